This design comes from an exercise in tuning for small area on the open sky130 flow, not from production work. Where RTL was checked, it was by simulation tests only, not by an equivalence proof against the original. Runs are listed by start time; runs that overlapped did not see each other's results, and the first one shown may already differ from the original design. Not every run is shown, and edits may drop behaviour that the tests do not exercise. The RTL of runs 3 to 5, 7 to 9, 16 and 17 was laid out without a check of its function. The flow treats the clock pin as an ideal source, which a real chip does not have. Power is estimated from default activity; no workload was simulated.

==> design/flow/design.v <==
module popcount #(
	parameter W_IN = 8,
	parameter W_OUT = $clog2(W_IN + 1)  
) (
	input  wire [W_IN-1:0]  din,
	output wire [W_OUT-1:0] dout
);
reg [W_OUT-1:0] accum;
integer i;
always @ (*) begin
	accum = {W_OUT{1'b0}};
	for (i = 0; i < W_IN; i = i + 1)
		accum = accum + din[i];
end
assign dout = accum;
endmodule
module tmds_encode (
	input  wire       clk,    
	input  wire       rst_n,
	input  wire [1:0] c,
	input  wire [7:0] d,
	input  wire       den,
	output reg  [9:0] q
);
reg [8:0] q_m;
wire [3:0] d_count;
popcount #(
	.W_IN (8)
) popcount_d (
	.din  (d),
	.dout (d_count)
);
always @ (posedge clk or negedge rst_n) begin
	if (!rst_n) begin
		q_m <= 9'h0;
	end else if (d_count > 4'd4 || (d_count == 4'd4 && !d[0])) begin
		q_m <= {1'b0, ~^d[7:0],  ^d[6:0], ~^d[5:0],  ^d[4:0], ~^d[3:0],  ^d[2:0], ~^d[1:0], d[0]};
	end else begin
		q_m <= {1'b1,  ^d[7:0],  ^d[6:0],  ^d[5:0],  ^d[4:0],  ^d[3:0],  ^d[2:0],  ^d[1:0], d[0]};
	end
end
localparam W_IMBALANCE = 5;
reg [W_IMBALANCE-1:0] imbalance;
wire [3:0] q_m_count;
popcount #(
	.W_IN (8)
) popcount_q_m (
	.din  (q_m[7:0]),
	.dout (q_m_count)
);
reg [1:0] den_delayed;
always @ (posedge clk or negedge rst_n) begin
	if (!rst_n) begin
		den_delayed <= 2'h0;
	end else begin
		den_delayed <= {den_delayed[0], den};
	end
end
reg [9:0] q_m_inv;
always @ (posedge clk or negedge rst_n) begin
	if (!rst_n) begin
		imbalance <= {W_IMBALANCE{1'b0}};
		q_m_inv <= 10'h0;
	end else begin
		if (~|imbalance || q_m_count == 4'd4) begin
			q_m_inv <= {!q_m[8], q_m[8], q_m[8] ? q_m[7:0] : ~q_m[7:0]};
			if (!q_m[8])
				imbalance <= imbalance + 5'd4 - q_m_count;
			else
				imbalance <= imbalance + q_m_count - 5'd4;
		end else if ($signed(imbalance) > 5'sh0 && q_m_count > 4'd4
		          || $signed(imbalance) < 5'sh0 && q_m_count < 4'd4) begin
			q_m_inv <= {1'b1, q_m[8], ~q_m[7:0]};
			imbalance <= imbalance + {4'h0, q_m[8]} - q_m_count + 5'd4;
		end else begin
			q_m_inv <= {1'b0, q_m[8],  q_m[7:0]};
			imbalance <= imbalance - {4'h0, !q_m[8]} + q_m_count - 5'd4;
		end 
		if (!den_delayed[0])
			imbalance <= 5'd0;
	end
end
reg [1:0] c_delayed [0:1];
always @ (posedge clk or negedge rst_n) begin
	if (!rst_n) begin
		q <= 10'd0;
		c_delayed[0] <= 2'b00;
		c_delayed[1] <= 2'b00;
	end else begin
		{c_delayed[1], c_delayed[0]} <= {c_delayed[0], c};
		if (den_delayed[1]) begin
			q <= q_m_inv;
		end else begin
			case (c_delayed[1])
				2'b00: q <= 10'b1101010100;
				2'b01: q <= 10'b0010101011;
				2'b10: q <= 10'b0101010100;
				2'b11: q <= 10'b1010101011;
			endcase
		end
	end
end
endmodule
module smoldvi_tmds_encode (
	input  wire       clk,
	input  wire       rst_n,
	input  wire [1:0] c,
	input  wire [7:0] d,
	input  wire       den,
	output reg  [9:0] q
);
reg [2:0] popcount;
wire low_balance = !popcount[2];
always @ (*) begin: count_d_pop
	integer i;
	popcount = 3'd0;
	for (i = 1; i < 8; i = i + 1)
		popcount = popcount + {2'h0, d[i]};
end
reg [7:0] d_reduced;
reg symbol_is_second;
always @ (*) begin: reduce_d
	integer i;
	d_reduced = 8'h0;
	for (i = 1; i < 8; i = i + 1)
		d_reduced[i] = d_reduced[i - 1] ^ d[i];
end
wire [9:0] pixel_q = {
	!low_balance,
	low_balance,
	d_reduced ^ (8'h55 & {8{!low_balance}}) ^ {8{symbol_is_second}}
};
always @ (posedge clk or negedge rst_n) begin
	if (!rst_n) begin
		symbol_is_second <= 1'b0;
		q <= 10'd0;
	end else begin
		if (den) begin
			symbol_is_second <= !symbol_is_second;
			q <= pixel_q;
		end else begin
			symbol_is_second <= 1'b0;
			case (c)
				2'b00: q <= 10'b1101010100;
				2'b01: q <= 10'b0010101011;
				2'b10: q <= 10'b0101010100;
				2'b11: q <= 10'b1010101011;
			endcase
		end
	end
end
endmodule
module dvi_timing #(
	parameter H_SYNC_POLARITY   = 1'b0,  
	parameter H_FRONT_PORCH     = 16,
	parameter H_SYNC_WIDTH      = 96,
	parameter H_BACK_PORCH      = 48,
	parameter H_ACTIVE_PIXELS   = 640,
	parameter V_SYNC_POLARITY   = 1'b0,  
	parameter V_FRONT_PORCH     = 10,
	parameter V_SYNC_WIDTH      = 2,
	parameter V_BACK_PORCH      = 33,
	parameter V_ACTIVE_LINES    = 480
) (
	input wire clk,
	input wire rst_n,
	input wire en,
	output reg vsync,
	output reg hsync,
	output reg den
);
parameter W_H_CTR = $clog2(H_ACTIVE_PIXELS);
parameter W_V_CTR = $clog2(V_ACTIVE_LINES);
localparam W_STATE = 2;
localparam S_FRONT_PORCH = 2'h0;
localparam S_SYNC        = 2'h1;
localparam S_BACK_PORCH  = 2'h2;
localparam S_ACTIVE      = 2'h3;
reg [W_H_CTR-1:0] h_ctr;
reg [W_STATE-1:0] h_state;
reg in_active_vertical_period;
reg v_advance;
always @ (posedge clk or negedge rst_n) begin
	if (!rst_n) begin
		h_state <= S_FRONT_PORCH;
		h_ctr <= {W_H_CTR{1'b0}};
		hsync <= !H_SYNC_POLARITY;
		den <= 1'b0;
		v_advance <= 1'b0;
	end else if (!en) begin
		hsync <= !H_SYNC_POLARITY;
		den <= 1'b0;
		h_ctr <= {W_H_CTR{1'b0}};
		h_state <= S_FRONT_PORCH;
		v_advance <= 1'b0;
	end else begin
		h_ctr <= h_ctr - 1'b1;
		v_advance <= h_state == S_ACTIVE && h_ctr == 1;
		case (h_state)
		S_FRONT_PORCH: if (h_ctr == 0) begin
			h_ctr <= H_SYNC_WIDTH - 1;
			h_state <= S_SYNC;
			hsync <= H_SYNC_POLARITY;
		end
		S_SYNC: if (h_ctr == 0) begin
			h_ctr <= H_BACK_PORCH - 1;
			h_state <= S_BACK_PORCH;
			hsync <= !H_SYNC_POLARITY;
		end
		S_BACK_PORCH: if (h_ctr == 0) begin
			h_ctr <= H_ACTIVE_PIXELS - 1;
			h_state <= S_ACTIVE;
			den <= in_active_vertical_period;
		end
		S_ACTIVE: if (h_ctr == 0) begin
			h_ctr <= H_FRONT_PORCH - 1;
			h_state <= S_FRONT_PORCH;
			den <= 1'b0;
		end
		endcase
	end
end
reg [W_V_CTR-1:0] v_ctr;
reg [W_STATE-1:0] v_state;
always @ (posedge clk or negedge rst_n) begin
	if (!rst_n) begin
		v_state <= S_FRONT_PORCH;
		v_ctr <= {W_V_CTR{1'b0}};
		vsync <= !V_SYNC_POLARITY;
		in_active_vertical_period <= 1'b0;
	end else if (!en) begin
		vsync <= !V_SYNC_POLARITY;
		in_active_vertical_period <= 1'b0;
		v_ctr <= {W_V_CTR{1'b0}};
		v_state <= S_FRONT_PORCH;
	end else if (v_advance) begin
		v_ctr <= v_ctr - 1'b1;
		case (v_state)
		S_FRONT_PORCH: if (v_ctr == 0) begin
			v_ctr <= V_SYNC_WIDTH - 1;
			v_state <= S_SYNC;
			vsync <= V_SYNC_POLARITY;
		end
		S_SYNC: if (v_ctr == 0) begin
			v_ctr <= V_BACK_PORCH - 1;
			v_state <= S_BACK_PORCH;
			vsync <= !V_SYNC_POLARITY;
		end
		S_BACK_PORCH: if (v_ctr == 0) begin
			v_ctr <= V_ACTIVE_LINES - 1;
			v_state <= S_ACTIVE;
			in_active_vertical_period <= 1'b1;
		end
		S_ACTIVE: if (v_ctr == 0) begin
			v_ctr <= V_FRONT_PORCH - 1;
			v_state <= S_FRONT_PORCH;
			in_active_vertical_period <= 1'b0;
		end
		endcase
	end
end
endmodule
module dvi_tx_parallel #(
	parameter H_SYNC_POLARITY   = 1'b0,  
	parameter H_FRONT_PORCH     = 16,
	parameter H_SYNC_WIDTH      = 96,
	parameter H_BACK_PORCH      = 48,
	parameter H_ACTIVE_PIXELS   = 640,
	parameter V_SYNC_POLARITY   = 1'b0,  
	parameter V_FRONT_PORCH     = 10,
	parameter V_SYNC_WIDTH      = 2,
	parameter V_BACK_PORCH      = 33,
	parameter V_ACTIVE_LINES    = 480,
	parameter SMOL_TMDS_ENCODE  = 0
) (
	input wire clk,
	input wire rst_n,
	input wire en,  
	input  wire [7:0] r,
	input  wire [7:0] g,
	input  wire [7:0] b,
	output wire       rgb_rdy,
	output wire [9:0]  tmds2,
	output wire [9:0]  tmds1,
	output wire [9:0]  tmds0
);
wire hsync;
wire vsync;
wire den;
dvi_timing #(
	.H_SYNC_POLARITY (H_SYNC_POLARITY),
	.H_FRONT_PORCH   (H_FRONT_PORCH),
	.H_SYNC_WIDTH    (H_SYNC_WIDTH),
	.H_BACK_PORCH    (H_BACK_PORCH),
	.H_ACTIVE_PIXELS (H_ACTIVE_PIXELS),
	.V_SYNC_POLARITY (V_SYNC_POLARITY),
	.V_FRONT_PORCH   (V_FRONT_PORCH),
	.V_SYNC_WIDTH    (V_SYNC_WIDTH),
	.V_BACK_PORCH    (V_BACK_PORCH),
	.V_ACTIVE_LINES  (V_ACTIVE_LINES)
) inst_dvi_timing (
	.clk   (clk),
	.rst_n (rst_n),
	.en    (en),
	.vsync (vsync),
	.hsync (hsync),
	.den   (den)
);
generate
if (SMOL_TMDS_ENCODE) begin: smol_encode
	smoldvi_tmds_encode tmds2_encoder (
		.clk   (clk),
		.rst_n (rst_n),
		.c     (2'b00),
		.d     (r),
		.den   (den),
		.q     (tmds2)
	);
	smoldvi_tmds_encode tmds1_encoder (
		.clk   (clk),
		.rst_n (rst_n),
		.c     (2'b00),
		.d     (g),
		.den   (den),
		.q     (tmds1)
	);
	smoldvi_tmds_encode tmds0_encoder (
		.clk   (clk),
		.rst_n (rst_n),
		.c     ({vsync, hsync}),
		.d     (b),
		.den   (den),
		.q     (tmds0)
	);
end else begin: full_encode
	tmds_encode tmds2_encoder (
		.clk   (clk),
		.rst_n (rst_n),
		.c     (2'b00),
		.d     (r),
		.den   (den),
		.q     (tmds2)
	);
	tmds_encode tmds1_encoder (
		.clk   (clk),
		.rst_n (rst_n),
		.c     (2'b00),
		.d     (g),
		.den   (den),
		.q     (tmds1)
	);
	tmds_encode tmds0_encoder (
		.clk   (clk),
		.rst_n (rst_n),
		.c     ({vsync, hsync}),
		.d     (b),
		.den   (den),
		.q     (tmds0)
	);
end
endgenerate
assign rgb_rdy = den;
endmodule
==> design/flow/run.sh <==
#!/bin/bash
# synth_recipe.tcl (not shown) runs the flow's synth.tcl, then flattens the netlist and writes it again
# the make line also repeats each setting of config.mk as NAME=value (left out here)
make -C /OpenROAD-flow-scripts/flow DESIGN_CONFIG=/design/flow/config.mk WORK_HOME=/design/flow/orfs CLKGATE_MAP_FILE= SYNTH_SCRIPT=/design/flow/synth_recipe.tcl finish
==> design/flow/config.mk <==
export PLATFORM = sky130hd
export DESIGN_NAME = dvi_tx_parallel
export DESIGN_NICKNAME = dvi_tx_parallel
export VERILOG_FILES = /design/flow/design.v
export SDC_FILE = /design/flow/constraint.sdc
export NUM_CORES = 4
export LEC_CHECK = 0
export CAP_MARGIN = 20
export CORE_MARGIN = 2
export CORE_UTILIZATION = 40
export SLEW_MARGIN = 20
==> design/flow/constraint.sdc <==
create_clock -name core_clock -period 6.0 [get_ports {clk}]
set_input_delay 1.2000 -clock core_clock [delete_from_list [all_inputs] [get_ports {clk}]]
set_output_delay 1.2000 -clock core_clock [all_outputs]
set_load 0.01 [all_outputs]
==> flow_metrics.env, run 1 <==
export IMPL_setup_tns_ns=0
export IMPL_critical_path_startpoint_type="flip-flop"
export IMPL_final_max_slew_viol_count=0
export IMPL_postRouteAntennaNets=0
export IMPL_first_iter_violations=269
export IMPL_global_route_usage_met3=0.0318
export IMPL_syn_mean_instance_area_um2=10.5
export IMPL_synthTopCellsByArea="dfrtp_1 (36%), ha_1 (15%), fa_1 (7.8%), inv_1 (5.5%), xnor2_1 (5.5%)"
export IMPL_grt_max_degree=85
export IMPL_netlist_area_um2=9280
export IMPL_timing_worst_setup_path_type="flip-flop to flip-flop"
export IMPL_cts_sink_count=136
export IMPL_port_buffers=57
export IMPL_cts_buffers_inserted=17
export IMPL_timing_worst_slew_pin_value_ns=0.872
export IMPL_dp_hpwl_um=12800
export IMPL_setup_viol=0
export IMPL_via_count_of_the_first_global_routing_pass=6009
export IMPL_drc=0
export IMPL_max_cap_viol_count=0
export IMPL_cts_repair_resized=0
export IMPL_synthesis_nets=1058
export IMPL_worst_path_max_fanout=6
export IMPL_r2r_worst_path_cells=17
export IMPL_layout_area_seq_um2=3410
export IMPL_grt_setup_unrepaired="no"
export IMPL_clock_fmax_mhz=202
export IMPL_core_area_um2=22700
export IMPL_die_w_um=156
export IMPL_fraction_of_layout_instances_using_a_drive_strength_above_1=0.0776
export IMPL_drt_vias_per_instance=4.90
export IMPL_top_ports=58
export IMPL_postSynthCellCount=882
export IMPL_finalWorstPathRequiredPeriod_ns=4.94
export IMPL_top_library_cells_by_usage_in_the_layout_fill_and_taps_aside="inv_1 (136), dfrtp_1 (134), ha_1 (113)"
export IMPL_chipHeight_um=156
export IMPL_cts_tree="yes"
export IMPL_groute_layer_met1_usage=0.209
export IMPL_antenna_violations_before_repair=0
export IMPL_whs_path_depth=0
export IMPL_synth_top_cell_area_share=0.361
export IMPL_synth_largest_area_cell="dfrtp_1"
export IMPL_drtPass1Iterations=5
export IMPL_yosys_warnings=4
export IMPL_nature_of_the_critical_path_endpoint="flip-flop"
export IMPL_yosys_cell_types_count=64
export IMPL_grtUsageMet2=0.238
export IMPL_globalRoute_busiestLayer="met2"
export IMPL_postCtsSetupRepairBufs=0
export IMPL_synth_enable_flop_cells=0
export IMPL_gp_congestion=0.811
export IMPL_async_sr_flop_fraction=1.00
export IMPL_timing_max_slew_rel_slack=0.419
export IMPL_critical_path_arrival_ns=5.25
export IMPL_final_common_cell="inv_1"
export IMPL_grt_overflow_total=0
export IMPL_area_delta_synth_final_pct=15.7
export IMPL_floorplan_die_area_um2=24400
export IMPL_postSynth_topFlopCell="dfrtp_1"
export IMPL_clock_latency_ns=0.42
export IMPL_root_buffer="clkbuf_16"
export IMPL_grt_first_pass_wirelength_um=29200
export IMPL_clock_tree_buffer_depth=2
export IMPL_num_fill_cells=2100
export IMPL_detailroute_via_count=6068
export IMPL_synth_seq_cells=136
export IMPL_wl_per_cell_um=13.8
export IMPL_final_setup_skew_ns=0.0140
export IMPL_core_rowCount=55
export IMPL_grtUsageTotal=0.150
export IMPL_fin_nets=1117
export IMPL_htree_levels=4
export IMPL_count_of_inserted_antenna_diode_cells=0
export IMPL_result_of_the_run="complete, no violations"
export IMPL_critical_path_required_time_ns=6.31
export IMPL_timing_final_hold_violations=0
export IMPL_multiInputGateArea_um2=5280
export IMPL_clk_pin_slew_worst_paths_ns=0.06
export IMPL_wirelength_um=17000
export IMPL_hold_path_class="flip-flop to flip-flop"
export IMPL_layout_worst_path_cycle_share=0.824
export IMPL_seq_area_frac_synth=0.367
export IMPL_floorplan_initialDensity=0.409
export IMPL_holdBufCountCts=0
kinds of logic after synthesis:
group / synth area share
muxes: 0.0213
adders and majority gates: 0.230
xor gates and xnor gates: 0.107
and+or+nand+nor: 0.0951
AOI/OAI and AO/OA: 0.115
DFF: 0.367
buffers and inverters: 0.0647
final cells by class:
type | count | area share
flip-flops and latches | 136 | 0.317
multi-input cells | 589 | 0.491
well taps | 285 | 0.0332
clock inverters | 14 | 0.0143
clock buffers | 18 | 0.0409
inverters | 136 | 0.0475
repair buffers | 61 | 0.0560
worst paths after layout:
path | from | to | slack (ns)
setup reg to reg | full_encode.tmds1_encoder.q_m[1] | full_encode.tmds1_encoder.imbalance[4] | 1.06
setup / recovery | full_encode.tmds1_encoder.q_m[1] | full_encode.tmds1_encoder.imbalance[4] | 1.06
hold reg to reg | full_encode.tmds0_encoder.c_delayed[0][0] | full_encode.tmds0_encoder.c_delayed[1][0] | 0.36
max in group asynchronous | rst_n | full_encode.tmds0_encoder.imbalance[4] | 4.02
hold / removal | full_encode.tmds0_encoder.c_delayed[0][0] | full_encode.tmds0_encoder.c_delayed[1][0] | 0.36
min in group asynchronous | rst_n | full_encode.tmds2_encoder.q[2] | 0.82
flip-flops by register name, summed over array words and instances, names as in the netlist, 2 cells and up:
register,count
full_encode.tmds0_encoder.c_delayed,4
full_encode.tmds0_encoder.den_delayed,2
full_encode.tmds0_encoder.imbalance,5
full_encode.tmds0_encoder.q,10
full_encode.tmds0_encoder.q_m,9
full_encode.tmds0_encoder.q_m_inv,10
full_encode.tmds1_encoder.imbalance,5
full_encode.tmds1_encoder.q,10
full_encode.tmds1_encoder.q_m,9
full_encode.tmds1_encoder.q_m_inv,10
full_encode.tmds2_encoder.imbalance,5
full_encode.tmds2_encoder.q,10
full_encode.tmds2_encoder.q_m,9
full_encode.tmds2_encoder.q_m_inv,10
inst_dvi_timing.h_ctr,10
inst_dvi_timing.h_state,2
inst_dvi_timing.v_ctr,9
inst_dvi_timing.v_state,2
worst max-delay path, stage by stage, from the launching register on:
cell,delay [ns]
dfrtp_1,0.36
inv_1,0.13
fa_1,0.45
fa_1,0.45
fa_1,0.51
inv_1,0.05
ha_1,0.19
fa_1,0.51
xor2_2,0.39
ha_1,0.34
inv_1,0.12
ha_1,0.28
a21o_1,0.18
a21oi_1,0.20
xor2_1,0.16
mux2i_1,0.11
xnor2_1,0.14
a32o_1,0.26
routing by layer:
metal  routed length, um  vias up
li1                    -     3058
met1                8480     2900
met2                7860      100
met3                 553       10
met4                 157        0
met5                   0        -
cells in the mapped netlist, drive strengths merged, types with 4 or more instances:
| library cell | count |
|---|---|
| a211oi | 5 |
| a21o | 23 |
| a21oi | 51 |
| a31oi | 8 |
| and2 | 13 |
| and3 | 5 |
| buf | 7 |
| clkbuf | 14 |
| dfrtp | 134 |
| fa | 36 |
| ha | 113 |
| inv | 136 |
| mux2 | 6 |
| mux2i | 13 |
| nand2 | 35 |
| nand2b | 23 |
| nand3 | 15 |
| nand4 | 6 |
| nor2 | 28 |
| nor2b | 5 |
| nor3 | 11 |
| nor4 | 8 |
| o211a | 4 |
| o211ai | 5 |
| o21ai | 25 |
| o22ai | 4 |
| o32ai | 5 |
| or4 | 5 |
| xnor2 | 69 |
| xor2 | 32 |
metrics by stage:
step | hold slack, ns | util | cell area [um2] | worst slack (ns) | std cells
after floorplan | 0.331 | - | 9280 | 1.41 | 882
after detailed placement | 0.338 | 0.447 | 10200 | 0.793 | 1207
after global placement | 0.342 | 0.447 | 10200 | 0.802 | 1207
after CTS | 0.359 | 0.473 | 10700 | 1.04 | 1239
after global routing | 0.370 | 0.473 | 10700 | 0.759 | 1239
final | 0.358 | 0.473 | 10700 | 1.06 | 1239
Power of run 1 is left out: the tool's default activity adds up to more than one toggle a clock period on the data nets, which glitch-free logic cannot reach.
==> run 2, diff against run 1 <==
==> design/flow/design.v (replaced) <==
module popcount #(
	parameter W_IN = 8,
	parameter W_OUT = $clog2(W_IN + 1)
) (
	input  wire [W_IN-1:0]  din,
	output wire [W_OUT-1:0] dout
);
reg [W_OUT-1:0] accum;
integer i;
always @ (*) begin
	accum = {W_OUT{1'b0}};
	for (i = 0; i < W_IN; i = i + 1)
		accum = accum + din[i];
end
assign dout = accum;
endmodule
module tmds_encode (
	input  wire [7:0] d,
	input  wire [3:0] imb,
	output wire [9:0] q,
	output wire [3:0] imb_next
);
wire [3:0] n_d;
popcount #(.W_IN(8)) pc_d (.din(d), .dout(n_d));
wire x = n_d > 4'd4 || (n_d == 4'd4 && !d[0]);
wire [7:0] pre = {^d[7:0], ^d[6:0], ^d[5:0], ^d[4:0], ^d[3:0], ^d[2:0], ^d[1:0], d[0]};
wire [7:0] q_m = pre ^ {4{x, 1'b0}};
wire [3:0] n_q;
popcount #(.W_IN(8)) pc_q (.din(q_m), .dout(n_q));
wire imb_zero = imb == 4'd0;
wire n_four = n_q == 4'd4;
wire inv = imb_zero || n_four ? x : (imb[3] == (n_q < 4'd4));
assign q = {inv, !x, q_m ^ {8{inv}}};
wire [3:0] d_q = n_q - 4'd4;
assign imb_next = inv ? imb + {3'b000, !x} - d_q : imb + d_q - {3'b000, x};
endmodule
module dvi_timing (
	input  wire clk,
	input  wire rst_n,
	input  wire en,
	output wire vsync,
	output wire hsync,
	output wire den
);
localparam S_FRONT_PORCH = 2'h0;
localparam S_SYNC        = 2'h1;
localparam S_BACK_PORCH  = 2'h2;
localparam S_ACTIVE      = 2'h3;
reg [9:0] h_ctr;
reg [1:0] h_state;
reg [8:0] v_ctr;
reg [1:0] v_state;
wire h_end = h_ctr == 10'd0;
wire v_advance = h_state == S_ACTIVE && h_end;
always @ (posedge clk or negedge rst_n) begin
	if (!rst_n) begin
		h_state <= S_FRONT_PORCH;
		h_ctr <= 10'd0;
	end else if (!en) begin
		h_ctr <= 10'd0;
		h_state <= S_FRONT_PORCH;
	end else begin
		h_ctr <= h_ctr - 1'b1;
		if (h_end) begin
			h_state <= h_state + 1'b1;
			case (h_state)
			S_FRONT_PORCH: h_ctr <= 10'd95;
			S_SYNC:        h_ctr <= 10'd47;
			S_BACK_PORCH:  h_ctr <= 10'd639;
			S_ACTIVE:      h_ctr <= 10'd15;
			endcase
		end
	end
end
always @ (posedge clk or negedge rst_n) begin
	if (!rst_n) begin
		v_state <= S_FRONT_PORCH;
		v_ctr <= 9'd0;
	end else if (!en) begin
		v_ctr <= 9'd0;
		v_state <= S_FRONT_PORCH;
	end else if (v_advance) begin
		v_ctr <= v_ctr - 1'b1;
		if (v_ctr == 9'd0) begin
			v_state <= v_state + 1'b1;
			case (v_state)
			S_FRONT_PORCH: v_ctr <= 9'd1;
			S_SYNC:        v_ctr <= 9'd32;
			S_BACK_PORCH:  v_ctr <= 9'd479;
			S_ACTIVE:      v_ctr <= 9'd9;
			endcase
		end
	end
end
assign hsync = h_state != S_SYNC;
assign vsync = v_state != S_SYNC;
assign den = h_state == S_ACTIVE && v_state == S_ACTIVE;
endmodule
module dvi_tx_parallel (
	input  wire       clk,
	input  wire       rst_n,
	input  wire       en,
	input  wire [7:0] r,
	input  wire [7:0] g,
	input  wire [7:0] b,
	output wire       rgb_rdy,
	output wire [9:0] tmds2,
	output wire [9:0] tmds1,
	output wire [9:0] tmds0
);
wire hsync, vsync, den;
dvi_timing inst_dvi_timing (
	.clk   (clk),
	.rst_n (rst_n),
	.en    (en),
	.vsync (vsync),
	.hsync (hsync),
	.den   (den)
);
assign rgb_rdy = den;
reg started;
reg den1, den2, den3;
reg [1:0] c1, c2, c3;
always @ (posedge clk or negedge rst_n) begin
	if (!rst_n) begin
		started <= 1'b0;
		{den3, den2, den1} <= 3'b000;
		{c3, c2, c1} <= 6'd0;
	end else begin
		started <= 1'b1;
		{den3, den2, den1} <= {den2, den1, den};
		{c3, c2, c1} <= {c2, c1, vsync, hsync};
	end
end
reg [23:0] p1, p2, p3;
always @ (posedge clk) begin
	p1 <= {r, g, b};
	p2 <= p1;
	p3 <= p2;
end
reg  [3:0] imb2, imb1, imb0;
wire [3:0] imb2_nxt, imb1_nxt, imb0_nxt;
wire [9:0] e2, e1, e0;
tmds_encode enc2 (.d(p3[23:16]), .imb(imb2), .q(e2), .imb_next(imb2_nxt));
tmds_encode enc1 (.d(p3[15:8]),  .imb(imb1), .q(e1), .imb_next(imb1_nxt));
tmds_encode enc0 (.d(p3[7:0]),   .imb(imb0), .q(e0), .imb_next(imb0_nxt));
always @ (posedge clk or negedge rst_n) begin
	if (!rst_n) begin
		imb2 <= 4'd0;
		imb1 <= 4'd0;
		imb0 <= 4'd0;
	end else if (den3) begin
		imb2 <= imb2_nxt;
		imb1 <= imb1_nxt;
		imb0 <= imb0_nxt;
	end else begin
		imb2 <= 4'd0;
		imb1 <= 4'd0;
		imb0 <= 4'd0;
	end
end
wire [9:0] ctl0 = {c3[1] ~^ c3[0], !c3[0], {3{c3[0], !c3[0]}}, c3[0], c3[0]};
wire [9:0] ctl00 = 10'b1101010100;
assign tmds2 = den3 ? e2 : ctl00 & {10{started}};
assign tmds1 = den3 ? e1 : ctl00 & {10{started}};
assign tmds0 = den3 ? e0 : ctl0  & {10{started}};
endmodule
==> run 2 against run 1 <==
The layout now fails its checks (negative setup slack). Register-to-register slack worse by 2.0 ns. Routed wire length down 18%. Count of clock-buffer cells in the layout rose by 1. Maximum frequency is 41% lower. Critical endpoint is now tmds2[1].
==> flow_metrics.env, run 2 <==
export IMPL_result_of_the_run="failed layout checks"
export IMPL_violations="negative setup slack"
export IMPL_clk_pin_slew_worst_paths_ns=0.06
export IMPL_setup_viol=39
export IMPL_fin_nets=963
export IMPL_postPlaceCellArea_um2=8510
export IMPL_synthTopCellsByArea="dfxtp_1 (22%), dfrtp_1 (17%), ha_1 (14%), fa_1 (9.0%), xnor2_1 (6.6%)"
export IMPL_worst_path_max_fanout=3
export IMPL_grt_max_degree=46
export IMPL_grt_overflow_total=0
export IMPL_top_library_cells_by_usage_in_the_layout_fill_and_taps_aside="buf_4 (121), inv_1 (80), dfxtp_1 (66)"
export IMPL_postRouteAntennaNets=0
export IMPL_synth_largest_area_cell="dfxtp_1"
export IMPL_r2r_worst_path_cells=41
export IMPL_chipHeight_um=133
export IMPL_fraction_of_layout_instances_using_a_drive_strength_above_1=0.390
export IMPL_dp_hpwl_um=10100
export IMPL_final_setup_skew_ns=0.00719
export IMPL_timing_worst_setup_path_type="flip-flop to primary output"
export IMPL_antenna_violations_before_repair=0
export IMPL_htree_levels=4
export IMPL_grt_first_pass_wirelength_um=24400
export IMPL_whs_path_depth=0
export IMPL_final_common_cell="buf_4"
export IMPL_postSynth_topFlopCell="dfxtp_1"
export IMPL_synth_top_cell_area_share=0.216
export IMPL_timing_max_slew_rel_slack=0.333
export IMPL_via_count_of_the_first_global_routing_pass=5182
export IMPL_clock_latency_ns=0.41
export IMPL_synth_seq_cells=117
export IMPL_cp_common_cell="buf_4"
export IMPL_synthesis_nets=759
export IMPL_wirelength_um=14000
export IMPL_postSynthCellCount=626
export IMPL_grtUsageTotal=0.172
export IMPL_drt_vias_per_instance=4.49
export IMPL_synth_top_cells_by_count="inv_1 (96), ha_1 (76), dfxtp_1 (72)"
export IMPL_clock_tree_buffer_depth=2
export IMPL_holdBufCountCts=0
export IMPL_netlist_area_um2=6670
export IMPL_detailroute_via_count=4773
export IMPL_critical_path_startpoint_type="flip-flop"
export IMPL_yosys_warnings=3
export IMPL_async_sr_flop_fraction=0.385
export IMPL_whs_ns=0.320
export IMPL_synth_most_common_cell="inv_1"
export IMPL_finalWorstPathRequiredPeriod_ns=8.38
export IMPL_clock_fmax_mhz=119
export IMPL_floorplan_initialDensity=0.405
export IMPL_root_buffer="clkbuf_16"
export IMPL_max_cap_viol_count=0
export IMPL_floorplan_die_area_um2=17700
export IMPL_core_area_um2=16500
export IMPL_cts_buffers_inserted=17
export IMPL_syn_mean_instance_area_um2=10.7
export IMPL_seq_area_frac_synth=0.385
export IMPL_final_setup_worst_slack_ns=-2.38
export IMPL_worst_path_largest_cell_delay_ns=0.48
export IMPL_cts_tree="yes"
export IMPL_critical_path_arrival_ns=7.18
export IMPL_timing_final_hold_violations=0
export IMPL_count_of_inserted_antenna_diode_cells=0
export IMPL_finalCoreUtilization=0.591
export IMPL_timing_critical_path_slowest_stage_cell="fa_1"
export IMPL_cts_sink_count=117
export IMPL_top_ports=58
export IMPL_layout_worst_path_cycle_share=1.40
export IMPL_first_iter_violations=145
export IMPL_drtPass1Iterations=4
export IMPL_area_delta_synth_final_pct=45.9
export IMPL_synth_enable_flop_cells=0
export IMPL_core_rowCount=47
export IMPL_grt_setup_unrepaired="yes"
export IMPL_port_buffers=57
export IMPL_final_cell_area_um2=9740
export IMPL_largestRegisters="p1 (24), p2 (24), p3 (24)"
export IMPL_nature_of_the_critical_path_endpoint="primary output"
export IMPL_final_max_slew_viol_count=0
export IMPL_die_w_um=133
export IMPL_hold_path_class="flip-flop to flip-flop"
export IMPL_timing_worst_slew_pin_value_ns=0.997
export IMPL_drc=0
export IMPL_yosys_cell_types_count=46
export IMPL_critical_path_required_time_ns=4.80
export IMPL_wl_per_cell_um=13.1
export IMPL_gp_congestion=0.806
-- run 2: cell count changes in the layout (fill, tap and decap cells not counted), sizes merged, moves of 27 or more --
cell           previous run  this run
inv                     146        98
ha                      113        76
dfxtp                     0        72
clkdlybuf4s50            56        29
dfrtp                   134        45
buf                       5       165
-- run 2: stage by stage --
| step | setup TNS, ns | setup WS [ns] | instances |
|---|---|---|---|
| after global placement | -66.81 | -2.27 | 984 |
| after global routing | -79.56 | -2.66 | 1063 |
| after floorplan | -51.16 | -1.76 | 626 |
| after detailed placement | -73.07 | -2.44 | 984 |
| after CTS | -71.38 | -2.41 | 1059 |
| final | -69.46 | -2.38 | 1063 |
-- run 2: final timing paths --
check,slack [ns],endpoint,start
hold / removal,0.32,p3[2],p2[2]
hold reg to reg,0.32,p3[2],p2[2]
min in group asynchronous,0.79,inst_dvi_timing.h_state[1],rst_n
max in group asynchronous,4.78,imb0[2],rst_n
setup / recovery,-2.38,tmds2[1],p3[16]
setup reg to reg,-0.99,imb2[2],p3[16]
-- run 2: area by class of cell --
class | count | area [um2]
fill | 1362 | 6730
multi-input combinational | 404 | 4400
sequential | 117 | 2570
timing repair buffer | 194 | 1530
clock buffer | 19 | 443
inverter | 96 | 380
tap | 220 | 275
clock inverter | 13 | 133
-- run 2: logic make-up after synthesis --
| family | after synthesis | synth area share |
|---|---|---|
| xor gates and xnor gates | 96 | 0.149 |
| muxes | 12 | 0.0180 |
| DFF | 117 | 0.385 |
| adders and majority gates | 106 | 0.232 |
| and+or+nand+nor | 107 | 0.0793 |
| other | 1 | 0.000562 |
| AOI/OAI and AO/OA | 82 | 0.0757 |
| buffers and inverters | 105 | 0.0598 |
-- run 2: what timing repair did --
item / in CTS / in global routing
buffers inserted: 66 / 13
pin swaps: 62 / 37
resized for setup: 149 / 34
setup endpoints to repair: 39 / 39
-- run 2: critical path: cells and delay by family (launching register included) --
kind | cells | cell delay, ns
xor gates and xnor gates | 3 | 0.46
adders and majority gates | 6 | 2.16
buffers and inverters | 32 | 3.60
DFF | 1 | 0.34
and+or+nand+nor | 3 | 0.23
-- run 2: routing by layer --
layer	vias to the layer above	wire length (um)	GRT usage
met5	-	0	0
met4	0	232	0.0650
met3	19	322	0.0426
met2	46	7350	0.305
met1	2288	6070	0.202
li1	2420	-	-
Power of run 2 is left out for the same reason.
==> run 3, diff against run 2 <==
--- a/design/flow/design.v
+++ b/design/flow/design.v
@@ -15,23 +15,29 @@
 assign dout = accum;
 endmodule
-module tmds_encode (
+module tmds_minimise (
 	input  wire [7:0] d,
+	output wire [8:0] q_m
+);
+wire [2:0] n_d;
+popcount #(.W_IN(7)) pc_d (.din(d[7:1]), .dout(n_d));
+wire x = n_d[2];
+wire [7:0] pre = {^d[7:0], ^d[6:0], ^d[5:0], ^d[4:0], ^d[3:0], ^d[2:0], ^d[1:0], d[0]};
+assign q_m = {!x, pre ^ {4{x, 1'b0}}};
+endmodule
+module tmds_balance (
+	input  wire [8:0] q_m,
 	input  wire [3:0] imb,
 	output wire [9:0] q,
 	output wire [3:0] imb_next
 );
-wire [3:0] n_d;
-popcount #(.W_IN(8)) pc_d (.din(d), .dout(n_d));
-wire x = n_d > 4'd4 || (n_d == 4'd4 && !d[0]);
-wire [7:0] pre = {^d[7:0], ^d[6:0], ^d[5:0], ^d[4:0], ^d[3:0], ^d[2:0], ^d[1:0], d[0]};
-wire [7:0] q_m = pre ^ {4{x, 1'b0}};
 wire [3:0] n_q;
-popcount #(.W_IN(8)) pc_q (.din(q_m), .dout(n_q));
+popcount #(.W_IN(8)) pc_q (.din(q_m[7:0]), .dout(n_q));
+wire x = !q_m[8];
 wire imb_zero = imb == 4'd0;
 wire n_four = n_q == 4'd4;
 wire inv = imb_zero || n_four ? x : (imb[3] == (n_q < 4'd4));
-assign q = {inv, !x, q_m ^ {8{inv}}};
+assign q = {inv, q_m[8], q_m[7:0] ^ {8{inv}}};
 wire [3:0] d_q = n_q - 4'd4;
-assign imb_next = inv ? imb + {3'b000, !x} - d_q : imb + d_q - {3'b000, x};
+assign imb_next = inv ? imb + {3'b000, q_m[8]} - d_q : imb + d_q - {3'b000, x};
 endmodule
 module dvi_timing (
@@ -121,42 +127,42 @@
 reg started;
 reg den1, den2, den3;
-reg [1:0] c1, c2, c3;
+reg [1:0] c1, c2;
 always @ (posedge clk or negedge rst_n) begin
 	if (!rst_n) begin
 		started <= 1'b0;
 		{den3, den2, den1} <= 3'b000;
-		{c3, c2, c1} <= 6'd0;
+		{c2, c1} <= 4'd0;
 	end else begin
 		started <= 1'b1;
 		{den3, den2, den1} <= {den2, den1, den};
-		{c3, c2, c1} <= {c2, c1, vsync, hsync};
+		{c2, c1} <= {c1, vsync, hsync};
 	end
 end
-reg [23:0] p1, p2, p3;
+reg [1:0] c3;
+always @ (posedge clk)
+	c3 <= c2;
+reg  [23:0] p1, p2;
+reg  [8:0]  m2, m1, m0;
+wire [8:0]  m2_nxt, m1_nxt, m0_nxt;
+tmds_minimise min2 (.d(p2[23:16]), .q_m(m2_nxt));
+tmds_minimise min1 (.d(p2[15:8]),  .q_m(m1_nxt));
+tmds_minimise min0 (.d(p2[7:0]),   .q_m(m0_nxt));
 always @ (posedge clk) begin
 	p1 <= {r, g, b};
 	p2 <= p1;
-	p3 <= p2;
+	m2 <= m2_nxt;
+	m1 <= m1_nxt;
+	m0 <= m0_nxt;
 end
 reg  [3:0] imb2, imb1, imb0;
 wire [3:0] imb2_nxt, imb1_nxt, imb0_nxt;
 wire [9:0] e2, e1, e0;
-tmds_encode enc2 (.d(p3[23:16]), .imb(imb2), .q(e2), .imb_next(imb2_nxt));
-tmds_encode enc1 (.d(p3[15:8]),  .imb(imb1), .q(e1), .imb_next(imb1_nxt));
-tmds_encode enc0 (.d(p3[7:0]),   .imb(imb0), .q(e0), .imb_next(imb0_nxt));
-always @ (posedge clk or negedge rst_n) begin
-	if (!rst_n) begin
-		imb2 <= 4'd0;
-		imb1 <= 4'd0;
-		imb0 <= 4'd0;
-	end else if (den3) begin
-		imb2 <= imb2_nxt;
-		imb1 <= imb1_nxt;
-		imb0 <= imb0_nxt;
-	end else begin
-		imb2 <= 4'd0;
-		imb1 <= 4'd0;
-		imb0 <= 4'd0;
-	end
+tmds_balance bal2 (.q_m(m2), .imb(imb2), .q(e2), .imb_next(imb2_nxt));
+tmds_balance bal1 (.q_m(m1), .imb(imb1), .q(e1), .imb_next(imb1_nxt));
+tmds_balance bal0 (.q_m(m0), .imb(imb0), .q(e0), .imb_next(imb0_nxt));
+always @ (posedge clk) begin
+	imb2 <= den3 ? imb2_nxt : 4'd0;
+	imb1 <= den3 ? imb1_nxt : 4'd0;
+	imb0 <= den3 ? imb0_nxt : 4'd0;
 end
 wire [9:0] ctl0 = {c3[1] ~^ c3[0], !c3[0], {3{c3[0], !c3[0]}}, c3[0], c3[0]};
--- a/design/flow/config.mk
+++ b/design/flow/config.mk
@@ -6,4 +6,5 @@
 export NUM_CORES = 4
 export LEC_CHECK = 0
+export ABC_AREA = 1
 export CAP_MARGIN = 20
 export CORE_MARGIN = 2
==> run 3 against run 2 <==
The run now finishes clean. Final cell count grew 14%. Clock skew shrank 0.00089 ns. Critical path depth shrank 28. Flip-flop and latch count grew 3. Die area grew 3.8%. Maximum frequency grew 41%. Worst setup slack gained 2.4 ns.
==> flow_metrics.env, run 3 <==
export IMPL_drc=0
export IMPL_result_of_the_run="complete, no violations"
export IMPL_postSynth_topFlopCell="dfxtp_1"
export IMPL_synth_largest_area_cell="dfxtp_1"
export IMPL_synth_top_cells_by_count="nand2_1 (267), inv_1 (154), dfxtp_1 (89)"
export IMPL_drtPass1Iterations=4
export IMPL_clock_tree_buffer_depth=2
export IMPL_final_common_cell="nand2_1"
export IMPL_synth_top_cell_area_share=0.257
export IMPL_grt_first_pass_wirelength_um=22000
export IMPL_fin_nets=1083
export IMPL_count_of_inserted_antenna_diode_cells=0
export IMPL_drt_vias_per_instance=4.44
export IMPL_netlist_area_um2=6940
export IMPL_nature_of_the_critical_path_endpoint="primary output"
export IMPL_top_library_cells_by_usage_in_the_layout_fill_and_taps_aside="nand2_1 (261), inv_1 (154), dfxtp_1 (89)"
export IMPL_htree_levels=4
export IMPL_postSynthCellCount=889
export IMPL_worst_path_max_fanout=9
export IMPL_async_sr_flop_fraction=0.258
export IMPL_die_w_um=136
export IMPL_yosys_warnings=4
export IMPL_multiInputGateArea_um2=3810
export IMPL_timing_final_hold_violations=0
export IMPL_detailroute_via_count=5359
export IMPL_fraction_of_layout_instances_using_a_drive_strength_above_1=0.0946
export IMPL_clk_pin_slew_worst_paths_ns=0.06
export IMPL_synthTopCellsByArea="dfxtp_1 (26%), nand2_1 (14%), dfrtp_1 (11%), ha_1 (11%), inv_1 (8.3%)"
export IMPL_wl_per_cell_um=11.1
export IMPL_seq_area_frac_synth=0.369
export IMPL_postRouteAntennaNets=0
export IMPL_largestRegisters="p1 (24), p2 (24), inst_dvi_timing.h_ctr (10)"
export IMPL_grtUsageTotal=0.151
export IMPL_syn_mean_instance_area_um2=7.80
export IMPL_top_ports=58
export IMPL_core_rowCount=48
export IMPL_floorplan_die_area_um2=18400
export IMPL_floorplan_initialDensity=0.405
export IMPL_wirelength_um=13400
export IMPL_synthesis_nets=1002
export IMPL_synth_seq_cells=120
export IMPL_first_iter_violations=190
export IMPL_beginning_of_the_critical_path="m2[0]"
export IMPL_cts_buffers_inserted=17
export IMPL_core_area_um2=17100
export IMPL_timing_max_slew_rel_slack=0.280
export IMPL_synth_enable_flop_cells=0
export IMPL_final_setup_skew_ns=0.00630
export IMPL_finalCoreUtilization=0.498
export IMPL_root_buffer="clkbuf_16"
export IMPL_hold_path_class="flip-flop to flip-flop"
export IMPL_area_delta_synth_final_pct=23.0
export IMPL_finalWorstPathRequiredPeriod_ns=5.94
export IMPL_setup_viol=0
export IMPL_via_count_of_the_first_global_routing_pass=4885
export IMPL_num_fill_cells=1663
export IMPL_cts_tree="yes"
export IMPL_critical_path_startpoint_type="flip-flop"
export IMPL_dp_hpwl_um=9990
export IMPL_min_delay_start="p1[13]"
export IMPL_clock_fmax_mhz=168
export IMPL_grt_max_degree=34
export IMPL_synth_most_common_cell="nand2_1"
export IMPL_crit_reg2reg_launch="m1[0]"
export IMPL_gp_congestion=0.802
export IMPL_layout_worst_path_cycle_share=0.990
export IMPL_antenna_violations_before_repair=0
export IMPL_cts_sink_count=120
export IMPL_layout_area_seq_um2=2560
export IMPL_max_cap_viol_count=0
export IMPL_timing_worst_setup_path_type="flip-flop to primary output"
export IMPL_grt_overflow_total=0
export IMPL_setup_tns_ns=0
export IMPL_final_max_slew_viol_count=0
export IMPL_yosys_cell_types_count=30
export IMPL_chipHeight_um=136
export IMPL_clock_latency_ns=0.41
export IMPL_grt_setup_unrepaired="yes"
export IMPL_timing_worst_slew_pin_value_ns=1.08
export IMPL_critical_path_arrival_ns=4.74
export IMPL_critical_path_required_time_ns=4.80
export IMPL_port_buffers=57
[run 3: cell types whose count changed in the layout (fill, tap and decap cells not counted), moves of 12 or more]
cell,before,now
dfrtp_1,45,31
buf_4,121,12
buf_6,16,0
xnor2_1,33,9
dfxtp_1,66,89
ha_4,16,0
xnor2_2,20,5
dlymetal6s2s_1,0,21
nand3_1,3,66
ha_1,50,62
buf_2,27,0
nand2_1,18,261
o21ai_1,4,17
inv_1,80,154
[run 3: final cells by class]
class | count | area share
Multi-Input combinational cell | 600 | 0.446
Inverter | 162 | 0.0713
Clock buffer | 22 | 0.0581
Tap cell | 225 | 0.0330
Sequential cell | 120 | 0.300
Timing Repair Buffer | 69 | 0.0836
Clock inverter | 10 | 0.00807
[run 3: final timing paths]
kind	endpoint	slack (ns)	cells past startpoint
max	tmds2[1]	0.06	16
min	p2[13]	0.32	0
max reg2reg	imb1[3]	1.97	18
min reg2reg	p2[13]	0.32	0
max in group asynchronous	inst_dvi_timing.h_ctr[7]	4.52	2
min in group asynchronous	inst_dvi_timing.v_ctr[3]	1.18	2
[run 3: what timing repair did]
action | CTS | global route
hold buffers | 0 | 0
setup buffers | 0 | 10
resized for setup | 3 | 36
gates cloned | 0 | 3
endpoints found under the setup margin | 4 | 27
pin swaps | 0 | 4
[run 3: routing by layer]
| layer | global-route usage | vias to the layer above | part of all wire |
|---|---|---|---|
| met2 | 0.244 | 73 | 0.45 |
| met3 | 0.0299 | 18 | 0.031 |
| li1 | - | 2897 | - |
| met4 | 0.0608 | 0 | 0.015 |
| met1 | 0.199 | 2371 | 0.50 |
| met5 | 0 | - | 0 |
[run 3: logic make-up (layout without fill, tap and decap cells)]
kind of cell,Yosys count,in the layout,synth area share
AO/OA/AOI/OAI,64,64,0.0492
multiplexers,1,1,0.00162
flip-flops,120,120,0.369
adder cells (fa/ha/maj),86,86,0.181
XOR/XNOR,43,43,0.0564
AND/OR/NAND/NOR,402,405,0.246
other,1,1,0.000541
buffers and inverters,172,263,0.0968
[run 3: worst max-delay path, cell delays in order (launching register included)]
cell             delay [ns]
dfxtp_1                0.33
fa_1                   0.54
inv_1                  0.05
fa_1                   0.45
fa_1                   0.49
inv_1                  0.04
ha_1                   0.20
fa_1                   0.41
xnor2_2                0.16
inv_1                  0.11
ha_1                   0.22
nand2_1                0.12
nand2_1                0.10
nand2_2                0.14
nand2_2                0.18
a21oi_2                0.23
clkdlybuf4s50_1        0.56
[run 3: metrics by stage]
| stage | cells | hold WS [ns] | instance area [um2] | worst slack, ns |
|---|---|---|---|---|
| final | 1208 | 0.318 | 8530 | 0.0588 |
| after global routing | 1208 | 0.324 | 8530 | -0.197 |
| after CTS | 1195 | 0.321 | 8320 | -0.00334 |
| after detailed placement | 1163 | 0.312 | 7740 | 0.407 |
| after global placement | 1163 | 0.311 | 7740 | 0.477 |
| after floorplan | 889 | 0.310 | 6940 | 1.21 |
Power of run 3 is not shown: the default activity estimate is doubtful for this run.
==> run 4, diff against run 3 <==
--- a/design/flow/config.mk
+++ b/design/flow/config.mk
@@ -10,3 +10,5 @@
 export CORE_MARGIN = 2
 export CORE_UTILIZATION = 40
+export CTS_BUF_LIST = sky130_fd_sc_hd__clkbuf_4
+export CTS_CLUSTER_SIZE = 20
 export SLEW_MARGIN = 20
==> run 4 against run 3 <==
Still clean on timing, DRC and antenna. Final cell count increased by 0.41%. Global-route usage grew 0.17 points. Clock skew increased by 0.012 ns. Routed wire length decreased by 0.84%. Design area decreased by 4.3%. Count of clock-buffer cells in the layout down 4. Register-to-register slack got worse by 0.05 ns. Synthesized cell count did not move.
==> flow_metrics.env, run 4 <==
export IMPL_port_buffers=57
export IMPL_crit_reg2reg_launch="m1[0]"
export IMPL_grtUsageTotal=0.153
export IMPL_grt_overflow_total=0
export IMPL_grt_max_degree=34
export IMPL_seq_area_frac_synth=0.369
export IMPL_critical_path_startpoint_type="flip-flop"
export IMPL_synthesis_nets=1002
export IMPL_synth_top_cells_by_count="nand2_1 (267), inv_1 (154), dfxtp_1 (89)"
export IMPL_timing_max_slew_rel_slack=0.279
export IMPL_hold_path_class="flip-flop to flip-flop"
export IMPL_fin_nets=1087
export IMPL_synth_seq_cells=120
export IMPL_drc=0
export IMPL_final_common_cell="nand2_1"
export IMPL_cts_tree="yes"
export IMPL_postSynthCellCount=889
export IMPL_die_w_um=136
export IMPL_synth_top_cell_area_share=0.257
export IMPL_synthTopCellsByArea="dfxtp_1 (26%), nand2_1 (14%), dfrtp_1 (11%), ha_1 (11%), inv_1 (8.3%)"
export IMPL_nature_of_the_critical_path_endpoint="primary output"
export IMPL_syn_mean_instance_area_um2=7.80
export IMPL_whs_path_depth=0
export IMPL_wirelength_um=13300
export IMPL_critical_path_arrival_ns=4.51
export IMPL_worst_path_largest_cell_delay_ns=0.53
export IMPL_netlist_area_um2=6940
export IMPL_result_of_the_run="complete, no violations"
export IMPL_async_sr_flop_fraction=0.258
export IMPL_htree_levels=4
export IMPL_detailroute_via_count=5375
export IMPL_r2r_worst_path_cells=18
export IMPL_clock_latency_ns=0.53
export IMPL_layout_worst_path_cycle_share=0.951
export IMPL_gp_congestion=0.802
export IMPL_core_rowCount=48
export IMPL_area_delta_synth_final_pct=17.7
export IMPL_grt_first_pass_wirelength_um=22200
export IMPL_clock_fmax_mhz=175
export IMPL_synth_enable_flop_cells=0
export IMPL_crit_reg2reg_capture="imb1[3]"
export IMPL_first_iter_violations=184
export IMPL_postRouteAntennaNets=0
export IMPL_setup_reg_to_reg_worst_slack_ns=1.92
export IMPL_final_max_slew_viol_count=0
export IMPL_cts_sink_count=120
export IMPL_via_count_of_the_first_global_routing_pass=4956
export IMPL_drtPass1Iterations=4
export IMPL_finalWorstPathRequiredPeriod_ns=5.71
export IMPL_antenna_violations_before_repair=1
export IMPL_synth_most_common_cell="nand2_1"
export IMPL_final_setup_skew_ns=0.0182
export IMPL_drt_vias_per_instance=4.43
export IMPL_floorplan_die_area_um2=18400
export IMPL_worstHoldEndpoint="p2[8]"
export IMPL_worst_path_max_fanout=6
export IMPL_chipHeight_um=136
export IMPL_top_library_cells_by_usage_in_the_layout_fill_and_taps_aside="nand2_1 (260), inv_1 (154), dfxtp_1 (88)"
export IMPL_postSynth_topFlopCell="dfxtp_1"
export IMPL_timing_final_hold_violations=0
export IMPL_timing_worst_setup_path_type="flip-flop to primary output"
export IMPL_crit_chain="fa_1 -> inv_1 -> fa_1 -> fa_1 -> inv_1 -> ha_1 -> fa_2 -> xnor2_2 -> inv_1 -> ha_1 -> nand3_2 -> nand2_2 -> nand2_2 -> nand2_2 -> buf_4 -> a21oi_1 -> dlygate4sd2_1"
export IMPL_top_ports=58
export IMPL_final_cell_area_um2=8170
export IMPL_floorplan_initialDensity=0.405
export IMPL_critical_path_required_time_ns=4.80
export IMPL_yosys_warnings=4
export IMPL_timing_critical_path_slowest_stage_cell="fa_1"
export IMPL_postPlaceCellArea_um2=7740
export IMPL_clock_tree_buffer_depth=2
export IMPL_root_buffer="clkbuf_4"
export IMPL_synth_largest_area_cell="dfxtp_1"
export IMPL_clk_pin_slew_worst_paths_ns=0.11
export IMPL_cts_buffers_inserted=17
export IMPL_wl_per_cell_um=11.0
export IMPL_timing_worst_slew_pin_value_ns=1.08
export IMPL_fraction_of_layout_instances_using_a_drive_strength_above_1=0.113
export IMPL_yosys_cell_types_count=30
export IMPL_min_delay_start="p1[8]"
export IMPL_core_area_um2=17100
export IMPL_dp_hpwl_um=9990
export IMPL_largestRegisters="p1 (24), p2 (24), inst_dvi_timing.h_ctr (10)"
export IMPL_setup_viol=0
export IMPL_max_cap_viol_count=0
-- run 4: cell counts after synthesis --
Identical to the previous run, type by type.
-- run 4: critical path, delay by kind of cell, from the launching register on --
| kind | cells | cell delay [ns] |
|---|---|---|
| flops | 1 | 0.35 |
| fa+ha+maj | 6 | 2.26 |
| xor+xnor | 1 | 0.15 |
| compound gates | 1 | 0.16 |
| buf+inv | 5 | 0.65 |
| simple gates | 4 | 0.43 |
-- run 4: cell families (layout without fill, tap and decap cells) --
kind of cell             after synthesis  count (layout)  synth area share
AO/OA/AOI/OAI                         64              64            0.0492
other                                  1               2          0.000541
AND/OR/NAND/NOR                      402             404             0.246
multiplexers                           1               1           0.00162
adder cells (fa/ha/maj)               86              86             0.181
buffers and inverters                172             268            0.0968
flip-flops                           120             120             0.369
XOR/XNOR                              43              43            0.0564
-- run 4: worst max-delay path by stage --
| stage | startpoint | endpoint | slack [ns] | cells after the start |
|---|---|---|---|---|
| after floorplan | m1[0] | tmds1[0] | 1.21 | 16 |
| after global placement | m1[0] | tmds1[6] | 0.48 | 18 |
| after detailed placement | m1[0] | tmds1[6] | 0.41 | 18 |
| after CTS | m0[0] | tmds0[6] | 0.006 | 18 |
| after global routing | m2[0] | tmds2[2] | -0.002 | 21 |
| final | m1[0] | tmds1[0] | 0.29 | 17 |
-- run 4: metal layers --
layer	share of wire	vias up	track usage
li1	-	2909	-
met1	0.51	2397	0.200
met2	0.45	59	0.248
met3	0.028	10	0.0355
met4	0.0086	0	0.0521
met5	0	-	0
-- run 4: layout make-up --
| type | instances | area, um2 |
|---|---|---|
| Antenna cell | 1 | 2.50 |
| Clock buffer | 18 | 135 |
| Clock inverter | 14 | 110 |
| Fill cell | 1726 | 8950 |
| Inverter | 162 | 608 |
| Multi-Input combinational cell | 599 | 3820 |
| Sequential cell | 120 | 2560 |
| Tap cell | 225 | 282 |
| Timing Repair Buffer | 74 | 646 |
-- run 4: through the flow --
| step | utilization | setup TNS (ns) | setup WS, ns | hold slack, ns | instances |
|---|---|---|---|---|---|
| after CTS | 0.471 | 0 | 0.00606 | 0.326 | 1202 |
| final | 0.477 | 0 | 0.293 | 0.328 | 1213 |
| after floorplan | - | 0 | 1.21 | 0.310 | 889 |
| after detailed placement | 0.452 | 0 | 0.407 | 0.312 | 1163 |
| after global placement | 0.452 | 0 | 0.477 | 0.311 | 1163 |
| after global routing | 0.477 | -0.00226 | -0.00167 | 0.330 | 1213 |
-- run 4: repair_timing --
item / CTS / global route
resized for setup: 33 / 44
hold buffers: 0 / 0
cloned: 1 / 1
buffers inserted: 6 / 9
pin swaps: 3 / 6
setup endpoints to repair: 25 / 25
Power of run 4 is not shown: the default activity estimate is doubtful for this run.
==> run 5, diff against run 4 <==
--- a/design/flow/config.mk
+++ b/design/flow/config.mk
@@ -10,5 +10,6 @@
 export CORE_MARGIN = 2
 export CORE_UTILIZATION = 40
-export CTS_BUF_LIST = sky130_fd_sc_hd__clkbuf_4
-export CTS_CLUSTER_SIZE = 20
+export CTS_BUF_LIST = sky130_fd_sc_hd__clkbuf_2 sky130_fd_sc_hd__clkbuf_4 sky130_fd_sc_hd__clkbuf_8
+export CTS_CLUSTER_DIAMETER = 100
+export CTS_CLUSTER_SIZE = 30
 export SLEW_MARGIN = 20
==> run 5 against run 4 <==
Worst setup slack worse by 0.061 ns. Count of clock-buffer cells in the layout up 3. Register-to-register slack better by 0.05 ns. Clock skew down 0.0074 ns. Non-clock buffer count down 4. Sequential share of layout area down 0.69 points. Routed wire length down 0.63%. Global-route usage down 0.34 points. Critical path depth down 1. Still clean on timing, DRC and antenna.
==> flow_metrics.env, run 5 <==
export IMPL_htree_levels=4
export IMPL_num_fill_cells=1689
export IMPL_fraction_of_layout_instances_using_a_drive_strength_above_1=0.0937
export IMPL_beginning_of_the_critical_path="m0[0]"
export IMPL_max_cap_viol_count=0
export IMPL_largestRegisters="p1 (24), p2 (24), inst_dvi_timing.h_ctr (10)"
export IMPL_number_of_logic_stages_on_the_critical_path_including_buffering=16
export IMPL_final_max_slew_viol_count=0
export IMPL_die_w_um=136
export IMPL_grtUsageTotal=0.149
export IMPL_whs_ns=0.320
export IMPL_synth_largest_area_cell="dfxtp_1"
export IMPL_synth_enable_flop_cells=0
export IMPL_grt_max_degree=34
export IMPL_netlist_area_um2=6940
export IMPL_layout_worst_path_cycle_share=0.961
export IMPL_core_area_um2=17100
export IMPL_floorplan_die_area_um2=18400
export IMPL_setup_reg_to_reg_worst_slack_ns=1.97
export IMPL_setup_worst_path_end="tmds0[9]"
export IMPL_yosys_cell_types_count=30
export IMPL_gp_congestion=0.802
export IMPL_drt_vias_per_instance=4.45
export IMPL_async_sr_flop_fraction=0.258
export IMPL_wl_per_cell_um=10.9
export IMPL_r2r_worst_path_cells=18
export IMPL_syn_mean_instance_area_um2=7.80
export IMPL_count_of_inserted_antenna_diode_cells=0
export IMPL_synth_seq_cells=120
export IMPL_area_delta_synth_final_pct=20.3
export IMPL_critical_path_top_delay_family="adder cells"
export IMPL_timing_max_slew_rel_slack=0.296
export IMPL_setup_tns_ns=0
export IMPL_drc=0
export IMPL_timing_critical_path_slowest_stage_cell="clkdlybuf4s50_1"
export IMPL_grt_first_pass_wirelength_um=21800
export IMPL_cp_common_cell="fa_1"
export IMPL_final_setup_skew_ns=0.0108
export IMPL_synthesis_nets=1002
export IMPL_seq_area_frac_synth=0.369
export IMPL_postRouteAntennaNets=0
export IMPL_timing_critical_path_buf_inv=4
export IMPL_synth_top_cells_by_count="nand2_1 (267), inv_1 (154), dfxtp_1 (89)"
export IMPL_wirelength_um=13200
export IMPL_worst_path_max_fanout=9
export IMPL_setup_viol=0
export IMPL_grt_overflow_total=0
export IMPL_critical_path_arrival_ns=4.57
export IMPL_clock_tree_buffer_depth=2
export IMPL_holdBufCountCts=0
export IMPL_timing_final_hold_violations=0
export IMPL_core_rowCount=48
export IMPL_clock_latency_ns=0.44
export IMPL_yosys_warnings=4
export IMPL_crit_chain="fa_1 -> inv_1 -> fa_1 -> fa_1 -> inv_1 -> ha_1 -> fa_1 -> xnor2_2 -> inv_1 -> ha_1 -> nand3_1 -> nand2_1 -> nand2_1 -> nand2_4 -> o21ai_1 -> clkdlybuf4s50_1"
export IMPL_final_common_cell="nand2_1"
export IMPL_cts_buffers_inserted=17
export IMPL_timing_worst_setup_path_type="flip-flop to primary output"
export IMPL_timing_worst_slew_pin_value_ns=1.06
export IMPL_worst_path_largest_cell_delay_ns=0.59
export IMPL_floorplan_initialDensity=0.405
export IMPL_drtPass1Iterations=4
export IMPL_synthTopCellsByArea="dfxtp_1 (26%), nand2_1 (14%), dfrtp_1 (11%), ha_1 (11%), inv_1 (8.3%)"
export IMPL_dp_hpwl_um=9990
export IMPL_crit_reg2reg_capture="imb1[3]"
export IMPL_hold_path_class="flip-flop to flip-flop"
export IMPL_postSynthCellCount=889
export IMPL_postSynth_topFlopCell="dfxtp_1"
export IMPL_clk_pin_slew_worst_paths_ns=0.07
export IMPL_top_library_cells_by_usage_in_the_layout_fill_and_taps_aside="nand2_1 (262), inv_1 (154), dfxtp_1 (89)"
export IMPL_critical_path_startpoint_type="flip-flop"
export IMPL_whs_path_depth=0
export IMPL_clock_fmax_mhz=173
export IMPL_nature_of_the_critical_path_endpoint="primary output"
export IMPL_critical_path_required_time_ns=4.80
export IMPL_chipHeight_um=136
export IMPL_fin_nets=1082
export IMPL_cts_sink_count=120
export IMPL_top_ports=58
export IMPL_first_iter_violations=192
export IMPL_synth_top_cell_area_share=0.257
export IMPL_root_buffer="clkbuf_8"
export IMPL_cts_tree="yes"
export IMPL_port_buffers=57
export IMPL_via_count_of_the_first_global_routing_pass=4888
export IMPL_synth_most_common_cell="nand2_1"
export IMPL_crit_reg2reg_launch="m1[0]"
export IMPL_finalWorstPathRequiredPeriod_ns=5.77
export IMPL_result_of_the_run="complete, no violations"
export IMPL_detailroute_via_count=5367
export IMPL_antenna_violations_before_repair=0
[run 5: metal layers]
| layer | vias up | routed length, um | track usage |
|---|---|---|---|
| met2 | 65 | 5980 | 0.242 |
| met3 | 16 | 433 | 0.0355 |
| li1 | 2889 | - | - |
| met5 | - | 0 | 0 |
| met4 | 0 | 138 | 0.0434 |
| met1 | 2397 | 6660 | 0.199 |
[run 5: worst min path at each step]
stage / startpoint / end / slack, ns
2_1_floorplan: p1[0] / p2[0] / 0.31
3_3_place_gp: p1[0] / p2[0] / 0.31
3_5_place_dp: p1[7] / p2[7] / 0.31
4_1_cts: p1[8] / p2[8] / 0.32
5_1_grt: p1[11] / p2[11] / 0.32
6_report: p1[12] / p2[12] / 0.32
[run 5: layout make-up]
type	count	area (um2)	share of cell area
Tap cell	225	282	0.0337
Inverter	162	608	0.0729
Timing Repair Buffer	70	726	0.0870
Clock inverter	11	98.8	0.0118
Sequential cell	120	2560	0.306
Multi-Input combinational cell	598	3790	0.454
Clock buffer	21	283	0.0339
[run 5: cell families after synthesis]
logic type,count (synthesis),share of synthesized area
flops,120,0.369
xor+xnor,43,0.0564
compound gates,64,0.0492
mux,1,0.00162
fa+ha+maj,86,0.181
simple gates,402,0.246
buf+inv,172,0.0968
other cells,1,0.000541
[run 5: timing repair]
action | 4_1_cts | 5_1_grt
cloned | 0 | 1
pin swaps | 2 | 2
buffers inserted | 4 | 7
gates resized for setup | 7 | 36
setup endpoints to repair | 12 | 27
[run 5: per-stage QoR]
step	std cells	instance area, um2	utilization	worst slack, ns
detailed placement	1163	7740	0.452	0.407
global placement	1163	7740	0.452	0.477
finish	1207	8340	0.488	0.232
CTS	1199	8170	0.477	0.00137
global route	1207	8340	0.488	-0.0127
floorplan	889	6940	-	1.21
Power of run 5 is not shown: the default activity estimate is doubtful for this run.
==> run 6, diff against run 5 <==
--- a/design/flow/design.v
+++ b/design/flow/design.v
@@ -19,8 +19,16 @@
 	output wire [8:0] q_m
 );
-wire [2:0] n_d;
-popcount #(.W_IN(7)) pc_d (.din(d[7:1]), .dout(n_d));
-wire x = n_d[2];
-wire [7:0] pre = {^d[7:0], ^d[6:0], ^d[5:0], ^d[4:0], ^d[3:0], ^d[2:0], ^d[1:0], d[0]};
+wire s1 = d[1] ^ d[2] ^ d[3];
+wire c1 = d[1] & d[2] | d[1] & d[3] | d[2] & d[3];
+wire s2 = d[4] ^ d[5] ^ d[6];
+wire c2 = d[4] & d[5] | d[4] & d[6] | d[5] & d[6];
+wire c3 = s1 & s2 | s1 & d[7] | s2 & d[7];
+wire x = c1 & c2 | c1 & c3 | c2 & c3;
+wire [7:0] pre;
+assign pre[0] = d[0];
+genvar i;
+generate for (i = 1; i < 8; i = i + 1) begin: chain
+	assign pre[i] = pre[i - 1] ^ d[i];
+end endgenerate
 assign q_m = {!x, pre ^ {4{x, 1'b0}}};
 endmodule
@@ -31,10 +39,25 @@
 	output wire [3:0] imb_next
 );
-wire [3:0] n_q;
-popcount #(.W_IN(8)) pc_q (.din(q_m[7:0]), .dout(n_q));
+wire [7:0] m = q_m[7:0];
+wire s1 = m[0] ^ m[1] ^ m[2];
+wire c1 = m[0] & m[1] | m[0] & m[2] | m[1] & m[2];
+wire s2 = m[3] ^ m[4] ^ m[5];
+wire c2 = m[3] & m[4] | m[3] & m[5] | m[4] & m[5];
+wire s3 = s1 ^ s2 ^ m[6];
+wire c3 = s1 & s2 | s1 & m[6] | s2 & m[6];
+wire b0 = s3 ^ m[7];
+wire c4 = s3 & m[7];
+wire s5 = c1 ^ c2 ^ c3;
+wire c5 = c1 & c2 | c1 & c3 | c2 & c3;
+wire b1 = s5 ^ c4;
+wire c6 = s5 & c4;
+wire b2 = c5 ^ c6;
+wire b3 = c5 & c6;
+wire [3:0] n_q = {b3, b2, b1, b0};
 wire x = !q_m[8];
 wire imb_zero = imb == 4'd0;
 wire n_four = n_q == 4'd4;
-wire inv = imb_zero || n_four ? x : (imb[3] == (n_q < 4'd4));
+wire n_low = !b3 && !b2;
+wire inv = imb_zero || n_four ? x : (imb[3] == n_low);
 assign q = {inv, q_m[8], q_m[7:0] ^ {8{inv}}};
 wire [3:0] d_q = n_q - 4'd4;
@@ -49,51 +72,67 @@
 	output wire den
 );
-localparam S_FRONT_PORCH = 2'h0;
-localparam S_SYNC        = 2'h1;
-localparam S_BACK_PORCH  = 2'h2;
-localparam S_ACTIVE      = 2'h3;
-reg [9:0] h_ctr;
+localparam S_FRONT_PORCH = 2'b00;
+localparam S_SYNC        = 2'b01;
+localparam S_BACK_PORCH  = 2'b11;
+localparam S_ACTIVE      = 2'b10;
+reg [9:0] h_pos;
 reg [1:0] h_state;
 reg [8:0] v_ctr;
 reg [1:0] v_state;
-wire h_end = h_ctr == 10'd0;
-wire v_advance = h_state == S_ACTIVE && h_end;
+wire h_fp_end  = !h_pos[9];
+wire h_wrap    = &h_pos[3:0];
+wire h_syn_end = h_pos[6] && h_pos[5];
+wire h_bp_end  = h_pos[7] && h_pos[4];
+wire h_act_end = h_pos[9] && h_pos[8] && h_pos[4];
+wire v_advance = h_state == S_ACTIVE && h_act_end;
 always @ (posedge clk or negedge rst_n) begin
 	if (!rst_n) begin
 		h_state <= S_FRONT_PORCH;
-		h_ctr <= 10'd0;
+		h_pos <= 10'd0;
 	end else if (!en) begin
-		h_ctr <= 10'd0;
 		h_state <= S_FRONT_PORCH;
+		h_pos <= 10'd0;
 	end else begin
-		h_ctr <= h_ctr - 1'b1;
-		if (h_end) begin
-			h_state <= h_state + 1'b1;
-			case (h_state)
-			S_FRONT_PORCH: h_ctr <= 10'd95;
-			S_SYNC:        h_ctr <= 10'd47;
-			S_BACK_PORCH:  h_ctr <= 10'd639;
-			S_ACTIVE:      h_ctr <= 10'd15;
-			endcase
+		h_pos <= h_pos + 1'b1;
+		case (h_state)
+		S_FRONT_PORCH: begin
+			if (h_fp_end)
+				h_state <= S_SYNC;
+			if (h_wrap)
+				h_pos <= 10'd0;
 		end
+		S_SYNC:       if (h_syn_end) h_state <= S_BACK_PORCH;
+		S_BACK_PORCH: if (h_bp_end)  h_state <= S_ACTIVE;
+		S_ACTIVE:     if (h_act_end) h_state <= S_FRONT_PORCH;
+		endcase
 	end
+end
+reg v_end;
+always @ (*) begin
+	case (v_state)
+	S_FRONT_PORCH: v_end = v_ctr[3] && v_ctr[0];
+	S_SYNC:        v_end = v_ctr[0];
+	S_BACK_PORCH:  v_end = v_ctr[5];
+	default:       v_end = &v_ctr[8:6] && &v_ctr[4:0];
+	endcase
 end
 always @ (posedge clk or negedge rst_n) begin
 	if (!rst_n) begin
 		v_state <= S_FRONT_PORCH;
-		v_ctr <= 9'd0;
+		v_ctr <= 9'd9;
 	end else if (!en) begin
-		v_ctr <= 9'd0;
 		v_state <= S_FRONT_PORCH;
+		v_ctr <= 9'd9;
 	end else if (v_advance) begin
-		v_ctr <= v_ctr - 1'b1;
-		if (v_ctr == 9'd0) begin
-			v_state <= v_state + 1'b1;
+		if (v_end) begin
+			v_ctr <= 9'd0;
 			case (v_state)
-			S_FRONT_PORCH: v_ctr <= 9'd1;
-			S_SYNC:        v_ctr <= 9'd32;
-			S_BACK_PORCH:  v_ctr <= 9'd479;
-			S_ACTIVE:      v_ctr <= 9'd9;
+			S_FRONT_PORCH: v_state <= S_SYNC;
+			S_SYNC:        v_state <= S_BACK_PORCH;
+			S_BACK_PORCH:  v_state <= S_ACTIVE;
+			default:       v_state <= S_FRONT_PORCH;
 			endcase
+		end else begin
+			v_ctr <= v_ctr + 1'b1;
 		end
 	end
==> design/flow/flow/run.sh (new file) <==
#!/bin/bash
# Layout flow: the standard flow, with an area-oriented synthesis (ABC's
# area mapper, no separate full/half-adder mapping), unit-size port buffers and
# a clock tree of small buffers without dummy loads.
set -euo pipefail
W=$(pwd)

# A private copy of ORFS's scripts that differs only in the ABC script used
# when ABC_AREA is 1.
rm -rf "$W/scripts_area"
cp -r "$FLOW_HOME/scripts" "$W/scripts_area"
cp "$W/flow/abc_area.script" "$W/scripts_area/abc_area.script"

bash standard.sh SCRIPTS_DIR="$W/scripts_area" ABC_AREA=1 ADDER_MAP_FILE= synth > "$W/synth.log" 2>&1

bash standard.sh \
	BUFFER_PORTS_ARGS="-buffer_cell sky130_fd_sc_hd__buf_1" \
	CTS_ARGS="-sink_clustering_enable -repair_clock_nets -buf_list sky130_fd_sc_hd__clkbuf_4 -dont_use_dummy_load" \
	finish > "$W/layout.log" 2>&1
==> design/flow/flow/abc_area.script (new file) <==
strash
dch -f
amap
topo
stime -c
==> design/flow/standard.sh (new file) <==
#!/bin/bash
# synth_recipe.tcl (not shown) runs the flow's synth.tcl, then flattens the netlist and writes it again
# the make line also repeats each setting of config.mk as NAME=value (left out here)
make -C /OpenROAD-flow-scripts/flow DESIGN_CONFIG=/design/flow/config.mk WORK_HOME=/design/flow/orfs CLKGATE_MAP_FILE= SYNTH_SCRIPT=/design/flow/synth_recipe.tcl "${@:-finish}"
==> design/flow/config.mk (replaced) <==
export PLATFORM = sky130hd
export DESIGN_NAME = dvi_tx_parallel
export DESIGN_NICKNAME = dvi_tx_parallel
export VERILOG_FILES = /design/flow/design.v
export SDC_FILE = /design/flow/constraint.sdc
export NUM_CORES = 4
export LEC_CHECK = 0
export CAP_MARGIN = 20
export CORE_MARGIN = 2
export CORE_UTILIZATION = 40
export SLEW_MARGIN = 20
removed: design/flow/run.sh
==> run 6 against run 5 <==
Non-clock buffer count shrank 7. Design area down 30%. Flip-flop and latch count did not move. Global-route usage rose by 0.84 points. Worst setup slack improved by 0.46 ns. Highest routed layer unchanged.
==> flow_metrics.env, run 6 <==
export IMPL_setup_tns_ns=0
export IMPL_yosys_warnings=2
export IMPL_synthTopCellsByArea="dfxtp_1 (34%), dfrtp_1 (14%), nor2_1 (9.5%), a21oi_1 (7.6%), o21ai_0 (6.8%)"
export IMPL_timing_final_hold_violations=0
export IMPL_synth_top_cell_area_share=0.340
export IMPL_worst_path_largest_cell_delay_ns=0.42
export IMPL_critical_path_startpoint_type="flip-flop"
export IMPL_crit_chain="clkinv_1 -> a21oi_1 -> nor2_1 -> a21oi_1 -> and2_0 -> o21bai_1 -> nor2_1 -> a21oi_1 -> nand2_1 -> o21ai_0 -> clkinv_1 -> a31oi_1 -> nand2_1 -> o21ai_1 -> clkinvlp_4 -> buf_4 -> nor2_1 -> a21oi_1 -> o21ai_0 -> buf_1"
export IMPL_cts_buffers_inserted=17
export IMPL_cts_sink_count=120
export IMPL_chipHeight_um=118
export IMPL_synthSimpleGateAreaFrac=0.184
export IMPL_timing_critical_path_slowest_stage_cell="o21ai_1"
export IMPL_drt_vias_per_instance=5.04
export IMPL_die_w_um=118
export IMPL_max_cap_viol_count=0
export IMPL_postRouteAntennaNets=0
export IMPL_postSynth_topFlopCell="dfxtp_1"
export IMPL_clock_fmax_mhz=188
export IMPL_synth_seq_cells=120
export IMPL_finalWorstPathRequiredPeriod_ns=5.31
export IMPL_syn_mean_instance_area_um2=7.67
export IMPL_wl_per_cell_um=11.5
export IMPL_hold_path_class="flip-flop to flip-flop"
export IMPL_htree_levels=4
export IMPL_pre_cts_slack_ns=0.758
export IMPL_count_of_inserted_antenna_diode_cells=0
export IMPL_core_rowCount=41
export IMPL_core_area_um2=12700
export IMPL_final_max_slew_viol_count=0
export IMPL_grt_setup_unrepaired="no"
export IMPL_clock_tree_buffer_depth=2
export IMPL_layout_worst_path_cycle_share=0.884
export IMPL_grt_max_degree=32
export IMPL_gp_congestion=0.846
export IMPL_num_fill_cells=1300
export IMPL_timing_worst_slew_pin_value_ns=0.772
export IMPL_synth_most_common_cell="nor2_1"
export IMPL_drc=0
export IMPL_port_buffers=57
export IMPL_timing_max_slew_rel_slack=0.482
export IMPL_synth_enable_flop_cells=0
export IMPL_postSynthCellCount=683
export IMPL_grtUsageTotal=0.158
export IMPL_clk_pin_slew_worst_paths_ns=0.10
export IMPL_synth_top_family_by_area="compound AO/OA/AOI/OAI gates"
export IMPL_wirelength_um=10700
export IMPL_holdBufCountCts=0
export IMPL_cp_common_cell="a21oi_1"
export IMPL_top_library_cells_by_usage_in_the_layout_fill_and_taps_aside="nor2_1 (132), dfxtp_1 (89), clkinv_1 (85)"
export IMPL_clock_latency_ns=0.50
export IMPL_synthXorXnorAreaFrac=0
export IMPL_netlist_area_um2=5240
export IMPL_antenna_violations_before_repair=0
export IMPL_final_setup_worst_slack_ns=0.694
export IMPL_synth_compound_area_frac=0.265
export IMPL_grt_first_pass_wirelength_um=18100
export IMPL_yosys_cell_types_count=32
export IMPL_final_setup_skew_ns=0.0358
export IMPL_root_buffer="clkbuf_4"
export IMPL_async_sr_flop_fraction=0.258
export IMPL_floorplan_initialDensity=0.412
export IMPL_grt_overflow_total=0
export IMPL_first_iter_violations=263
export IMPL_detailroute_via_count=4715
export IMPL_drtPass1Iterations=5
export IMPL_cts_tree="yes"
export IMPL_fin_nets=792
export IMPL_synthesis_nets=710
export IMPL_largestRegisters="p1 (24), p2 (24), inst_dvi_timing.h_pos (10)"
export IMPL_top_ports=58
export IMPL_floorplan_die_area_um2=14000
export IMPL_area_delta_synth_final_pct=11.6
export IMPL_nature_of_the_critical_path_endpoint="primary output"
export IMPL_power_density_nw_per_um2=388
export IMPL_timing_worst_setup_path_type="flip-flop to primary output"
export IMPL_post_synth_fa_ha_maj_area_fraction=0
export IMPL_whs_ns=0.317
export IMPL_peakVddDrop_mv=0.143
export IMPL_critical_path_required_time_ns=4.80
export IMPL_synth_top_cells_by_count="nor2_1 (132), dfxtp_1 (89), clkinv_1 (86)"
export IMPL_setup_viol=0
export IMPL_critical_path_arrival_ns=4.11
export IMPL_via_count_of_the_first_global_routing_pass=4171
export IMPL_synth_largest_area_cell="dfxtp_1"
export IMPL_result_of_the_run="complete, no violations"
export IMPL_yosys_mux_area_fraction=0
export IMPL_worst_path_max_fanout=16
export IMPL_p_leak_uw=0.00223
export IMPL_final_common_cell="nor2_1"
export IMPL_seq_area_frac_synth=0.489
export IMPL_dp_hpwl_um=8140
export IMPL_fraction_of_layout_instances_using_a_drive_strength_above_1=0.0354
[run 6: kinds of logic after synthesis]
family,after synthesis
simple gates,237
other cells,1
compound gates,239
flops,120
buf+inv,86
[run 6: final timing paths]
kind / slack [ns] / cells past startpoint / to / startpoint
max: 0.69 / 20 / tmds0[5] / m0[4]
min: 0.32 / 0 / p2[10] / p1[10]
max reg2reg: 2.32 / 19 / imb0[3] / m0[4]
min reg2reg: 0.32 / 0 / p2[10] / p1[10]
max in group asynchronous: 4.72 / 1 / started / rst_n
min in group asynchronous: 0.76 / 1 / inst_dvi_timing.h_state[1] / rst_n
[run 6: cell type report]
class | instances | area [um2] | share of cell area
inverters | 86 | 327 | 0.0559
repair buffers | 63 | 260 | 0.0445
clock buffers | 17 | 128 | 0.0218
multi-input cells | 477 | 2350 | 0.403
well taps | 172 | 215 | 0.0368
flip-flops and latches | 120 | 2560 | 0.438
[run 6: critical path, delay by kind of cell, from the launching register on]
kind            cells  cell delay (ns)
flops               1             0.37
simple gates        6             0.55
compound gates      9             1.84
buf+inv             5             0.82
[run 6: routing by layer]
| layer | track usage | up-vias | part of all wire |
|---|---|---|---|
| met3 | 0.0473 | 14 | 0.039 |
| li1 | - | 2553 | - |
| met1 | 0.198 | 2060 | 0.49 |
| met2 | 0.254 | 88 | 0.46 |
| met5 | 0 | - | 0 |
| met4 | 0.0618 | 0 | 0.016 |
[run 6: report_power, final]
group / internal [uW] / total, uW / switching (uW) / leakage [uW]
logic: 339 / 957 / 618 / 0.00100
clock network: 129 / 364 / 234 / 0.0000782
registers: 885 / 948 / 62.6 / 0.00115
[run 6: timing repair]
action,4_1_cts,5_1_grt
setup endpoints to repair,0,9
buffers inserted,0,2
gates resized for setup,0,2
[run 6: stage by stage]
step	cell area, um2	cells	util	total power [uW]
4_1_cts	5820	933	0.458	2280
2_1_floorplan	5240	683	-	1700
3_5_place_dp	5700	916	0.448	1910
6_report	5840	935	0.459	2270
3_3_place_gp	5700	916	0.448	1880
5_1_grt	5840	935	0.459	2480
==> run 7, diff against run 6 <==
--- a/design/flow/design.v
+++ b/design/flow/design.v
@@ -66,5 +66,5 @@
 module dvi_timing (
 	input  wire clk,
-	input  wire rst_n,
+	input  wire started,
 	input  wire en,
 	output wire vsync,
@@ -72,73 +72,36 @@
 	output wire den
 );
-localparam S_FRONT_PORCH = 2'b00;
-localparam S_SYNC        = 2'b01;
-localparam S_BACK_PORCH  = 2'b11;
-localparam S_ACTIVE      = 2'b10;
-reg [9:0] h_pos;
-reg [1:0] h_state;
-reg [8:0] v_ctr;
-reg [1:0] v_state;
-wire h_fp_end  = !h_pos[9];
-wire h_wrap    = &h_pos[3:0];
-wire h_syn_end = h_pos[6] && h_pos[5];
-wire h_bp_end  = h_pos[7] && h_pos[4];
-wire h_act_end = h_pos[9] && h_pos[8] && h_pos[4];
-wire v_advance = h_state == S_ACTIVE && h_act_end;
-always @ (posedge clk or negedge rst_n) begin
-	if (!rst_n) begin
-		h_state <= S_FRONT_PORCH;
-		h_pos <= 10'd0;
-	end else if (!en) begin
-		h_state <= S_FRONT_PORCH;
-		h_pos <= 10'd0;
+reg [3:0] h_lo;
+reg [5:0] h_hi;
+reg [9:0] v_pos;
+wire h_lo_end  = &h_lo;
+wire h_last    = h_hi[5] && h_hi[4] && h_hi[0];    
+wire h_act_end = h_hi[5] && h_hi[4] && !h_hi[0];   
+wire v_advance = h_act_end && h_lo_end;
+wire v_last    = &v_pos[9:5] && v_pos[3] && v_pos[0];  
+always @ (posedge clk) begin
+	if (!en) begin
+		h_lo <= 4'd15;
+		h_hi <= 6'd49;
+		v_pos <= 10'd1001;
+	end else if (!started) begin
+		h_lo <= 4'd0;
+		h_hi <= 6'd0;
+		v_pos <= 10'd1001;
 	end else begin
-		h_pos <= h_pos + 1'b1;
-		case (h_state)
-		S_FRONT_PORCH: begin
-			if (h_fp_end)
-				h_state <= S_SYNC;
-			if (h_wrap)
-				h_pos <= 10'd0;
-		end
-		S_SYNC:       if (h_syn_end) h_state <= S_BACK_PORCH;
-		S_BACK_PORCH: if (h_bp_end)  h_state <= S_ACTIVE;
-		S_ACTIVE:     if (h_act_end) h_state <= S_FRONT_PORCH;
-		endcase
+		h_lo <= h_lo + 1'b1;
+		if (h_lo_end)
+			h_hi <= h_last ? 6'd0 : h_hi + 1'b1;
+		if (v_advance)
+			v_pos <= v_last ? 10'd477 : v_pos + 1'b1;
 	end
 end
-reg v_end;
-always @ (*) begin
-	case (v_state)
-	S_FRONT_PORCH: v_end = v_ctr[3] && v_ctr[0];
-	S_SYNC:        v_end = v_ctr[0];
-	S_BACK_PORCH:  v_end = v_ctr[5];
-	default:       v_end = &v_ctr[8:6] && &v_ctr[4:0];
-	endcase
-end
-always @ (posedge clk or negedge rst_n) begin
-	if (!rst_n) begin
-		v_state <= S_FRONT_PORCH;
-		v_ctr <= 9'd9;
-	end else if (!en) begin
-		v_state <= S_FRONT_PORCH;
-		v_ctr <= 9'd9;
-	end else if (v_advance) begin
-		if (v_end) begin
-			v_ctr <= 9'd0;
-			case (v_state)
-			S_FRONT_PORCH: v_state <= S_SYNC;
-			S_SYNC:        v_state <= S_BACK_PORCH;
-			S_BACK_PORCH:  v_state <= S_ACTIVE;
-			default:       v_state <= S_FRONT_PORCH;
-			endcase
-		end else begin
-			v_ctr <= v_ctr + 1'b1;
-		end
-	end
-end
-assign hsync = h_state != S_SYNC;
-assign vsync = v_state != S_SYNC;
-assign den = h_state == S_ACTIVE && v_state == S_ACTIVE;
+wire h_sync   = !(h_hi[5] || h_hi[4] || h_hi[3]) && !(h_hi[2] && h_hi[1]);  
+wire h_active = (h_hi[5] || h_hi[4] || h_hi[3] && (h_hi[2] || h_hi[1] || h_hi[0])) && !h_last;  
+wire v_sync   = !v_pos[9] && !v_pos[5] && !(&v_pos[4:0]);  
+wire v_active = v_pos[9] && !(&v_pos[8:5]);                
+assign hsync = !(started && h_sync);
+assign vsync = !(started && v_sync);
+assign den = started && h_active && v_active;
 endmodule
 module dvi_tx_parallel (
@@ -155,8 +118,9 @@
 );
 wire hsync, vsync, den;
+reg started;
 dvi_timing inst_dvi_timing (
-	.clk   (clk),
-	.rst_n (rst_n),
-	.en    (en),
+	.clk     (clk),
+	.started (started),
+	.en      (en),
 	.vsync (vsync),
 	.hsync (hsync),
@@ -164,5 +128,4 @@
 );
 assign rgb_rdy = den;
-reg started;
 reg den1, den2, den3;
 reg [1:0] c1, c2;
==> run 7 against run 6 <==
Still clean. Combinational power shrank 23%. Hold slack lost 0.0068 ns. Worst setup slack lost 0.0050 ns. Synthesized cell count shrank 0.15%. Maximum frequency is essentially flat. Clock power shrank 1%. Power shrank 13%. Critical path type unchanged.
==> flow_metrics.env, run 7 <==
export IMPL_max_cap_viol_count=0
export IMPL_synth_enable_flop_cells=0
export IMPL_setup_reg_to_reg_worst_slack_ns=2.33
export IMPL_wl_met2_um=4750
export IMPL_highest_signal_layer="met4"
export IMPL_final_common_cell="nor2_1"
export IMPL_fraction_of_layout_instances_using_a_drive_strength_above_1=0.0315
export IMPL_crit_reg2reg_launch="m1[4]"
export IMPL_root_buffer="clkbuf_4"
export IMPL_dp_hpwl_um=8060
export IMPL_finalWorstPathRequiredPeriod_ns=5.31
export IMPL_top_library_cells_by_usage_in_the_layout_fill_and_taps_aside="nor2_1 (131), dfxtp_1 (109), clkinv_1 (93)"
export IMPL_drc=0
export IMPL_nature_of_the_critical_path_endpoint="primary output"
export IMPL_grt_first_pass_wirelength_um=18000
export IMPL_largestRegisters="p1 (24), p2 (24), inst_dvi_timing.v_pos (10)"
export IMPL_core_area_um2=12500
export IMPL_area_delta_synth_final_pct=12.1
export IMPL_setup_tns_ns=0
export IMPL_clock_latency_ns=0.51
export IMPL_async_sr_flop_fraction=0.0684
export IMPL_peakVddDrop_mv=0.130
export IMPL_core_rowCount=41
export IMPL_clk_pin_slew_worst_paths_ns=0.10
export IMPL_wl_per_cell_um=11.3
export IMPL_postSynth_topFlopCell="dfxtp_1"
export IMPL_min_delay_start="p1[7]"
export IMPL_yosys_warnings=2
export IMPL_postSynthCellCount=682
export IMPL_seq_area_frac_synth=0.471
export IMPL_floorplan_die_area_um2=13600
export IMPL_postRouteAntennaNets=0
export IMPL_grt_max_degree=39
export IMPL_port_buffers=57
export IMPL_wirelength_um=10500
export IMPL_synth_seq_cells=117
export IMPL_clock_fmax_mhz=188
export IMPL_layout_worst_path_cycle_share=0.885
export IMPL_synth_top_cell_area_share=0.431
export IMPL_timing_critical_path_buf_inv=4
export IMPL_first_iter_violations=352
export IMPL_fin_nets=792
export IMPL_detailroute_via_count=4661
export IMPL_grtUsageTotal=0.168
export IMPL_timing_worst_slew_pin_value_ns=0.542
export IMPL_syn_mean_instance_area_um2=7.42
export IMPL_synthTopCellsByArea="dfxtp_1 (43%), nor2_1 (9.7%), a21oi_1 (8.6%), o21ai_0 (7.0%), clkinv_1 (6.9%)"
export IMPL_timing_final_hold_violations=0
export IMPL_critical_path_required_time_ns=4.80
export IMPL_die_w_um=117
export IMPL_antenna_violations_before_repair=1
export IMPL_met3WireLength_um=475
export IMPL_critical_path_top_delay_family="compound AO/OA/AOI/OAI gates"
export IMPL_yosys_cell_types_count=27
export IMPL_power_density_nw_per_um2=347
export IMPL_gp_congestion=0.837
export IMPL_whs_ns=0.310
export IMPL_clock_tree_buffer_depth=2
export IMPL_grt_setup_unrepaired="no"
export IMPL_beginning_of_the_critical_path="m2[1]"
export IMPL_worst_path_largest_cell_delay_ns=0.42
export IMPL_holdBufCountCts=0
export IMPL_critical_path_arrival_ns=4.11
export IMPL_synth_top_cells_by_count="nor2_1 (131), dfxtp_1 (109), clkinv_1 (93)"
export IMPL_grt_overflow_total=0
export IMPL_hold_path_class="flip-flop to flip-flop"
export IMPL_synth_largest_area_cell="dfxtp_1"
export IMPL_cts_tree="yes"
export IMPL_result_of_the_run="complete, no violations"
export IMPL_timing_worst_setup_path_type="flip-flop to primary output"
export IMPL_cts_sink_count=117
export IMPL_drt_vias_per_instance=4.98
export IMPL_wl_met1_um=5150
export IMPL_timing_critical_path_slowest_stage_cell="o21ai_1"
export IMPL_cp_common_cell="a21oi_1"
export IMPL_crit_chain="clkinv_1 -> nor2_1 -> a21oi_1 -> nor2_1 -> a21oi_1 -> and2_0 -> a221o_1 -> a21oi_1 -> nand2_1 -> o21ai_0 -> clkinv_1 -> a31oi_1 -> nand2_1 -> o21ai_0 -> clkinv_1 -> o21ai_1 -> a21oi_1 -> a21oi_1 -> buf_1"
export IMPL_worst_path_max_fanout=10
export IMPL_via_count_of_the_first_global_routing_pass=4194
export IMPL_htree_levels=4
export IMPL_p_leak_uw=0.00209
export IMPL_setup_viol=0
export IMPL_floorplan_initialDensity=0.406
export IMPL_top_ports=58
export IMPL_drtPass1Iterations=4
export IMPL_timing_max_slew_rel_slack=0.635
export IMPL_synth_most_common_cell="nor2_1"
export IMPL_synthesis_nets=709
export IMPL_chipHeight_um=117
export IMPL_critical_path_startpoint_type="flip-flop"
export IMPL_cts_buffers_inserted=17
export IMPL_postCtsSetupRepairBufs=0
export IMPL_final_setup_skew_ns=0.0244
export IMPL_final_max_slew_viol_count=0
export IMPL_num_fill_cells=1270
export IMPL_netlist_area_um2=5060
-- run 7: metal layers --
layer / vias up / global-route usage
met1: 2017 / 0.215
met5: - / 0
met4: 0 / 0.0651
li1: 2549 / -
met2: 80 / 0.265
met3: 15 / 0.0524
-- run 7: worst reg2reg max path: stages (launching register included) --
cell      delay [ns]
dfxtp_1         0.40
clkinv_1        0.10
a21oi_1         0.18
nor2_1          0.06
a21oi_1         0.20
and2_0          0.19
nor2_1          0.07
nor2_1          0.08
a21oi_1         0.06
nand2_1         0.09
clkinv_1        0.07
o21ai_0         0.38
nand2_1         0.17
o21ai_0         0.20
clkinv_1        0.15
nor2_1          0.16
a21oi_1         0.07
and2_0          0.18
nor2_1          0.13
nor2_1          0.08
a21oi_1         0.16
o21ai_0         0.11
a22oi_1         0.18
nor2_1          0.06
-- run 7: cell families (layout without fill, tap and decap cells) --
family / after synthesis / in the layout / synth area share
other: 1 / 2 / 0.000741
buffers and inverters: 93 / 174 / 0.0690
AND/OR/NAND/NOR: 230 / 230 / 0.188
flip-flops: 117 / 117 / 0.471
AO/OA/AOI/OAI: 241 / 241 / 0.272
-- run 7: repair_timing --
item / 4_1_cts / 5_1_grt
setup endpoints to repair: 0 / 1
gates resized for setup: 0 / 1
endpoints found under the hold margin: 0 / 0
-- run 7: stage by stage --
| step | total power [uW] | utilization | cells | instance area (um2) | setup slack, ns |
|---|---|---|---|---|---|
| detailed placement | 1620 | 0.445 | 918 | 5540 | 1.08 |
| global route | 2160 | 0.455 | 936 | 5670 | 0.141 |
| global placement | 1600 | 0.445 | 918 | 5540 | 1.25 |
| floorplan | 1480 | - | 682 | 5060 | 1.06 |
| CTS | 1990 | 0.455 | 935 | 5670 | 0.478 |
| finish | 1970 | 0.455 | 936 | 5670 | 0.689 |
-- run 7: path summary, 6_finish.rpt --
path,end,cells past startpoint
worst max-delay path,tmds2[4],19
worst min-delay path,p2[7],0
worst max register to register,imb1[3],23
worst min register to register,p2[7],0
max in group asynchronous,c2[1],1
min in group asynchronous,started,1
-- run 7: final cells by class --
cell class | instances | area (um2) | share of cell area
clock buffers | 17 | 128 | 0.0225
multi-input cells | 472 | 2330 | 0.411
inverters | 93 | 349 | 0.0615
flip-flops and latches | 117 | 2380 | 0.420
diodes | 1 | 2.50 | 0.000441
well taps | 172 | 215 | 0.0379
repair buffers | 64 | 267 | 0.0470
-- run 7: where the power goes --
group	leakage, uW	internal (uW)	switching [uW]	total, uW
clock network	0.0000782	129	229	359
logic	0.00102	261	478	739
registers	0.000999	829	42.6	872
total	0.00209	1220	750	1970
==> run 8, diff against run 7 <==
--- a/design/flow/flow/run.sh
+++ b/design/flow/flow/run.sh
@@ -16,4 +16,4 @@
 bash standard.sh \
 	BUFFER_PORTS_ARGS="-buffer_cell sky130_fd_sc_hd__buf_1" \
-	CTS_ARGS="-sink_clustering_enable -repair_clock_nets -buf_list sky130_fd_sc_hd__clkbuf_4 -dont_use_dummy_load" \
+	CTS_ARGS="-sink_clustering_enable -repair_clock_nets -buf_list \"sky130_fd_sc_hd__clkbuf_8 sky130_fd_sc_hd__clkbuf_2\" -dont_use_dummy_load -sink_clustering_size 24 -sink_clustering_max_diameter 80" \
 	finish > "$W/layout.log" 2>&1
==> run 8 against run 7 <==
The flow now stops in clock tree synthesis (4_1_cts). Synthesized area unchanged. Synthesized cell count unchanged.
==> flow_metrics.env, run 8 <==
export IMPL_placedCellCount=918
export IMPL_synth_top_cell_area_share=0.431
export IMPL_seq_area_frac_synth=0.471
export IMPL_yosys_warnings=2
export IMPL_floorplan_initialDensity=0.406
export IMPL_async_sr_flop_fraction=0.0684
export IMPL_netlist_area_um2=5060
export IMPL_synthTopCellsByArea="dfxtp_1 (43%), nor2_1 (9.7%), a21oi_1 (8.6%), o21ai_0 (7.0%), clkinv_1 (6.9%)"
export IMPL_postSynthCellCount=682
export IMPL_synth_top_cells_by_count="nor2_1 (131), dfxtp_1 (109), clkinv_1 (93)"
export IMPL_port_buffers=57
export IMPL_die_w_um=117
export IMPL_result_of_the_run="stopped before the end"
export IMPL_gp_congestion=0.837
export IMPL_synthesis_nets=709
export IMPL_toolErrorMsg="[ERROR STA-0564] clock_tree_synthesis positional arguments not supported."
export IMPL_pre_cts_slack_ns=1.08
export IMPL_chipHeight_um=117
export IMPL_yosys_cell_types_count=27
export IMPL_postSynth_topFlopCell="dfxtp_1"
export IMPL_core_rowCount=41
export IMPL_top_ports=58
export IMPL_dp_hpwl_um=8060
export IMPL_synth_seq_cells=117
export IMPL_syn_mean_instance_area_um2=7.42
export IMPL_synth_enable_flop_cells=0
export IMPL_synth_largest_area_cell="dfxtp_1"
export IMPL_outcome_stop_stage="clock tree synthesis (4_1_cts)"
export IMPL_synth_most_common_cell="nor2_1"
run 8: kinds of logic after synthesis:
family,share of synthesized area
other cells,0.000741
flops,0.471
simple gates,0.188
compound gates,0.272
buf+inv,0.0690
run 8: through the flow:
| step | instance area [um2] | utilization |
|---|---|---|
| after floorplan | 5060 | - |
| after global placement | 5540 | 0.445 |
| after detailed placement | 5540 | 0.445 |
run 8: how the worst min path moves through the flow:
stage | start | endpoint | depth (start not counted)
global placement | p1[0] | p2[0] | 0
floorplan | p1[0] | p2[0] | 0
detailed placement | p1[18] | p2[18] | 0
==> run 9, diff against run 8 <==
--- a/design/flow/flow/run.sh
+++ b/design/flow/flow/run.sh
@@ -16,4 +16,4 @@
 bash standard.sh \
 	BUFFER_PORTS_ARGS="-buffer_cell sky130_fd_sc_hd__buf_1" \
-	CTS_ARGS="-sink_clustering_enable -repair_clock_nets -buf_list \"sky130_fd_sc_hd__clkbuf_8 sky130_fd_sc_hd__clkbuf_2\" -dont_use_dummy_load -sink_clustering_size 24 -sink_clustering_max_diameter 80" \
+	CTS_ARGS="-sink_clustering_enable -repair_clock_nets -buf_list {sky130_fd_sc_hd__clkbuf_8 sky130_fd_sc_hd__clkbuf_2} -dont_use_dummy_load -sink_clustering_size 24 -sink_clustering_max_diameter 80" \
 	finish > "$W/layout.log" 2>&1
==> run 9 against run 8 <==
The run now finishes clean. Synthesized cell count is the same. Synthesized area unchanged.
==> flow_metrics.env, run 9 <==
export IMPL_result_of_the_run="complete, no violations"
export IMPL_cts_sink_count=117
export IMPL_area_delta_synth_final_pct=14.1
export IMPL_wl_per_cell_um=11.4
export IMPL_max_cap_viol_count=0
export IMPL_port_buffers=57
export IMPL_dp_hpwl_um=8060
export IMPL_peakVddDrop_mv=0.155
export IMPL_worst_path_max_fanout=10
export IMPL_fin_nets=792
export IMPL_die_w_um=117
export IMPL_largestRegisters="p1 (24), p2 (24), inst_dvi_timing.v_pos (10)"
export IMPL_synth_most_common_cell="nor2_1"
export IMPL_timing_final_hold_violations=0
export IMPL_synthTopCellsByArea="dfxtp_1 (43%), nor2_1 (9.7%), a21oi_1 (8.6%), o21ai_0 (7.0%), clkinv_1 (6.9%)"
export IMPL_hold_path_class="flip-flop to flip-flop"
export IMPL_final_setup_skew_ns=0.0162
export IMPL_clock_tree_buffer_depth=2
export IMPL_postCtsSetupRepairBufs=0
export IMPL_postRouteAntennaNets=0
export IMPL_critical_path_required_time_ns=4.80
export IMPL_htree_levels=4
export IMPL_synthesis_nets=709
export IMPL_clk_pin_slew_worst_paths_ns=0.07
export IMPL_synth_top_cell_area_share=0.431
export IMPL_final_setup_worst_slack_ns=0.600
export IMPL_timing_worst_setup_path_type="flip-flop to primary output"
export IMPL_clock_latency_ns=0.42
export IMPL_cts_buffers_inserted=17
export IMPL_drtPass1Iterations=4
export IMPL_detailroute_via_count=4660
export IMPL_timing_worst_slew_pin_value_ns=0.590
export IMPL_chipHeight_um=117
export IMPL_final_common_cell="nor2_1"
export IMPL_placedCellCount=918
export IMPL_pre_cts_slack_ns=1.08
export IMPL_syn_mean_instance_area_um2=7.42
export IMPL_setup_tns_ns=0
export IMPL_top_ports=58
export IMPL_critical_path_arrival_ns=4.20
export IMPL_seq_area_frac_synth=0.471
export IMPL_critical_path_startpoint_type="flip-flop"
export IMPL_grt_first_pass_wirelength_um=18000
export IMPL_grtUsageTotal=0.169
export IMPL_postSynth_topFlopCell="dfxtp_1"
export IMPL_gp_congestion=0.837
export IMPL_yosys_warnings=2
export IMPL_nature_of_the_critical_path_endpoint="primary output"
export IMPL_top_library_cells_by_usage_in_the_layout_fill_and_taps_aside="nor2_1 (131), dfxtp_1 (109), clkinv_1 (93)"
export IMPL_timing_max_slew_rel_slack=0.602
export IMPL_synth_top_cells_by_count="nor2_1 (131), dfxtp_1 (109), clkinv_1 (93)"
export IMPL_drc=0
export IMPL_finalWorstPathRequiredPeriod_ns=5.40
export IMPL_final_max_slew_viol_count=0
export IMPL_cts_tree="yes"
export IMPL_yosys_cell_types_count=27
export IMPL_synth_enable_flop_cells=0
export IMPL_netlist_area_um2=5060
export IMPL_first_iter_violations=343
export IMPL_antenna_violations_before_repair=0
export IMPL_p_leak_uw=0.00214
export IMPL_grt_max_degree=39
export IMPL_via_count_of_the_first_global_routing_pass=4190
export IMPL_grt_overflow_total=0
export IMPL_async_sr_flop_fraction=0.0684
export IMPL_setup_viol=0
export IMPL_postSynthCellCount=682
export IMPL_whs_ns=0.316
export IMPL_wirelength_um=10600
export IMPL_synth_largest_area_cell="dfxtp_1"
export IMPL_layout_worst_path_cycle_share=0.900
export IMPL_root_buffer="clkbuf_8"
export IMPL_cts_repair_resized=0
export IMPL_floorplan_initialDensity=0.406
export IMPL_core_rowCount=41
export IMPL_core_area_um2=12500
export IMPL_clock_fmax_mhz=185
export IMPL_grt_setup_unrepaired="no"
export IMPL_holdBufCountCts=0
export IMPL_power_density_nw_per_um2=365
export IMPL_count_of_inserted_antenna_diode_cells=0
export IMPL_final_cells=935
export IMPL_fraction_of_layout_instances_using_a_drive_strength_above_1=0.0315
export IMPL_floorplan_die_area_um2=13600
export IMPL_synth_seq_cells=117
export IMPL_drt_vias_per_instance=4.98
==> run 9: cell counts after synthesis <==
No cell type changed its count.
==> run 9: routing by layer <==
layer  track usage  routed length, um  up-vias
li1              -                  -     2542
met1         0.216               5280     2018
met3        0.0446                392       18
met5             0                  0        -
met4        0.0770                195        0
met2         0.267               4770       82
==> run 9: final cells by class <==
cell class | instances | area (um2)
fillers | 1260 | 6690
multi-input cells | 472 | 2330
well taps | 172 | 215
clock buffers | 17 | 234
inverters | 93 | 349
flip-flops and latches | 117 | 2380
repair buffers | 64 | 267
==> run 9: logic make-up after synthesis <==
| logic type | after synthesis | share of synthesized area |
|---|---|---|
| buffers and inverters | 93 | 0.0690 |
| other | 1 | 0.000741 |
| AO/OA/AOI/OAI | 241 | 0.272 |
| AND/OR/NAND/NOR | 230 | 0.188 |
| flip-flops | 117 | 0.471 |
==> run 9: path summary, 6_finish.rpt <==
check,slack [ns],cells after the start,start,endpoint
max in group asynchronous,5.03,1,rst_n,c2[1]
max,0.60,19,m2[1],tmds2[4]
min,0.32,0,p1[4],p2[4]
max reg2reg,2.34,23,m1[4],imb1[3]
min reg2reg,0.32,0,p1[4],p2[4]
min in group asynchronous,0.68,1,rst_n,started
==> run 9: worst max-delay path, stage by stage (launching register included) <==
cell      delay (ns)
dfxtp_1         0.36
clkinv_1        0.11
nor2_1          0.13
a21oi_1         0.07
nor2_1          0.08
a21oi_1         0.07
and2_0          0.19
a221o_1         0.29
a21oi_1         0.19
nand2_1         0.10
o21ai_0         0.31
clkinv_1        0.15
a31oi_1         0.23
nand2_1         0.07
o21ai_0         0.11
clkinv_1        0.31
o21ai_0         0.58
a21oi_1         0.08
a21oi_1         0.17
buf_1           0.19
==> run 9: metrics by stage <==
stage	util	power, uW	area (um2)
global route	0.464	2300	5780
detailed placement	0.445	1620	5540
finish	0.464	2110	5780
floorplan	-	1480	5060
CTS	0.464	2130	5780
global placement	0.445	1600	5540
==> run 9: power by group <==
| part | switching, uW | internal (uW) | leakage, uW |
|---|---|---|---|
| combinational | 478 | 261 | 0.00102 |
| clock | 248 | 248 | 0.000122 |
| sequential | 42.9 | 831 | 0.000999 |
==> run 10, diff against run 9 <==
--- a/design/flow/design.v
+++ b/design/flow/design.v
@@ -39,20 +39,7 @@
 	output wire [3:0] imb_next
 );
-wire [7:0] m = q_m[7:0];
-wire s1 = m[0] ^ m[1] ^ m[2];
-wire c1 = m[0] & m[1] | m[0] & m[2] | m[1] & m[2];
-wire s2 = m[3] ^ m[4] ^ m[5];
-wire c2 = m[3] & m[4] | m[3] & m[5] | m[4] & m[5];
-wire s3 = s1 ^ s2 ^ m[6];
-wire c3 = s1 & s2 | s1 & m[6] | s2 & m[6];
-wire b0 = s3 ^ m[7];
-wire c4 = s3 & m[7];
-wire s5 = c1 ^ c2 ^ c3;
-wire c5 = c1 & c2 | c1 & c3 | c2 & c3;
-wire b1 = s5 ^ c4;
-wire c6 = s5 & c4;
-wire b2 = c5 ^ c6;
-wire b3 = c5 & c6;
-wire [3:0] n_q = {b3, b2, b1, b0};
+wire [3:0] n_q;
+popcount #(.W_IN(8)) pc_q (.din(q_m[7:0]), .dout(n_q));
+wire b3 = n_q[3], b2 = n_q[2];
 wire x = !q_m[8];
 wire imb_zero = imb == 4'd0;
@@ -61,6 +48,6 @@
 wire inv = imb_zero || n_four ? x : (imb[3] == n_low);
 assign q = {inv, q_m[8], q_m[7:0] ^ {8{inv}}};
-wire [3:0] d_q = n_q - 4'd4;
-assign imb_next = inv ? imb + {3'b000, q_m[8]} - d_q : imb + d_q - {3'b000, x};
+wire [3:0] k = inv ? 4'd5 : 4'd11;
+assign imb_next = imb + (n_q ^ {4{inv}}) + k + {3'b000, q_m[8]};
 endmodule
 module dvi_timing (
--- a/design/flow/flow/run.sh
+++ b/design/flow/flow/run.sh
@@ -16,4 +16,4 @@
 bash standard.sh \
 	BUFFER_PORTS_ARGS="-buffer_cell sky130_fd_sc_hd__buf_1" \
-	CTS_ARGS="-sink_clustering_enable -repair_clock_nets -buf_list {sky130_fd_sc_hd__clkbuf_8 sky130_fd_sc_hd__clkbuf_2} -dont_use_dummy_load -sink_clustering_size 24 -sink_clustering_max_diameter 80" \
+	CTS_ARGS="-sink_clustering_enable -repair_clock_nets -buf_list sky130_fd_sc_hd__clkbuf_4 -dont_use_dummy_load" \
 	finish > "$W/layout.log" 2>&1
==> run 10 against run 9 <==
Critical path type unchanged. Critical path depth increased by 6. Global-route usage decreased by 1.2 points. Largest cell class unchanged. Highest routed layer unchanged. Sequential power decreased by 0.9%. Still clean. Clock power decreased by 29%.
==> flow_metrics.env, run 10 <==
export IMPL_final_common_cell="dfxtp_1"
export IMPL_floorplan_die_area_um2=12800
export IMPL_top_library_cells_by_usage_in_the_layout_fill_and_taps_aside="dfxtp_1 (108), nor2_1 (86), clkinv_1 (83)"
export IMPL_design_power_total_uw=1780
export IMPL_core_rowCount=39
export IMPL_seq_area_frac_synth=0.500
export IMPL_top_ports=58
export IMPL_wl_per_cell_um=11.6
export IMPL_peakVddDrop_mv=0.133
export IMPL_worst_path_largest_cell_delay_ns=0.38
export IMPL_cts_buffers_inserted=17
export IMPL_cts_tree="yes"
export IMPL_syn_mean_instance_area_um2=7.88
export IMPL_postRouteAntennaNets=0
export IMPL_critical_path_startpoint_type="flip-flop"
export IMPL_final_setup_skew_ns=0.0274
export IMPL_grt_first_pass_wirelength_um=16400
export IMPL_whs_ns=0.328
export IMPL_cp_common_cell="nor2_1"
export IMPL_yosys_warnings=3
export IMPL_r2r_worst_path_cells=30
export IMPL_grt_max_degree=20
export IMPL_cts_sink_count=117
export IMPL_synth_top_cells_by_count="dfxtp_1 (109), nor2_1 (86), clkinv_1 (85)"
export IMPL_clock_latency_ns=0.47
export IMPL_layout_worst_path_cycle_share=0.897
export IMPL_critical_path_required_time_ns=4.80
export IMPL_drtPass1Iterations=15
export IMPL_synth_seq_cells=117
export IMPL_clock_fmax_mhz=186
export IMPL_timing_critical_path_slowest_stage_cell="dfxtp_1"
export IMPL_timing_final_hold_violations=0
export IMPL_result_of_the_run="complete, no violations"
export IMPL_postSynthCellCount=605
export IMPL_power_density_nw_per_um2=330
export IMPL_finalCoreUtilization=0.468
export IMPL_grt_setup_unrepaired="no"
export IMPL_first_iter_violations=201
export IMPL_timing_worst_setup_path_type="flip-flop to primary output"
export IMPL_fin_nets=716
export IMPL_floorplan_initialDensity=0.414
export IMPL_synthesis_nets=632
export IMPL_max_cap_viol_count=0
export IMPL_setup_reg_to_reg_worst_slack_ns=1.39
export IMPL_synthTopCellsByArea="dfxtp_1 (46%), o21ai_0 (7.0%), nor2_1 (6.8%), clkinv_1 (6.7%), o22ai_1 (5.5%)"
export IMPL_p_leak_uw=0.00204
export IMPL_setup_tns_ns=0
export IMPL_whs_path_depth=0
export IMPL_final_max_slew_viol_count=0
export IMPL_final_cells=830
export IMPL_worstHoldEndpoint="p2[10]"
export IMPL_timing_worst_slew_pin_value_ns=0.610
export IMPL_grt_overflow_total=0
export IMPL_synth_most_common_cell="dfxtp_1"
export IMPL_yosys_cell_types_count=29
export IMPL_fraction_of_layout_instances_using_a_drive_strength_above_1=0.0524
export IMPL_detailroute_via_count=4258
export IMPL_htree_levels=4
export IMPL_chipHeight_um=113
export IMPL_worst_path_max_fanout=8
export IMPL_dp_hpwl_um=7290
export IMPL_hold_path_class="flip-flop to flip-flop"
export IMPL_netlist_area_um2=4760
export IMPL_die_w_um=113
export IMPL_area_delta_synth_final_pct=13.1
export IMPL_postSynth_topFlopCell="dfxtp_1"
export IMPL_antenna_violations_before_repair=0
export IMPL_synth_largest_area_cell="dfxtp_1"
export IMPL_via_count_of_the_first_global_routing_pass=3895
export IMPL_largestRegisters="p1 (24), p2 (24), inst_dvi_timing.v_pos (10)"
export IMPL_port_buffers=57
export IMPL_nature_of_the_critical_path_endpoint="primary output"
export IMPL_setup_viol=0
export IMPL_count_of_inserted_antenna_diode_cells=0
export IMPL_grtUsageTotal=0.156
export IMPL_drt_vias_per_instance=5.13
export IMPL_synth_top_cell_area_share=0.458
export IMPL_critical_path_arrival_ns=4.18
export IMPL_crit_reg2reg_capture="imb1[3]"
export IMPL_root_buffer="clkbuf_4"
export IMPL_synth_enable_flop_cells=0
export IMPL_clk_pin_slew_worst_paths_ns=0.09
export IMPL_timing_max_slew_rel_slack=0.593
export IMPL_async_sr_flop_fraction=0.0684
export IMPL_gp_congestion=0.814
export IMPL_min_delay_start="p1[10]"
export IMPL_drc=0
export IMPL_num_fill_cells=1129
export IMPL_placedCellCount=810
export IMPL_crit_reg2reg_launch="m1[0]"
export IMPL_core_area_um2=11500
export IMPL_wirelength_um=9630
export IMPL_clock_tree_buffer_depth=2
export IMPL_finalWorstPathRequiredPeriod_ns=5.38
run 10: per-layer routing:
| metal | wire (um) | vias to the layer above | GRT usage |
|---|---|---|---|
| met5 | 0 | - | 0 |
| met4 | 94 | 0 | 0.0650 |
| met3 | 276 | 10 | 0.0423 |
| met2 | 4570 | 67 | 0.260 |
| met1 | 4690 | 1872 | 0.192 |
| li1 | - | 2309 | - |
run 10: logic make-up after synthesis:
logic type / Yosys count / share of synthesized area
simple gates: 190 / 0.169
buf+inv: 85 / 0.0670
other cells: 1 / 0.000787
flops: 117 / 0.500
compound gates: 212 / 0.264
run 10: where the power goes:
| part | total (uW) | internal (uW) | switching (uW) |
|---|---|---|---|
| Sequential | 866 | 830 | 36.8 |
| Combinational | 558 | 195 | 363 |
| Clock | 351 | 130 | 221 |
| Total | 1780 | 1150 | 621 |
run 10: worst max path at each step:
stage          start  endpoint  depth (start not counted)
2_1_floorplan  m2[1]  tmds2[4]                         24
3_3_place_gp   m1[1]  tmds1[6]                         25
3_5_place_dp   m2[1]  tmds2[4]                         25
4_1_cts        m2[1]  tmds2[4]                         25
5_1_grt        m1[0]  tmds1[5]                         24
6_report       m0[1]  tmds0[0]                         25
run 10: worst max-delay path: cells and delay by family (launching register included):
family	cells	cell delay, ns
AOI/OAI and AO/OA	12	1.85
and+or+nand+nor	9	0.86
buffers and inverters	4	0.65
DFF	1	0.38
run 10: per-stage QoR:
| stage | instance area (um2) | setup slack [ns] |
|---|---|---|
| 3_3_place_gp | 5190 | 1.03 |
| 2_1_floorplan | 4760 | 0.705 |
| 5_1_grt | 5390 | 0.000151 |
| 4_1_cts | 5320 | 0.280 |
| 3_5_place_dp | 5190 | 0.844 |
| 6_report | 5390 | 0.620 |
run 10: final cells by class:
cell class	count	area, um2	share of cell area
Multi-Input combinational cell	403	2100	0.390
Timing Repair Buffer	65	275	0.0511
Sequential cell	117	2380	0.442
Inverter	85	323	0.0599
Clock buffer	17	128	0.0237
Tap cell	143	179	0.0332
run 10: what timing repair did:
action | CTS | global route
hold buffers | 0 | 0
setup buffers | 0 | 3
endpoints found under the setup margin | 0 | 24
resized for setup | 0 | 16
endpoints found under the hold margin | 0 | 0
==> run 11, diff against run 10 <==
--- a/design/flow/config.mk
+++ b/design/flow/config.mk
@@ -8,4 +8,4 @@
 export CAP_MARGIN = 20
 export CORE_MARGIN = 2
-export CORE_UTILIZATION = 40
+export CORE_UTILIZATION = 65
 export SLEW_MARGIN = 20
==> run 11 against run 10 <==
Still clean. Global-route usage is 8.3 points higher. Synthesized cell count stayed put. Combinational power is 3% lower. Routed wire length is 4.4% lower. Design area is 1.7% lower. Synthesized area stayed put. Non-clock buffer count is 3 lower. Clock power is 2% lower. Hold slack worse by 0.013 ns. Largest power group unchanged.
==> flow_metrics.env, run 11 <==
export IMPL_wirelength_um=9200
export IMPL_timing_max_slew_rel_slack=0.430
export IMPL_gp_congestion=0.892
export IMPL_design_power_total_uw=1760
export IMPL_grt_overflow_total=0
export IMPL_synthesis_nets=632
export IMPL_cts_buffers_inserted=17
export IMPL_setup_viol=0
export IMPL_synth_enable_flop_cells=0
export IMPL_timing_critical_path_slowest_stage_cell="dfxtp_1"
export IMPL_first_iter_violations=141
export IMPL_grtUsageTotal=0.239
export IMPL_finalWorstPathRequiredPeriod_ns=5.55
export IMPL_largestRegisters="p1 (24), p2 (24), inst_dvi_timing.v_pos (10)"
export IMPL_cts_sink_count=117
export IMPL_syn_mean_instance_area_um2=7.88
export IMPL_clock_tree_buffer_depth=2
export IMPL_yosys_cell_types_count=29
export IMPL_crit_chain="clkinv_1 -> o22ai_2 -> nor2_1 -> a21oi_1 -> nand2_1 -> o21ai_0 -> nor2_1 -> a21oi_1 -> nand2_1 -> o21ai_0 -> o21ai_0 -> o21ai_0 -> nor2_1 -> clkinv_1 -> nand3_1 -> o21ai_2 -> clkinv_1 -> a31oi_2 -> o211ai_1 -> o21ai_2 -> clkinv_1 -> buf_4 -> a221oi_1 -> buf_1"
export IMPL_clock_latency_ns=0.49
export IMPL_grt_first_pass_wirelength_um=14900
export IMPL_detailroute_via_count=4338
export IMPL_chipHeight_um=89.6
export IMPL_wl_per_cell_um=11.7
export IMPL_final_setup_skew_ns=0.0420
export IMPL_cts_tree="yes"
export IMPL_timing_worst_slew_pin_value_ns=0.850
export IMPL_highest_signal_layer="met4"
export IMPL_die_w_um=89.6
export IMPL_count_of_inserted_antenna_diode_cells=0
export IMPL_final_cell_area_um2=5300
export IMPL_synth_top_cells_by_count="dfxtp_1 (109), nor2_1 (86), clkinv_1 (85)"
export IMPL_core_area_um2=7180
export IMPL_synth_largest_area_cell="dfxtp_1"
export IMPL_crit_reg2reg_launch="m1[1]"
export IMPL_worst_path_max_fanout=8
export IMPL_htree_levels=4
export IMPL_antenna_violations_before_repair=0
export IMPL_layout_worst_path_cycle_share=0.925
export IMPL_drc=0
export IMPL_synth_seq_cells=117
export IMPL_p_leak_uw=0.00202
export IMPL_clock_fmax_mhz=180
export IMPL_fin_nets=713
export IMPL_postPlaceCellArea_um2=5120
export IMPL_top_library_cells_by_usage_in_the_layout_fill_and_taps_aside="dfxtp_1 (109), nor2_1 (86), clkinv_1 (83)"
export IMPL_postSynthCellCount=605
export IMPL_whs_ns=0.315
export IMPL_timing_worst_setup_path_type="flip-flop to primary output"
export IMPL_final_setup_worst_slack_ns=0.447
export IMPL_synthTopCellsByArea="dfxtp_1 (46%), o21ai_0 (7.0%), nor2_1 (6.8%), clkinv_1 (6.7%), o22ai_1 (5.5%)"
export IMPL_floorplan_die_area_um2=8030
export IMPL_nature_of_the_critical_path_endpoint="primary output"
export IMPL_timing_final_hold_violations=0
export IMPL_result_of_the_run="complete, no violations"
export IMPL_seq_area_frac_synth=0.500
export IMPL_peakVddDrop_mv=0.212
export IMPL_floorplan_initialDensity=0.664
export IMPL_wl_met2_um=4560
export IMPL_via_count_of_the_first_global_routing_pass=3675
export IMPL_fraction_of_layout_instances_using_a_drive_strength_above_1=0.0439
export IMPL_pre_cts_slack_ns=0.497
export IMPL_power_density_nw_per_um2=332
export IMPL_drtPass1Iterations=4
export IMPL_min_delay_start="p1[20]"
export IMPL_beginning_of_the_critical_path="m1[1]"
export IMPL_netlist_area_um2=4760
export IMPL_met3WireLength_um=397
export IMPL_top_ports=58
export IMPL_worst_path_largest_cell_delay_ns=0.37
export IMPL_grt_max_degree=32
export IMPL_num_fill_cells=592
export IMPL_critical_path_required_time_ns=4.80
export IMPL_final_common_cell="dfxtp_1"
export IMPL_async_sr_flop_fraction=0.0684
export IMPL_clk_pin_slew_worst_paths_ns=0.10
export IMPL_hold_path_class="flip-flop to flip-flop"
export IMPL_drt_vias_per_instance=5.54
export IMPL_dp_hpwl_um=6830
export IMPL_max_cap_viol_count=0
export IMPL_wl_met1_um=4180
export IMPL_area_delta_synth_final_pct=11.1
export IMPL_core_rowCount=31
export IMPL_synth_most_common_cell="dfxtp_1"
export IMPL_postSynth_topFlopCell="dfxtp_1"
export IMPL_synth_top_cell_area_share=0.458
export IMPL_root_buffer="clkbuf_4"
export IMPL_port_buffers=57
export IMPL_yosys_warnings=3
export IMPL_critical_path_arrival_ns=4.35
export IMPL_setup_tns_ns=0
export IMPL_final_max_slew_viol_count=0
export IMPL_critical_path_startpoint_type="flip-flop"
export IMPL_postRouteAntennaNets=0
run 11: final cells by class:
cell class                      count  area [um2]  area share
Tap cell                           99         124      0.0234
Timing Repair Buffer               62         253      0.0477
Multi-Input combinational cell    403        2090       0.395
Sequential cell                   117        2380       0.450
Inverter                           85         319      0.0603
Clock buffer                       17         128      0.0241
run 11: final timing paths:
kind | cells after the start | slack (ns) | to
worst max-delay path | 24 | 0.45 | tmds1[5]
worst min-delay path | 0 | 0.31 | p2[20]
worst max register to register | 30 | 1.21 | imb1[3]
worst min register to register | 0 | 0.31 | p2[20]
max in group asynchronous | 1 | 5.08 | den3
min in group asynchronous | 1 | 0.62 | started
run 11: cell families (layout without fill, tap and decap cells):
family / Yosys count / in the layout / synth area share
AND/OR/NAND/NOR: 190 / 190 / 0.169
AO/OA/AOI/OAI: 212 / 212 / 0.264
flip-flops: 117 / 117 / 0.500
other: 1 / 1 / 0.000787
buffers and inverters: 85 / 164 / 0.0670
run 11: worst max-delay path, delay by kind of cell (launching register included):
kind / cells / cell delay (ns)
flops: 1 / 0.37
compound gates: 12 / 2.13
simple gates: 6 / 0.54
buf+inv: 6 / 0.85
run 11: report_power, final:
| group | total (uW) | switching [uW] | internal (uW) |
|---|---|---|---|
| clock network | 345 | 216 | 129 |
| logic | 543 | 355 | 189 |
| registers | 867 | 37.7 | 830 |
| total | 1760 | 608 | 1150 |
run 11: routing by layer:
| metal | GRT usage | up-vias |
|---|---|---|
| met1 | 0.278 | 1912 |
| met4 | 0.113 | 0 |
| met2 | 0.413 | 103 |
| li1 | - | 2313 |
| met5 | 0 | - |
| met3 | 0.0603 | 10 |
run 11: timing repair:
action                                  4_1_cts  5_1_grt
pin swaps                                     0        0
gates resized for setup                       1       12
hold buffers                                  0        0
endpoints found under the setup margin        2       21
setup buffers                                 0        2
run 11: stage by stage:
step / util / std cells
global route: 0.738 / 783
global placement: 0.714 / 764
CTS: 0.732 / 781
finish: 0.738 / 783
detailed placement: 0.714 / 764
floorplan: - / 605
==> run 12, diff against run 11 <==
--- a/design/flow/flow/run.sh
+++ b/design/flow/flow/run.sh
@@ -16,4 +16,4 @@
 bash standard.sh \
 	BUFFER_PORTS_ARGS="-buffer_cell sky130_fd_sc_hd__buf_1" \
-	CTS_ARGS="-sink_clustering_enable -repair_clock_nets -buf_list sky130_fd_sc_hd__clkbuf_4 -dont_use_dummy_load" \
+	CTS_ARGS="-sink_clustering_enable -repair_clock_nets -buf_list sky130_fd_sc_hd__clkbuf_8 -dont_use_dummy_load -sink_clustering_size 30 -sink_clustering_max_diameter 300 -sink_buffer_max_cap_derate 1.0" \
 	finish > "$W/layout.log" 2>&1
--- a/design/flow/config.mk
+++ b/design/flow/config.mk
@@ -8,4 +8,4 @@
 export CAP_MARGIN = 20
 export CORE_MARGIN = 2
-export CORE_UTILIZATION = 65
+export CORE_UTILIZATION = 40
 export SLEW_MARGIN = 20
==> run 12 against run 11 <==
Power up 8.3%. Flip-flop and latch count did not move. Largest power group unchanged. Final cell count increased by 6.0%. Synthesized cell count unchanged. Die area grew 59%.
==> flow_metrics.env, run 12 <==
export IMPL_result_of_the_run="complete, no violations"
export IMPL_postSynth_topFlopCell="dfxtp_1"
export IMPL_count_of_inserted_antenna_diode_cells=0
export IMPL_seq_area_frac_synth=0.500
export IMPL_top_library_cells_by_usage_in_the_layout_fill_and_taps_aside="dfxtp_1 (109), nor2_1 (86), clkinv_1 (83)"
export IMPL_final_setup_worst_slack_ns=0.667
export IMPL_final_cells=830
export IMPL_gp_congestion=0.814
export IMPL_final_common_cell="dfxtp_1"
export IMPL_grt_overflow_total=0
export IMPL_clock_fmax_mhz=188
export IMPL_port_buffers=57
export IMPL_max_cap_viol_count=0
export IMPL_htree_levels=4
export IMPL_drtPass1Iterations=16
export IMPL_first_iter_violations=216
export IMPL_fin_nets=716
export IMPL_top_ports=58
export IMPL_grt_first_pass_wirelength_um=16400
export IMPL_layout_area_seq_um2=2380
export IMPL_drt_vias_per_instance=5.12
export IMPL_cts_buffers_inserted=17
export IMPL_synth_largest_area_cell="dfxtp_1"
export IMPL_finalWorstPathRequiredPeriod_ns=5.33
export IMPL_cts_tree="yes"
export IMPL_wirelength_um=9560
export IMPL_pre_cts_slack_ns=0.844
export IMPL_p_leak_uw=0.00207
export IMPL_antenna_violations_before_repair=0
export IMPL_floorplan_die_area_um2=12800
export IMPL_fraction_of_layout_instances_using_a_drive_strength_above_1=0.0451
export IMPL_core_rowCount=39
export IMPL_floorplan_initialDensity=0.414
export IMPL_crit_chain="clkinv_1 -> o22ai_2 -> nor2_1 -> a21oi_1 -> nand2_1 -> o21ai_0 -> nor2_1 -> a21oi_1 -> nand2_1 -> o21ai_0 -> o21ai_0 -> nand2_1 -> o21ai_0 -> nor2_1 -> clkinv_1 -> o21ai_2 -> clkinv_1 -> a31oi_1 -> o211ai_1 -> o21ai_0 -> clkinv_1 -> buf_4 -> a221oi_1 -> buf_1"
export IMPL_drc=0
export IMPL_dp_hpwl_um=7290
export IMPL_timing_final_hold_violations=0
export IMPL_synth_seq_cells=117
export IMPL_async_sr_flop_fraction=0.0684
export IMPL_critical_path_required_time_ns=4.80
export IMPL_final_setup_skew_ns=0.0172
export IMPL_timing_critical_path_buf_inv=6
export IMPL_cts_sink_count=117
export IMPL_grtUsageTotal=0.156
export IMPL_chipHeight_um=113
export IMPL_root_buffer="clkbuf_8"
export IMPL_timing_critical_path_slowest_stage_cell="dfxtp_1"
export IMPL_clock_latency_ns=0.40
export IMPL_die_w_um=113
export IMPL_nature_of_the_critical_path_endpoint="primary output"
export IMPL_cp_common_cell="o21ai_0"
export IMPL_synth_enable_flop_cells=0
export IMPL_power_density_nw_per_um2=347
export IMPL_yosys_cell_types_count=29
export IMPL_yosys_warnings=3
export IMPL_clock_tree_buffer_depth=2
export IMPL_num_fill_cells=1112
export IMPL_wl_per_cell_um=11.5
export IMPL_worst_path_max_fanout=8
export IMPL_detailroute_via_count=4249
export IMPL_timing_worst_setup_path_type="flip-flop to primary output"
export IMPL_clk_pin_slew_worst_paths_ns=0.06
export IMPL_synth_top_cell_area_share=0.458
export IMPL_grt_max_degree=20
export IMPL_synthesis_nets=632
export IMPL_largestRegisters="p1 (24), p2 (24), inst_dvi_timing.v_pos (10)"
export IMPL_via_count_of_the_first_global_routing_pass=3899
export IMPL_whs_ns=0.324
export IMPL_final_max_slew_viol_count=0
export IMPL_area_delta_synth_final_pct=15.0
export IMPL_netlist_area_um2=4760
export IMPL_postRouteAntennaNets=0
export IMPL_critical_path_startpoint_type="flip-flop"
export IMPL_timing_max_slew_rel_slack=0.589
export IMPL_placedCellCount=810
export IMPL_syn_mean_instance_area_um2=7.88
export IMPL_postSynthCellCount=605
export IMPL_multiInputGateArea_um2=2090
export IMPL_critical_path_top_delay_family="compound AO/OA/AOI/OAI gates"
export IMPL_layout_worst_path_cycle_share=0.889
export IMPL_hold_path_class="flip-flop to flip-flop"
export IMPL_holdBufCountCts=0
export IMPL_number_of_logic_stages_on_the_critical_path_including_buffering=24
export IMPL_whs_path_depth=0
export IMPL_synthTopCellsByArea="dfxtp_1 (46%), o21ai_0 (7.0%), nor2_1 (6.8%), clkinv_1 (6.7%), o22ai_1 (5.5%)"
export IMPL_peakVddDrop_mv=0.150
export IMPL_setup_viol=0
export IMPL_critical_path_arrival_ns=4.13
export IMPL_timing_worst_slew_pin_value_ns=0.617
export IMPL_setup_tns_ns=0
export IMPL_r2r_worst_path_cells=30
export IMPL_core_area_um2=11500
export IMPL_grt_setup_unrepaired="no"
export IMPL_synth_top_cells_by_count="dfxtp_1 (109), nor2_1 (86), clkinv_1 (85)"
export IMPL_synth_most_common_cell="dfxtp_1"
export IMPL_worst_path_largest_cell_delay_ns=0.38
-- run 12: path summary, 6_finish.rpt --
check | from | to | slack, ns
min in group asynchronous | rst_n | den2 | 0.73
min | p1[14] | p2[14] | 0.32
max in group asynchronous | rst_n | c2[0] | 4.94
max reg2reg | m1[1] | imb1[3] | 1.34
min reg2reg | p1[14] | p2[14] | 0.32
max | m1[1] | tmds1[5] | 0.67
-- run 12: repair_timing --
item	CTS	global route
setup buffers	0	3
setup endpoints to repair	0	23
resized for setup	0	10
-- run 12: where the power goes --
part           internal (uW)  switching [uW]  total (uW)  leakage (uW)
Combinational            193             357         550      0.000953
Clock                    247             236         483      0.000122
Sequential               831            36.5         868      0.000999
Total                   1270             629        1900       0.00207
-- run 12: area by class of cell --
class / count / share of cell area
sequential: 117 / 0.435
tap: 143 / 0.0327
inverter: 85 / 0.0589
multi-input combinational: 403 / 0.381
timing repair buffer: 65 / 0.0500
clock buffer: 17 / 0.0427
-- run 12: cell families after synthesis --
group | after synthesis | synth area share
AO/OA/AOI/OAI | 212 | 0.264
buffers and inverters | 85 | 0.0670
flip-flops | 117 | 0.500
other | 1 | 0.000787
AND/OR/NAND/NOR | 190 | 0.169
-- run 12: routing by layer --
metal	vias to the layer above	wire length, um	track usage
li1	2299	-	-
met1	1857	4680	0.192
met2	81	4440	0.260
met3	12	312	0.0407
met4	0	130	0.0675
met5	-	0	0
-- run 12: through the flow --
step / total power, uW / util / cell area (um2)
after floorplan: 1300 / - / 4760
after global placement: 1390 / 0.451 / 5190
after global routing: 2050 / 0.476 / 5480
final: 1900 / 0.476 / 5480
after detailed placement: 1410 / 0.451 / 5190
after CTS: 1900 / 0.471 / 5430
-- run 12: worst reg2reg max path, delay by kind of cell (launching register included) --
kind / cells / cell delay [ns]
compound gates: 16 / 2.45
simple gates: 9 / 1.05
buf+inv: 5 / 0.69
flops: 1 / 0.38
==> run 13, diff against run 12 <==
--- a/design/flow/flow/run.sh
+++ b/design/flow/flow/run.sh
@@ -16,4 +16,4 @@
 bash standard.sh \
 	BUFFER_PORTS_ARGS="-buffer_cell sky130_fd_sc_hd__buf_1" \
-	CTS_ARGS="-sink_clustering_enable -repair_clock_nets -buf_list sky130_fd_sc_hd__clkbuf_8 -dont_use_dummy_load -sink_clustering_size 30 -sink_clustering_max_diameter 300 -sink_buffer_max_cap_derate 1.0" \
+	CTS_ARGS="-sink_clustering_enable -repair_clock_nets -buf_list sky130_fd_sc_hd__clkbuf_4 -dont_use_dummy_load" \
 	finish > "$W/layout.log" 2>&1
==> design/flow/flow/abc_area.script (replaced) <==
strash
&get -n
&deepsyn -T 60
&put
dch -f
amap
topo
stime -c
--- a/design/flow/config.mk
+++ b/design/flow/config.mk
@@ -8,4 +8,4 @@
 export CAP_MARGIN = 20
 export CORE_MARGIN = 2
-export CORE_UTILIZATION = 40
+export CORE_UTILIZATION = 85
 export SLEW_MARGIN = 20
==> run 13 against run 12 <==
The flow now stops in global placement (3_3_place_gp). Synthesized cell count fell by 2.8%. Synthesized area fell by 1.7%.
==> flow_metrics.env, run 13 <==
export IMPL_result_of_the_run="stopped before the end"
export IMPL_synthTopCellsByArea="dfxtp_1 (47%), nor2_1 (7.4%), o21ai_0 (6.6%), a21oi_1 (6.5%), nand2_1 (5.7%)"
export IMPL_netlist_area_um2=4690
export IMPL_yosys_warnings=3
export IMPL_synth_top_cell_area_share=0.466
export IMPL_synthesis_nets=615
export IMPL_synth_top_cells_by_count="dfxtp_1 (109), nor2_1 (92), nand2_1 (71)"
export IMPL_postSynthCellCount=588
export IMPL_floorplan_initialDensity=0.867
export IMPL_postSynth_topFlopCell="dfxtp_1"
export IMPL_toolErrorMsg="[ERROR GPL-0301] Utilization 103.595 % exceeds 100%."
export IMPL_syn_mean_instance_area_um2=7.97
export IMPL_yosys_cell_types_count=31
export IMPL_async_sr_flop_fraction=0.0684
export IMPL_outcome_stop_stage="global placement (3_3_place_gp)"
export IMPL_die_w_um=78.2
export IMPL_synth_enable_flop_cells=0
export IMPL_seq_area_frac_synth=0.508
export IMPL_chipHeight_um=78.2
export IMPL_synth_largest_area_cell="dfxtp_1"
export IMPL_synth_seq_cells=117
export IMPL_port_buffers=57
export IMPL_top_ports=58
export IMPL_core_rowCount=27
export IMPL_synth_most_common_cell="dfxtp_1"
==> run 13: cell families after synthesis <==
kind of cell    count (synthesis)  synth area share
other cells                     1          0.000800
compound gates                211             0.267
buf+inv                        69            0.0553
xor+xnor                        4           0.00748
simple gates                  186             0.161
flops                         117             0.508
==> run 14, diff against run 13 <==
--- a/design/flow/config.mk
+++ b/design/flow/config.mk
@@ -8,4 +8,4 @@
 export CAP_MARGIN = 20
 export CORE_MARGIN = 2
-export CORE_UTILIZATION = 85
+export CORE_UTILIZATION = 75
 export SLEW_MARGIN = 20
==> run 14 against run 13 <==
Now clean on timing, DRC and antenna. Synthesized cell count stayed put. Synthesized area stayed put.
==> flow_metrics.env, run 14 <==
export IMPL_synth_enable_flop_cells=0
export IMPL_synth_most_common_cell="dfxtp_1"
export IMPL_synth_largest_area_cell="dfxtp_1"
export IMPL_final_setup_skew_ns=0.0295
export IMPL_peakVddDrop_mv=0.297
export IMPL_synth_top_cell_area_share=0.466
export IMPL_grt_setup_unrepaired="no"
export IMPL_finalWorstPathRequiredPeriod_ns=5.38
export IMPL_htree_levels=4
export IMPL_clock_latency_ns=0.50
export IMPL_grt_max_degree=17
export IMPL_synth_seq_cells=117
export IMPL_critical_path_arrival_ns=4.18
export IMPL_whs_path_depth=0
export IMPL_postCtsSetupRepairBufs=0
export IMPL_top_ports=58
export IMPL_worst_path_max_fanout=5
export IMPL_detailroute_via_count=4364
export IMPL_via_count_of_the_first_global_routing_pass=4109
export IMPL_synthTopCellsByArea="dfxtp_1 (47%), nor2_1 (7.4%), o21ai_0 (6.6%), a21oi_1 (6.5%), nand2_1 (5.7%)"
export IMPL_chipHeight_um=83.0
export IMPL_r2r_worst_path_cells=26
export IMPL_area_delta_synth_final_pct=9.29
export IMPL_drtPass1Iterations=6
export IMPL_timing_worst_setup_path_type="flip-flop to primary output"
export IMPL_hold_path_class="flip-flop to flip-flop"
export IMPL_holdBufCountCts=0
export IMPL_yosys_cell_types_count=31
export IMPL_pre_cts_slack_ns=1.24
export IMPL_clk_pin_slew_worst_paths_ns=0.10
export IMPL_wirelength_um=9580
export IMPL_dp_hpwl_um=7170
export IMPL_port_buffers=57
export IMPL_timing_max_slew_rel_slack=0.390
export IMPL_setup_reg_to_reg_worst_slack_ns=1.62
export IMPL_layout_worst_path_cycle_share=0.897
export IMPL_floorplan_die_area_um2=6900
export IMPL_cts_repair_resized=0
export IMPL_grt_overflow_total=0
export IMPL_die_w_um=83.0
export IMPL_placedCellCount=720
export IMPL_largestRegisters="p1 (24), p2 (24), inst_dvi_timing.v_pos (10)"
export IMPL_p_leak_uw=0.00199
export IMPL_antenna_violations_before_repair=0
export IMPL_netlist_area_um2=4690
export IMPL_gp_congestion=0.914
export IMPL_floorplan_initialDensity=0.782
export IMPL_count_of_inserted_antenna_diode_cells=0
export IMPL_critical_path_startpoint_type="flip-flop"
export IMPL_syn_mean_instance_area_um2=7.97
export IMPL_crit_reg2reg_launch="m2[3]"
export IMPL_synth_top_cells_by_count="dfxtp_1 (109), nor2_1 (92), nand2_1 (71)"
export IMPL_root_buffer="clkbuf_4"
export IMPL_cts_buffers_inserted=17
export IMPL_timing_final_hold_violations=0
export IMPL_timing_worst_slew_pin_value_ns=0.912
export IMPL_first_iter_violations=171
export IMPL_final_setup_worst_slack_ns=0.619
export IMPL_postSynthCellCount=588
export IMPL_cts_tree="yes"
export IMPL_grtUsageTotal=0.287
export IMPL_max_cap_viol_count=0
export IMPL_setup_tns_ns=0
export IMPL_final_max_slew_viol_count=0
export IMPL_postRouteAntennaNets=0
export IMPL_synthesis_nets=615
export IMPL_seq_area_frac_synth=0.508
export IMPL_core_rowCount=28
export IMPL_core_area_um2=5990
export IMPL_fin_nets=691
export IMPL_nature_of_the_critical_path_endpoint="primary output"
export IMPL_postSynth_topFlopCell="dfxtp_1"
export IMPL_final_cells=737
export IMPL_critical_path_required_time_ns=4.80
export IMPL_drt_vias_per_instance=5.92
export IMPL_final_common_cell="dfxtp_1"
export IMPL_worstHoldEndpoint="p2[18]"
export IMPL_whs_ns=0.316
export IMPL_clock_fmax_mhz=186
export IMPL_crit_reg2reg_capture="imb2[3]"
export IMPL_clock_tree_buffer_depth=2
export IMPL_result_of_the_run="complete, no violations"
export IMPL_min_delay_start="p1[18]"
export IMPL_cts_sink_count=117
export IMPL_power_density_nw_per_um2=371
export IMPL_async_sr_flop_fraction=0.0684
export IMPL_top_library_cells_by_usage_in_the_layout_fill_and_taps_aside="dfxtp_1 (109), nor2_1 (92), nand2_1 (71)"
export IMPL_yosys_warnings=3
export IMPL_fraction_of_layout_instances_using_a_drive_strength_above_1=0.0257
export IMPL_grt_first_pass_wirelength_um=16400
export IMPL_wl_per_cell_um=13.0
export IMPL_setup_viol=0
export IMPL_drc=0
run 14: area by class of cell:
| type | instances | area [um2] |
|---|---|---|
| Inverter | 69 | 259 |
| Clock buffer | 17 | 128 |
| Multi-Input combinational cell | 402 | 2040 |
| Timing Repair Buffer | 57 | 214 |
| Sequential cell | 117 | 2380 |
| Tap cell | 75 | 93.8 |
| Fill cell | 344 | 870 |
run 14: per-stage QoR:
step	total power, uW	area [um2]	utilization
final	1900	5120	0.855
after global routing	2030	5120	0.855
after CTS	1890	5120	0.855
after detailed placement	1540	4990	0.834
after global placement	1500	4990	0.834
after floorplan	1410	4690	-
run 14: kinds of logic after synthesis:
| group | count (synthesis) | share of synthesized area |
|---|---|---|
| AOI/OAI and AO/OA | 211 | 0.267 |
| and+or+nand+nor | 186 | 0.161 |
| DFF | 117 | 0.508 |
| buffers and inverters | 69 | 0.0553 |
| xor gates and xnor gates | 4 | 0.00748 |
| other | 1 | 0.000800 |
run 14: how the worst max path moves through the flow:
stage,from,to,slack [ns],depth (start not counted)
2_1_floorplan,m2[3],tmds2[0],1.75,19
3_3_place_gp,m2[3],tmds2[0],1.48,20
3_5_place_dp,m2[3],tmds2[5],1.24,20
4_1_cts,m2[3],tmds2[5],0.67,20
5_1_grt,m2[3],tmds2[3],0.007,20
6_report,m2[3],tmds2[5],0.62,20
run 14: critical path, cell delays in order (launching register included):
cell and delay, ns:
dfxtp_1 0.37, clkinv_1 0.11, o22ai_1 0.19, nor2_1 0.08, a21o_1 0.17, nand2_1 0.06
o21ai_0 0.13, nor2_1 0.17, a21oi_1 0.07, o21ai_0 0.28, nand2_1 0.10, nor2_1 0.16
nor2_1 0.10, a31oi_1 0.24, clkinv_1 0.10, o22ai_1 0.34, clkinv_1 0.14, nor2_1 0.29
clkinv_1 0.22, o22ai_1 0.17, buf_1 0.17
run 14: power breakdown:
part | internal [uW] | total [uW] | switching [uW] | leakage (uW)
registers | 833 | 880 | 47.3 | 0.000999
logic | 234 | 669 | 435 | 0.000918
clock network | 129 | 350 | 221 | 0.0000782
total | 1200 | 1900 | 703 | 0.00199
run 14: routing by layer:
layer	up-vias	global-route usage	wire length, um
li1	2218	-	-
met4	0	0.127	164
met5	-	0	0
met2	180	0.514	4990
met1	1939	0.317	3820
met3	27	0.0805	608
==> run 15, diff against run 14 <==
--- a/design/flow/design.v
+++ b/design/flow/design.v
@@ -53,10 +53,26 @@
 module dvi_timing (
 	input  wire clk,
-	input  wire started,
+	input  wire rst_n,
 	input  wire en,
-	output wire vsync,
-	output wire hsync,
-	output wire den
+	output wire den_now,    
+	output wire started,    
+	output wire den3,       
+	output wire vsync3,     
+	output wire hsync3      
 );
+reg [2:0] en_d;
+reg [1:0] age;
+always @ (posedge clk or negedge rst_n) begin
+	if (!rst_n) begin
+		en_d <= 3'b000;
+		age <= 2'd0;
+	end else begin
+		en_d <= {en_d[1:0], en};
+		if (age != 2'd3)
+			age <= age + 1'b1;
+	end
+end
+assign started = age != 2'd0;
+wire ready = age == 2'd3;
 reg [3:0] h_lo;
 reg [5:0] h_hi;
@@ -68,11 +84,7 @@
 wire v_last    = &v_pos[9:5] && v_pos[3] && v_pos[0];  
 always @ (posedge clk) begin
-	if (!en) begin
+	if (!en_d[2]) begin
 		h_lo <= 4'd15;
 		h_hi <= 6'd49;
-		v_pos <= 10'd1001;
-	end else if (!started) begin
-		h_lo <= 4'd0;
-		h_hi <= 6'd0;
 		v_pos <= 10'd1001;
 	end else begin
@@ -88,7 +100,11 @@
 wire v_sync   = !v_pos[9] && !v_pos[5] && !(&v_pos[4:0]);  
 wire v_active = v_pos[9] && !(&v_pos[8:5]);                
-assign hsync = !(started && h_sync);
-assign vsync = !(started && v_sync);
-assign den = started && h_active && v_active;
+wire lo_ge13   = h_lo[3] && h_lo[2] && (h_lo[1] || h_lo[0]);
+wire h_is8     = h_hi == 6'd8;
+wire h_ahead   = (h_active && !h_act_end) || (h_is8 && lo_ge13) || (h_act_end && !lo_ge13);
+assign den_now = &en_d && h_ahead && v_active;
+assign den3   = ready && h_active && v_active;
+assign hsync3 = ready && !h_sync;
+assign vsync3 = ready && !v_sync;
 endmodule
 module dvi_tx_parallel (
@@ -104,31 +120,16 @@
 	output wire [9:0] tmds0
 );
-wire hsync, vsync, den;
-reg started;
+wire started, den3, vsync3, hsync3;
 dvi_timing inst_dvi_timing (
 	.clk     (clk),
+	.rst_n   (rst_n),
+	.en      (en),
+	.den_now (rgb_rdy),
 	.started (started),
-	.en      (en),
-	.vsync (vsync),
-	.hsync (hsync),
-	.den   (den)
+	.den3    (den3),
+	.vsync3  (vsync3),
+	.hsync3  (hsync3)
 );
-assign rgb_rdy = den;
-reg den1, den2, den3;
-reg [1:0] c1, c2;
-always @ (posedge clk or negedge rst_n) begin
-	if (!rst_n) begin
-		started <= 1'b0;
-		{den3, den2, den1} <= 3'b000;
-		{c2, c1} <= 4'd0;
-	end else begin
-		started <= 1'b1;
-		{den3, den2, den1} <= {den2, den1, den};
-		{c2, c1} <= {c1, vsync, hsync};
-	end
-end
-reg [1:0] c3;
-always @ (posedge clk)
-	c3 <= c2;
+wire [1:0] c3 = {vsync3, hsync3};
 reg  [23:0] p1, p2;
 reg  [8:0]  m2, m1, m0;
==> design/flow/flow/run.sh (replaced) <==
#!/bin/bash
# Layout flow: the standard flow, with an area-oriented synthesis (the
# logic mapped by each of the ABC scripts flow/abc_*.script, keeping the
# smallest, with no separate full/half-adder mapping), unit-size port buffers
# and a clock tree of small buffers without dummy loads, where each buffer
# whose output slew comes out high is then upsized (flow/post_cts.tcl).
set -euo pipefail
W=$(pwd)

# A private copy of ORFS's scripts whose synth.tcl calls my_abc_best
# (flow/abc_best.tcl) in place of its single abc call.
rm -rf "$W/scripts_area"
cp -r "$FLOW_HOME/scripts" "$W/scripts_area"
grep -q '^  log_cmd abc {\*}\$abc_args$' "$W/scripts_area/synth.tcl"
sed -i 's|^  log_cmd abc {\*}\$abc_args$|  source '"$W"'/flow/abc_best.tcl; my_abc_best $abc_args|' "$W/scripts_area/synth.tcl"
export FLOW_ABC_DIR="$W/flow"

bash standard.sh SCRIPTS_DIR="$W/scripts_area" ABC_AREA=1 ADDER_MAP_FILE= synth > "$W/synth.log" 2>&1

bash standard.sh \
	BUFFER_PORTS_ARGS="-buffer_cell sky130_fd_sc_hd__buf_1" \
	CTS_ARGS="-sink_clustering_enable -repair_clock_nets -buf_list sky130_fd_sc_hd__clkbuf_4 -dont_use_dummy_load" \
	POST_CTS_TCL="$W/flow/post_cts.tcl" \
	finish > "$W/layout.log" 2>&1
==> design/flow/flow/abc_1.script (new file) <==
strash
&get -n
&deepsyn -T 30
&put
dch -f
amap
topo
stime -c
==> design/flow/flow/abc_2.script (new file) <==
strash
dch -f
amap
topo
stime -c
==> design/flow/flow/abc_3.script (new file) <==
strash
dc2
dch -f
amap
topo
stime -c
==> design/flow/flow/abc_4.script (new file) <==
strash
&get -n
&st
&syn2
&dch -f
&nf -a -R 1000
&put
topo
stime -c
==> design/flow/flow/abc_best.tcl (new file) <==
# Maps the design's logic with each ABC script flow/abc_*.script and keeps the
# mapping with the smallest cell area. Replaces the single abc call in ORFS's
# synth.tcl; everything else in synthesis is unchanged.
proc my_abc_best { abc_args } {
  set scripts [lsort [glob $::env(FLOW_ABC_DIR)/abc_*.script]]
  set at [lsearch -exact $abc_args -script]
  set libs {}
  for {set i 0} {$i < [llength $abc_args]} {incr i} {
    if {[lindex $abc_args $i] eq "-liberty"} {
      lappend libs -liberty [lindex $abc_args [expr {$i + 1}]]
    }
  }
  design -save my_pre_abc
  set best ""
  set best_area 0
  foreach s $scripts {
    design -load my_pre_abc
    log_cmd abc {*}[lreplace $abc_args [expr {$at + 1}] [expr {$at + 1}] $s]
    set out [tee -q -s result.string stat {*}$libs]
    if {![regexp {Chip area for module '[^']*': ([0-9.]+)} $out -> area]} {
      error "my_abc_best: no area for $s"
    }
    puts "my_abc_best: [file tail $s] gives $area um2"
    if {$best eq "" || $area < $best_area} {
      set best $s
      set best_area $area
      design -save my_best_abc
    }
  }
  design -load my_best_abc
  puts "my_abc_best: kept [file tail $best] ($best_area um2)"
}
==> design/flow/flow/post_cts.tcl (new file) <==
proc my_upsize_clock_buffers {} {
  set limit [expr {[info exists ::env(FLOW_CLK_SLEW)] ? $::env(FLOW_CLK_SLEW) : 0.1}]
  set big [get_lib_cells sky130_fd_sc_hd__clkbuf_8]
  estimate_parasitics -placement
  set changed 0
  foreach inst [[ord::get_db_block] getInsts] {
    set m [[$inst getMaster] getName]
    if {![string match "sky130_fd_sc_hd__clkbuf_*" $m] || $m eq "sky130_fd_sc_hd__clkbuf_8" || $m eq "sky130_fd_sc_hd__clkbuf_16"} { continue }
    if {[[$inst findITerm X] getNet] eq "NULL"} { continue }
    set net [[$inst findITerm X] getNet]
    if {[$net getSigType] ne "CLOCK"} { continue }
    set pin [get_pins [$inst getName]/X]
    set s 0
    foreach rf {rise fall} { set v [get_property $pin slew_max_$rf]; if {$v > $s} { set s $v } }
    if {$s > $limit} {
      replace_cell [get_cells [$inst getName]] $big
      incr changed
      puts "my_upsize_clock_buffers: [$inst getName] $m slew $s -> clkbuf_8"
    }
  }
  if {$changed > 0} {
    estimate_parasitics -placement
    detailed_placement
  }
}
my_upsize_clock_buffers
removed: design/flow/flow/abc_area.script
==> run 15 against run 14 <==
Worst setup slack better by 0.27 ns. Clock power is 3% lower. Sequential share of layout area decreased by 1.2 points. Sequential power is 3.2% lower. Combinational power shrank 8.1%. Global-route usage grew 0.79 points. Design area fell by 2.3%. Power decreased by 4.8%. Synthesized area down 2.4%. Synthesized cell count is 0.68% lower. First-iteration DRC count rose by 16%. Count of clock-buffer cells in the layout shrank 8. Largest cell class unchanged. Largest power group unchanged.
==> flow_metrics.env, run 15 <==
export IMPL_clock_latency_ns=0.36
export IMPL_worst_path_max_fanout=6
export IMPL_synth_top_cells_by_count="dfxtp_1 (107), nor2_1 (100), clkinv_1 (78)"
export IMPL_seq_area_frac_synth=0.496
export IMPL_timing_worst_setup_path_type="flip-flop to primary output"
export IMPL_grt_first_pass_wirelength_um=15400
export IMPL_drtPass1Iterations=7
export IMPL_cts_tree="yes"
export IMPL_setup_viol=0
export IMPL_critical_path_arrival_ns=3.92
export IMPL_power_sequential_fraction=0.471
export IMPL_combPwrFrac=0.340
export IMPL_postSynth_topFlopCell="dfxtp_1"
export IMPL_synth_top_cell_area_share=0.469
export IMPL_synthTopCellsByArea="dfxtp_1 (47%), nor2_1 (8.2%), o22ai_1 (6.4%), clkinv_1 (6.4%), a21oi_1 (6.1%)"
export IMPL_power_density_nw_per_um2=361
export IMPL_syn_mean_instance_area_um2=7.83
export IMPL_whs_ns=0.329
export IMPL_fraction_of_layout_instances_using_a_drive_strength_above_1=0.0138
export IMPL_detailroute_via_count=4343
export IMPL_multiInputGateArea_um2=2010
export IMPL_timing_worst_slew_pin_value_ns=0.895
export IMPL_final_setup_skew_ns=0.0167
export IMPL_core_rowCount=28
export IMPL_grt_max_degree=19
export IMPL_synth_seq_cells=112
export IMPL_final_common_cell="dfxtp_1"
export IMPL_synthesis_nets=611
export IMPL_critical_path_required_time_ns=4.80
export IMPL_drc=0
export IMPL_drt_vias_per_instance=5.99
export IMPL_min_delay_start="p1[14]"
export IMPL_r2r_worst_path_cells=25
export IMPL_timing_final_hold_violations=0
export IMPL_gp_congestion=0.930
export IMPL_first_iter_violations=198
export IMPL_clk_pin_slew_worst_paths_ns=0.08
export IMPL_wl_per_cell_um=13.6
export IMPL_clockPowerShare=0.189
export IMPL_via_count_of_the_first_global_routing_pass=3847
export IMPL_area_delta_synth_final_pct=9.44
export IMPL_crit_reg2reg_launch="m1[6]"
export IMPL_cellInternalPower_uw=1160
export IMPL_core_area_um2=5920
export IMPL_antenna_violations_before_repair=0
export IMPL_synth_most_common_cell="dfxtp_1"
export IMPL_wirelength_um=9860
export IMPL_grtUsageTotal=0.295
export IMPL_top_library_cells_by_usage_in_the_layout_fill_and_taps_aside="dfxtp_1 (107), nor2_1 (100), clkinv_1 (78)"
export IMPL_grt_setup_unrepaired="no"
export IMPL_whs_path_depth=0
export IMPL_top_ports=58
export IMPL_nature_of_the_critical_path_endpoint="primary output"
export IMPL_count_of_inserted_antenna_diode_cells=0
export IMPL_setup_reg_to_reg_worst_slack_ns=1.55
export IMPL_num_fill_cells=372
export IMPL_p_leak_uw=0.00190
export IMPL_worstHoldEndpoint="p2[14]"
export IMPL_layout_area_seq_um2=2270
export IMPL_final_max_slew_viol_count=0
export IMPL_switching_share=0.361
export IMPL_yosys_warnings=3
export IMPL_postRouteAntennaNets=0
export IMPL_floorplan_initialDensity=0.772
export IMPL_synth_enable_flop_cells=0
export IMPL_hold_path_class="flip-flop to flip-flop"
export IMPL_dp_hpwl_um=7430
export IMPL_largestRegisters="p1 (24), p2 (24), inst_dvi_timing.v_pos (10)"
export IMPL_timing_max_slew_rel_slack=0.396
export IMPL_floorplan_die_area_um2=6740
export IMPL_finalCoreUtilization=0.845
export IMPL_cts_sink_count=112
export IMPL_peakVddDrop_mv=0.302
export IMPL_max_cap_viol_count=0
export IMPL_yosys_cell_types_count=37
export IMPL_finalWorstPathRequiredPeriod_ns=5.12
export IMPL_synth_largest_area_cell="dfxtp_1"
export IMPL_crit_reg2reg_capture="imb1[2]"
export IMPL_grt_overflow_total=0
export IMPL_layout_worst_path_cycle_share=0.853
export IMPL_chipHeight_um=82.1
export IMPL_critical_path_startpoint_type="flip-flop"
export IMPL_postSynthCellCount=584
export IMPL_fin_nets=679
export IMPL_async_sr_flop_fraction=0.0446
export IMPL_clock_fmax_mhz=196
export IMPL_port_buffers=57
export IMPL_netlist_area_um2=4570
export IMPL_power_net_switching_uw=653
export IMPL_die_w_um=82.1
export IMPL_setup_tns_ns=0
export IMPL_result_of_the_run="complete, no violations"
## run 15: changes by cell type after synthesis, sizes merged, moves of 4 or more
cell and change:
a22oi -4, o22ai +18, nor2 +8, nor3 +13, clkinv +9, o21ai -18
nand2 -20, nor2b +8, a211oi -6, a21oi -5
## run 15: how the worst max path moves through the flow
stage	from	endpoint	cells after the start
after detailed placement	m0[6]	tmds0[4]	21
after global routing	m0[6]	tmds0[4]	21
final	m0[6]	tmds0[4]	21
after floorplan	m0[6]	tmds0[2]	20
after global placement	m0[6]	tmds0[6]	21
## run 15: metrics by stage
stage / setup slack [ns] / cell area [um2] / total power [uW] / cells
detailed placement: 1.36 / 4880 / 1460 / 716
global placement: 1.59 / 4880 / 1420 / 716
floorplan: 1.83 / 4570 / 1330 / 584
finish: 0.885 / 5000 / 1810 / 725
global route: 0.526 / 5000 / 1920 / 725
## run 15: area by class of cell
type,instances,area share
Sequential cell,112,0.453
Multi-Input combinational cell,394,0.402
Inverter,78,0.0585
Timing Repair Buffer,57,0.0428
Clock buffer,9,0.0248
Tap cell,75,0.0188
## run 15: kinds of logic (layout without fill, tap and decap cells)
| group | after synthesis | count (layout) | share of synthesized area |
|---|---|---|---|
| AOI/OAI and AO/OA | 194 | 194 | 0.253 |
| buffers and inverters | 78 | 144 | 0.0640 |
| DFF | 112 | 112 | 0.496 |
| and+or+nand+nor | 200 | 200 | 0.187 |
## run 15: routing by layer
layer	vias to the layer above	GRT usage	routed length, um	share of wire
met5	-	0	0	0
met4	0	0.107	233	0.024
met1	1981	0.295	3890	0.39
li1	2173	-	-	-
met3	30	0.0725	545	0.055
met2	159	0.581	5200	0.53
## run 15: power by group through the flow
| stage | Sequential [uW] | Combinational, uW | Clock, uW |
|---|---|---|---|
| global placement | 864 | 553 | 0 |
| finish | 852 | 615 | 341 |
| global route | 859 | 688 | 371 |
| detailed placement | 867 | 594 | 0 |
| floorplan | 855 | 478 | 0 |
## run 15: worst max-delay path: stages, from the launching register on
cell and delay, ns:
dfxtp_1 0.37, clkinv_1 0.12, o22ai_1 0.18, nor2_1 0.08, a21o_1 0.17, nand2_1 0.07
o21a_1 0.13, nand2_1 0.09, o21a_1 0.13, or2_0 0.25, nor2_1 0.15, o21a_1 0.18
nor2_1 0.08, and3_1 0.19, a21oi_1 0.14, o22ai_1 0.10, clkinv_1 0.08, a21oi_1 0.06
o21ai_0 0.47, nand2_1 0.21, o22ai_1 0.16, buf_1 0.17
==> run 16, diff against run 15 <==
--- a/design/flow/design.v
+++ b/design/flow/design.v
@@ -132,17 +132,14 @@
 );
 wire [1:0] c3 = {vsync3, hsync3};
-reg  [23:0] p1, p2;
-reg  [8:0]  m2, m1, m0;
-wire [8:0]  m2_nxt, m1_nxt, m0_nxt;
-tmds_minimise min2 (.d(p2[23:16]), .q_m(m2_nxt));
-tmds_minimise min1 (.d(p2[15:8]),  .q_m(m1_nxt));
-tmds_minimise min0 (.d(p2[7:0]),   .q_m(m0_nxt));
+reg [23:0] p1, p2, p3;
 always @ (posedge clk) begin
 	p1 <= {r, g, b};
 	p2 <= p1;
-	m2 <= m2_nxt;
-	m1 <= m1_nxt;
-	m0 <= m0_nxt;
+	p3 <= p2;
 end
+wire [8:0] m2, m1, m0;
+tmds_minimise min2 (.d(p3[23:16]), .q_m(m2));
+tmds_minimise min1 (.d(p3[15:8]),  .q_m(m1));
+tmds_minimise min0 (.d(p3[7:0]),   .q_m(m0));
 reg  [3:0] imb2, imb1, imb0;
 wire [3:0] imb2_nxt, imb1_nxt, imb0_nxt;
==> run 16 against run 15 <==
The flow now stops in global routing (5_1_grt). Synthesized cell count fell by 2.9%. Synthesized area decreased by 2.4%.
==> flow_metrics.env, run 16 <==
export IMPL_result_of_the_run="stopped before the end"
export IMPL_outcome_stop_stage="global routing (5_1_grt)"
export IMPL_toolErrorMsg="[ERROR GRT-0116] Global routing finished with congestion. Check the congestion regions in the DRC Viewer."
export IMPL_postSynth_topFlopCell="dfxtp_1"
export IMPL_yosys_warnings=3
export IMPL_cts_sink_count=109
export IMPL_grt_max_degree=23
export IMPL_synth_top_cells_by_count="dfxtp_1 (104), nor2_1 (91), clkinv_1 (68)"
export IMPL_seq_area_frac_synth=0.495
export IMPL_synthTopCellsByArea="dfxtp_1 (47%), nor2_1 (7.7%), o21ai_0 (7.2%), o22ai_1 (6.3%), a21oi_1 (6.3%)"
export IMPL_postPlaceCellArea_um2=5030
export IMPL_synth_enable_flop_cells=0
export IMPL_chipHeight_um=81.1
export IMPL_grt_overflow_total=30
export IMPL_synth_top_cell_area_share=0.467
export IMPL_postSynthCellCount=567
export IMPL_die_w_um=81.1
export IMPL_grtUsageTotal=0.726
export IMPL_yosys_cell_types_count=28
export IMPL_floorplan_initialDensity=0.763
export IMPL_dp_hpwl_um=7910
export IMPL_gp_congestion=0.939
export IMPL_pre_cts_slack_ns=-0.225
export IMPL_port_buffers=57
export IMPL_via_count_of_the_first_global_routing_pass=6668
export IMPL_top_ports=58
export IMPL_syn_mean_instance_area_um2=7.87
export IMPL_netlist_area_um2=4460
export IMPL_synth_most_common_cell="dfxtp_1"
export IMPL_synthesis_nets=594
export IMPL_async_sr_flop_fraction=0.0459
export IMPL_synth_largest_area_cell="dfxtp_1"
export IMPL_grt_first_pass_wirelength_um=35900
export IMPL_core_rowCount=28
export IMPL_synth_seq_cells=109
run 16: cell count changes after synthesis, moves of 4 or more:
| cell | before | now |
|---|---|---|
| a211oi_1 | 5 | 12 |
| clkinv_1 | 78 | 68 |
| a22oi_1 | 5 | 10 |
| o221ai_1 | 3 | 12 |
| a21o_1 | 5 | 1 |
| o21ai_0 | 44 | 64 |
| nor2_1 | 100 | 91 |
| nor3_1 | 18 | 7 |
| nor2b_1 | 8 | 0 |
run 16: layer usage:
layer  GRT overflow  global-route usage
met3              0               0.531
met2              8               0.914
met4             22               0.780
met1              0               0.721
met5              0               0.108
run 16: worst max path at each step:
stage / endpoint / slack, ns / depth (start not counted)
floorplan: tmds2[4] / 0.02 / 26
global placement: tmds0[7] / 0.02 / 30
detailed placement: tmds0[7] / -0.23 / 30
run 16: stage by stage:
stage,std cells,util,TNS [ns]
after floorplan,567,-,0
after global placement,734,0.860,0
after detailed placement,734,0.860,-2.90
run 16: kinds of logic after synthesis:
| kind of cell | Yosys count | synth area share |
|---|---|---|
| buf+inv | 68 | 0.0572 |
| flops | 109 | 0.495 |
| compound gates | 216 | 0.286 |
| simple gates | 174 | 0.162 |
==> run 17, diff against run 16 <==
--- a/design/flow/config.mk
+++ b/design/flow/config.mk
@@ -8,4 +8,4 @@
 export CAP_MARGIN = 20
 export CORE_MARGIN = 2
-export CORE_UTILIZATION = 75
+export CORE_UTILIZATION = 70
 export SLEW_MARGIN = 20
==> run 17 against run 16 <==
The run again fails in global routing (5_1_grt). Synthesized area did not move. Synthesized cell count did not move.
==> flow_metrics.env, run 17 <==
export IMPL_synthTopCellsByArea="dfxtp_1 (47%), nor2_1 (7.7%), o21ai_0 (7.2%), o22ai_1 (6.3%), a21oi_1 (6.3%)"
export IMPL_syn_mean_instance_area_um2=7.87
export IMPL_postSynth_topFlopCell="dfxtp_1"
export IMPL_worst_path_end_type="output port"
export IMPL_synth_most_common_cell="dfxtp_1"
export IMPL_synthSimpleGateAreaFrac=0.162
export IMPL_result_of_the_run="stopped before the end"
export IMPL_dp_hpwl_um=7480
export IMPL_cts_sink_count=109
export IMPL_synth_enable_flop_cells=0
export IMPL_die_w_um=83.8
export IMPL_seq_area_frac_synth=0.495
export IMPL_chipHeight_um=83.8
export IMPL_synthXorXnorAreaFrac=0
export IMPL_async_sr_flop_fraction=0.0459
export IMPL_synth_seq_cells=109
export IMPL_postSynthCellCount=567
export IMPL_grt_max_degree=23
export IMPL_core_rowCount=29
export IMPL_worst_endpoint_after_global_route_timing_repair="tmds2[1]"
export IMPL_top_ports=58
export IMPL_yosys_cell_types_count=28
export IMPL_yosys_warnings=3
export IMPL_synth_top_family_by_area="compound AO/OA/AOI/OAI gates"
export IMPL_post_synth_fa_ha_maj_area_fraction=0
export IMPL_outcome_stop_stage="global routing (5_1_grt)"
export IMPL_floorplan_initialDensity=0.715
export IMPL_synth_top_cell_area_share=0.467
export IMPL_netlist_area_um2=4460
export IMPL_gp_congestion=0.980
export IMPL_toolErrorMsg="[ERROR DPL-0038] Utilization greater than 100%, impossible to legalize"
export IMPL_synth_top_cells_by_count="dfxtp_1 (104), nor2_1 (91), clkinv_1 (68)"
export IMPL_yosys_mux_area_fraction=0
export IMPL_synth_largest_area_cell="dfxtp_1"
export IMPL_port_buffers=57
export IMPL_synth_compound_area_frac=0.286
export IMPL_synthesis_nets=594
-- run 17: worst max-delay path by stage --
| stage | endpoint | slack (ns) | cells after the start |
|---|---|---|---|
| detailed placement | tmds0[7] | -0.17 | 30 |
| global placement | tmds1[2] | 0.18 | 29 |
| floorplan | tmds2[4] | 0.02 | 26 |
-- run 17: per-stage QoR --
stage	worst slack [ns]	setup TNS (ns)	hold WS [ns]	cells	cell area, um2
detailed placement	-0.165	-1.01	0.312	738	5050
global placement	0.183	0	0.310	738	5050
floorplan	0.0235	0	0.310	567	4460
-- run 17: logic make-up after synthesis --
logic type / Yosys count
compound gates: 216
buf+inv: 68
flops: 109
simple gates: 174
==> run 18, diff against run 17 <==
--- a/design/flow/design.v
+++ b/design/flow/design.v
@@ -132,14 +132,17 @@
 );
 wire [1:0] c3 = {vsync3, hsync3};
-reg [23:0] p1, p2, p3;
+reg  [23:0] p1, p2;
+reg  [8:0]  m2, m1, m0;
+wire [8:0]  m2_nxt, m1_nxt, m0_nxt;
+tmds_minimise min2 (.d(p2[23:16]), .q_m(m2_nxt));
+tmds_minimise min1 (.d(p2[15:8]),  .q_m(m1_nxt));
+tmds_minimise min0 (.d(p2[7:0]),   .q_m(m0_nxt));
 always @ (posedge clk) begin
 	p1 <= {r, g, b};
 	p2 <= p1;
-	p3 <= p2;
+	m2 <= m2_nxt;
+	m1 <= m1_nxt;
+	m0 <= m0_nxt;
 end
-wire [8:0] m2, m1, m0;
-tmds_minimise min2 (.d(p3[23:16]), .q_m(m2));
-tmds_minimise min1 (.d(p3[15:8]),  .q_m(m1));
-tmds_minimise min0 (.d(p3[7:0]),   .q_m(m0));
 reg  [3:0] imb2, imb1, imb0;
 wire [3:0] imb2_nxt, imb1_nxt, imb0_nxt;
==> run 18 against run 17 <==
Now clean on timing, DRC and antenna. Synthesized cell count grew 3.0%. Synthesized area increased by 2.5%.
==> flow_metrics.env, run 18 <==
export IMPL_hold_path_class="flip-flop to flip-flop"
export IMPL_peakVddDrop_mv=0.245
export IMPL_via_count_of_the_first_global_routing_pass=3764
export IMPL_grt_first_pass_wirelength_um=15100
export IMPL_fraction_of_layout_instances_using_a_drive_strength_above_1=0.0138
export IMPL_largestRegisters="p1 (24), p2 (24), inst_dvi_timing.v_pos (10)"
export IMPL_clockPowerShare=0.190
export IMPL_design_power_total_uw=1780
export IMPL_layout_worst_path_cycle_share=0.864
export IMPL_final_cell_area_um2=5010
export IMPL_clock_fmax_mhz=193
export IMPL_clk_pin_slew_worst_paths_ns=0.09
export IMPL_power_density_nw_per_um2=356
export IMPL_timing_max_slew_rel_slack=0.478
export IMPL_synthXorXnorAreaFrac=0
export IMPL_synth_top_cells_by_count="dfxtp_1 (107), nor2_1 (100), clkinv_1 (78)"
export IMPL_combPwrFrac=0.331
export IMPL_final_setup_worst_slack_ns=0.815
export IMPL_synthSimpleGateAreaFrac=0.187
export IMPL_critical_path_arrival_ns=3.98
export IMPL_drc=0
export IMPL_finalWorstPathRequiredPeriod_ns=5.18
export IMPL_yosys_cell_types_count=37
export IMPL_postPlaceCellArea_um2=4880
export IMPL_power_net_switching_uw=625
export IMPL_multiInputGateArea_um2=2010
export IMPL_synth_seq_cells=112
export IMPL_timing_worst_setup_path_type="flip-flop to primary output"
export IMPL_postSynthCellCount=584
export IMPL_core_rowCount=29
export IMPL_result_of_the_run="complete, no violations"
export IMPL_antenna_violations_before_repair=0
export IMPL_grt_setup_unrepaired="no"
export IMPL_post_synth_fa_ha_maj_area_fraction=0
export IMPL_final_common_cell="dfxtp_1"
export IMPL_count_of_inserted_antenna_diode_cells=0
export IMPL_setup_viol=0
export IMPL_synthTopCellsByArea="dfxtp_1 (47%), nor2_1 (8.2%), o22ai_1 (6.4%), clkinv_1 (6.4%), a21oi_1 (6.1%)"
export IMPL_seq_area_frac_synth=0.496
export IMPL_clock_latency_ns=0.36
export IMPL_port_buffers=57
export IMPL_layout_area_seq_um2=2270
export IMPL_synthesis_nets=611
export IMPL_final_max_slew_viol_count=0
export IMPL_syn_mean_instance_area_um2=7.83
export IMPL_first_iter_violations=239
export IMPL_postRouteAntennaNets=0
export IMPL_netlist_area_um2=4570
export IMPL_cts_tree="yes"
export IMPL_chipHeight_um=84.8
export IMPL_critical_path_required_time_ns=4.80
export IMPL_detailroute_via_count=4179
export IMPL_power_sequential_fraction=0.478
export IMPL_final_setup_skew_ns=0.0229
export IMPL_num_fill_cells=453
export IMPL_p_leak_uw=0.00190
export IMPL_core_area_um2=6350
export IMPL_setup_tns_ns=0
export IMPL_cts_sink_count=112
export IMPL_synth_most_common_cell="dfxtp_1"
export IMPL_cellInternalPower_uw=1160
export IMPL_wl_per_cell_um=12.3
export IMPL_grt_max_degree=19
export IMPL_synth_top_cell_area_share=0.469
export IMPL_whs_path_depth=0
export IMPL_floorplan_initialDensity=0.720
export IMPL_grtUsageTotal=0.254
export IMPL_timing_final_hold_violations=0
export IMPL_gp_congestion=0.944
export IMPL_top_library_cells_by_usage_in_the_layout_fill_and_taps_aside="dfxtp_1 (107), nor2_1 (100), clkinv_1 (78)"
export IMPL_whs_ns=0.315
export IMPL_synth_enable_flop_cells=0
export IMPL_synth_largest_area_cell="dfxtp_1"
export IMPL_async_sr_flop_fraction=0.0446
export IMPL_fin_nets=679
export IMPL_timing_worst_slew_pin_value_ns=0.774
export IMPL_critical_path_startpoint_type="flip-flop"
export IMPL_dp_hpwl_um=6870
export IMPL_r2r_worst_path_cells=25
export IMPL_synth_compound_area_frac=0.253
export IMPL_yosys_mux_area_fraction=0
export IMPL_yosys_warnings=3
export IMPL_max_cap_viol_count=0
export IMPL_drtPass1Iterations=6
export IMPL_synth_top_family_by_area="compound AO/OA/AOI/OAI gates"
export IMPL_pre_cts_slack_ns=1.33
export IMPL_drt_vias_per_instance=5.75
export IMPL_top_ports=58
export IMPL_postSynth_topFlopCell="dfxtp_1"
export IMPL_area_delta_synth_final_pct=9.50
export IMPL_switching_share=0.351
export IMPL_die_w_um=84.8
export IMPL_floorplan_die_area_um2=7190
export IMPL_nature_of_the_critical_path_endpoint="primary output"
export IMPL_wirelength_um=8910
export IMPL_worst_path_max_fanout=6
export IMPL_grt_overflow_total=0
==> run 18: worst max-delay path, stage by stage (launching register included) <==
cell and delay [ns]:
dfxtp_1 0.38, clkinv_1 0.13, o22ai_1 0.20, nor2_1 0.10
a21o_1 0.18, nand2_1 0.07, o21a_1 0.13, nand2_1 0.10
o21a_1 0.13, or2_0 0.24, nor2_1 0.13, o21a_1 0.17
nor2_1 0.08, and3_1 0.18, a21oi_1 0.12, o22ai_1 0.11
clkinv_1 0.09, a21oi_1 0.06, o21ai_0 0.48, nand2_1 0.19
o22ai_1 0.16, buf_1 0.18
==> run 18: per-layer routing <==
metal	GRT usage	vias up	part of all wire
li1	-	2168	-
met1	0.293	1882	0.44
met2	0.452	114	0.50
met3	0.0691	15	0.047
met4	0.0938	0	0.013
met5	0	-	0
==> run 18: cell type report <==
class | instances | area share
repair buffers | 57 | 0.0427
well taps | 77 | 0.0192
inverters | 78 | 0.0585
multi-input cells | 394 | 0.402
flip-flops and latches | 112 | 0.453
clock buffers | 9 | 0.0247
==> run 18: power by group through the flow <==
stage	registers, uW	logic (uW)	clock network (uW)
after floorplan	855	478	0
after global placement	865	556	0
after detailed placement	867	576	0
after global routing	859	667	381
final	852	590	339
==> run 18: cell families after synthesis <==
logic type             after synthesis
AND/OR/NAND/NOR                    200
buffers and inverters               78
AO/OA/AOI/OAI                      194
flip-flops                         112
==> run 18: path summary, 6_finish.rpt <==
check / start / to / slack, ns
min in group asynchronous: rst_n / inst_dvi_timing.en_d[1] / 0.69
max reg2reg: m1[6] / imb1[2] / 1.66
min: p1[6] / p2[6] / 0.32
min reg2reg: p1[6] / p2[6] / 0.32
max: m0[6] / tmds0[4] / 0.82
max in group asynchronous: rst_n / inst_dvi_timing.en_d[2] / 5.12
==> run 18: through the flow <==
stage	utilization	instances
2_1_floorplan	-	584
3_3_place_gp	0.769	718
3_5_place_dp	0.769	718
5_1_grt	0.788	727
6_report	0.788	727
==> run 19, diff against run 18 <==
--- a/design/flow/config.mk
+++ b/design/flow/config.mk
@@ -8,4 +8,4 @@
 export CAP_MARGIN = 20
 export CORE_MARGIN = 2
-export CORE_UTILIZATION = 70
+export CORE_UTILIZATION = 80
 export SLEW_MARGIN = 20
==> run 19 against run 18 <==
Combinational power rose by 9.5%. Critical path depth down 3. Core utilization rose by 12 points. Synthesized area unchanged. Critical path type unchanged. Final cell count shrank 0.69%. Via count grew 12%. Clock skew decreased by 0.0097 ns. Flip-flop and latch count is the same. Routed wire length is 36% higher. Power up 3.9%. Sequential share of layout area increased by 0.057 points.
==> flow_metrics.env, run 19 <==
export IMPL_nature_of_the_critical_path_endpoint="primary output"
export IMPL_finalCoreUtilization=0.908
export IMPL_wirelength_um=12100
export IMPL_seq_area_frac_synth=0.496
export IMPL_grt_first_pass_wirelength_um=19600
export IMPL_setup_viol=0
export IMPL_via_count_of_the_first_global_routing_pass=4435
export IMPL_design_power_total_uw=1850
export IMPL_chipHeight_um=79.6
export IMPL_core_area_um2=5510
export IMPL_port_buffers=57
export IMPL_critical_path_startpoint_type="flip-flop"
export IMPL_postSynth_topFlopCell="dfxtp_1"
export IMPL_power_density_nw_per_um2=370
export IMPL_synth_top_cells_by_count="dfxtp_1 (107), nor2_1 (100), clkinv_1 (78)"
export IMPL_hold_path_class="flip-flop to flip-flop"
export IMPL_num_fill_cells=244
export IMPL_final_common_cell="dfxtp_1"
export IMPL_fraction_of_layout_instances_using_a_drive_strength_above_1=0.0138
export IMPL_core_rowCount=27
export IMPL_wl_per_cell_um=16.7
export IMPL_layout_worst_path_cycle_share=0.894
export IMPL_synth_most_common_cell="dfxtp_1"
export IMPL_async_sr_flop_fraction=0.0446
export IMPL_floorplan_initialDensity=0.830
export IMPL_result_of_the_run="complete, no violations"
export IMPL_final_cells=722
export IMPL_gp_congestion=0.944
export IMPL_largestRegisters="p1 (24), p2 (24), inst_dvi_timing.v_pos (10)"
export IMPL_synth_seq_cells=112
export IMPL_whs_ns=0.334
export IMPL_grt_setup_unrepaired="no"
export IMPL_drc=0
export IMPL_synthesis_nets=611
export IMPL_max_cap_viol_count=0
export IMPL_cts_tree="yes"
export IMPL_clk_pin_slew_worst_paths_ns=0.09
export IMPL_syn_mean_instance_area_um2=7.83
export IMPL_postSynthCellCount=584
export IMPL_finalWorstPathRequiredPeriod_ns=5.36
export IMPL_drt_vias_per_instance=6.51
export IMPL_final_max_slew_viol_count=0
export IMPL_critical_path_arrival_ns=4.16
export IMPL_grt_overflow_total=0
export IMPL_clock_fmax_mhz=186
export IMPL_critical_path_required_time_ns=4.80
export IMPL_timing_final_hold_violations=0
export IMPL_grt_max_degree=18
export IMPL_fin_nets=679
export IMPL_netlist_area_um2=4570
export IMPL_timing_max_slew_rel_slack=0.475
export IMPL_layout_area_seq_um2=2270
export IMPL_first_iter_violations=511
export IMPL_yosys_warnings=3
export IMPL_synth_top_cell_area_share=0.469
export IMPL_drtPass1Iterations=5
export IMPL_timing_worst_slew_pin_value_ns=0.778
export IMPL_die_w_um=79.6
export IMPL_top_library_cells_by_usage_in_the_layout_fill_and_taps_aside="dfxtp_1 (107), nor2_1 (100), clkinv_1 (78)"
export IMPL_placedCellCount=713
export IMPL_floorplan_die_area_um2=6340
export IMPL_dp_hpwl_um=8080
export IMPL_synth_enable_flop_cells=0
export IMPL_detailroute_via_count=4698
export IMPL_peakVddDrop_mv=0.302
export IMPL_count_of_inserted_antenna_diode_cells=0
export IMPL_top_ports=58
export IMPL_multiInputGateArea_um2=2010
export IMPL_timing_worst_setup_path_type="flip-flop to primary output"
export IMPL_antenna_violations_before_repair=0
export IMPL_synthTopCellsByArea="dfxtp_1 (47%), nor2_1 (8.2%), o22ai_1 (6.4%), clkinv_1 (6.4%), a21oi_1 (6.1%)"
export IMPL_setup_tns_ns=0
export IMPL_area_delta_synth_final_pct=9.36
export IMPL_postRouteAntennaNets=0
export IMPL_clock_latency_ns=0.37
export IMPL_p_leak_uw=0.00190
export IMPL_synth_largest_area_cell="dfxtp_1"
export IMPL_final_setup_skew_ns=0.0132
export IMPL_yosys_cell_types_count=37
export IMPL_worst_path_max_fanout=6
export IMPL_cts_sink_count=112
export IMPL_grtUsageTotal=0.397
## run 19: cell counts in the layout (fill, tap and decap cells not counted)
Identical to the previous run, type by type.
## run 19: cell type report
cell class / count / share of cell area
inverter: 78 / 0.0586
clock buffer: 9 / 0.0248
multi-input combinational: 394 / 0.402
tap: 72 / 0.0180
sequential: 112 / 0.453
timing repair buffer: 57 / 0.0428
## run 19: final timing paths
kind	slack [ns]	end	cells after the start	from
worst min register to register	0.33	p2[11]	0	p1[11]
min in group asynchronous	0.68	inst_dvi_timing.en_d[2]	1	rst_n
max in group asynchronous	5.07	inst_dvi_timing.en_d[1]	1	rst_n
worst max-delay path	0.64	tmds2[6]	18	m2[3]
worst max register to register	1.03	imb2[3]	24	m2[3]
worst min-delay path	0.33	p2[11]	0	p1[11]
## run 19: layer usage
metal / vias up / share of wire / global-route usage
li1: 2171 / - / -
met1: 2060 / 0.35 / 0.434
met2: 365 / 0.51 / 0.713
met3: 102 / 0.089 / 0.0690
met4: 0 / 0.049 / 0.240
met5: - / 0 / 0
## run 19: through the flow
step,setup slack [ns],instance area (um2)
floorplan,1.83,4570
global placement,1.61,4880
detailed placement,1.36,4880
global route,0.0351,5000
finish,0.636,5000
## run 19: cells by family after synthesis
logic type	share of synthesized area
buffers and inverters	0.0640
AND/OR/NAND/NOR	0.187
AO/OA/AOI/OAI	0.253
flip-flops	0.496
## run 19: worst max-delay path: stages, from the launching register on
cell	delay [ns]
dfxtp_1	0.38
clkinv_1	0.14
o22ai_1	0.21
nor2_1	0.08
a21o_1	0.19
o21ai_0	0.25
nor2_1	0.12
nand3_1	0.12
o21a_1	0.17
nor2_1	0.07
o21ai_0	0.38
o21ai_0	0.30
nor3b_1	0.32
nor2_1	0.07
a21oi_1	0.30
nand2_1	0.21
nand2_1	0.25
o22ai_1	0.11
buf_1	0.13
## run 19: report_power, final
group          internal [uW]  leakage (uW)  switching, uW
logic                    217      0.000891            429
clock network            135     0.0000647            214
registers                803      0.000946           51.6
==> run 20, diff against run 19 <==
==> design/flow/flow/abc_5.script (new file) <==
strash
&get -n
&deepsyn -T 30
&put
dch -f
amap
mfs3 -a
topo
stime -c
==> design/flow/flow/abc_6.script (new file) <==
strash
&get -n
&deepsyn -T 30 -S 5
&put
dch -f
amap -F 4 -A 10
topo
stime -c
==> design/flow/flow/post_cts.tcl (replaced) <==
proc my_clock_buffer_slew { name } {
  set pin [get_pins $name/X]
  set s 0
  foreach rf {rise fall} {
    set v [get_property $pin slew_max_$rf]
    if {$v > $s} { set s $v }
  }
  return $s
}

proc my_upsize_clock_buffers {} {
  set limit [expr {[info exists ::env(FLOW_CLK_SLEW)] ? $::env(FLOW_CLK_SLEW) : 0.1}]
  set sizes {sky130_fd_sc_hd__buf_6 sky130_fd_sc_hd__clkbuf_8 sky130_fd_sc_hd__buf_8 sky130_fd_sc_hd__clkbuf_16}
  estimate_parasitics -placement
  set bufs {}
  foreach inst [[ord::get_db_block] getInsts] {
    set m [[$inst getMaster] getName]
    if {![string match "sky130_fd_sc_hd__clkbuf_*" $m]} { continue }
    set net [[$inst findITerm X] getNet]
    if {$net eq "NULL" || [$net getSigType] ne "CLOCK"} { continue }
    lappend bufs [$inst getName]
  }
  set changed 0
  foreach name $bufs {
    set s [my_clock_buffer_slew $name]
    if {$s <= $limit} { continue }
    foreach cell $sizes {
      replace_cell [get_cells $name] [get_lib_cells $cell]
      estimate_parasitics -placement
      set s2 [my_clock_buffer_slew $name]
      if {$s2 <= $limit} { break }
    }
    incr changed
    puts "my_upsize_clock_buffers: $name slew $s -> $cell, slew $s2"
  }
  if {$changed > 0} {
    detailed_placement
  }
}
my_upsize_clock_buffers
--- a/design/flow/config.mk
+++ b/design/flow/config.mk
@@ -8,4 +8,4 @@
 export CAP_MARGIN = 20
 export CORE_MARGIN = 2
-export CORE_UTILIZATION = 80
+export CORE_UTILIZATION = 70
 export SLEW_MARGIN = 20
==> run 20 against run 19 <==
Sequential power about the same. Highest routed layer unchanged. Routed wire length fell by 24%. Critical path type unchanged. Largest power group unchanged. Still clean on timing, DRC and antenna. Non-clock buffer count stayed put. Hold slack got worse by 0.039 ns.
==> flow_metrics.env, run 20 <==
export IMPL_clock_latency_ns=0.34
export IMPL_synth_enable_flop_cells=0
export IMPL_async_sr_flop_fraction=0.0446
export IMPL_area_delta_synth_final_pct=9.29
export IMPL_min_delay_start="p1[1]"
export IMPL_pre_cts_slack_ns=1.25
export IMPL_floorplan_initialDensity=0.723
export IMPL_seq_area_frac_synth=0.497
export IMPL_netlist_area_um2=4560
export IMPL_dp_hpwl_um=7050
export IMPL_final_setup_worst_slack_ns=0.744
export IMPL_detailroute_via_count=4187
export IMPL_finalCoreUtilization=0.790
export IMPL_synth_most_common_cell="dfxtp_1"
export IMPL_multiInputGateArea_um2=2020
export IMPL_synth_largest_area_cell="dfxtp_1"
export IMPL_final_common_cell="dfxtp_1"
export IMPL_synth_top_cells_by_count="dfxtp_1 (107), nor2_1 (94), clkinv_1 (73)"
export IMPL_top_ports=58
export IMPL_drc=0
export IMPL_syn_mean_instance_area_um2=7.92
export IMPL_timing_worst_slew_pin_value_ns=0.870
export IMPL_layout_worst_path_cycle_share=0.876
export IMPL_top_library_cells_by_usage_in_the_layout_fill_and_taps_aside="dfxtp_1 (107), nor2_1 (94), clkinv_1 (73)"
export IMPL_cts_sink_count=112
export IMPL_layout_area_seq_um2=2270
export IMPL_final_cells=719
export IMPL_fraction_of_layout_instances_using_a_drive_strength_above_1=0.0140
export IMPL_yosys_warnings=3
export IMPL_postRouteAntennaNets=0
export IMPL_hold_path_class="flip-flop to flip-flop"
export IMPL_num_fill_cells=466
export IMPL_drtPass1Iterations=4
export IMPL_final_cell_area_um2=4990
export IMPL_grt_max_degree=20
export IMPL_timing_final_hold_violations=0
export IMPL_floorplan_die_area_um2=7180
export IMPL_beginning_of_the_critical_path="m0[6]"
export IMPL_final_max_slew_viol_count=0
export IMPL_wl_per_cell_um=12.8
export IMPL_grtUsageTotal=0.269
export IMPL_crit_reg2reg_launch="m1[6]"
export IMPL_clock_fmax_mhz=190
export IMPL_placedCellCount=710
export IMPL_die_w_um=84.8
export IMPL_critical_path_arrival_ns=4.06
export IMPL_postSynth_topFlopCell="dfxtp_1"
export IMPL_chipHeight_um=84.8
export IMPL_postPlaceCellArea_um2=4870
export IMPL_peakVddDrop_mv=0.286
export IMPL_synthesis_nets=603
export IMPL_final_setup_skew_ns=0.0498
export IMPL_drt_vias_per_instance=5.82
export IMPL_core_area_um2=6310
export IMPL_finalWorstPathRequiredPeriod_ns=5.26
export IMPL_grt_overflow_total=0
export IMPL_p_leak_uw=0.00188
export IMPL_timing_worst_setup_path_type="flip-flop to primary output"
export IMPL_gp_congestion=0.916
export IMPL_setup_viol=0
export IMPL_wirelength_um=9180
export IMPL_core_rowCount=29
export IMPL_worst_path_max_fanout=6
export IMPL_postSynthCellCount=576
export IMPL_synth_seq_cells=112
export IMPL_fin_nets=671
export IMPL_count_of_inserted_antenna_diode_cells=0
export IMPL_grt_first_pass_wirelength_um=15700
export IMPL_port_buffers=57
export IMPL_setup_tns_ns=0
export IMPL_setup_reg_to_reg_worst_slack_ns=1.75
export IMPL_critical_path_startpoint_type="flip-flop"
export IMPL_first_iter_violations=169
export IMPL_via_count_of_the_first_global_routing_pass=3871
export IMPL_timing_max_slew_rel_slack=0.412
export IMPL_clk_pin_slew_worst_paths_ns=0.10
export IMPL_cts_tree="yes"
export IMPL_grt_setup_unrepaired="no"
export IMPL_power_density_nw_per_um2=358
export IMPL_critical_path_required_time_ns=4.80
export IMPL_synth_top_cell_area_share=0.469
export IMPL_nature_of_the_critical_path_endpoint="primary output"
export IMPL_result_of_the_run="complete, no violations"
export IMPL_synthTopCellsByArea="dfxtp_1 (47%), nor2_1 (7.7%), o22ai_1 (6.4%), a21oi_1 (6.1%), clkinv_1 (6.0%)"
export IMPL_yosys_cell_types_count=38
export IMPL_largestRegisters="p1 (24), p2 (24), inst_dvi_timing.v_pos (10)"
export IMPL_max_cap_viol_count=0
export IMPL_antenna_violations_before_repair=0
## run 20: changes by cell type after synthesis, sizes merged, moves of 3 or more
cell / delta
clkinv: -5
nor2: -6
nand2: -3
and2: +4
## run 20: layout make-up
| cell class | instances | area share |
|---|---|---|
| well taps | 77 | 0.0193 |
| repair buffers | 57 | 0.0429 |
| clock buffers | 9 | 0.0228 |
| flip-flops and latches | 112 | 0.454 |
| multi-input cells | 391 | 0.406 |
| inverters | 73 | 0.0549 |
## run 20: report_power, final
group | switching, uW | internal, uW
combinational | 376 | 218
sequential | 48.8 | 804
clock | 210 | 132
total | 635 | 1150
## run 20: routing by layer
layer,global-route usage,vias up,routed length [um],share of wire
met5,0,-,0,0
met4,0.104,0,150,0.016
met3,0.0639,18,382,0.042
met2,0.489,100,4750,0.52
met1,0.303,1901,3890,0.42
li1,-,2168,-,-
## run 20: critical path: stages, from the launching register on
cell      delay [ns]
dfxtp_1         0.38
clkinv_1        0.12
o22ai_1         0.20
nor2_1          0.08
a21o_1          0.17
nand2_1         0.07
o21a_1          0.17
nand2_1         0.11
o21a_1          0.13
a41o_1          0.22
nor2_1          0.13
o21a_1          0.19
nor2_1          0.09
and3_1          0.19
a21oi_1         0.13
o22ai_1         0.10
clkinv_1        0.08
a21oi_1         0.06
o21ai_0         0.54
nand2_1         0.20
o22ai_1         0.17
buf_1           0.19
## run 20: worst paths after layout
path,endpoint,cells after the start
worst min register to register,p2[1],0
min in group asynchronous,inst_dvi_timing.en_d[0],1
max in group asynchronous,inst_dvi_timing.age[0],1
worst max register to register,imb1[2],25
worst min-delay path,p2[1],0
worst max-delay path,tmds0[4],21
## run 20: cells by family after synthesis
kind of cell,Yosys count,share of synthesized area
buffers and inverters,73,0.0600
DFF,112,0.497
AOI/OAI and AO/OA,197,0.259
and+or+nand+nor,194,0.184
## run 20: stage by stage
stage | hold WS (ns) | power, uW
after floorplan | 0.310 | 1330
after global placement | 0.310 | 1420
after detailed placement | 0.312 | 1450
after global routing | 0.294 | 1920
final | 0.296 | 1790
==> run 21, diff against run 20 <==
--- a/design/flow/design.v
+++ b/design/flow/design.v
@@ -43,6 +43,6 @@
 wire b3 = n_q[3], b2 = n_q[2];
 wire x = !q_m[8];
-wire imb_zero = imb == 4'd0;
-wire n_four = n_q == 4'd4;
+wire imb_zero = imb[2:0] == 3'd0;
+wire n_four = n_q[2:0] == 3'd4;
 wire n_low = !b3 && !b2;
 wire inv = imb_zero || n_four ? x : (imb[3] == n_low);
==> run 21 against run 20 <==
Maximum frequency decreased by 3.5%. Sequential share of layout area increased by 0.19 points. Power decreased by 2.2%. Worst setup slack got worse by 0.19 ns. Core utilization decreased by 0.34 points. Critical path depth unchanged. Flip-flop and latch count unchanged. Final cell count decreased by 0.56%. Critical path type unchanged. Largest power group unchanged.
==> flow_metrics.env, run 21 <==
export IMPL_detailroute_via_count=4140
export IMPL_crit_reg2reg_launch="m2[1]"
export IMPL_cts_tree="yes"
export IMPL_worst_path_largest_cell_delay_ns=0.37
export IMPL_timing_critical_path_buf_inv=5
export IMPL_synth_top_cell_area_share=0.471
export IMPL_largestRegisters="p1 (24), p2 (24), inst_dvi_timing.v_pos (10)"
export IMPL_synthSimpleGateAreaFrac=0.161
export IMPL_setup_tns_ns=0
export IMPL_grt_setup_unrepaired="no"
export IMPL_clock_latency_ns=0.32
export IMPL_finalWorstPathRequiredPeriod_ns=5.45
export IMPL_via_count_of_the_first_global_routing_pass=3728
export IMPL_die_w_um=84.6
export IMPL_count_of_inserted_antenna_diode_cells=0
export IMPL_synth_enable_flop_cells=0
export IMPL_critical_path_arrival_ns=4.25
export IMPL_synth_compound_area_frac=0.276
export IMPL_final_setup_skew_ns=0.0418
export IMPL_timing_worst_setup_path_type="flip-flop to primary output"
export IMPL_core_area_um2=6310
export IMPL_synthTopCellsByArea="dfxtp_1 (47%), nor2_1 (7.0%), o21ai_0 (6.8%), o22ai_1 (6.3%), clkinv_1 (6.1%)"
export IMPL_clk_pin_slew_worst_paths_ns=0.09
export IMPL_synth_most_common_cell="dfxtp_1"
export IMPL_area_delta_synth_final_pct=9.19
export IMPL_worst_path_max_fanout=8
export IMPL_seq_area_frac_synth=0.498
export IMPL_floorplan_initialDensity=0.721
export IMPL_postSynth_topFlopCell="dfxtp_1"
export IMPL_grt_overflow_total=0
export IMPL_port_buffers=57
export IMPL_layout_worst_path_cycle_share=0.908
export IMPL_chipHeight_um=84.6
export IMPL_pre_cts_slack_ns=0.930
export IMPL_crit_chain="clkinv_1 -> o22ai_1 -> nor2_1 -> a21o_1 -> nand2_1 -> o21ai_0 -> o21ai_0 -> nor2_1 -> a21oi_1 -> nand2_1 -> nor2_1 -> a21oi_1 -> nor2_1 -> clkinv_1 -> a31oi_1 -> clkinv_1 -> o22ai_1 -> clkinv_1 -> or2_0 -> o22ai_1 -> buf_1"
export IMPL_antenna_violations_before_repair=0
export IMPL_first_iter_violations=192
export IMPL_p_leak_uw=0.00187
export IMPL_synth_top_cells_by_count="dfxtp_1 (107), nor2_1 (85), clkinv_1 (74)"
export IMPL_wirelength_um=8870
export IMPL_placedCellCount=706
export IMPL_grt_max_degree=23
export IMPL_critical_path_top_delay_family="compound AO/OA/AOI/OAI gates"
export IMPL_floorplan_die_area_um2=7160
export IMPL_hold_path_class="flip-flop to flip-flop"
export IMPL_critical_path_startpoint_type="flip-flop"
export IMPL_timing_worst_slew_pin_value_ns=0.819
export IMPL_yosys_mux_area_fraction=0
export IMPL_grt_first_pass_wirelength_um=15000
export IMPL_synth_top_family_by_area="compound AO/OA/AOI/OAI gates"
export IMPL_synth_largest_area_cell="dfxtp_1"
export IMPL_setup_viol=0
export IMPL_drt_vias_per_instance=5.79
export IMPL_netlist_area_um2=4550
export IMPL_yosys_cell_types_count=30
export IMPL_synth_seq_cells=112
export IMPL_final_cells=715
export IMPL_wl_per_cell_um=12.4
export IMPL_max_cap_viol_count=0
export IMPL_final_setup_worst_slack_ns=0.552
export IMPL_post_synth_fa_ha_maj_area_fraction=0
export IMPL_synthXorXnorAreaFrac=0.00385
export IMPL_gp_congestion=0.935
export IMPL_syn_mean_instance_area_um2=7.95
export IMPL_nature_of_the_critical_path_endpoint="primary output"
export IMPL_clock_fmax_mhz=184
export IMPL_async_sr_flop_fraction=0.0446
export IMPL_timing_final_hold_violations=0
export IMPL_postSynthCellCount=572
export IMPL_beginning_of_the_critical_path="m2[1]"
export IMPL_top_library_cells_by_usage_in_the_layout_fill_and_taps_aside="dfxtp_1 (107), nor2_1 (85), clkinv_1 (73)"
export IMPL_fraction_of_layout_instances_using_a_drive_strength_above_1=0.0157
export IMPL_min_delay_start="p1[8]"
export IMPL_grtUsageTotal=0.254
export IMPL_timing_max_slew_rel_slack=0.452
export IMPL_fin_nets=667
export IMPL_power_density_nw_per_um2=352
export IMPL_dp_hpwl_um=6760
export IMPL_result_of_the_run="complete, no violations"
export IMPL_final_common_cell="dfxtp_1"
export IMPL_peakVddDrop_mv=0.228
export IMPL_synthesis_nets=599
export IMPL_critical_path_required_time_ns=4.80
export IMPL_drtPass1Iterations=5
export IMPL_core_rowCount=29
export IMPL_final_max_slew_viol_count=0
export IMPL_top_ports=58
export IMPL_drc=0
export IMPL_yosys_warnings=3
export IMPL_timing_critical_path_slowest_stage_cell="dfxtp_1"
export IMPL_cts_sink_count=112
export IMPL_postRouteAntennaNets=0
-- run 21: worst paths after layout --
kind                                      endpoint  slack (ns)  depth (start not counted)
max reg2reg                                imb2[3]        1.38                         27
min                                          p2[8]        0.33                          0
max                                       tmds2[5]        0.55                         21
min reg2reg                                  p2[8]        0.33                          0
max in group asynchronous  inst_dvi_timing.en_d[0]        5.03                          1
min in group asynchronous  inst_dvi_timing.en_d[2]        0.74                          1
-- run 21: cells by family after synthesis --
logic type      after synthesis
compound gates              210
xor+xnor                      2
buf+inv                      74
flops                       112
simple gates                174
-- run 21: routing by layer --
layer	part of all wire	GRT usage	vias to the layer above
met3	0.039	0.0619	22
met1	0.43	0.287	1852
met4	0.020	0.0996	0
met5	0	0	-
li1	-	-	2164
met2	0.51	0.459	102
-- run 21: stage by stage --
step	util	cell area, um2	hold WS (ns)	power (uW)
floorplan	-	4550	0.310	1310
global placement	0.770	4860	0.310	1390
detailed placement	0.770	4860	0.312	1420
global route	0.787	4970	0.338	1880
finish	0.787	4970	0.333	1750
-- run 21: power by group --
group / internal (uW) / switching, uW
clock: 124 / 206
combinational: 187 / 374
sequential: 805 / 51.5
-- run 21: layout make-up --
cell class | count | area [um2]
Timing Repair Buffer | 57 | 214
Multi-Input combinational cell | 386 | 2000
Tap cell | 77 | 96.3
Fill cell | 465 | 1350
Clock buffer | 9 | 108
Sequential cell | 112 | 2270
Inverter | 74 | 278
==> run 22, diff against run 21 <==
--- a/design/flow/design.v
+++ b/design/flow/design.v
@@ -19,10 +19,7 @@
 	output wire [8:0] q_m
 );
-wire s1 = d[1] ^ d[2] ^ d[3];
-wire c1 = d[1] & d[2] | d[1] & d[3] | d[2] & d[3];
-wire s2 = d[4] ^ d[5] ^ d[6];
-wire c2 = d[4] & d[5] | d[4] & d[6] | d[5] & d[6];
-wire c3 = s1 & s2 | s1 & d[7] | s2 & d[7];
-wire x = c1 & c2 | c1 & c3 | c2 & c3;
+wire [2:0] n_d;
+popcount #(.W_IN(7)) pc_d (.din(d[7:1]), .dout(n_d));
+wire x = n_d[2];
 wire [7:0] pre;
 assign pre[0] = d[0];
==> design/flow/flow/abc_5.script (replaced) <==
strash
&get -n
&deepsyn -T 30 -S 5
&put
dch -f
amap
topo
stime -c
==> run 22 against run 21 <==
Die area down 0.50%. Non-clock buffer count increased by 1. Routed wire length is 1.2% lower. Critical path depth unchanged. Largest power group unchanged.
==> flow_metrics.env, run 22 <==
export IMPL_timing_worst_slew_pin_value_ns=0.687
export IMPL_worst_path_largest_cell_delay_ns=0.38
export IMPL_combPwrFrac=0.328
export IMPL_fin_nets=678
export IMPL_grt_overflow_total=0
export IMPL_final_common_cell="dfxtp_1"
export IMPL_clock_latency_ns=0.34
export IMPL_seq_area_frac_synth=0.501
export IMPL_synth_enable_flop_cells=0
export IMPL_r2r_worst_path_cells=25
export IMPL_synthTopCellsByArea="dfxtp_1 (47%), nor2_1 (8.3%), o21ai_0 (8.3%), a21oi_1 (6.4%), nand2_1 (5.9%)"
export IMPL_switching_share=0.361
export IMPL_groute_layer_met1_usage=0.299
export IMPL_global_route_usage_met3=0.0541
export IMPL_final_setup_worst_slack_ns=0.803
export IMPL_cts_tree="yes"
export IMPL_async_sr_flop_fraction=0.0446
export IMPL_port_buffers=57
export IMPL_max_cap_viol_count=0
export IMPL_clockPowerShare=0.194
export IMPL_yosys_mux_area_fraction=0
export IMPL_first_iter_violations=164
export IMPL_drtPass1Iterations=5
export IMPL_beginning_of_the_critical_path="m0[1]"
export IMPL_fraction_of_layout_instances_using_a_drive_strength_above_1=0.0169
export IMPL_synth_top_cell_area_share=0.473
export IMPL_gp_congestion=0.953
export IMPL_layout_worst_path_cycle_share=0.866
export IMPL_drc=0
export IMPL_clock_fmax_mhz=192
export IMPL_yosys_cell_types_count=31
export IMPL_chipHeight_um=84.4
export IMPL_top_library_cells_by_usage_in_the_layout_fill_and_taps_aside="dfxtp_1 (107), nor2_1 (100), o21ai_0 (75)"
export IMPL_synth_seq_cells=112
export IMPL_post_synth_fa_ha_maj_area_fraction=0
export IMPL_count_of_inserted_antenna_diode_cells=0
export IMPL_postRouteAntennaNets=0
export IMPL_syn_mean_instance_area_um2=7.78
export IMPL_globalRoute_busiestLayer="met2"
export IMPL_dp_hpwl_um=6700
export IMPL_largestRegisters="p1 (24), p2 (24), inst_dvi_timing.v_pos (10)"
export IMPL_crit_reg2reg_capture="imb2[3]"
export IMPL_yosys_warnings=4
export IMPL_timing_max_slew_rel_slack=0.537
export IMPL_crit_reg2reg_launch="m2[0]"
export IMPL_result_of_the_run="complete, no violations"
export IMPL_synth_largest_area_cell="dfxtp_1"
export IMPL_die_w_um=84.4
export IMPL_synth_compound_area_frac=0.261
export IMPL_num_fill_cells=447
export IMPL_cp_common_cell="nor2_1"
export IMPL_area_delta_synth_final_pct=9.79
export IMPL_synth_most_common_cell="dfxtp_1"
export IMPL_detailroute_via_count=4065
export IMPL_multiInputGateArea_um2=2040
export IMPL_postSynth_topFlopCell="dfxtp_1"
export IMPL_timing_critical_path_slowest_stage_cell="dfxtp_1"
export IMPL_synthSimpleGateAreaFrac=0.180
export IMPL_nature_of_the_critical_path_endpoint="primary output"
export IMPL_worst_path_max_fanout=7
export IMPL_core_rowCount=29
export IMPL_cts_sink_count=112
export IMPL_grt_setup_unrepaired="no"
export IMPL_final_setup_skew_ns=0.0490
export IMPL_setup_worst_path_end="tmds0[2]"
export IMPL_timing_worst_setup_path_type="flip-flop to primary output"
export IMPL_critical_path_startpoint_type="flip-flop"
export IMPL_synthXorXnorAreaFrac=0.00774
export IMPL_pre_cts_slack_ns=1.18
export IMPL_critical_path_arrival_ns=4.00
export IMPL_core_area_um2=6310
export IMPL_floorplan_initialDensity=0.717
export IMPL_grtUsageTotal=0.254
export IMPL_wl_per_cell_um=12.1
export IMPL_finalWorstPathRequiredPeriod_ns=5.20
export IMPL_layout_area_seq_um2=2270
export IMPL_power_density_nw_per_um2=362
export IMPL_peakVddDrop_mv=0.249
export IMPL_via_count_of_the_first_global_routing_pass=3742
export IMPL_netlist_area_um2=4530
export IMPL_setup_viol=0
export IMPL_hold_path_class="flip-flop to flip-flop"
export IMPL_top_ports=58
export IMPL_grtUsageMet2=0.449
export IMPL_postSynthCellCount=582
export IMPL_setup_tns_ns=0
export IMPL_final_max_slew_viol_count=0
export IMPL_power_net_switching_uw=650
export IMPL_synth_top_family_by_area="compound AO/OA/AOI/OAI gates"
export IMPL_wirelength_um=8770
export IMPL_floorplan_die_area_um2=7120
export IMPL_grt_first_pass_wirelength_um=14900
export IMPL_drt_vias_per_instance=5.60
export IMPL_crit_chain="clkinv_1 -> o22ai_1 -> nor2_1 -> a21o_1 -> nand2_1 -> o21ai_0 -> o21ai_0 -> nor2_1 -> a21oi_1 -> nand2_1 -> nor2_1 -> a21oi_1 -> nor2_1 -> clkinv_1 -> a31oi_1 -> o211ai_1 -> o21ai_0 -> clkinv_1 -> nand2_1 -> o221ai_1 -> buf_1"
export IMPL_power_sequential_fraction=0.478
export IMPL_clk_pin_slew_worst_paths_ns=0.10
export IMPL_p_leak_uw=0.00190
export IMPL_grt_max_degree=21
export IMPL_critical_path_required_time_ns=4.80
export IMPL_timing_final_hold_violations=0
export IMPL_synthesis_nets=609
export IMPL_synth_top_cells_by_count="dfxtp_1 (107), nor2_1 (100), o21ai_0 (75)"
export IMPL_antenna_violations_before_repair=0
export IMPL_cellInternalPower_uw=1150
export IMPL_setup_reg_to_reg_worst_slack_ns=1.50
[run 22: cell types whose count changed in the layout (fill, tap and decap cells not counted), sizes merged, moves of 3 or more]
cell / before / now
and2: 8 / 5
clkinv: 73 / 61
a31oi: 3 / 8
o21ai: 62 / 75
nand2: 52 / 71
o221ai: 15 / 9
a21oi: 52 / 58
xnor2: 0 / 4
or2: 8 / 1
o22ai: 46 / 22
nor3: 10 / 13
nor2: 85 / 100
[run 22: layout make-up]
type	count	share of cell area
clock buffers	9	0.0239
inverters	61	0.0461
multi-input cells	409	0.410
flip-flops and latches	112	0.456
well taps	77	0.0194
repair buffers	58	0.0446
[run 22: worst min-delay path by stage]
| stage | startpoint | end | slack, ns | cells after the start |
|---|---|---|---|---|
| 2_1_floorplan | p1[0] | p2[0] | 0.31 | 0 |
| 3_3_place_gp | p1[11] | p2[11] | 0.31 | 0 |
| 3_5_place_dp | p1[10] | p2[10] | 0.31 | 0 |
| 5_1_grt | p1[6] | p2[6] | 0.33 | 0 |
| 6_report | p1[6] | p2[6] | 0.31 | 0 |
[run 22: stage by stage]
stage | util | std cells | hold slack, ns | power (uW) | area, um2
after global routing | 0.787 | 726 | 0.329 | 1930 | 4970
after global placement | 0.768 | 717 | 0.309 | 1420 | 4850
after floorplan | - | 582 | 0.310 | 1340 | 4530
after detailed placement | 0.768 | 717 | 0.312 | 1460 | 4850
final | 0.787 | 726 | 0.314 | 1800 | 4970
[run 22: critical path, delay by kind of cell (launching register included)]
kind / cells / cell delay (ns)
buffers and inverters: 4 / 0.77
and+or+nand+nor: 7 / 0.89
DFF: 1 / 0.38
AOI/OAI and AO/OA: 10 / 1.64
[run 22: cell families after synthesis]
kind of cell | Yosys count
AO/OA/AOI/OAI | 204
XOR/XNOR | 4
buffers and inverters | 61
flip-flops | 112
AND/OR/NAND/NOR | 201
[run 22: layer usage]
metal | up-vias | share of wire
met2 | 84 | 0.50
li1 | 2166 | -
met1 | 1800 | 0.44
met3 | 15 | 0.041
met4 | 0 | 0.019
met5 | - | 0
[run 22: power by group through the flow]
stage / sequential, uW / clock (uW) / combinational, uW
final: 860 / 348 / 591
after global placement: 871 / 0 / 551
after detailed placement: 875 / 0 / 581
after global routing: 868 / 382 / 685
after floorplan: 861 / 0 / 481
==> run 23, diff against run 22 <==
--- a/design/flow/flow/post_cts.tcl
+++ b/design/flow/flow/post_cts.tcl
@@ -11,5 +11,6 @@
 proc my_upsize_clock_buffers {} {
   set limit [expr {[info exists ::env(FLOW_CLK_SLEW)] ? $::env(FLOW_CLK_SLEW) : 0.1}]
-  set sizes {sky130_fd_sc_hd__buf_6 sky130_fd_sc_hd__clkbuf_8 sky130_fd_sc_hd__buf_8 sky130_fd_sc_hd__clkbuf_16}
+  set root_limit [expr {[info exists ::env(FLOW_CLK_ROOT_SLEW)] ? $::env(FLOW_CLK_ROOT_SLEW) : 0.25}]
+  set sizes {sky130_fd_sc_hd__buf_6 sky130_fd_sc_hd__clkbuf_8 sky130_fd_sc_hd__buf_8 sky130_fd_sc_hd__buf_12 sky130_fd_sc_hd__clkbuf_16}
   estimate_parasitics -placement
   set bufs {}
@@ -23,11 +24,19 @@
   set changed 0
   foreach name $bufs {
+    # Only the clock pins' slew is limited: a buffer that drives no register
+    # may have a slower output.
+    set lim $limit
+    set leaf 0
+    foreach it [[[[[ord::get_db_block] findInst $name] findITerm X] getNet] getITerms] {
+      if {[[$it getMTerm] getName] eq "CLK"} { set leaf 1 }
+    }
+    if {!$leaf} { set lim $root_limit }
     set s [my_clock_buffer_slew $name]
-    if {$s <= $limit} { continue }
+    if {$s <= $lim} { continue }
     foreach cell $sizes {
       replace_cell [get_cells $name] [get_lib_cells $cell]
       estimate_parasitics -placement
       set s2 [my_clock_buffer_slew $name]
-      if {$s2 <= $limit} { break }
+      if {$s2 <= $lim} { break }
     }
     incr changed
==> run 23 against run 22 <==
Design area decreased by 0.35%. Global-route usage decreased by 0.068 points. Final cell count unchanged. Register-to-register slack about the same. Clock skew increased by 0.011 ns. Power decreased by 1.4%. Largest power group unchanged.
==> flow_metrics.env, run 23 <==
export IMPL_clk_pin_slew_worst_paths_ns=0.10
export IMPL_drtPass1Iterations=5
export IMPL_number_of_logic_stages_on_the_critical_path_including_buffering=18
export IMPL_timing_critical_path_slowest_stage_cell="o21ai_0"
export IMPL_clock_fmax_mhz=187
export IMPL_cts_sink_count=112
export IMPL_final_common_cell="dfxtp_1"
export IMPL_core_rowCount=29
export IMPL_synth_most_common_cell="dfxtp_1"
export IMPL_grt_first_pass_wirelength_um=14800
export IMPL_gp_congestion=0.953
export IMPL_netlist_area_um2=4530
export IMPL_largestRegisters="p1 (24), p2 (24), inst_dvi_timing.v_pos (10)"
export IMPL_setup_viol=0
export IMPL_grt_overflow_total=0
export IMPL_top_library_cells_by_usage_in_the_layout_fill_and_taps_aside="dfxtp_1 (107), nor2_1 (100), o21ai_0 (75)"
export IMPL_wl_met1_um=3900
export IMPL_drc=0
export IMPL_result_of_the_run="complete, no violations"
export IMPL_p_leak_uw=0.00189
export IMPL_grtUsageTotal=0.254
export IMPL_timing_worst_setup_path_type="flip-flop to primary output"
export IMPL_synth_enable_flop_cells=0
export IMPL_r2r_worst_path_cells=25
export IMPL_power_density_nw_per_um2=358
export IMPL_worst_path_largest_cell_delay_ns=0.58
export IMPL_synth_top_cells_by_count="dfxtp_1 (107), nor2_1 (100), o21ai_0 (75)"
export IMPL_synth_seq_cells=112
export IMPL_floorplan_initialDensity=0.717
export IMPL_port_buffers=57
export IMPL_postSynthCellCount=582
export IMPL_clock_latency_ns=0.47
export IMPL_first_iter_violations=178
export IMPL_critical_path_arrival_ns=4.13
export IMPL_async_sr_flop_fraction=0.0446
export IMPL_final_cell_area_um2=4950
export IMPL_finalWorstPathRequiredPeriod_ns=5.33
export IMPL_placedCellCount=717
export IMPL_wl_per_cell_um=12.0
export IMPL_cp_common_cell="nand2_1"
export IMPL_top_ports=58
export IMPL_grt_max_degree=21
export IMPL_yosys_cell_types_count=31
export IMPL_final_max_slew_viol_count=0
export IMPL_layout_worst_path_cycle_share=0.889
export IMPL_beginning_of_the_critical_path="m2[0]"
export IMPL_final_cells=726
export IMPL_hold_path_class="flip-flop to flip-flop"
export IMPL_timing_max_slew_rel_slack=0.533
export IMPL_postPlaceCellArea_um2=4850
export IMPL_floorplan_die_area_um2=7120
export IMPL_whs_ns=0.315
export IMPL_antenna_violations_before_repair=0
export IMPL_synthesis_nets=609
export IMPL_fin_nets=678
export IMPL_cts_tree="yes"
export IMPL_crit_reg2reg_launch="m2[0]"
export IMPL_final_setup_skew_ns=0.0604
export IMPL_worst_path_max_fanout=8
export IMPL_whs_path_depth=0
export IMPL_nature_of_the_critical_path_endpoint="primary output"
export IMPL_wl_met2_um=4330
export IMPL_area_delta_synth_final_pct=9.40
export IMPL_wirelength_um=8730
export IMPL_yosys_warnings=4
export IMPL_seq_area_frac_synth=0.501
export IMPL_synth_top_cell_area_share=0.473
export IMPL_setup_tns_ns=0
export IMPL_peakVddDrop_mv=0.247
export IMPL_max_cap_viol_count=0
export IMPL_postRouteAntennaNets=0
export IMPL_highest_signal_layer="met4"
export IMPL_drt_vias_per_instance=5.58
export IMPL_met3WireLength_um=341
export IMPL_min_delay_start="p1[6]"
export IMPL_synth_largest_area_cell="dfxtp_1"
export IMPL_count_of_inserted_antenna_diode_cells=0
export IMPL_critical_path_required_time_ns=4.80
export IMPL_timing_critical_path_buf_inv=2
export IMPL_detailroute_via_count=4050
export IMPL_critical_path_startpoint_type="flip-flop"
export IMPL_crit_chain="clkinv_1 -> o22ai_1 -> nor2_1 -> a21o_1 -> nand2_1 -> o21ai_0 -> o21ai_0 -> nand2_1 -> o21a_1 -> nand2_1 -> nand2_1 -> and2_0 -> nor2_1 -> a31oi_1 -> o21ai_0 -> nand2_1 -> o22ai_1 -> buf_1"
export IMPL_grt_setup_unrepaired="no"
export IMPL_critical_path_top_delay_family="compound AO/OA/AOI/OAI gates"
export IMPL_chipHeight_um=84.4
export IMPL_core_area_um2=6310
export IMPL_dp_hpwl_um=6700
export IMPL_timing_final_hold_violations=0
export IMPL_die_w_um=84.4
export IMPL_syn_mean_instance_area_um2=7.78
export IMPL_fraction_of_layout_instances_using_a_drive_strength_above_1=0.0169
export IMPL_postSynth_topFlopCell="dfxtp_1"
export IMPL_via_count_of_the_first_global_routing_pass=3730
export IMPL_synthTopCellsByArea="dfxtp_1 (47%), nor2_1 (8.3%), o21ai_0 (8.3%), a21oi_1 (6.4%), nand2_1 (5.9%)"
export IMPL_timing_worst_slew_pin_value_ns=0.694
run 23: cell types whose count changed in the layout (fill, tap and decap cells not counted):
cell	change
clkbuf_16	-1
clkbuf_4	+1
run 23: logic make-up (layout without fill, tap and decap cells):
kind of cell,Yosys count,in the layout,share of synthesized area
xor+xnor,4,4,0.00774
buf+inv,61,128,0.0506
flops,112,112,0.501
compound gates,204,204,0.261
simple gates,201,201,0.180
run 23: cell type report:
type / instances / area, um2
clock buffer: 9 / 101
fill: 446 / 1360
timing repair buffer: 58 / 221
multi-input combinational: 409 / 2040
tap: 77 / 96.3
inverter: 61 / 229
sequential: 112 / 2270
run 23: power by group:
group	internal [uW]	total [uW]	switching [uW]
registers	807	860	53.1
logic	203	590	387
clock network	115	324	209
run 23: per-stage QoR:
step	worst slack (ns)	utilization	total power, uW
floorplan	1.12	-	1340
global placement	1.35	0.768	1420
detailed placement	1.18	0.768	1460
global route	0.0856	0.784	1910
finish	0.666	0.784	1770
run 23: worst paths after layout:
path                                           end  slack, ns
max                                       tmds2[3]       0.67
min                                          p2[6]       0.32
min in group asynchronous  inst_dvi_timing.en_d[0]       0.61
max in group asynchronous   inst_dvi_timing.age[1]       5.17
max reg2reg                                imb2[3]       1.49
min reg2reg                                  p2[6]       0.32
run 23: per-layer routing:
metal	global-route usage	up-vias
li1	-	2164
met1	0.299	1790
met2	0.447	80
met3	0.0570	16
met4	0.104	0
met5	0	-

port drivers added, routing unchanged:
Ports are ideal in the flow. The routed layouts listed here were re-timed in OpenROAD. Step 1 assumes that a clkbuf_16 drives the clock port and a buf_2 every other input. Step 2, shift: input delay + t, output delay - t, t = (earliest + latest rising clock arrival at the registers) / 2. This alone moves slack from input paths to output paths. Slacks: ideal / step 1 / step 2; pairs: ideal / step 1.
run | shift t [ns] | slack for setup (ns) | hold slack, ns | latest minus earliest clock arrival (ns)
run 1 | 0.465 | 1.059 / 1.059 / 0.820 | 0.358 / 0.358 / 0.358 | 0.015 / 0.016
run 2 | 0.448 | -2.379 / -2.421 / -1.973 | 0.320 / 0.320 / 0.320 | 0.008 / 0.008
run 3 | 0.447 | 0.059 / 0.022 / 0.469 | 0.318 / 0.318 / 0.318 | 0.007 / 0.007
run 4 | 0.552 | 0.293 / 0.258 / 0.810 | 0.328 / 0.328 / 0.328 | 0.022 / 0.022
run 5 | 0.460 | 0.232 / 0.200 / 0.660 | 0.320 / 0.320 / 0.320 | 0.016 / 0.016
run 6 | 0.524 | 0.694 / 0.658 / 1.181 | 0.317 / 0.317 / 0.317 | 0.046 / 0.045
run 7 | 0.527 | 0.689 / 0.657 / 1.184 | 0.310 / 0.310 / 0.310 | 0.031 / 0.030
run 9 | 0.448 | 0.600 / 0.565 / 1.013 | 0.316 / 0.316 / 0.316 | 0.021 / 0.022
run 10 | 0.487 | 0.620 / 0.590 / 1.078 | 0.328 / 0.328 / 0.328 | 0.030 / 0.029
run 11 | 0.491 | 0.447 / 0.421 / 0.912 | 0.315 / 0.315 / 0.315 | 0.056 / 0.056
run 12 | 0.428 | 0.667 / 0.635 / 1.064 | 0.324 / 0.324 / 0.324 | 0.019 / 0.019
run 14 | 0.514 | 0.619 / 0.590 / 1.103 | 0.316 / 0.316 / 0.316 | 0.032 / 0.031
run 15 | 0.379 | 0.885 / 0.854 / 1.232 | 0.329 / 0.329 / 0.329 | 0.020 / 0.021
run 18 | 0.381 | 0.815 / 0.785 / 1.166 | 0.315 / 0.315 / 0.315 | 0.025 / 0.025
run 19 | 0.393 | 0.636 / 0.604 / 0.996 | 0.334 / 0.334 / 0.334 | 0.014 / 0.013
run 20 | 0.346 | 0.744 / 0.710 / 1.056 | 0.296 / 0.296 / 0.296 | 0.050 / 0.050
run 21 | 0.340 | 0.552 / 0.515 / 0.855 | 0.333 / 0.333 / 0.333 | 0.042 / 0.042
run 22 | 0.349 | 0.803 / 0.767 / 1.115 | 0.314 / 0.314 / 0.314 | 0.049 / 0.049
run 23 | 0.474 | 0.666 / 0.636 / 1.110 | 0.315 / 0.315 / 0.315 | 0.061 / 0.061
The setup slack of run 1, which loses most, moves by 0.000 ns with the drivers and by -0.239 ns with both steps.
